This design comes from an exercise in tuning for small area, a short achievable clock period and few clock cycles on the open sky130 flow, not from production work. At most, simulation tests tie the RTL to the original design; equivalence was not proved. Runs are listed by start time; runs that overlapped did not see each other's results, and the first one shown may already differ from the original design. Not every run is shown, and edits may drop behaviour that the tests do not exercise. No functional check of the RTL was part of runs 5 to 9, 17, 18 and 25. Power is estimated from default activity; no workload was simulated.

==> flow/design.v <==
`timescale 1ns / 1ps
module R(
    input [15:0] in_bus,
    input Read,
    input Write,
    input clk,
    input rst,
    output reg [15:0] out_bus
    );
    reg [15:0] register;
    always@(posedge clk)
            begin
                if (rst) begin
                    register <= 16'b0;
                    out_bus <= 16'b0;
                end else begin
                if (Read) begin
                    out_bus <= register;
                end else begin
                    out_bus <= 16'b0;
                end
                if (Write) begin
                    register <= in_bus;
                end
                end
            end
endmodule
`timescale 1ns / 1ps
module PC(
input [15:0] in_bus,
input fetch,
input Ins_Con,
input Write,
input clk,
input rst,
input PC1,
input [7:0] TR_PC,
input [7:0] MBR_PC,
output reg [15:0] out_bus,
output reg finish_signal
);
always@(posedge clk)
    begin
    if (rst) begin
        out_bus <= 16'b0;
        finish_signal <= 1'b0;
    end else begin
        if (Ins_Con) begin
            out_bus[15:8] <= TR_PC;
            out_bus[7:0] <= MBR_PC;
        end
        if (Write) begin
            out_bus <= in_bus;
        end
        if (PC1) begin
            out_bus <= out_bus + 1;
        end
    if (out_bus==333) begin
        finish_signal <= 1;
    end
    end
    end
endmodule
`timescale 1ns / 1ps
module IR(
input [15:0] in_bus,
input Decode,
input Write,
input clk,
input rst,
output reg [7:0] out_bus
);
always@(posedge clk)
        begin
            if (rst) begin
                out_bus <= 8'b0;
            end else if (Write) begin
                out_bus <= in_bus[7:0];
            end
        end 
endmodule
`timescale 1ns / 1ps
module MBR(
input [7:0] in_bus,
input Read,
input fetch,
input clk,
input rst,
output reg [7:0] AR_PC_MBR,
output reg [15:0] out_bus
);
reg [7:0] register;
always@(posedge clk)
        begin
            if (rst) begin
                register <= 8'b0;
                AR_PC_MBR <= 8'b0;
                out_bus <= 16'b0;
            end else begin
            if (Read) begin
                out_bus[15:8] <= 8'b0;
                out_bus[7:0] <= register;
            end else begin
                out_bus <= 16'b0;
            end
            if (fetch) begin
                register <= in_bus;
                AR_PC_MBR <= in_bus;
            end
            end
        end
endmodule
`timescale 1ns / 1ps
module TR(
input [15:0] in_bus,
input Read,
input Write,
input clk,
input rst,
output reg [7:0] AR_PC_TR,
output reg [15:0] out_bus
);
reg [7:0] register;
always@(posedge clk)
        begin
            if (rst) begin
                register <= 8'b0;
                AR_PC_TR <= 8'b0;
                out_bus <= 16'b0;
            end else begin
            if (Read) begin
                out_bus[15:8] <= 8'b0;
                out_bus[7:0] <= register;
            end else begin
                out_bus <= 16'b0;
            end
            if (Write) begin
                register <= in_bus[7:0];
                AR_PC_TR <= in_bus[7:0];
            end
            end
        end
endmodule
`timescale 1ns / 1ps
module DR(
input [15:0] in_bus,
input Read,
input Write,
input clk,
input rst,
input Mem_Read,
input Mem_Write,
input [7:0] memory_out,
output reg [7:0] memory_in,
output reg [15:0] out_bus
);
reg [7:0] register;
always@(posedge clk)
        begin
            if (rst) begin
                register <= 8'b0;
                memory_in <= 8'b0;
                out_bus <= 16'b0;
            end else begin
            if (Read) begin
                out_bus[15:8] <= 8'b0;
                out_bus[7:0] <= register;
            end else begin
                out_bus <= 16'b0;
            end
            if (Write) begin
                register <= in_bus[7:0];
                memory_in <= in_bus[7:0];
            end
            if (Mem_Read) begin
                register <= memory_out;
                memory_in <= memory_out;
            end
            end
        end
endmodule
`timescale 1ns / 1ps
module AR(
input [15:0] in_bus,
input Write,
input Mem_Read,
input Mem_Write,
input clk,
input rst,
input Ins_Con,
input [7:0] TR_AR,
input [7:0] MBR_AR,
output reg [15:0] out_bus
);
always@(posedge clk)
        begin
            if (rst) begin
                out_bus <= 16'b0;
            end else begin
            if (Ins_Con) begin
                    out_bus[15:8] <= TR_AR;
                    out_bus[7:0] <= MBR_AR;
                end
            if (Write) begin
                out_bus <= in_bus;
            end
            end
        end
endmodule
`timescale 1ns / 1ps
module ALU(
input [15:0] A_bus,
input [15:0] B_bus,
input [2:0] operation,
input [3:0] shift,
input clk,
input rst,
output reg [15:0] C_bus,
output reg z_flag
);
parameter ADD = 3'b001;
parameter SUB = 3'b010;
parameter INC = 3'b011;
parameter DEC = 3'b100;
parameter LSHIFT = 3'b101;
parameter RSHIFT = 3'b110;
parameter RESET = 3'b111;
wire [15:0] diff = A_bus - B_bus;
wire [15:0] decr = A_bus + B_bus - 1;
always@(posedge clk)
    begin
    if (rst) begin
        C_bus <= 16'b0;
        z_flag <= 1'b0;
    end else begin
    case(operation)
        ADD : C_bus <= A_bus + B_bus;
        SUB : begin
        C_bus <= diff;
        z_flag <= (diff == 16'b0) ? 1'b1 : 1'b0;
        end
        INC : C_bus <= A_bus + B_bus + 1;
        DEC : begin
        C_bus <= decr;
        z_flag <= (decr == 16'b0) ? 1'b1 : 1'b0;
        end
        RSHIFT : C_bus <= A_bus >> shift;
        LSHIFT : C_bus <= A_bus << shift;
        RESET : C_bus <= 16'b0;
        default : C_bus <= C_bus;
    endcase 
    end
    end
endmodule
`timescale 1ns / 1ps
module Control_Store(
input clk,
input rst,
input z_flag,
input Decode,
input [7:0] Dec_IN,
input [5:0] next_address_micro,
output reg [55:0] signal
);
reg [55:0] ROM_data;
reg [5:0] next_address;
reg [5:0] old_address;
reg [15:0] Read_LUT_data;
reg [17:0] Write_LUT_data;
parameter LOADACI   = 4'b0000;
parameter LOADAC    = 4'b0001;
parameter WRITEAC   = 4'b0010;
parameter TRFR2AC   = 4'b0011;
parameter LOADR     = 4'b0100;
parameter JPNZ      = 4'b0101;
parameter ADD       = 4'b0110;
parameter SUB       = 4'b0111;
parameter ADDI      = 4'b1000;
parameter SUBI      = 4'b1001;
parameter INCRMNT   = 4'b1010;
parameter DCRMNT    = 4'b1011;
parameter LSHIFT    = 4'b1100;
parameter RSHIFT    = 4'b1101;
parameter CLAC      = 4'b1110;
parameter Fetch     = 4'b1111;
wire [55:0] signal_wire;
wire [55:0] signal_wire_temp;
wire [5:0] ROM_address_decode;
wire [5:0] ROM_address_micro;
wire [5:0] ROM_address;
assign ROM_address_decode[5] = next_address[5]&z_flag;
assign ROM_address_decode[4:0] = next_address[4:0];
assign ROM_address_micro[5] = next_address_micro[5]&z_flag;
assign ROM_address_micro[4:0] = next_address_micro[4:0];
assign ROM_address = Decode? ROM_address_decode:ROM_address_micro;
assign signal_wire_temp = ROM_data;
assign signal_wire[55:45] = signal_wire_temp[55:45];
assign signal_wire[40:39] = signal_wire_temp[40:39];
assign signal_wire[22] = signal_wire_temp[22];
assign signal_wire[3:0] = signal_wire_temp[3:0];
assign signal_wire[44:41] = Dec_IN[3:0];
assign signal_wire[38:23] = signal_wire_temp[39]? Read_LUT_data: signal_wire_temp[38:23];
assign signal_wire[21:4] = signal_wire_temp[22]? Write_LUT_data: signal_wire_temp[21:4];
reg [1:0] state;
always@(posedge clk)
	begin
        if (rst) begin
            state <= 2'b00;
        end else begin
        case(state)
            2'b00 : state <= 2'b01;
            2'b01 : state <= 2'b10;
            2'b10 : state <= 2'b11;
            2'b11 : state <= 2'b00;
            default : state <= state;
        endcase
        end
	end
always@(posedge clk)
    begin
        if (rst) begin
            signal <= 56'b0;
            old_address <= 6'b0;
        end else begin
        case(state)
            2'b00 :begin
                signal[55]<=0;  
                signal[54]<=signal_wire[54];  
                signal[53:48]<=ROM_address;  
                signal[47:45]<=3'b0;         
                signal[44:41]<=signal_wire[44:41]; 
                signal[40]<=signal_wire[40];  
                signal[39]<=signal_wire[39]; 
                signal[38:23]<=signal_wire[38:23]; 
                signal[22]<=signal_wire[22]; 
                signal[21:4]<=18'b0;  
                signal[3:0]<=signal_wire[3:0];  
                old_address<=ROM_address;
            end
            2'b01 :begin
                signal[55]<=0;  
                signal[54]<=0;  
                signal[53:48]<=old_address;  
                signal[47:45]<=signal_wire[47:45];  
                signal[44:41]<=signal_wire[44:41]; 
                signal[40]<=0;  
                signal[39]<=signal_wire[39]; 
                signal[38:23]<=16'b0; 
                signal[22]<=signal_wire[22]; 
                signal[21:4]<=18'b0;  
                signal[3:0]<=signal_wire[3:0];  
            end
            2'b10 :begin
                signal[55]<=0;  
                signal[54]<=0;  
                signal[53:48]<=old_address;  
                signal[47:45]<=3'b0;         
                signal[44:41]<=signal_wire[44:41]; 
                signal[40]<=0;  
                signal[39]<=signal_wire[39]; 
                signal[38:23]<=16'b0; 
                signal[22]<=signal_wire[22]; 
                signal[21:4]<=signal_wire[21:4];  
                signal[3:0]<=signal_wire[3:0];  
            end
            2'b11 :begin
                signal[55]<=signal_wire[55];  
                signal[54]<=0;  
                signal[53:48]<=signal_wire[53:48];  
                signal[47:45]<=3'b0;         
                signal[44:41]<=signal_wire[44:41]; 
                signal[40]<=0;  
                signal[39]<=0; 
                signal[38:23]<=16'b0; 
                signal[22]<=0; 
                signal[21:4]<=18'b0;  
                signal[3:0]<=4'b0;  
            end
        endcase
        end
    end
always@(*) begin
case (Dec_IN[3:0])
4'd0:  Read_LUT_data = 16'b1000000000000000;
4'd1:  Read_LUT_data = 16'b0000000000000001;
4'd2:  Read_LUT_data = 16'b0000000000000010;
4'd3:  Read_LUT_data = 16'b0000000000000100;
4'd4:  Read_LUT_data = 16'b0000000000001000;
4'd5:  Read_LUT_data = 16'b0000000000010000;
4'd6:  Read_LUT_data = 16'b0000000000100000;
4'd7:  Read_LUT_data = 16'b0000000001000000;
4'd8:  Read_LUT_data = 16'b0000000010000000;
4'd9:  Read_LUT_data = 16'b0000000100000000;
4'd10: Read_LUT_data = 16'b0000001000000000;
4'd11: Read_LUT_data = 16'b0000010000000000;
4'd12: Read_LUT_data = 16'b0000100000000000;
default: Read_LUT_data = 16'b0;
endcase
end
always@(*) begin
case (Dec_IN[3:0])
4'd0:  Write_LUT_data = 18'b000000000000000001;
4'd1:  Write_LUT_data = 18'b000000000000000010;
4'd2:  Write_LUT_data = 18'b000000000000000100;
4'd3:  Write_LUT_data = 18'b000000000000001000;
4'd4:  Write_LUT_data = 18'b000000000000010000;
4'd5:  Write_LUT_data = 18'b000000000000100000;
4'd6:  Write_LUT_data = 18'b000000000001000000;
4'd7:  Write_LUT_data = 18'b000000000010000000;
4'd8:  Write_LUT_data = 18'b000000000100000000;
4'd9:  Write_LUT_data = 18'b000000001000000000;
4'd10: Write_LUT_data = 18'b000000010000000000;
4'd11: Write_LUT_data = 18'b000000100000000000;
4'd12: Write_LUT_data = 18'b000001000000000000;
default: Write_LUT_data = 18'b0;
endcase
end
always@(*) begin
case (Dec_IN[7:4])
LOADACI: next_address = 6'b000011;
LOADAC:  next_address = 6'b001001;
WRITEAC: next_address = 6'b001100;
TRFR2AC: next_address = 6'b001111;
LOADR:   next_address = 6'b010000;
JPNZ:    next_address = 6'b110001;
ADD:     next_address = 6'b010101;
SUB:     next_address = 6'b010110;
ADDI:    next_address = 6'b010111;
SUBI:    next_address = 6'b011001;
INCRMNT: next_address = 6'b011011;
DCRMNT:  next_address = 6'b011100;
LSHIFT:  next_address = 6'b011101;
RSHIFT:  next_address = 6'b011110;
CLAC:    next_address = 6'b011111;
default: next_address = 6'b000000;
endcase
end
always@(*) begin
case (ROM_address)
6'd0: ROM_data = 56'b0_1_0_00001_000_0000_0_0_0_000000000000000_0_000000000000000000_00_0_0;  
6'd1: ROM_data = 56'b0_0_0_00010_001_0000_1_0_0_001000000000000_0_000100000000000000_00_0_0;  
6'd2: ROM_data = 56'b1_0_0_00000_000_0000_0_0_0_000000000000000_0_000000000000000000_00_0_0;  
6'd3: ROM_data = 56'b0_1_0_00100_000_0000_1_0_0_000000000000000_0_000000000000000000_00_0_0;  
6'd4: ROM_data = 56'b0_0_0_00101_001_0000_0_0_0_001000000000000_0_001000000000000000_00_0_0;  
6'd5: ROM_data = 56'b0_1_0_00110_000_0000_1_0_0_000000000000000_0_000000000000000000_00_0_0;  
6'd6: ROM_data = 56'b0_0_0_00111_000_0000_0_0_0_000000000000000_0_000000000000000000_01_0_0;  
6'd7: ROM_data = 56'b0_0_0_01000_000_0000_0_0_0_000000000000000_0_000000000000000000_00_1_0;  
6'd8: ROM_data = 56'b0_0_0_00000_001_0000_0_0_0_100000000000000_0_000000000000000001_00_0_0;  
6'd9: ROM_data = 56'b0_0_0_01010_001_0000_0_1_0_000000000000000_0_100000000000000000_00_0_0;  
6'd10: ROM_data = 56'b0_0_0_01011_000_0000_0_0_0_000000000000000_0_000000000000000000_00_1_0;  
6'd11: ROM_data = 56'b0_0_0_00000_001_0000_0_0_0_100000000000000_0_000000000000000001_00_0_0;  
6'd12: ROM_data = 56'b0_0_0_1101_001_0000_0_0_1_000000000000000_0_010000000000000000_00_0_0;  
6'd13: ROM_data = 56'b0_0_0_1110_001_0000_0_0_0_000000000000001_0_100000000000000000_00_0_0;  
6'd14: ROM_data = 56'b0_0_0_0000_000_0000_0_0_0_000000000000000_0_000000000000000000_00_0_1;  
6'd15: ROM_data = 56'b0_0_0_00000_001_0000_0_1_0_000000000000000_0_000000000000000001_00_0_0;  
6'd16: ROM_data = 56'b0_0_0_00000_001_0000_0_0_1_000000000000000_1_000000000000000000_00_0_0;  
6'd17: ROM_data = 56'b0_1_0_10010_000_0000_1_0_0_000000000000000_0_000000000000000000_00_0_0;  
6'd18: ROM_data = 56'b0_0_0_10011_001_0000_0_0_0_001000000000000_0_001000000000000000_00_0_0;  
6'd19: ROM_data = 56'b0_1_0_10100_000_0000_1_0_0_000000000000000_0_000000000000000000_00_0_0;  
6'd20: ROM_data = 56'b0_0_0_00000_000_0000_0_0_0_000000000000000_0_000000000000000000_10_0_0;  
6'd21: ROM_data = 56'b0_0_0_00000_001_0000_0_0_1_000000000000001_0_000000000000000001_00_0_0;  
6'd22: ROM_data = 56'b0_0_0_00000_010_0000_0_0_1_000000000000001_0_000000000000000001_00_0_0;  
6'd23: ROM_data = 56'b0_1_0_11000_000_0000_1_0_0_000000000000000_0_000000000000000000_00_0_0;  
6'd24: ROM_data = 56'b0_0_0_00000_001_0000_0_0_1_001000000000000_0_000000000000000001_00_0_0;  
6'd25: ROM_data = 56'b0_1_0_11010_000_0000_1_0_0_000000000000000_0_000000000000000000_00_0_0;  
6'd26: ROM_data = 56'b0_0_0_00000_010_0000_0_0_1_001000000000000_0_000000000000000001_00_0_0;  
6'd27: ROM_data = 56'b0_0_0_00000_011_0000_0_1_0_000000000000000_1_000000000000000000_00_0_0;  
6'd28: ROM_data = 56'b0_0_0_00000_100_0000_0_1_0_000000000000000_1_000000000000000000_00_0_0;  
6'd29: ROM_data = 56'b0_0_0_00000_101_0000_0_0_1_000000000000000_0_000000000000000001_00_0_0;  
6'd30: ROM_data = 56'b0_0_0_00000_110_0000_0_0_1_000000000000000_0_000000000000000001_00_0_0;  
6'd31: ROM_data = 56'b0_0_0_00000_111_0000_0_0_1_000000000000000_0_000000000000000001_00_0_0;  
6'd49: ROM_data = 56'b0_0_1_10010_000_0000_1_0_0_000000000000000_0_000000000000000000_00_0_0;  
6'd50: ROM_data = 56'b0_0_0_00000_000_0000_1_0_0_000000000000000_0_000000000000000000_00_0_0;  
default: ROM_data = 56'b0;
endcase
end
endmodule
`timescale 1ns / 1ps
module CPU(
input [2:0] Op,
input [3:0] shift,
input clk,
input rst,
input fetch,
input Decode,
input PC1,
input Read_AC,
input [1:0] Ins_Con,
input Mem_Read,
input Mem_Write,
input [14:0] Read_RL,
input [17:0] Write_RL,
input [7:0] IM_OUT,
output wire [7:0] memory_in,
output wire [15:0] address,
input [7:0] memory_out,
output wire[7:0] Dec_IN,
output wire [15:0] IM_IN,
output wire z_flag,
output wire [15:0] C_bus,
output wire [15:0] A_bus, B_bus,
output wire finish_signal
);
wire [15:0] B_0;
wire [15:0] B_1;
wire [15:0] B_2;
wire [15:0] B_3;
wire [15:0] B_4;
wire [15:0] B_5;
wire [15:0] B_6;
wire [15:0] B_7;
wire [15:0] B_8;
wire [15:0] B_9;
wire [15:0] B_10;
wire [15:0] B_11;
wire [15:0] B_12;
wire [15:0] B_13;
wire [15:0] B_14;
wire [7:0] AR_PC_TR;
wire [7:0] AR_PC_MBR;
assign B_bus = B_0|B_1|B_2|B_3|B_4|B_5|B_6|B_7|B_8|B_9|B_10|B_11|B_12|B_13|B_14;
R AC(.in_bus(C_bus), .out_bus(A_bus), .Read(Read_AC), .Write(Write_RL[0]), .clk(clk), .rst(rst));
R R(.in_bus(C_bus), .out_bus(B_0), .Read(Read_RL[0]), .Write(Write_RL[1]), .clk(clk), .rst(rst));
R R1(.in_bus(C_bus), .out_bus(B_1), .Read(Read_RL[1]), .Write(Write_RL[2]), .clk(clk), .rst(rst));
R R2(.in_bus(C_bus), .out_bus(B_2), .Read(Read_RL[2]), .Write(Write_RL[3]), .clk(clk), .rst(rst));
R R3(.in_bus(C_bus), .out_bus(B_3), .Read(Read_RL[3]), .Write(Write_RL[4]), .clk(clk), .rst(rst));
R R4(.in_bus(C_bus), .out_bus(B_4), .Read(Read_RL[4]), .Write(Write_RL[5]), .clk(clk), .rst(rst));
R R5(.in_bus(C_bus), .out_bus(B_5), .Read(Read_RL[5]), .Write(Write_RL[6]), .clk(clk), .rst(rst));
R R6(.in_bus(C_bus), .out_bus(B_6), .Read(Read_RL[6]), .Write(Write_RL[7]), .clk(clk), .rst(rst));
R R7(.in_bus(C_bus), .out_bus(B_7), .Read(Read_RL[7]), .Write(Write_RL[8]), .clk(clk), .rst(rst));
R R8(.in_bus(C_bus), .out_bus(B_8), .Read(Read_RL[8]), .Write(Write_RL[9]), .clk(clk), .rst(rst));
R R9(.in_bus(C_bus), .out_bus(B_9), .Read(Read_RL[9]), .Write(Write_RL[10]), .clk(clk), .rst(rst));
R R10(.in_bus(C_bus), .out_bus(B_10), .Read(Read_RL[10]), .Write(Write_RL[11]), .clk(clk), .rst(rst));
R R11(.in_bus(C_bus), .out_bus(B_11), .Read(Read_RL[11]), .Write(Write_RL[12]), .clk(clk), .rst(rst));
PC PC(.in_bus(C_bus), .out_bus(IM_IN), .fetch(fetch), .Write(Write_RL[13]), .clk(clk), .rst(rst), .PC1(PC1), .Ins_Con(Ins_Con[1]),
.TR_PC(AR_PC_TR), .MBR_PC(AR_PC_MBR), .finish_signal(finish_signal));
IR IR(.in_bus(C_bus), .out_bus(Dec_IN), .Decode(Decode), .Write(Write_RL[14]), .clk(clk), .rst(rst));
MBR MBR(.in_bus(IM_OUT), .out_bus(B_12), .Read(Read_RL[12]), .fetch(fetch), .clk(clk), .rst(rst), .AR_PC_MBR(AR_PC_MBR));
TR TR(.in_bus(C_bus), .out_bus(B_13), .Read(Read_RL[13]), .Write(Write_RL[15]), .clk(clk), .rst(rst), .AR_PC_TR(AR_PC_TR));
DR DR(.in_bus(C_bus), .out_bus(B_14), .Read(Read_RL[14]), .Write(Write_RL[16]), .clk(clk), .rst(rst), .Mem_Read(Mem_Read),
.Mem_Write(Mem_Write), .memory_in(memory_in), .memory_out(memory_out));
AR AR(.in_bus(C_bus), .out_bus(address), .Write(Write_RL[17]), .Mem_Read(Mem_Read), .Mem_Write(Mem_Write), .clk(clk), .rst(rst),
.Ins_Con(Ins_Con[0]), .TR_AR(AR_PC_TR), .MBR_AR(AR_PC_MBR));
ALU alu(.A_bus(A_bus), .B_bus(B_bus), .operation(Op), .clk(clk), .rst(rst), .C_bus(C_bus), .z_flag(z_flag), .shift(shift));  
endmodule
`timescale 1ns / 1ps
module CPU_COMP(
input clk,
input rst,
output wire [15:0] imem_addr,
input [7:0] imem_data,
output wire [15:0] dmem_addr,
output wire [7:0] dmem_wdata,
output wire dmem_we,
input [7:0] dmem_rdata,
output wire done
);
wire z_flag;
wire [15:0] C_bus;
wire [15:0] A_bus, B_bus;
wire [5:0] next_address_micro;
wire [2:0] Op;
wire [3:0] shift;
wire fetch;
wire Decode;
wire PC1;
wire [7:0] Dec_IN;
wire Read_AC;
wire [1:0] Ins_Con;
wire Mem_Read;
wire Mem_Write;
wire [14:0] Read_RL;
wire [17:0] Write_RL;
wire [15:0] IM_IN;
wire [7:0] IM_OUT;
wire [7:0] memory_in;
wire [7:0] memory_out;
wire [15:0] address;
wire [55:0] signal;
wire finish_signal;
assign Mem_Write = signal[0];
assign Mem_Read = signal[1];
assign Ins_Con = signal[3:2];
assign Write_RL = signal[21:4];
assign Read_RL = signal[37:23];
assign Read_AC = signal[38];
assign PC1 = signal[40];
assign shift = signal[44:41];
assign Op = signal[47:45];
assign next_address_micro = signal[53:48];
assign fetch = signal[54];
assign Decode = signal[55];
assign imem_addr = IM_IN;
assign IM_OUT = imem_data;
assign dmem_addr = address;
assign dmem_wdata = memory_in;
assign dmem_we = Mem_Write;
assign memory_out = dmem_rdata;
assign done = finish_signal;
CPU CPU(.Op(Op), .shift(shift), .clk(clk), .rst(rst), .Read_AC(Read_AC), .z_flag(z_flag), .C_bus(C_bus), .Read_RL(Read_RL), .Write_RL(Write_RL), .A_bus(A_bus),
     .B_bus(B_bus), .fetch(fetch), .PC1(PC1), .Decode(Decode), .Mem_Read(Mem_Read), .Mem_Write(Mem_Write), .IM_OUT(IM_OUT),
     .memory_in(memory_in), .address(address), .memory_out(memory_out), .Dec_IN(Dec_IN), .IM_IN(IM_IN), .Ins_Con(Ins_Con), .finish_signal(finish_signal));
Control_Store Control_Store(.z_flag(z_flag), .Dec_IN(Dec_IN), .signal(signal), .Decode(Decode), .next_address_micro(next_address_micro), .clk(clk), .rst(rst));
endmodule
==> flow/run.sh <==
#!/bin/bash
# synth_recipe.tcl (not shown) runs the flow's synth.tcl, then flattens the netlist and writes it again
# the make line also repeats each setting of config.mk as NAME=value (left out here)
make -C /OpenROAD-flow-scripts/flow DESIGN_CONFIG=/design/flow/config.mk WORK_HOME=/design/flow/orfs CLKGATE_MAP_FILE= SYNTH_SCRIPT=/design/flow/synth_recipe.tcl finish
==> flow/config.mk <==
export PLATFORM = sky130hd
export DESIGN_NAME = CPU_COMP
export DESIGN_NICKNAME = CPU_COMP
export VERILOG_FILES = /design/flow/design.v
export SDC_FILE = /design/flow/constraint.sdc
export NUM_CORES = 4
export LEC_CHECK = 0
export CAP_MARGIN = 20
export CORE_MARGIN = 2
export CORE_UTILIZATION = 40
export SLEW_MARGIN = 20
==> flow/constraint.sdc <==
create_clock -name core_clock -period 8.0 [get_ports {clk}]
set_input_delay 1.6000 -clock core_clock [delete_from_list [all_inputs] [get_ports {clk}]]
set_output_delay 1.6000 -clock core_clock [all_outputs]
set_load 0.01 [all_outputs]
==> run_results.csv, run 1 <==
group,metric,value,unit
route,vias_per_cell,5.41,
pwr,seq_power_share,49.1,%
pwr,p_sw,1580,uW
floorplanning,die_area,0.0642,sq mm
cts,root_buffer,"clkbuf_16",
cts,clockBufferDepth,3,
grt,grt_max_degree,101,
pwr,pwr-share-clk,43.5,%
sta,report.final.slew_viol_count,0,
pwr,p_int,4700,uW
finish,top_register,"Control_Store.signal",
grt,overflow,0,
synth,syn-num-nets,2731,
synth,synthDistinctLibCells,93,
synth,yosysSeqAreaShare,48.1,%
place,hpwl,48.3,mm
finish,largest_reg_flops,52,
synth,synth-edff-count,0,
pwr,power_density,224,mW/mm^2
floorplanning,row_count,91,
cts,cts_buffers,59,
pwr,p_leak,0.0103,uW
synth,synth_flop_cell,"dfxtp_1",
sta,tightest_slew,1.18,ns
sta,hold_ws,0.416,ns
job,cap_viol_max_count,0,
synth,ys_top_cells_by_area,"dfxtp_1 48%, mux2i_1 11%, nor2_1 6.6%, and2_1 6.4%, ha_1 2.7%",
finish,antenna_cells,0,
finish,layout-drive-gt1-share,7.92,%
synth,ys_warn_count,9,
floorplanning,die_width,253,um
cts,cts.sinks,597,
setup_path,startpoint_type,"flop",
grt,antenna_found_initial,1,
pwr,power,6280,uW
setup_path,path_class,"reg2reg",
floorplanning,die_h,253,um
route,drcViolationCount,0,
sta,max_freq,216,MHz
cts,post-cts-setup-buffers,0,
cts,post_cts_resized,0,
sta,rsz0062_at_grt,"false",
finish,synthToLayoutAreaGrowth,12.7,%
grt,grt_pass1_vias,18300,
sta,period_minus_slack,4.63,ns
route,wl_per_cell,20.4,um
floorplanning,io-pin-count,60,
floorplanning,fp.coreArea,0.0616,sq mm
pwr,p_comb_share,7.4,%
pwr,switching_share,25.2,%
place,io_buffers,59,
cts,insertion_delay,0.64,ns
grt,track_usage,22.3,%
cts,path_clk_slew,0.06,ns
setup_path,worst-endpoint-arrival,5.12,ns
setup_path,end_kind,"flop",
sta,maxSlewHeadroom,21.5,%
outcome,status,"timing/DRC/antenna clean",
setup_path,cp.required,8.49,ns
place,place_area,0.0261,sq mm
floorplanning,start_util,40.4,%
sta,timing.final.crit_share,57.9,%
synth,async_reset_ff_share,0,%
setup_path,critPathMaxFanout,12,
synth,syn_inst,2658,
route,drt_iter0_markers,1561,
finish,n_fill_cell,5862,
cts,cts_tree,"built",
route,wl,72.1,mm
sta,fin_skew,0.0436,ns
grt,grt_first_pass_wirelength,110,mm
synth,synth_top_area_share,48.1,%
cts,cts_hold_buf,0,
place,place_congestion,0.942,
cts,cts_max_level,2,
route,vias,19100,
sta,setup_tns,0,ns
synth,synth_seq_cells,597,
worst_hold_path,worstHoldPathType,"reg2reg",
sta,setup_viol,0,
synth,synth.avg_cell_area,9.35,sq um
synth,yosys.area.top_type,"dfxtp_1",
finish,final_cell_area,0.0280,sq mm
pwr,irDropWorstVdd,177,uV
finish,nets,2713,
synth,syn-cell-area,0.0249,sq mm
sta,final_hold_viol_count,0,
route,dr.pass1.iters,6,
route,ant_nets,0,
## critical path: stages (launching register included)
cell,delay [ns]
dfxtp_1,0.30
nor4_1,0.78
nand4_1,0.31
ha_1,0.61
and2_0,0.33
o21a_1,0.14
o21ai_0,0.10
a31oi_1,0.36
xor2_1,0.54
nand2_1,0.20
nor4_1,0.48
mux2i_1,0.24
a21oi_1,0.08
## stage by stage
step,util [%],worst slack (ns),cells
2_1_floorplan,-,4.23,2658
3_3_place_gp,42.3,3.49,3416
3_5_place_dp,42.3,3.45,3416
4_1_cts,45.5,3.40,3527
5_1_grt,45.5,3.08,3527
6_report,45.5,3.37,3527
## layout by cell type, fill, tap and decap left out, types with 7 or more instances in the layout
master	count
a211oi_1	26
a21o_1	11
a21oi_1	99
a221oi_1	18
a22oi_1	7
a31oi_1	18
and2_1	256
and3_1	7
buf_4	43
clkbuf_1	10
clkbuf_16	59
clkbuf_8	16
clkdlybuf4s50_1	58
clkinv_2	13
dfxtp_1	594
ha_1	53
inv_1	53
mux2_2	10
mux2i_1	284
nand2_1	87
nand2b_1	19
nand3_1	36
nand4_1	19
nor2_1	440
nor2b_1	17
nor2b_2	9
nor3_1	37
nor4_1	74
o2111ai_1	8
o211ai_1	9
o21a_1	7
o21ai_0	73
o22ai_1	10
o31ai_1	9
or2_2	11
or3_1	12
or4_1	7
xnor2_1	29
xor2_1	12
## cell families (layout without fill, tap and decap cells)
logic type | Yosys count | in the layout | synth area share [%]
muxes | 300 | 300 | 12.4
buffers and inverters | 236 | 268 | 3.98
and+or+nand+nor | 1058 | 1058 | 21.3
adders and majority gates | 55 | 55 | 2.83
AOI/OAI and AO/OA | 370 | 370 | 9.92
DFF | 597 | 597 | 48.1
xor gates and xnor gates | 42 | 42 | 1.51
## per-layer routing
layer  part of all wire [%]  global-route usage (%)  up-vias
li1                       -                       -     9107
met1                     46                    30.2     9207
met2                     46                    36.3      633
met3                    5.3                    3.15      118
met4                    3.4                    7.76        0
met5                      0                       0        -
## Yosys cell counts, types with 6 or more instances
cell and n:
a22o_1 6, mux2_2 10, nor2_1 440, ha_1 53
nand4_1 19, a211oi_1 26, mux2i_1 284, or2_2 11
nand2b_1 19, a311oi_1 6, or3_1 12, a22oi_1 7
a21o_1 11, and3_1 7, nor4_1 74, a221oi_1 18
xor2_1 12, mux4_2 6, o21a_1 7, o31ai_1 9
and2_1 256, nor2b_1 26, clkbuf_1 144, nor3_1 37
nand3_1 36, a31oi_1 18, nand2_1 87, o2111ai_1 8
inv_1 53, o21ai_0 73, buf_1 21, a21oi_1 99
o22ai_1 10, dfxtp_1 597, o211ai_1 9, xnor2_1 29
or4_1 7
## path summary, 6_finish.rpt
kind                                    end  slack, ns                             from  cells after the start
max          CPU.alu.C_bus[15]$_SDFFE_PP0P_       3.37     CPU.R9.out_bus[7]$_SDFF_PP0_                     12
min            CPU.R4.out_bus[1]$_SDFF_PP0_       0.42  CPU.R4.register[1]$_SDFFE_PP0P_                      1
max reg2reg  CPU.alu.C_bus[15]$_SDFFE_PP0P_       3.37     CPU.R9.out_bus[7]$_SDFF_PP0_                     12
min reg2reg    CPU.R4.out_bus[1]$_SDFF_PP0_       0.42  CPU.R4.register[1]$_SDFFE_PP0P_                      1
## power by group through the flow
stage | sequential, uW | clock [uW] | combinational (uW)
2_1_floorplan | 3100 | 0 | 350
3_3_place_gp | 3150 | 0 | 462
3_5_place_dp | 3150 | 0 | 458
4_1_cts | 3080 | 2780 | 460
5_1_grt | 3090 | 2890 | 513
6_report | 3080 | 2730 | 466
## cell type report
class / count / area (sq um) / area share (%)
timing repair buffer: 102 / 918 / 3.28
tap: 837 / 1050 / 3.74
clock buffer: 85 / 1730 / 6.19
clock inverter: 26 / 206 / 0.737
sequential: 597 / 12000 / 42.7
inverter: 55 / 206 / 0.737
multi-input combinational: 1825 / 12000 / 42.7
Testbench counts, summed over its fixed seeds: cycles 2,833,980.
==> run 2, diff against run 1 <==
==> flow/design.v (replaced) <==
`timescale 1ns / 1ps
module CPU_COMP(
input clk,
input rst,
output wire [15:0] imem_addr,
input [7:0] imem_data,
output wire [15:0] dmem_addr,
output wire [7:0] dmem_wdata,
output wire dmem_we,
input [7:0] dmem_rdata,
output wire done
);
localparam ST_NOP  = 3'd0;    
localparam ST_OP   = 3'd1;    
localparam ST_HIL  = 3'd2;    
localparam ST_LOL  = 3'd3;    
localparam ST_HIJ  = 3'd4;    
localparam ST_IMMA = 3'd5;    
localparam ST_IMMS = 3'd6;    
reg [15:0] pc;
reg [7:0]  ir;
reg [2:0]  st;
reg [7:0]  hi;
reg [15:0] ac;
reg [15:0] g [1:12];
reg [12:1] gv;                
reg        z;
reg        done_r;
wire [3:0] op = ir[7:4];
wire [3:0] x  = ir[3:0];
wire is_op = (st == ST_OP);
wire use_g1 = (op == 4'h2) | (op == 4'h6) | (op == 4'h7);
wire [3:0] bsel = use_g1 ? 4'd1 : x;
reg [15:0] b;
integer k;
always @(*) begin
    b = (bsel == 4'd0) ? ac : 16'd0;
    for (k = 1; k <= 12; k = k + 1)
        if (bsel == k && gv[k]) b = b | g[k];
end
wire is_imm  = (st == ST_IMMA) | (st == ST_IMMS);
wire do_sub  = (is_op & (op == 4'h7)) | (st == ST_IMMS);
wire do_inc  = is_op & (op == 4'hA);
wire do_dec  = is_op & (op == 4'hB);
wire [15:0] yraw = is_imm ? {8'd0, ir} : b;
wire [15:0] xa   = do_inc ? 16'd0 : do_dec ? 16'hFFFF : ac;
wire [15:0] ya   = do_sub ? ~yraw : yraw;
wire [15:0] sum  = xa + ya + {15'd0, do_sub | do_inc};
wire [15:0] shl = ac << x;
wire [15:0] shr = ac >> x;
wire is_lol = (st == ST_LOL);
assign dmem_addr  = is_lol ? {hi, ir} : b;
assign dmem_wdata = ac[7:0];
assign dmem_we    = is_op & (op == 4'h2);
wire jpnz  = is_op & (op == 4'h5);
wire skip2 = jpnz & z;
assign imem_addr = pc;
assign done = done_r;
always @(posedge clk) begin
    ir <= imem_data;
    if (st == ST_HIL) hi <= ir;
end
always @(posedge clk) begin
    if (rst) begin
        pc <= 16'd0;
        st <= ST_NOP;
        ac <= 16'd0;
        z <= 1'b0;
        gv <= 12'd0;
        done_r <= 1'b0;
    end else begin
        if (st == ST_HIJ) begin
            pc <= {ir, imem_data};
            st <= ST_NOP;
        end else if (skip2) begin
            pc <= pc + 16'd2;
            st <= ST_NOP;
        end else begin
            pc <= pc + 16'd1;
            if (is_op) begin
                case (op)
                4'h0: st <= ST_HIL;
                4'h5: st <= ST_HIJ;
                4'h8: st <= ST_IMMA;
                4'h9: st <= ST_IMMS;
                default: st <= ST_OP;
                endcase
            end else if (st == ST_HIL) st <= ST_LOL;
            else st <= ST_OP;
        end
        if (pc[15:1] == 15'd166) done_r <= 1'b1;
        if (is_lol) ac <= {8'd0, dmem_rdata};
        else if (is_imm) ac <= sum;
        else if (is_op) begin
            case (op)
            4'h1: ac <= {8'd0, dmem_rdata};
            4'h3: ac <= b;
            4'h6, 4'h7: ac <= sum;
            4'hA, 4'hB: if (x == 4'd0) ac <= sum;
            4'hC: ac <= shl;
            4'hD: ac <= shr;
            4'hE: ac <= 16'd0;
            default: ;
            endcase
        end
        if (st == ST_IMMS) z <= (ac == {8'd0, ir});
        else if (is_op & (op == 4'h7)) z <= (ac == b);
        else if (do_dec) z <= (b == 16'd1);
        for (k = 1; k <= 12; k = k + 1)
            if (is_op & (x == k) & ((op == 4'h4) | (op == 4'hA) | (op == 4'hB)))
                gv[k] <= 1'b1;
    end
end
always @(posedge clk) begin
    for (k = 1; k <= 12; k = k + 1)
        if (is_op & (x == k)) begin
            if (op == 4'h4) g[k] <= ac;
            else if ((op == 4'hA) | (op == 4'hB)) g[k] <= sum;
        end
end
endmodule
==> run 2 against run 1 <==
Die area shrank 44%. First-iteration DRC count shrank 4.6%. Synthesized area shrank 45%. Largest power group unchanged. Still clean. Sequential power down 52%. Global-route usage increased by 4.2 points. Final area fell by 44%. Via count down 40%. Non-clock buffer count increased by 4.
==> run_results.csv, run 2 <==
group,metric,value,unit
grt,grt_first_pass_wirelength,70.9,mm
synth,async_reset_ff_share,0,%
cts,cts_max_level,1,
synth,synth_seq_cells,257,
synth,ys_warn_count,2,
sta,final_hold_viol_count,0,
synth,yosysSeqAreaShare,52.2,%
route,vias,11400,
finish,antenna_cells,0,
outcome,status,"timing/DRC/antenna clean",
floorplanning,start_util,40.8,%
floorplanning,io-pin-count,60,
cts,post-cts-setup-buffers,0,
place,io_buffers,59,
cts,insertion_delay,0.57,ns
floorplanning,fp.coreArea,0.0336,sq mm
route,wl,48.2,mm
cts,cts_hold_buf,0,
cts,cts.sinks,257,
sta,report.final.slew_viol_count,0,
route,dr.pass1.iters,8,
cts,cts_buffers,28,
synth,synth_top_area_share,43.8,%
synth,synth_fa_ha_area_share,1.94,%
setup_path,r2r_cells,20,
sta,max_freq,155,MHz
pwr,p_leak,0.00539,uW
pwr,switching_share,25.3,%
sta,period_minus_slack,6.44,ns
synth,synth_xor_area_share,3.71,%
floorplanning,die_area,0.0358,sq mm
setup_path,path_class,"reg2reg",
cts,cts_tree,"built",
sta,fin_skew,0.0316,ns
synth,synth_top_family_by_area,"compound AO/OA/AOI/OAI gates",
grt,track_usage,26.6,%
synth,synthDistinctLibCells,88,
setup_path,critPathMaxFanout,47,
pwr,p_sw,764,uW
sta,rsz0062_at_grt,"false",
cts,root_buffer,"clkbuf_16",
synth,syn-cell-area,0.0137,sq mm
cts,path_clk_slew,0.06,ns
worst_hold_path,worstHoldPathType,"reg2reg",
worst_hold_path,hold_start,"gv[7]$_SDFFE_PP0P_",
finish,layout-drive-gt1-share,11.0,%
pwr,seq_power_share,49.1,%
finish,top_register,"g",
job,cap_viol_max_count,0,
route,vias_per_cell,6.33,
grt,grt_max_degree,48,
pwr,pwr-share-clk,40.5,%
route,drcViolationCount,0,
sta,setup_viol,0,
setup_path,reg2reg_slack,1.56,ns
synth,yosys.area.top_type,"edfxtp_1",
place,place_ws,1.77,ns
setup_path,worst-endpoint-arrival,6.74,ns
finish,synthToLayoutAreaGrowth,14.1,%
place,place_area,0.0148,sq mm
synth,synth_common_cells,"200 x edfxtp_1, 158 x nor2_1, 95 x nand2_1",
route,ant_nets,0,
sta,maxSlewHeadroom,26.2,%
setup_path,startpoint_type,"flop",
finish,largest_reg_flops,192,
synth,synth.avg_cell_area,10.5,sq um
grt,antenna_found_initial,0,
synth,syn-num-nets,1338,
pwr,power,3020,uW
cts,clockBufferDepth,3,
setup_path,worstReg2RegEnd,"g[8][14]$_DFFE_PP_",
synth,synthSimpleGateAreaFrac,15.4,%
sta,timing.final.ws_setup,1.56,ns
place,place_congestion,0.949,
pwr,p_comb_share,10.4,%
route,wl_per_cell,26.8,um
place,hpwl,33.4,mm
route,drt_iter0_markers,1489,
setup_path,rr_startpoint,"ir[2]$_DFF_P_",
synth,synth_compound_area_share,19.8,%
grt,overflow,0,
finish,final_cell_area,0.0156,sq mm
finish,nets,1367,
finish,top_regs,"g (192), ac (16), pc (16)",
synth,syn_inst,1300,
setup_path,cp.required,8.30,ns
sta,setup_tns,0,ns
synth,synth_flop_cell,"edfxtp_1",
worst_hold_path,min_path_cells,2,
finish,final_cell_mix,"200 x edfxtp_1, 147 x nor2_1, 95 x nand2_1",
grt,grt_pass1_vias,10900,
synth,synth-edff-count,200,
finish,layout_commonest_cell,"edfxtp_1",
floorplanning,die_h,189,um
synth,yosysMostFrequentCell,"edfxtp_1",
cts,post_cts_resized,0,
pwr,power_density,193,mW/mm^2
setup_path,end_kind,"flop",
pwr,irDropWorstVdd,122,uV
finish,n_fill_cell,3085,
synth,muxShareOfSynthArea,3.19,%
worst_hold_path,hold_path_end,"gv[7]$_SDFFE_PP0P_",
pwr,p_int,2260,uW
floorplanning,row_count,67,
synth,ys_top_cells_by_area,"edfxtp_1 44%, dfxtp_1 8.3%, nor2_1 4.3%, o21ai_0 3.0%, nand2_1 2.6%",
floorplanning,die_width,189,um
sta,timing.final.crit_share,80.5,%
sta,tightest_slew,1.10,ns
-- run 2: cell type report --
cell class	count	area [sq um]	area share, %
clock inverter	13	134	0.856
timing repair buffer	106	938	6.00
sequential	257	7150	45.7
clock buffer	37	734	4.70
tap	448	561	3.58
inverter	8	30.0	0.192
multi-input combinational	928	6090	39.0
-- run 2: worst max-delay path by stage --
stage | startpoint | depth (start not counted) | to | slack, ns
after detailed placement | ir[2]$_DFF_P_ | 20 | g[6][14]$_DFFE_PP_ | 1.77
after global placement | ir[2]$_DFF_P_ | 20 | g[10][15]$_DFFE_PP_ | 1.89
after global routing | ir[5]$_DFF_P_ | 19 | g[12][14]$_DFFE_PP_ | 1.26
final | ir[2]$_DFF_P_ | 20 | g[8][14]$_DFFE_PP_ | 1.56
after floorplan | st[1]$_SDFF_PP0_ | 19 | g[10][15]$_DFFE_PP_ | 3.03
after CTS | ir[2]$_DFF_P_ | 20 | g[8][14]$_DFFE_PP_ | 1.71
-- run 2: worst max-delay path, cell delays in order (launching register included) --
cell	delay, ns
dfxtp_1	0.29
buf_4	0.27
nor2b_1	0.85
o2111a_1	0.85
a22oi_1	0.22
nand4_2	0.24
o21ai_0	0.13
xor2_1	0.24
fa_1	0.24
inv_1	0.07
fa_1	0.46
a21o_1	0.17
a21oi_1	0.23
nor2b_1	0.12
o2111ai_1	0.24
nand2_1	0.11
o41ai_1	0.44
o21ai_0	0.21
xor2_1	0.33
nand2_1	0.09
nand2_1	0.36
-- run 2: through the flow --
stage	std cells	hold slack, ns	util [%]
5_1_grt	1797	0.492	46.5
3_5_place_dp	1747	0.459	43.9
4_1_cts	1797	0.473	46.5
6_report	1797	0.464	46.5
2_1_floorplan	1300	0.403	-
3_3_place_gp	1747	0.450	43.9
-- run 2: per-layer routing --
layer	GRT usage, %	share of wire, %	vias to the layer above	wire [um]
li1	-	-	4995	-
met1	36.3	41	5537	19600
met2	41.9	45	698	21800
met3	3.74	9.1	150	4380
met4	12.2	4.9	0	2370
met5	0	0	-	0
-- run 2: power by group through the flow --
stage / Combinational, uW / Sequential (uW) / Clock, uW
2_1_floorplan: 186 / 1510 / 0
3_3_place_gp: 305 / 1510 / 0
3_5_place_dp: 305 / 1510 / 0
4_1_cts: 306 / 1480 / 1240
5_1_grt: 333 / 1490 / 1280
6_report: 313 / 1490 / 1220
-- run 2: cell families after synthesis --
| kind of cell | after synthesis |
|---|---|
| AND/OR/NAND/NOR | 428 |
| XOR/XNOR | 58 |
| flip-flops | 257 |
| multiplexers | 36 |
| AO/OA/AOI/OAI | 386 |
| adder cells (fa/ha/maj) | 20 |
| buffers and inverters | 115 |
Testbench counts for the RTL of run 2, summed over its fixed seeds: cycles 178,261.
==> run 3, diff against run 2 <==
--- a/flow/config.mk
+++ b/flow/config.mk
@@ -5,7 +5,9 @@
 export SDC_FILE = /design/flow/constraint.sdc
 export NUM_CORES = 4
 export LEC_CHECK = 0
+export ABC_CLOCK_PERIOD_IN_PS = 3000
 export CAP_MARGIN = 20
 export CORE_MARGIN = 2
 export CORE_UTILIZATION = 40
+export SETUP_SLACK_MARGIN = 4.5
 export SLEW_MARGIN = 20
==> run 3 against run 2 <==
First-iteration DRC count increased by 13%. Via count increased by 9.8%. Wire length grew 15%. Total power up 5.4%. Maximum frequency is 28% higher. Critical path depth rose by 1. Critical endpoint is now g[6][14]$_DFFE_PP_.
==> run_results.csv, run 3 <==
group,metric,value,unit
place,io_buffers,59,
floorplanning,start_util,40.8,%
synth,syn-cell-area,0.0137,sq mm
sta,setup_tns,0,ns
cts,path_clk_slew,0.06,ns
route,drcViolationCount,0,
grt,grt_first_pass_wirelength,78.2,mm
synth,yosys.area.top_type,"edfxtp_1",
setup_path,end_kind,"flop",
cts,root_buffer,"clkbuf_16",
finish,final_cell_mix,"200 x edfxtp_1, 141 x buf_4, 131 x nor2_1",
floorplanning,die_h,189,um
route,vias,12500,
floorplanning,die_width,189,um
sta,tightest_slew,1.25,ns
finish,layout_commonest_cell,"edfxtp_1",
synth,synth.avg_cell_area,10.5,sq um
place,place_area,0.0149,sq mm
outcome,status,"timing/DRC/antenna clean",
synth,ys_top_cells_by_area,"edfxtp_1 44%, dfxtp_1 8.3%, nor2_1 4.3%, o21ai_0 3.0%, nand2_1 2.6%",
finish,nets,1537,
sta,timing.final.crit_share,62.9,%
synth,synth_common_cells,"200 x edfxtp_1, 158 x nor2_1, 95 x nand2_1",
job,cap_viol_max_count,0,
setup_path,path_class,"reg2reg",
finish,largest_reg_flops,192,
sta,max_freq,199,MHz
synth,synth_flop_cell,"edfxtp_1",
finish,synthToLayoutAreaGrowth,35.7,%
sta,fin_skew,0.0221,ns
finish,fin_cells,1968,
sta,period_minus_slack,5.03,ns
cts,cts_tree,"built",
sta,maxSlewHeadroom,16.6,%
route,drt_iter0_markers,1683,
cts,cts.sinks,257,
setup_path,cp.required,8.39,ns
finish,antenna_cells,0,
setup_path,critPathMaxFanout,6,
synth,synthDistinctLibCells,88,
grt,grt_max_degree,44,
sta,setup_viol,0,
cts,clockBufferDepth,3,
synth,syn_inst,1300,
floorplanning,die_area,0.0358,sq mm
synth,synth_top_area_share,43.8,%
route,wl_per_cell,28.0,um
route,wl,55.2,mm
cts,cts_max_level,1,
grt,track_usage,29.5,%
synth,yosysMostFrequentCell,"edfxtp_1",
finish,layout-drive-gt1-share,33.0,%
place,place_congestion,0.955,
sta,report.final.slew_viol_count,0,
route,dr.pass1.iters,6,
cts,insertion_delay,0.58,ns
finish,top_regs,"g (192), ac (16), pc (16)",
floorplanning,fp.coreArea,0.0336,sq mm
grt,overflow,0,
synth,synth_seq_cells,257,
synth,yosysSeqAreaShare,52.2,%
sta,final_hold_viol_count,0,
place,dp_cells,1742,
place,hpwl,32.9,mm
pwr,irDropWorstVdd,129,uV
worst_hold_path,worstHoldPathType,"reg2reg",
sta,rsz0062_at_grt,"true",
synth,async_reset_ff_share,0,%
finish,final_cell_area,0.0186,sq mm
setup_path,startpoint_type,"flop",
synth,syn-num-nets,1338,
pwr,power_density,171,mW/mm^2
finish,top_register,"g",
setup_path,worst-endpoint-arrival,5.43,ns
pwr,p_leak,0.00677,uW
route,vias_per_cell,6.35,
synth,ys_warn_count,2,
floorplanning,io-pin-count,60,
grt,grt_pass1_vias,11900,
cts,cts_hold_buf,0,
synth,synth-edff-count,200,
cts,cts_buffers,28,
floorplanning,row_count,67,
pwr,power,3190,uW
grt,antenna_found_initial,0,
route,ant_nets,0,
run 3: cell counts after synthesis:
No cell type changed its count.
run 3: report_power, final:
| part | switching, uW | total [uW] | internal [uW] |
|---|---|---|---|
| clock | 538 | 1270 | 732 |
| combinational | 257 | 436 | 178 |
| sequential | 16.7 | 1480 | 1470 |
run 3: worst paths after layout:
kind | start | endpoint | slack (ns) | cells past startpoint
hold / removal | gv[11]$_SDFFE_PP0P_ | gv[11]$_SDFFE_PP0P_ | 0.47 | 2
hold reg to reg | gv[11]$_SDFFE_PP0P_ | gv[11]$_SDFFE_PP0P_ | 0.47 | 2
setup reg to reg | ir[4]$_DFF_P_ | g[6][14]$_DFFE_PP_ | 2.97 | 21
setup / recovery | ir[4]$_DFF_P_ | g[6][14]$_DFFE_PP_ | 2.97 | 21
run 3: cells by family (layout without fill, tap and decap cells):
logic type | after synthesis | after routing | share of synthesized area [%]
flops | 257 | 257 | 52.2
xor+xnor | 58 | 58 | 3.71
mux | 36 | 36 | 3.19
buf+inv | 115 | 331 | 3.83
fa+ha+maj | 20 | 20 | 1.94
compound gates | 386 | 388 | 19.8
simple gates | 428 | 430 | 15.4
run 3: critical path, cell delays in order (launching register included):
cell and delay (ns):
dfxtp_4 0.35, buf_12 0.13, and2b_4 0.19, o2111a_2 0.33
buf_12 0.15, a222oi_1 0.43, nand4_2 0.29, o21ai_2 0.21
xor2_1 0.24, fa_2 0.27, inv_2 0.04, fa_2 0.35
a21o_1 0.19, a21oi_2 0.16, nor2b_2 0.08, o2111ai_2 0.18
nand2_2 0.09, o41ai_2 0.39, o21ai_2 0.12, xor2_2 0.27
nand2_2 0.19, nand2_4 0.21
run 3: metal layers:
| metal | track usage (%) | vias to the layer above | part of all wire [%] |
|---|---|---|---|
| li1 | - | 5348 | - |
| met1 | 38.4 | 6074 | 37 |
| met2 | 45.8 | 837 | 45 |
| met3 | 5.71 | 238 | 11 |
| met4 | 17.7 | 0 | 7.1 |
| met5 | 0 | - | 0 |
run 3: per-stage QoR:
| stage | hold WS (ns) | utilization, % | worst slack [ns] |
|---|---|---|---|
| 4_1_cts | 0.474 | 52.8 | 3.24 |
| 6_report | 0.470 | 55.3 | 2.97 |
| 3_3_place_gp | 0.447 | 44.2 | 2.14 |
| 3_5_place_dp | 0.458 | 44.2 | 1.97 |
| 2_1_floorplan | 0.403 | - | 3.54 |
| 5_1_grt | 0.519 | 55.3 | 2.88 |
run 3: final cells by class:
cell class / instances / area, sq um
Clock buffer: 39 / 762
Clock inverter: 12 / 138
Timing Repair Buffer: 272 / 2730
Inverter: 8 / 37.5
Sequential cell: 257 / 7180
Tap cell: 448 / 561
Multi-Input combinational cell: 932 / 7190
Fill cell: 2772 / 15000
run 3: timing repair:
| action | CTS | global route |
|---|---|---|
| buffers inserted | 123 | 41 |
| endpoints found under the setup margin | 227 | 226 |
| cloned | 9 | 2 |
| gates resized for setup | 229 | 107 |
| pin swaps | 83 | 68 |
==> run 4, diff against run 3 <==
==> flow/config.mk (replaced) <==
export PLATFORM = sky130hd
export DESIGN_NAME = CPU_COMP
export DESIGN_NICKNAME = CPU_COMP
export VERILOG_FILES = /design/flow/design.v
export SDC_FILE = /design/flow/constraint.sdc
export NUM_CORES = 4
export LEC_CHECK = 0
export CAP_MARGIN = 20
export CORE_MARGIN = 2
export CORE_UTILIZATION = 55
export SETUP_SLACK_MARGIN = 3.5
export SLEW_MARGIN = 20
==> run 4 against run 3 <==
Clock skew up 0.0088 ns. Critical path depth unchanged. Via count up 1.7%. Sequential share of layout area up 1.7 points. Largest cell class is now flip-flops and latches.
==> run_results.csv, run 4 <==
group,metric,value,unit
outcome,status,"timing/DRC/antenna clean",
place,hpwl,32.5,mm
grt,grt_pass1_vias,12100,
synth,synth_top_area_share,43.8,%
synth,syn-cell-area,0.0137,sq mm
setup_path,cp.required,8.31,ns
route,ant_nets,0,
setup_path,rr_startpoint,"ir[7]$_DFF_P_",
grt,track_usage,39.4,%
pwr,power_density,176,mW/mm^2
sta,max_freq,203,MHz
setup_path,slowest_stage,"a311oi_2",
setup_path,critPathMaxStageDelay,0.41,ns
grt,busiest_layer,"met2",
finish,nets,1534,
route,wl_per_cell,28.8,um
sta,setup_viol,0,
floorplanning,start_util,56.2,%
cts,clockBufferDepth,3,
sta,maxSlewHeadroom,25.4,%
grt,met2_usage,62.0,%
finish,antenna_cells,0,
synth,synth_xor_area_share,3.71,%
synth,syn_inst,1300,
sta,report.final.slew_viol_count,0,
synth,synth-edff-count,200,
route,wl,53.1,mm
finish,final_cell_area,0.0178,sq mm
finish,multiInputGateArea,0.00682,sq mm
finish,top_register,"g",
floorplanning,die_width,162,um
setup_path,critical_path.startpoint,"ir[7]$_DFF_P_",
synth,async_reset_ff_share,0,%
setup_path,critPathMaxFanout,8,
grt,grt_first_pass_wirelength,76.5,mm
finish,regArea,0.00717,sq mm
synth,yosysSeqAreaShare,52.2,%
finish,final_cell_mix,"200 x edfxtp_1, 165 x buf_4, 134 x nor2_1",
place,dp_cells,1628,
finish,layout_commonest_cell,"edfxtp_1",
sta,setup_tns,0,ns
cts,root_buffer,"clkbuf_16",
grt,grt_max_degree,48,
synth,synthSimpleGateAreaFrac,15.4,%
cts,cts_buffers,27,
finish,layout-drive-gt1-share,29.3,%
place,place_ws,1.95,ns
route,drcViolationCount,0,
floorplanning,row_count,57,
worst_hold_path,worstHoldPathType,"reg2reg",
route,drt_iter0_markers,1875,
setup_path,startpoint_type,"flop",
place,place_area,0.0147,sq mm
finish,synthToLayoutAreaGrowth,30.0,%
pwr,p_leak,0.00662,uW
synth,yosysMostFrequentCell,"edfxtp_1",
synth,synth_compound_area_share,19.8,%
synth,syn-num-nets,1338,
grt,use_met1,51.1,%
finish,top_regs,"g (192), ac (16), pc (16)",
route,vias,12700,
synth,synth_seq_cells,257,
sta,fin_skew,0.0309,ns
floorplanning,fp.coreArea,0.0244,sq mm
synth,synth_common_cells,"200 x edfxtp_1, 158 x nor2_1, 95 x nand2_1",
cts,cts_tree,"built",
route,dr.pass1.iters,6,
floorplanning,die_area,0.0262,sq mm
sta,timing.final.ws_setup,3.06,ns
sta,period_minus_slack,4.94,ns
sta,timing.final.crit_share,61.7,%
floorplanning,io-pin-count,60,
sta,rsz0062_at_grt,"true",
synth,muxShareOfSynthArea,3.19,%
finish,largest_reg_flops,192,
setup_path,cp_cell_sequence,"buf_12 -> nand2b_4 -> o2111a_2 -> buf_12 -> o2bb2ai_1 -> a221oi_4 -> nand3_4 -> mux2i_2 -> xnor2_2 -> ha_1 -> nor2b_1 -> o2111ai_2 -> nand4b_1 -> a311oi_2 -> nor3_2 -> nor3_1 -> nor3_1 -> xnor2_1 -> xnor2_1 -> o21ai_4 -> buf_12",
cts,insertion_delay,0.57,ns
floorplanning,die_h,162,um
place,place_congestion,1.01,
grt,overflow,0,
synth,synth_top_family_by_area,"compound AO/OA/AOI/OAI gates",
route,vias_per_cell,6.90,
cts,cts.sinks,257,
sta,hold_ws,0.472,ns
sta,final_hold_viol_count,0,
grt,gr-usage-met3,8.78,%
setup_path,crit_top_cell,"buf_12",
cts,cts_max_level,1,
grt,antenna_found_initial,0,
cts,path_clk_slew,0.06,ns
synth,synth_fa_ha_area_share,1.94,%
finish,n_fill_cell,1730,
synth,ys_top_cells_by_area,"edfxtp_1 44%, dfxtp_1 8.3%, nor2_1 4.3%, o21ai_0 3.0%, nand2_1 2.6%",
synth,synth_flop_cell,"edfxtp_1",
finish,fin_cells,1841,
worst_hold_path,hold_start,"done_r$_SDFFE_PP0N_",
place,io_buffers,59,
setup_path,worst-endpoint-arrival,5.25,ns
setup_path,path_class,"reg2reg",
synth,ys_warn_count,2,
synth,yosys.area.top_type,"edfxtp_1",
pwr,irDropWorstVdd,195,uV
sta,tightest_slew,1.12,ns
synth,synthDistinctLibCells,88,
setup_path,end_kind,"flop",
synth,synth.avg_cell_area,10.5,sq um
job,cap_viol_max_count,0,
[run 4: layer usage]
layer | vias up | wire length (um)
li1 | 5347 | -
met1 | 6046 | 19000
met2 | 1039 | 23600
met3 | 278 | 6770
met4 | 0 | 3760
met5 | - | 0
[run 4: kinds of logic after synthesis]
logic type	Yosys count
AND/OR/NAND/NOR	428
AO/OA/AOI/OAI	386
flip-flops	257
buffers and inverters	115
XOR/XNOR	58
multiplexers	36
adder cells (fa/ha/maj)	20
[run 4: final cells by class]
type / count / share of cell area, %
Inverter: 8 / 0.218
Clock inverter: 22 / 1.19
Clock buffer: 28 / 3.81
Tap cell: 324 / 2.28
Multi-Input combinational cell: 934 / 38.3
Timing Repair Buffer: 268 / 14.0
Sequential cell: 257 / 40.3
[run 4: path summary, 6_finish.rpt]
path         cells after the start                   to  slack (ns)
min reg2reg                      2  done_r$_SDFFE_PP0N_        0.47
max                             21  g[11][15]$_DFFE_PP_        3.06
max reg2reg                     21  g[11][15]$_DFFE_PP_        3.06
min                              2  done_r$_SDFFE_PP0N_        0.47
[run 4: power breakdown]
part / switching (uW) / internal (uW) / total, uW / leakage [uW]
sequential: 18.2 / 1470 / 1480 / 0.00231
clock: 555 / 723 / 1280 / 0.000437
combinational: 233 / 145 / 377 / 0.00387
[run 4: what timing repair did]
item | 4_1_cts | 5_1_grt
hold buffers | 0 | 0
gates resized for setup | 187 | 64
pin swaps | 73 | 48
endpoints found under the setup margin | 223 | 145
gates cloned | 9 | 3
setup buffers | 120 | 31
[run 4: critical path, delay by kind of cell, from the launching register on]
kind                     cells  cell delay (ns)
adder cells (fa/ha/maj)      1             0.26
AO/OA/AOI/OAI                6             1.60
flip-flops                   1             0.33
buffers and inverters        3             0.46
multiplexers                 1             0.26
XOR/XNOR                     3             0.72
AND/OR/NAND/NOR              7             1.04
[run 4: through the flow]
| step | utilization (%) | power [uW] |
|---|---|---|
| final | 73.1 | 3140 |
| after global routing | 73.1 | 3220 |
| after CTS | 70.9 | 3100 |
| after detailed placement | 60.1 | 1810 |
| after global placement | 60.1 | 1810 |
| after floorplan | - | 1690 |
==> run 5, diff against run 4 <==
==> flow/design.v (replaced) <==
`timescale 1ns / 1ps
module CPU_COMP(
input clk,
input rst,
output wire [15:0] imem_addr,
input [7:0] imem_data,
output wire [15:0] dmem_addr,
output wire [7:0] dmem_wdata,
output wire dmem_we,
input [7:0] dmem_rdata,
output wire done
);
reg [15:0] pc;
reg [7:0]  ir;                
reg [7:0]  ir2;               
reg        t_op;              
reg        t_hil;             
reg        t_lol;             
reg        t_hij;             
reg        t_imm;             
reg [13:0] bsel;              
reg [15:0] ac;
reg [15:0] g [1:12];
reg [12:1] gv;                
reg        z;
reg        done_r;
wire [3:0] op = ir[7:4];
wire [3:0] x  = ir[3:0];
wire o_ldac = t_op & (op == 4'h1);
wire o_wr   = t_op & (op == 4'h2);
wire o_tr   = t_op & (op == 4'h3);
wire o_ldr  = t_op & (op == 4'h4);
wire o_jp   = t_op & (op == 4'h5);
wire o_add  = t_op & (op == 4'h6);
wire o_sub  = t_op & (op == 4'h7);
wire o_inc  = t_op & (op == 4'hA);
wire o_dec  = t_op & (op == 4'hB);
wire o_shl  = t_op & (op == 4'hC);
wire o_shr  = t_op & (op == 4'hD);
wire o_clac = t_op & (op == 4'hE);
wire o_two  = t_op & ((op == 4'h0) | (op == 4'h5) | (op == 4'h8) | (op == 4'h9));
wire subi   = t_imm & ir2[4];
integer k;
reg [15:0] b;
always @(*) begin
    b = bsel[0] ? ac : 16'd0;
    for (k = 1; k <= 12; k = k + 1)
        if (bsel[k] & gv[k]) b = b | g[k];
    if (bsel[13]) b = b | {t_lol ? ir2 : 8'd0, ir};
end
wire inv = o_sub | subi;
wire [15:0] xa = (o_tr | o_inc) ? 16'd0 : o_dec ? 16'hFFFF : ac;
wire [15:0] sum = xa + (b ^ {16{inv}}) + {15'd0, inv | o_inc};
wire [15:0] shl = ac << x;
wire [15:0] shr = ac >> x;
wire wg = o_ldr | o_inc | o_dec;
wire [15:0] gdata = ir[7] ? sum : ac;
assign dmem_addr  = b;
assign dmem_wdata = ac[7:0];
assign dmem_we    = o_wr;
assign imem_addr  = pc;
assign done       = done_r;
wire skip = o_jp & z;
wire n_op  = ~(t_hil | t_hij | o_two);
wire n_hil = t_op & (op == 4'h0);
wire n_hij = o_jp & ~z;
wire n_imm = t_op & ((op == 4'h8) | (op == 4'h9));
wire n_lol = t_hil;
wire [3:0] nop_ = imem_data[7:4];
wire [3:0] nx   = imem_data[3:0];
wire use_g1 = (nop_ == 4'h2) | (nop_ == 4'h6) | (nop_ == 4'h7);
wire [3:0] nsel = use_g1 ? 4'd1 : nx;
always @(posedge clk) begin
    ir  <= imem_data;
    ir2 <= ir;
end
always @(posedge clk) begin
    if (rst) begin
        pc <= 16'd0;
        t_op <= 1'b0;
        t_hil <= 1'b0;
        t_lol <= 1'b0;
        t_hij <= 1'b0;
        t_imm <= 1'b0;
        bsel <= 14'd0;
        ac <= 16'd0;
        z <= 1'b0;
        gv <= 12'd0;
        done_r <= 1'b0;
    end else begin
        if (t_hij) pc <= {ir, imem_data};
        else pc <= pc + {14'd0, skip, ~skip};
        if (pc[15:1] == 15'd166) done_r <= 1'b1;
        t_op  <= n_op;
        t_hil <= n_hil;
        t_lol <= n_lol;
        t_hij <= n_hij;
        t_imm <= n_imm;
        for (k = 0; k <= 12; k = k + 1)
            bsel[k] <= n_op & (nsel == k);
        bsel[13] <= n_imm | n_lol;
        if (t_lol | o_ldac) ac <= {8'd0, dmem_rdata};
        else if (t_imm | o_tr | o_add | o_sub | ((o_inc | o_dec) & bsel[0])) ac <= sum;
        else if (o_shl) ac <= shl;
        else if (o_shr) ac <= shr;
        else if (o_clac) ac <= 16'd0;
        if (o_sub | subi | o_dec) z <= (sum == 16'd0);
        for (k = 1; k <= 12; k = k + 1)
            if (wg & bsel[k]) gv[k] <= 1'b1;
    end
end
always @(posedge clk) begin
    for (k = 1; k <= 12; k = k + 1)
        if (wg & bsel[k]) g[k] <= gdata;
end
endmodule
--- a/flow/config.mk
+++ b/flow/config.mk
@@ -5,8 +5,9 @@
 export SDC_FILE = /design/flow/constraint.sdc
 export NUM_CORES = 4
 export LEC_CHECK = 0
+export ABC_CLOCK_PERIOD_IN_PS = 3000
 export CAP_MARGIN = 20
 export CORE_MARGIN = 2
-export CORE_UTILIZATION = 55
-export SETUP_SLACK_MARGIN = 3.5
+export CORE_UTILIZATION = 40
+export SETUP_SLACK_MARGIN = 5
 export SLEW_MARGIN = 20
==> run 5 against run 4 <==
First-iteration DRC count is 14% lower. Register-to-register slack better by 0.88 ns. Combinational power is 4% higher. Non-clock buffer count is 57 lower. Wire length is 8.0% lower.
==> run_results.csv, run 5 <==
group,metric,value,unit
route,vias_per_cell,6.31,
place,place_area,0.0140,sq mm
finish,regArea,0.00746,sq mm
setup_path,path_delay_family,"compound AO/OA/AOI/OAI gates",
synth,synth_fa_ha_area_share,2.00,%
place,place_congestion,0.947,
setup_path,startpoint_type,"flop",
route,wl_per_cell,27.9,um
place,hpwl,26.9,mm
setup_path,slowest_stage,"a222oi_1",
place,dp_cells,1550,
cts,insertion_delay,0.60,ns
place,io_buffers,59,
sta,setup_tns,0,ns
synth,synth_compound_area_share,16.5,%
cts,cts_buffers,30,
finish,antenna_cells,0,
setup_path,cp_num_buf_inv,2,
floorplanning,row_count,66,
finish,fin_cells,1749,
grt,grt_max_degree,47,
setup_path,end_kind,"flop",
pwr,power_density,201,mW/mm^2
grt,track_usage,27.9,%
sta,setup_viol,0,
sta,max_freq,247,MHz
floorplanning,die_h,184,um
synth,synth_top_area_share,44.3,%
floorplanning,fp.coreArea,0.0323,sq mm
finish,top_register,"g",
grt,grt_first_pass_wirelength,69.9,mm
synth,muxShareOfSynthArea,6.27,%
setup_path,critPathMaxStageDelay,0.53,ns
synth,syn-cell-area,0.0130,sq mm
sta,maxSlewHeadroom,32.4,%
grt,grt_pass1_vias,10400,
synth,syn_inst,1121,
synth,async_reset_ff_share,0,%
route,drcViolationCount,0,
setup_path,cp_cell_sequence,"and2_4 -> buf_6 -> a222oi_1 -> nand3_1 -> buf_4 -> xor2_1 -> ha_1 -> o21ai_2 -> o211ai_1 -> nand3_1 -> a221o_1 -> a211oi_2 -> nor2_2 -> mux2_4",
finish,top_regs,"g (192), ac (16), pc (16)",
synth,synthSimpleGateAreaFrac,12.3,%
grt,overflow,0,
job,cap_viol_max_count,0,
synth,yosys.area.top_type,"edfxtp_1",
cts,cts_tree,"built",
route,dr.pass1.iters,6,
setup_path,critPathMaxFanout,6,
floorplanning,start_util,40.3,%
synth,synth.avg_cell_area,11.6,sq um
synth,ys_warn_count,2,
finish,nets,1320,
finish,layout-drive-gt1-share,35.0,%
synth,synth-edff-count,192,
pwr,irDropWorstVdd,208,uV
synth,synth_flop_cell,"edfxtp_1",
floorplanning,io-pin-count,60,
route,ant_nets,0,
cts,root_buffer,"clkbuf_16",
synth,ys_top_cells_by_area,"edfxtp_1 44%, dfxtp_1 12%, nor2_1 3.1%, mux2i_1 2.5%, a221oi_1 2.4%",
synth,synth_common_cells,"192 x edfxtp_1, 106 x nor2_1, 81 x dfxtp_1",
outcome,status,"timing/DRC/antenna clean",
cts,clockBufferDepth,3,
floorplanning,die_area,0.0340,sq mm
sta,tightest_slew,1.01,ns
finish,n_fill_cell,2634,
finish,final_cell_area,0.0177,sq mm
cts,cts_max_level,1,
setup_path,crit_top_cell,"nand3_1",
synth,synth_xor_area_share,2.42,%
cts,cts.sinks,273,
setup_path,path_class,"reg2reg",
worst_hold_path,worstHoldPathType,"reg2reg",
sta,rsz0062_at_grt,"true",
synth,synthDistinctLibCells,76,
sta,report.final.slew_viol_count,0,
cts,path_clk_slew,0.06,ns
sta,fin_skew,0.0436,ns
finish,final_cell_mix,"192 x edfxtp_1, 103 x buf_4, 101 x nor2_1",
synth,yosysMostFrequentCell,"edfxtp_1",
synth,yosysSeqAreaShare,56.8,%
pwr,p_leak,0.00670,uW
finish,multiInputGateArea,0.00641,sq mm
setup_path,cp.required,8.30,ns
floorplanning,die_width,184,um
synth,syn-num-nets,1158,
synth,synth_top_family_by_area,"compound AO/OA/AOI/OAI gates",
route,wl,48.9,mm
finish,synthToLayoutAreaGrowth,35.9,%
setup_path,worst-endpoint-arrival,4.35,ns
sta,final_hold_viol_count,0,
finish,layout_commonest_cell,"edfxtp_1",
grt,antenna_found_initial,0,
route,vias,11000,
sta,hold_ws,0.469,ns
finish,largest_reg_flops,192,
synth,synth_seq_cells,273,
route,drt_iter0_markers,1604,
sta,timing.final.crit_share,50.7,%
sta,period_minus_slack,4.06,ns
run 5: where the power goes:
part	internal (uW)	switching [uW]	leakage (uW)
clock network	983	613	0.000544
registers	1540	26.7	0.00246
logic	165	229	0.00370
total	2690	868	0.00670
run 5: worst paths after layout:
| path | endpoint | start | cells after the start | slack (ns) |
|---|---|---|---|---|
| max | g[12][15]$_DFFE_PP_ | bsel[8]$_SDFF_PP0_ | 14 | 3.94 |
| min | gv[1]$_SDFFE_PP0P_ | gv[1]$_SDFFE_PP0P_ | 2 | 0.47 |
| max reg2reg | g[12][15]$_DFFE_PP_ | bsel[8]$_SDFF_PP0_ | 14 | 3.94 |
| min reg2reg | gv[1]$_SDFFE_PP0P_ | gv[1]$_SDFFE_PP0P_ | 2 | 0.47 |
run 5: kinds of logic (layout without fill, tap and decap cells):
family | Yosys count | in the layout
simple gates | 325 | 329
compound gates | 286 | 287
flops | 273 | 273
buf+inv | 115 | 284
mux | 67 | 79
xor+xnor | 36 | 36
fa+ha+maj | 19 | 19
run 5: worst min-delay path, stage by stage (launching register included):
cell and delay (ns):
dfxtp_2 0.32, nor2_1 0.04, nor2_1 0.07
run 5: what timing repair did:
action                                 in CTS  in global routing
setup endpoints to repair                 336                265
endpoints found under the hold margin       0                  0
hold buffers                                0                  0
gates cloned                               18                  3
resized for setup                         339                 75
pin swaps                                  71                 55
buffers inserted                           91                 31
run 5: per-layer routing:
layer	global-route usage (%)	vias up	wire length, um
met5	0	-	0
met4	11.8	0	2450
met3	5.39	180	5170
met2	42.9	753	21700
met1	38.5	5418	19600
li1	-	4678	-
run 5: metrics by stage:
stage               util (%)  power (uW)  setup slack (ns)
global placement        43.4        1860              3.52
global route            54.8        3630              3.87
detailed placement      43.4        1860              3.49
CTS                     53.0        3510              4.10
finish                  54.8        3560              3.94
floorplan                  -        1760              4.20
run 5: area by class of cell:
cell class | count | area share, %
sequential | 273 | 42.2
tap | 442 | 3.13
clock inverter | 25 | 2.26
timing repair buffer | 211 | 11.6
multi-input combinational | 750 | 36.2
inverter | 17 | 0.361
clock buffer | 31 | 4.26
==> run 6, diff against run 5 <==
--- a/flow/design.v
+++ b/flow/design.v
@@ -51,8 +51,11 @@
 wire inv = o_sub | subi;
 wire [15:0] xa = (o_tr | o_inc) ? 16'd0 : o_dec ? 16'hFFFF : ac;
 wire [15:0] sum = xa + (b ^ {16{inv}}) + {15'd0, inv | o_inc};
-wire [15:0] shl = ac << x;
-wire [15:0] shr = ac >> x;
+wire sh_two = x[3] | x[2] | x[1];
+wire sh_any = sh_two | x[0];
+wire [15:0] shl = sh_two ? {ac[13:0], 2'b0} : {ac[14:0], 1'b0};
+wire [15:0] shr = sh_two ? {2'b0, ac[15:2]} : {1'b0, ac[15:1]};
+wire stall = (o_shl | o_shr) & (x[3] | x[2] | (x[1] & x[0]));    
 wire wg = o_ldr | o_inc | o_dec;
 wire [15:0] gdata = ir[7] ? sum : ac;
 assign dmem_addr  = b;
@@ -71,7 +74,8 @@
 wire use_g1 = (nop_ == 4'h2) | (nop_ == 4'h6) | (nop_ == 4'h7);
 wire [3:0] nsel = use_g1 ? 4'd1 : nx;
 always @(posedge clk) begin
-    ir  <= imem_data;
+    if (stall) ir[3:0] <= x - 4'd2;       
+    else ir <= imem_data;
     ir2 <= ir;
 end
 always @(posedge clk) begin
@@ -89,9 +93,9 @@
         done_r <= 1'b0;
     end else begin
         if (t_hij) pc <= {ir, imem_data};
-        else pc <= pc + {14'd0, skip, ~skip};
+        else pc <= pc + {14'd0, skip, ~skip & ~stall};
         if (pc[15:1] == 15'd166) done_r <= 1'b1;
-        t_op  <= n_op;
+        t_op  <= n_op | stall;
         t_hil <= n_hil;
         t_lol <= n_lol;
         t_hij <= n_hij;
@@ -101,8 +105,8 @@
         bsel[13] <= n_imm | n_lol;
         if (t_lol | o_ldac) ac <= {8'd0, dmem_rdata};
         else if (t_imm | o_tr | o_add | o_sub | ((o_inc | o_dec) & bsel[0])) ac <= sum;
-        else if (o_shl) ac <= shl;
-        else if (o_shr) ac <= shr;
+        else if (o_shl & sh_any) ac <= shl;
+        else if (o_shr & sh_any) ac <= shr;
         else if (o_clac) ac <= 16'd0;
         if (o_sub | subi | o_dec) z <= (sum == 16'd0);
         for (k = 1; k <= 12; k = k + 1)
--- a/flow/config.mk
+++ b/flow/config.mk
@@ -5,7 +5,6 @@
 export SDC_FILE = /design/flow/constraint.sdc
 export NUM_CORES = 4
 export LEC_CHECK = 0
-export ABC_CLOCK_PERIOD_IN_PS = 3000
 export CAP_MARGIN = 20
 export CORE_MARGIN = 2
 export CORE_UTILIZATION = 40
==> run 6 against run 5 <==
Still clean on timing, DRC and antenna. Critical path depth increased by 3. Core utilization decreased by 0.71 points. Clock power decreased by 18%. Total power decreased by 8.3%. Hold slack got worse by 0.0096 ns. Count of clock-buffer cells in the layout increased by 10. Cell count decreased by 9.0%. Global-route usage decreased by 3.0 points. Critical endpoint is now g[11][15]$_DFFE_PP_.
==> run_results.csv, run 6 <==
group,metric,value,unit
outcome,status,"timing/DRC/antenna clean",
place,hpwl,22.6,mm
cts,clockBufferDepth,3,
synth,syn_inst,1013,
sta,setup_tns,0,ns
finish,nets,1217,
sta,report.final.slew_viol_count,0,
setup_path,path_class,"reg2reg",
finish,n_fill_cell,2500,
finish,synthToLayoutAreaGrowth,33.0,%
route,vias,9572,
pwr,irDropWorstVdd,147,uV
grt,grt_max_degree,47,
finish,regArea,0.00748,sq mm
grt,antenna_found_initial,1,
pwr,pwr-share-clk,40.3,%
finish,top_regs,"g (192), ac (16), pc (16)",
synth,syn-cell-area,0.0121,sq mm
synth,yosysSeqAreaShare,61.6,%
place,place_congestion,0.884,
floorplanning,fp.coreArea,0.0297,sq mm
floorplanning,start_util,40.7,%
sta,maxSlewHeadroom,34.1,%
synth,synth.avg_cell_area,11.9,sq um
cts,cts.sinks,273,
grt,grt_pass1_vias,9016,
setup_path,critPathMaxFanout,6,
floorplanning,row_count,63,
worst_hold_path,worstHoldPathType,"reg2reg",
floorplanning,die_area,0.0316,sq mm
pwr,power_density,203,mW/mm^2
sta,max_freq,243,MHz
pwr,p_comb_share,10.8,%
route,wl_per_cell,25.1,um
sta,timing.final.crit_share,51.4,%
synth,ys_warn_count,2,
finish,final_util,54.1,%
cts,insertion_delay,0.57,ns
finish,top_register,"g",
finish,fin_cells,1592,
grt,overflow,0,
cts,root_buffer,"clkbuf_16",
floorplanning,io-pin-count,60,
route,dr.pass1.iters,8,
sta,rsz0062_at_grt,"true",
finish,layout_commonest_cell,"edfxtp_1",
pwr,seq_power_share,48.9,%
sta,final_hold_viol_count,0,
synth,syn-num-nets,1051,
route,ant_nets,0,
setup_path,cp.required,8.30,ns
place,dp_cells,1409,
finish,largest_reg_flops,192,
finish,final_cell_area,0.0161,sq mm
synth,async_reset_ff_share,0,%
synth,ys_top_cells_by_area,"edfxtp_1 49%, dfxtp_1 13%, nand2_1 2.7%, nor2_1 2.5%, a21oi_1 2.4%",
cts,cts_hold_buf,0,
route,drcViolationCount,0,
finish,layout-drive-gt1-share,31.8,%
finish,multiInputGateArea,0.00520,sq mm
finish,final_cell_mix,"197 x edfxtp_1, 104 x buf_4, 84 x nand2_1",
grt,track_usage,24.8,%
sta,tightest_slew,0.983,ns
synth,synth-edff-count,197,
setup_path,startpoint_type,"flop",
synth,yosysMostFrequentCell,"edfxtp_1",
sta,fin_skew,0.0113,ns
floorplanning,die_h,178,um
place,io_buffers,59,
setup_path,end_kind,"flop",
synth,yosys.area.top_type,"edfxtp_1",
cts,cts_tree,"built",
sta,period_minus_slack,4.11,ns
pwr,p_sw,791,uW
pwr,p_leak,0.00607,uW
synth,synth_flop_cell,"edfxtp_1",
place,place_area,0.0131,sq mm
route,wl,39.9,mm
synth,synth_top_area_share,49.0,%
sta,setup_viol,0,
synth,synth_seq_cells,273,
grt,grt_first_pass_wirelength,58.3,mm
setup_path,worst-endpoint-arrival,4.41,ns
floorplanning,die_width,178,um
synth,synth_common_cells,"197 x edfxtp_1, 87 x nand2_1, 80 x nor2_1",
cts,cts_buffers,28,
cts,cts_max_level,1,
pwr,power,3260,uW
job,cap_viol_max_count,0,
route,drt_iter0_markers,1079,
pwr,switching_share,24.3,%
cts,path_clk_slew,0.06,ns
pwr,p_int,2470,uW
route,vias_per_cell,6.01,
synth,synthDistinctLibCells,70,
run 6: cell count changes in the layout (fill, tap and decap cells not counted), sizes merged, moves of 9 or more:
cell,delta
buf,-10
nand2,+21
mux2i,-31
o21ai,-15
a21oi,+19
nor2,-25
mux2,-15
a2111oi,+9
mux4,-9
nor3,+9
run 6: per-layer routing:
metal	up-vias	part of all wire, %	GRT usage (%)
li1	4241	-	-
met1	4689	40	33.4
met2	517	47	40.8
met3	125	8.8	3.60
met4	0	4.7	9.39
met5	-	0	0
run 6: kinds of logic after synthesis:
family,share of synthesized area (%)
flops,61.6
buf+inv,3.30
compound gates,15.7
simple gates,13.0
xor+xnor,2.83
mux,1.29
fa+ha+maj,2.26
run 6: worst max-delay path, stage by stage (launching register included):
cell,delay [ns]
dfxtp_2,0.31
and2_4,0.15
buf_12,0.13
a222oi_1,0.48
nand2_1,0.14
a221oi_2,0.23
nand4_1,0.18
buf_4,0.20
xor2_1,0.14
ha_1,0.37
nand3_1,0.16
o211ai_4,0.12
buf_6,0.14
a41o_1,0.23
a41oi_2,0.24
o21a_1,0.27
nor3_4,0.08
a21o_2,0.27
run 6: area by class of cell:
type                            count  share of cell area (%)
Sequential cell                   273                    46.6
Multi-Input combinational cell    661                    32.4
Timing Repair Buffer              199                    11.8
Clock buffer                       41                    4.97
Tap cell                          390                    3.04
Clock inverter                     11                   0.856
Inverter                           16                   0.374
Antenna cell                        1                  0.0156
run 6: power by group through the flow:
stage                     Clock, uW  Combinational (uW)  Sequential, uW
after floorplan                   0                 169            1610
after global placement            0                 242            1620
after detailed placement          0                 243            1620
after CTS                      1330                 315            1590
after global routing           1390                 375            1590
final                          1310                 354            1590
run 6: timing repair:
item	in CTS	in global routing
endpoints found under the setup margin	328	229
setup buffers	77	39
pin swaps	66	54
cloned	11	3
gates resized for setup	261	62
run 6: through the flow:
step | setup slack [ns] | hold WS (ns)
3_5_place_dp | 3.57 | 0.452
4_1_cts | 3.98 | 0.466
3_3_place_gp | 3.52 | 0.441
6_report | 3.89 | 0.459
2_1_floorplan | 4.34 | 0.329
5_1_grt | 3.74 | 0.479
run 6: final timing paths:
check             slack [ns]                   to               start  cells after the start
hold / removal          0.46   gv[6]$_SDFFE_PP0P_  gv[6]$_SDFFE_PP0P_                      2
setup / recovery        3.89  g[11][15]$_DFFE_PP_  bsel[5]$_SDFF_PP0_                     17
hold reg to reg         0.46   gv[6]$_SDFFE_PP0P_  gv[6]$_SDFFE_PP0P_                      2
setup reg to reg        3.89  g[11][15]$_DFFE_PP_  bsel[5]$_SDFF_PP0_                     17
==> run 7, diff against run 6 <==
--- a/flow/config.mk
+++ b/flow/config.mk
@@ -5,6 +5,7 @@
 export SDC_FILE = /design/flow/constraint.sdc
 export NUM_CORES = 4
 export LEC_CHECK = 0
+export ABC_CLOCK_PERIOD_IN_PS = 3000
 export CAP_MARGIN = 20
 export CORE_MARGIN = 2
 export CORE_UTILIZATION = 40
==> run 7 against run 6 <==
Critical path depth unchanged. Total power unchanged. Hold slack stayed put. Final area unchanged. Flip-flop and latch count unchanged. Sequential power about the same. Register-to-register slack about the same. Maximum frequency is the same.
==> run_results.csv, run 7 <==
group,metric,value,unit
sta,setup_tns,0,ns
floorplanning,die_area,0.0316,sq mm
sta,max_freq,243,MHz
pwr,switching_share,24.3,%
synth,synthDistinctLibCells,70,
grt,track_usage,24.8,%
finish,layout-drive-gt1-share,31.8,%
finish,layout_commonest_cell,"edfxtp_1",
cts,cts_tree,"built",
setup_path,critPathMaxFanout,6,
floorplanning,fp.coreArea,0.0297,sq mm
sta,maxSlewHeadroom,34.1,%
floorplanning,die_width,178,um
route,dr.pass1.iters,8,
pwr,p_leak,0.00607,uW
grt,antenna_found_initial,1,
sta,timing.final.ws_setup,3.89,ns
route,drcViolationCount,0,
synth,synth_flop_cell,"edfxtp_1",
finish,top_register,"g",
route,wl_per_cell,25.1,um
finish,synthToLayoutAreaGrowth,33.0,%
setup_path,startpoint_type,"flop",
pwr,p_sw,791,uW
synth,yosys.area.top_type,"edfxtp_1",
synth,synth-edff-count,197,
worst_hold_path,hold_start,"gv[6]$_SDFFE_PP0P_",
cts,cts_buffers,28,
synth,ys_top_cells_by_area,"edfxtp_1 49%, dfxtp_1 13%, nand2_1 2.7%, nor2_1 2.5%, a21oi_1 2.4%",
route,vias_per_cell,6.01,
route,wl,39.9,mm
setup_path,end_kind,"flop",
cts,insertion_delay,0.57,ns
synth,yosysSeqAreaShare,61.6,%
floorplanning,io-pin-count,60,
synth,synth.avg_cell_area,11.9,sq um
sta,fin_skew,0.0113,ns
setup_path,critical_path.startpoint,"bsel[5]$_SDFF_PP0_",
grt,grt_first_pass_wirelength,58.3,mm
setup_path,path_class,"reg2reg",
job,cap_viol_max_count,0,
grt,grt_max_degree,47,
route,vias,9572,
cts,path_clk_slew,0.06,ns
setup_path,worst-endpoint-arrival,4.41,ns
sta,report.final.slew_viol_count,0,
synth,synth_common_cells,"197 x edfxtp_1, 87 x nand2_1, 80 x nor2_1",
setup_path,rr_startpoint,"bsel[5]$_SDFF_PP0_",
place,place_ws,3.57,ns
floorplanning,row_count,63,
cts,clockBufferDepth,3,
sta,period_minus_slack,4.11,ns
sta,setup_viol,0,
sta,rsz0062_at_grt,"true",
synth,synth_top_area_share,49.0,%
floorplanning,start_util,40.7,%
synth,ys_warn_count,2,
cts,cts.sinks,273,
pwr,pwr-share-clk,40.3,%
sta,timing.final.crit_share,51.4,%
place,place_congestion,0.884,
finish,final_cell_mix,"197 x edfxtp_1, 104 x buf_4, 84 x nand2_1",
setup_path,cp.required,8.30,ns
finish,final_util,54.1,%
synth,yosysMostFrequentCell,"edfxtp_1",
synth,syn_inst,1013,
finish,nets,1217,
synth,syn-cell-area,0.0121,sq mm
finish,largest_reg_flops,192,
grt,grt_pass1_vias,9016,
floorplanning,die_h,178,um
place,io_buffers,59,
outcome,status,"timing/DRC/antenna clean",
synth,async_reset_ff_share,0,%
cts,root_buffer,"clkbuf_16",
synth,synth_seq_cells,273,
finish,top_regs,"g (192), ac (16), pc (16)",
sta,tightest_slew,0.983,ns
pwr,p_comb_share,10.8,%
place,hpwl,22.6,mm
pwr,irDropWorstVdd,147,uV
sta,final_hold_viol_count,0,
cts,cts_max_level,1,
pwr,seq_power_share,48.9,%
pwr,power_density,203,mW/mm^2
grt,overflow,0,
synth,syn-num-nets,1051,
route,ant_nets,0,
route,drt_iter0_markers,1079,
worst_hold_path,worstHoldPathType,"reg2reg",
pwr,p_int,2470,uW
## run 7: cell counts in the layout (fill, tap and decap cells not counted)
No cell type changed its count.
## run 7: logic make-up after synthesis
group	synth area share [%]
adder cells (fa/ha/maj)	2.26
flip-flops	61.6
AO/OA/AOI/OAI	15.7
XOR/XNOR	2.83
multiplexers	1.29
buffers and inverters	3.30
AND/OR/NAND/NOR	13.0
## run 7: power groups by stage
stage               clock (uW)  sequential, uW  combinational (uW)
floorplan                    0            1610                 169
global placement             0            1620                 242
detailed placement           0            1620                 243
CTS                       1330            1590                 315
global route              1390            1590                 375
finish                    1310            1590                 354
## run 7: critical path: stages (launching register included)
cell	delay, ns
dfxtp_2	0.31
and2_4	0.15
buf_12	0.13
a222oi_1	0.48
nand2_1	0.14
a221oi_2	0.23
nand4_1	0.18
buf_4	0.20
xor2_1	0.14
ha_1	0.37
nand3_1	0.16
o211ai_4	0.12
buf_6	0.14
a41o_1	0.23
a41oi_2	0.24
o21a_1	0.27
nor3_4	0.08
a21o_2	0.27
## run 7: final cells by class
class                           count  area, sq um
Clock buffer                       41          800
Multi-Input combinational cell    661         5200
Sequential cell                   273         7480
Tap cell                          390          488
Clock inverter                     11          138
Fill cell                        2500        13600
Timing Repair Buffer              199         1900
Inverter                           16         60.1
Antenna cell                        1         2.50
## run 7: stage by stage
step                      cells  hold slack [ns]  area [sq um]  power (uW)
after CTS                  1549            0.466         15400        3240
after detailed placement   1409            0.452         13100        1870
final                      1592            0.459         16100        3260
after global placement     1409            0.441         13100        1870
after floorplan            1013            0.329         12200        1770
after global routing       1591            0.479         16100        3360
## run 7: final timing paths
check / slack, ns / end / cells past startpoint
hold reg to reg: 0.46 / gv[6]$_SDFFE_PP0P_ / 2
setup reg to reg: 3.89 / g[11][15]$_DFFE_PP_ / 17
hold / removal: 0.46 / gv[6]$_SDFFE_PP0P_ / 2
setup / recovery: 3.89 / g[11][15]$_DFFE_PP_ / 17
## run 7: what timing repair did
item / 4_1_cts / 5_1_grt
setup buffers: 77 / 39
cloned: 11 / 3
pin swaps: 66 / 54
gates resized for setup: 261 / 62
endpoints found under the setup margin: 328 / 229
hold buffers: 0 / 0
## run 7: per-layer routing
layer	GRT usage, %	routed length (um)
met5	0	0
met1	33.4	15800
met2	40.8	18700
met4	9.39	1870
met3	3.60	3510
==> run 8, diff against run 7 <==
--- a/flow/design.v
+++ b/flow/design.v
@@ -19,6 +19,7 @@
 reg        t_hij;             
 reg        t_imm;             
 reg [13:0] bsel;              
+reg [12:1] wsel;              
 reg [15:0] ac;
 reg [15:0] g [1:12];
 reg [12:1] gv;                
@@ -45,11 +46,11 @@
 always @(*) begin
     b = bsel[0] ? ac : 16'd0;
     for (k = 1; k <= 12; k = k + 1)
-        if (bsel[k] & gv[k]) b = b | g[k];
+        if (bsel[k]) b = b | g[k];
     if (bsel[13]) b = b | {t_lol ? ir2 : 8'd0, ir};
 end
 wire inv = o_sub | subi;
-wire [15:0] xa = (o_tr | o_inc) ? 16'd0 : o_dec ? 16'hFFFF : ac;
+wire [15:0] xa = (o_tr | o_inc | o_clac) ? 16'd0 : o_dec ? 16'hFFFF : ac;
 wire [15:0] sum = xa + (b ^ {16{inv}}) + {15'd0, inv | o_inc};
 wire sh_two = x[3] | x[2] | x[1];
 wire sh_any = sh_two | x[0];
@@ -57,7 +58,7 @@
 wire [15:0] shr = sh_two ? {2'b0, ac[15:2]} : {1'b0, ac[15:1]};
 wire stall = (o_shl | o_shr) & (x[3] | x[2] | (x[1] & x[0]));    
 wire wg = o_ldr | o_inc | o_dec;
-wire [15:0] gdata = ir[7] ? sum : ac;
+wire [12:1] gw = wsel & {12{wg}};
 assign dmem_addr  = b;
 assign dmem_wdata = ac[7:0];
 assign dmem_we    = o_wr;
@@ -72,11 +73,16 @@
 wire [3:0] nop_ = imem_data[7:4];
 wire [3:0] nx   = imem_data[3:0];
 wire use_g1 = (nop_ == 4'h2) | (nop_ == 4'h6) | (nop_ == 4'h7);
+wire use_b  = (nop_ == 4'h1) | (nop_ == 4'h3) | (nop_ == 4'hA) | (nop_ == 4'hB);
 wire [3:0] nsel = use_g1 ? 4'd1 : nx;
+wire n_opb = n_op & (use_g1 | use_b);
+wire [12:1] gv_now = gv | gw;
 always @(posedge clk) begin
     if (stall) ir[3:0] <= x - 4'd2;       
     else ir <= imem_data;
     ir2 <= ir;
+    for (k = 1; k <= 12; k = k + 1)
+        wsel[k] <= (nx == k);
 end
 always @(posedge clk) begin
     if (rst) begin
@@ -100,21 +106,20 @@
         t_lol <= n_lol;
         t_hij <= n_hij;
         t_imm <= n_imm;
-        for (k = 0; k <= 12; k = k + 1)
-            bsel[k] <= n_op & (nsel == k);
+        bsel[0] <= n_opb & (nsel == 4'd0);
+        for (k = 1; k <= 12; k = k + 1)
+            bsel[k] <= n_opb & (nsel == k) & gv_now[k];
         bsel[13] <= n_imm | n_lol;
         if (t_lol | o_ldac) ac <= {8'd0, dmem_rdata};
-        else if (t_imm | o_tr | o_add | o_sub | ((o_inc | o_dec) & bsel[0])) ac <= sum;
+        else if (t_imm | o_tr | o_add | o_sub | o_clac | ((o_inc | o_dec) & (x == 4'd0))) ac <= sum;
         else if (o_shl & sh_any) ac <= shl;
         else if (o_shr & sh_any) ac <= shr;
-        else if (o_clac) ac <= 16'd0;
         if (o_sub | subi | o_dec) z <= (sum == 16'd0);
-        for (k = 1; k <= 12; k = k + 1)
-            if (wg & bsel[k]) gv[k] <= 1'b1;
+        gv <= gv_now;
     end
 end
 always @(posedge clk) begin
     for (k = 1; k <= 12; k = k + 1)
-        if (wg & bsel[k]) g[k] <= gdata;
+        if (gw[k]) g[k] <= sum;
 end
 endmodule
--- a/flow/config.mk
+++ b/flow/config.mk
@@ -5,7 +5,6 @@
 export SDC_FILE = /design/flow/constraint.sdc
 export NUM_CORES = 4
 export LEC_CHECK = 0
-export ABC_CLOCK_PERIOD_IN_PS = 3000
 export CAP_MARGIN = 20
 export CORE_MARGIN = 2
 export CORE_UTILIZATION = 40
==> run 8 against run 7 <==
Register-to-register slack worse by 0.15 ns. Clock skew grew 0.0093 ns. Largest power group unchanged. Count of clock-buffer cells in the layout fell by 2. Via count is 6.2% lower. Largest cell class unchanged. Sequential power is 4% higher. Hold slack lost 0.014 ns.
==> run_results.csv, run 8 <==
group,metric,value,unit
place,place_congestion,0.842,
place,hpwl,22.3,mm
setup_path,startpoint_type,"flop",
sta,rsz0062_at_grt,"true",
sta,max_freq,235,MHz
setup_path,cp.required,8.49,ns
cts,insertion_delay,0.56,ns
synth,synth_seq_cells,285,
cts,cts_tree,"built",
grt,track_usage,23.6,%
sta,report.final.slew_viol_count,0,
setup_path,r2r_cells,15,
synth,yosys.area.top_type,"edfxtp_1",
cts,path_clk_slew,0.06,ns
pwr,power,3280,uW
pwr,irDropWorstVdd,151,uV
floorplanning,row_count,63,
finish,top_regs,"g (192), ac (16), pc (16)",
grt,overflow,0,
sta,setup_viol,0,
pwr,seq_power_share,50.2,%
synth,syn-cell-area,0.0121,sq mm
finish,final_cell_area,0.0159,sq mm
finish,final_cell_mix,"197 x edfxtp_1, 91 x nor2_1, 78 x buf_4",
floorplanning,die_h,178,um
synth,synth_top_area_share,48.8,%
setup_path,critPathMaxFanout,6,
pwr,power_density,206,mW/mm^2
finish,antenna_cells,0,
route,drt_iter0_markers,1050,
synth,ys_top_cells_by_area,"edfxtp_1 49%, dfxtp_1 15%, nor2_1 2.9%, a22oi_1 2.9%, mux4_2 2.2%",
pwr,pwr-share-clk,40.0,%
finish,synthToLayoutAreaGrowth,31.5,%
sta,timing.final.ws_setup,3.74,ns
grt,grt_first_pass_wirelength,55.3,mm
sta,maxSlewHeadroom,43.7,%
outcome,status,"timing/DRC/antenna clean",
place,place_ws,3.05,ns
pwr,p_leak,0.00596,uW
route,vias_per_cell,5.89,
grt,grt_pass1_vias,8937,
synth,ys_warn_count,2,
setup_path,path_class,"reg2reg",
finish,layout_commonest_cell,"edfxtp_1",
finish,top_register,"g",
setup_path,end_kind,"flop",
sta,period_minus_slack,4.26,ns
finish,layout-drive-gt1-share,31.2,%
grt,grt_max_degree,50,
route,wl_per_cell,24.6,um
cts,clockBufferDepth,3,
floorplanning,start_util,40.8,%
synth,synth_common_cells,"197 x edfxtp_1, 93 x nor2_1, 88 x dfxtp_1",
route,vias,8974,
sta,timing.final.crit_share,53.3,%
floorplanning,die_area,0.0317,sq mm
floorplanning,fp.coreArea,0.0297,sq mm
pwr,switching_share,23.6,%
cts,cts_max_level,1,
synth,async_reset_ff_share,0,%
floorplanning,die_width,178,um
pwr,p_comb_share,9.8,%
route,dr.pass1.iters,5,
setup_path,worst-endpoint-arrival,4.75,ns
synth,synthDistinctLibCells,68,
route,ant_nets,0,
cts,root_buffer,"clkbuf_16",
grt,antenna_found_initial,2,
cts,cts_hold_buf,0,
pwr,p_int,2500,uW
synth,yosysMostFrequentCell,"edfxtp_1",
place,io_buffers,59,
cts,cts.sinks,285,
synth,synth.avg_cell_area,12.7,sq um
sta,tightest_slew,0.844,ns
sta,setup_tns,0,ns
cts,cts_buffers,29,
finish,nets,1148,
synth,yosysSeqAreaShare,63.4,%
sta,fin_skew,0.0206,ns
sta,final_hold_viol_count,0,
worst_hold_path,min_path_cells,0,
floorplanning,io-pin-count,60,
job,cap_viol_max_count,0,
synth,synth_flop_cell,"edfxtp_1",
synth,syn_inst,952,
synth,syn-num-nets,990,
synth,synth-edff-count,197,
place,place_area,0.0132,sq mm
worst_hold_path,worstHoldPathType,"reg2reg",
pwr,p_sw,773,uW
finish,largest_reg_flops,192,
route,drcViolationCount,0,
route,wl,37.5,mm
-- run 8: cell types whose count changed in the layout (fill, tap and decap cells not counted), moves of 12 or more --
cell | previous run | this run
mux2_4 | 22 | 0
buf_6 | 19 | 45
and3_1 | 4 | 20
nand2_1 | 84 | 44
nor2_1 | 74 | 91
mux4_2 | 0 | 12
o21a_1 | 16 | 2
buf_4 | 104 | 78
a21oi_1 | 51 | 32
-- run 8: path summary, 6_finish.rpt --
check | startpoint | to | slack (ns)
worst max-delay path | bsel[2]$_SDFF_PP0_ | z$_SDFFE_PP0P_ | 3.74
worst min-delay path | ir[2]$_DFF_P_ | ir2[2]$_DFF_P_ | 0.45
worst max register to register | bsel[2]$_SDFF_PP0_ | z$_SDFFE_PP0P_ | 3.74
worst min register to register | ir[2]$_DFF_P_ | ir2[2]$_DFF_P_ | 0.45
-- run 8: layout make-up --
cell class	count	area (sq um)
Clock buffer	39	803
Clock inverter	15	115
Fill cell	2437	13800
Inverter	12	45.0
Multi-Input combinational cell	589	4860
Sequential cell	285	7750
Tap cell	390	488
Timing Repair Buffer	193	1870
-- run 8: power by group through the flow --
stage / registers, uW / logic (uW) / clock network, uW
2_1_floorplan: 1670 / 145 / 0
3_3_place_gp: 1680 / 207 / 0
3_5_place_dp: 1680 / 209 / 0
4_1_cts: 1640 / 285 / 1330
5_1_grt: 1650 / 341 / 1390
6_report: 1650 / 320 / 1310
-- run 8: logic make-up (layout without fill, tap and decap cells) --
logic type,after synthesis,in the layout,share of synthesized area [%]
DFF,285,285,63.4
xor gates and xnor gates,39,39,2.93
muxes,17,17,2.64
adders and majority gates,20,20,2.25
buffers and inverters,78,259,2.87
AOI/OAI and AO/OA,228,228,14.1
and+or+nand+nor,285,285,11.9
-- run 8: per-stage QoR --
stage                     std cells  hold slack [ns]  util (%)
after CTS                      1498            0.440      52.2
after global placement         1354            0.419      44.4
after global routing           1523            0.467      53.6
after floorplan                 952            0.343         -
after detailed placement       1355            0.423      44.4
final                          1523            0.446      53.6
-- run 8: routing by layer --
layer	GRT usage [%]	share of wire (%)	vias to the layer above
met1	31.0	40	4484
met4	7.58	3.0	0
li1	-	-	3996
met5	0	0	-
met2	39.7	49	415
met3	4.48	8.5	79
-- run 8: worst max-delay path: stages, from the launching register on --
cell and delay, ns:
dfxtp_2 0.33, buf_12 0.14, a22oi_2 0.15, nand2_1 0.09
a221oi_2 0.27, nand3_2 0.18, xor2_2 0.19, fa_2 0.42
fa_2 0.42, a21o_1 0.22, a21oi_4 0.22, xnor2_4 0.11
or4_4 0.54, or3_1 0.33, or4_1 0.48, o21ai_1 0.12
-- run 8: what timing repair did --
action / 4_1_cts / 5_1_grt
endpoints found under the hold margin: 0 / 0
pin swaps: 57 / 53
endpoints found under the setup margin: 258 / 207
setup buffers: 89 / 23
gates cloned: 0 / 2
resized for setup: 268 / 63
==> run 9, diff against run 8 <==
==> flow/design.v (replaced) <==
`timescale 1ns / 1ps
module CPU_COMP(
input clk,
input rst,
output wire [15:0] imem_addr,
input [7:0] imem_data,
output wire [15:0] dmem_addr,
output wire [7:0] dmem_wdata,
output wire dmem_we,
input [7:0] dmem_rdata,
output wire done
);
reg [15:0] pc;
reg [7:0]  ir;                
reg        t_op;              
reg        t_hil;             
reg        t_lol;             
reg        t_hij;             
reg        t_imm;             
reg [15:0] breg;              
reg [12:1] wsel;              
reg        c_inv;             
reg        c_cin;
reg        c_x0;              
reg        c_xf;              
reg        c_we;              
reg [15:0] ac;
reg [15:0] g [1:12];
reg [12:1] gv;                
reg        z;
reg        done_r;
integer    k;
wire [3:0] op = ir[7:4];
wire [3:0] x  = ir[3:0];
wire o_ldac = t_op & (op == 4'h1);
wire o_tr   = t_op & (op == 4'h3);
wire o_ldr  = t_op & (op == 4'h4);
wire o_jp   = t_op & (op == 4'h5);
wire o_add  = t_op & (op == 4'h6);
wire o_sub  = t_op & (op == 4'h7);
wire o_inc  = t_op & (op == 4'hA);
wire o_dec  = t_op & (op == 4'hB);
wire o_shl  = t_op & (op == 4'hC);
wire o_shr  = t_op & (op == 4'hD);
wire o_clac = t_op & (op == 4'hE);
wire o_two  = t_op & ((op == 4'h0) | (op == 4'h5) | (op == 4'h8) | (op == 4'h9));
wire [15:0] xa = c_x0 ? 16'd0 : c_xf ? 16'hFFFF : ac;
wire [15:0] yb = breg ^ {16{c_inv}};
wire [15:0] sum = xa + yb + {15'd0, c_cin};
wire [15:0] xy_x = xa ^ yb;
wire sum_zero = c_xf ? (breg == 16'd1) : &xy_x;
wire sh_two = x[3] | x[2] | x[1];
wire sh_any = sh_two | x[0];
wire [15:0] shl = sh_two ? {ac[13:0], 2'b0} : {ac[14:0], 1'b0};
wire [15:0] shr = sh_two ? {2'b0, ac[15:2]} : {1'b0, ac[15:1]};
wire stall = (o_shl | o_shr) & (x[3] | x[2] | (x[1] & x[0]));    
wire wg = o_ldr | o_inc | o_dec;
wire [12:1] gw = wsel & {12{wg}};
wire [12:1] gv_now = gv | gw;
reg [15:0] ac_d;
always @(*) begin
    if (t_lol | o_ldac) ac_d = {8'd0, dmem_rdata};
    else if (t_imm | o_tr | o_add | o_sub | o_clac | ((o_inc | o_dec) & (x == 4'd0))) ac_d = sum;
    else if (o_shl & sh_any) ac_d = shl;
    else if (o_shr & sh_any) ac_d = shr;
    else ac_d = ac;
end
assign dmem_addr  = breg;
assign dmem_wdata = ac[7:0];
assign dmem_we    = c_we;
assign imem_addr  = pc;
assign done       = done_r;
wire skip = o_jp & z;
wire n_op  = ~(t_hil | t_hij | o_two);
wire n_hil = t_op & (op == 4'h0);
wire n_hij = o_jp & ~z;
wire n_imm = t_op & ((op == 4'h8) | (op == 4'h9));
wire n_lol = t_hil;
wire n_subi = t_op & (op == 4'h9);
wire [3:0] nop_ = imem_data[7:4];
wire [3:0] nx   = imem_data[3:0];
wire use_g1 = (nop_ == 4'h2) | (nop_ == 4'h6) | (nop_ == 4'h7);
wire use_b  = (nop_ == 4'h1) | (nop_ == 4'h3) | (nop_ == 4'hA) | (nop_ == 4'hB);
wire [3:0] nsel = use_g1 ? 4'd1 : nx;
wire n_opb = n_op & (use_g1 | use_b);
wire [12:1] gsel;
genvar gi;
generate for (gi = 1; gi <= 12; gi = gi + 1) begin : gs
    assign gsel[gi] = n_opb & (nsel == gi);
end endgenerate
wire fwd_g = |(gsel & gw);             
wire [12:1] grd = gsel & gv & ~gw;
reg [15:0] b_d;
always @(*) begin
    b_d = (n_opb & (nsel == 4'd0)) ? ac_d : 16'd0;
    if (fwd_g) b_d = b_d | sum;
    for (k = 1; k <= 12; k = k + 1)
        if (grd[k]) b_d = b_d | g[k];
    if (n_imm | n_lol) b_d = {n_lol ? ir : 8'd0, imem_data};
end
always @(posedge clk) begin
    if (stall) ir[3:0] <= x - 4'd2;       
    else ir <= imem_data;
    for (k = 1; k <= 12; k = k + 1)
        wsel[k] <= (nx == k);
    breg <= b_d;
end
always @(posedge clk) begin
    if (rst) begin
        pc <= 16'd0;
        t_op <= 1'b0;
        t_hil <= 1'b0;
        t_lol <= 1'b0;
        t_hij <= 1'b0;
        t_imm <= 1'b0;
        c_inv <= 1'b0;
        c_cin <= 1'b0;
        c_x0 <= 1'b0;
        c_xf <= 1'b0;
        c_we <= 1'b0;
        ac <= 16'd0;
        z <= 1'b0;
        gv <= 12'd0;
        done_r <= 1'b0;
    end else begin
        if (t_hij) pc <= {ir, imem_data};
        else pc <= pc + {14'd0, skip, ~skip & ~stall};
        if (pc[15:1] == 15'd166) done_r <= 1'b1;
        t_op  <= n_op | stall;
        t_hil <= n_hil;
        t_lol <= n_lol;
        t_hij <= n_hij;
        t_imm <= n_imm;
        c_inv <= (n_op & (nop_ == 4'h7)) | n_subi;
        c_cin <= (n_op & ((nop_ == 4'h7) | (nop_ == 4'hA))) | n_subi;
        c_x0  <= n_op & ((nop_ == 4'h3) | (nop_ == 4'hA) | (nop_ == 4'hE));
        c_xf  <= n_op & (nop_ == 4'hB);
        c_we  <= n_op & ~stall & (nop_ == 4'h2);
        ac <= ac_d;
        if (o_sub | (t_imm & c_inv) | o_dec) z <= sum_zero;
        gv <= gv_now;
    end
end
always @(posedge clk) begin
    for (k = 1; k <= 12; k = k + 1)
        if (gw[k]) g[k] <= sum;
end
endmodule
==> run 9 against run 8 <==
Clock power grew 8%. Hold slack gained 0.027 ns. Register-to-register slack gained 0.98 ns. Critical path depth shrank 5. Core utilization shrank 2.2 points. Flip-flop and latch count shrank 1. Cell count grew 15%. Count of clock-buffer cells in the layout shrank 9. Sequential share of layout area shrank 2.3 points. Die area grew 8.0%. Highest routed layer unchanged.
==> run_results.csv, run 9 <==
group,metric,value,unit
outcome,status,"timing/DRC/antenna clean",
cts,root_buffer,"clkbuf_16",
job,cap_viol_max_count,0,
sta,timing.final.ws_setup,4.67,ns
route,ant_nets,0,
finish,final_cell_mix,"197 x edfxtp_1, 125 x nor2_1, 86 x buf_4",
synth,ys_warn_count,2,
setup_path,critPathMaxStageDelay,0.48,ns
synth,synthSimpleGateAreaFrac,16.4,%
finish,layout_commonest_cell,"edfxtp_1",
setup_path,worstReg2RegEnd,"breg[6]$_DFF_P_",
route,wl,42.0,mm
cts,cts_max_level,1,
worst_hold_path,worstHoldPathType,"reg2reg",
worst_hold_path,min_path_cells,2,
pwr,p_int,2610,uW
finish,top_register,"g",
route,wl_per_cell,23.9,um
setup_path,crit_top_cell,"buf_6",
synth,synth_seq_cells,284,
pwr,irDropWorstVdd,159,uV
synth,ys_top_cells_by_area,"edfxtp_1 45%, dfxtp_1 13%, nor2_1 3.7%, nand2_1 2.2%, a21oi_1 2.0%",
synth,yosysMostFrequentCell,"edfxtp_1",
finish,regArea,0.00771,sq mm
cts,cts.sinks,284,
synth,synth_top_area_share,45.1,%
grt,overflow,0,
finish,synthToLayoutAreaGrowth,26.9,%
pwr,power,3490,uW
floorplanning,die_width,185,um
floorplanning,start_util,40.5,%
setup_path,critPathMaxFanout,6,
synth,synthDistinctLibCells,78,
route,drcViolationCount,0,
sta,fin_skew,0.0129,ns
pwr,pwr-share-clk,40.8,%
grt,grt_pass1_vias,10100,
grt,track_usage,24.5,%
setup_path,critical_path.startpoint,"imem_data[5]",
sta,period_minus_slack,3.33,ns
synth,async_reset_ff_share,0,%
synth,synth_compound_area_share,15.6,%
setup_path,rr_startpoint,"ir[7]$_DFFE_PN_",
setup_path,r2r_cells,9,
synth,synth_fa_ha_area_share,2.18,%
pwr,power_density,210,mW/mm^2
worst_hold_path,hold_path_end,"gv[6]$_SDFF_PP0_",
setup_path,slowest_stage,"or4_4",
floorplanning,die_h,185,um
synth,yosysSeqAreaShare,58.4,%
finish,layout-drive-gt1-share,23.9,%
place,dp_cells,1618,
route,vias,10400,
floorplanning,io-pin-count,60,
cts,cts_tree,"built",
sta,hold_ws,0.473,ns
setup_path,worst-endpoint-arrival,3.76,ns
cts,cts_buffers,29,
finish,antenna_cells,0,
setup_path,reg2reg_slack,4.72,ns
worst_hold_path,hold_start,"gv[6]$_SDFF_PP0_",
place,place_congestion,0.906,
cts,clockBufferDepth,3,
grt,grt_max_degree,49,
finish,n_fill_cell,2858,
floorplanning,die_area,0.0342,sq mm
synth,syn-cell-area,0.0131,sq mm
synth,synth.avg_cell_area,11.3,sq um
setup_path,path_delay_family,"compound AO/OA/AOI/OAI gates",
synth,syn_inst,1165,
synth,yosys.area.top_type,"edfxtp_1",
place,place_ws,2.94,ns
sta,max_freq,300,MHz
grt,antenna_found_initial,0,
synth,muxShareOfSynthArea,1.18,%
route,dr.pass1.iters,5,
finish,nets,1332,
cts,insertion_delay,0.56,ns
pwr,seq_power_share,47.8,%
setup_path,path_class,"in2reg",
finish,multiInputGateArea,0.00565,sq mm
sta,tightest_slew,1.09,ns
sta,setup_tns,0,ns
route,vias_per_cell,5.94,
synth,synth_top_family_by_area,"simple AND/OR/NAND/NOR gates",
finish,fin_cells,1757,
floorplanning,fp.coreArea,0.0324,sq mm
synth,synth_common_cells,"197 x edfxtp_1, 128 x nor2_1, 87 x dfxtp_1",
sta,final_hold_viol_count,0,
sta,timing.final.crit_share,41.6,%
sta,setup_viol,0,
setup_path,cp_cell_sequence,"buf_12 -> a21boi_4 -> o221ai_4 -> buf_6 -> nor4_2 -> buf_6 -> a21o_1 -> a221o_1 -> or4_4 -> o32a_1",
setup_path,end_kind,"flop",
place,hpwl,27.5,mm
pwr,p_leak,0.00609,uW
synth,synth_flop_cell,"edfxtp_1",
floorplanning,row_count,66,
setup_path,cp_num_buf_inv,3,
pwr,switching_share,25.1,%
route,drt_iter0_markers,1177,
cts,path_clk_slew,0.06,ns
setup_path,cp.required,8.43,ns
grt,grt_first_pass_wirelength,63.0,mm
synth,synth-edff-count,197,
setup_path,startpoint_type,"primary input",
synth,syn-num-nets,1204,
synth,synth_xor_area_share,2.81,%
sta,report.final.slew_viol_count,0,
finish,largest_reg_flops,192,
place,io_buffers,59,
sta,maxSlewHeadroom,27.6,%
sta,rsz0062_at_grt,"true",
pwr,p_sw,877,uW
pwr,p_comb_share,11.4,%
[run 9: tightest hold or removal path, cell delays in order, from the launching register on]
cell and delay [ns]:
dfxtp_1 0.33, nor2_1 0.05, nor2_1 0.07
[run 9: cell type report]
cell class | instances | share of cell area (%)
sequential | 284 | 46.4
inverter | 34 | 0.812
multi-input combinational | 774 | 34.0
timing repair buffer | 169 | 9.49
tap | 442 | 3.32
clock buffer | 30 | 4.39
timing repair inverter | 1 | 0.0451
clock inverter | 23 | 1.57
[run 9: stage by stage]
step | instance area [sq um] | util, %
after floorplan | 13300 | -
after global placement | 14300 | 44.1
after detailed placement | 14300 | 44.2
after CTS | 16100 | 49.8
after global routing | 16600 | 51.4
final | 16600 | 51.4
[run 9: how the worst max path moves through the flow]
stage,slack (ns),cells past startpoint,endpoint
6_report,4.67,10,breg[6]$_DFF_P_
4_1_cts,4.72,9,breg[6]$_DFF_P_
2_1_floorplan,4.34,9,breg[6]$_DFF_P_
3_5_place_dp,2.94,9,breg[6]$_DFF_P_
5_1_grt,4.66,12,breg[8]$_DFF_P_
3_3_place_gp,2.98,9,breg[6]$_DFF_P_
[run 9: repair_timing]
action,4_1_cts,5_1_grt
pin swaps,39,31
setup buffers,60,24
cloned,1,0
hold buffers,0,0
setup endpoints to repair,356,84
resized for setup,221,47
[run 9: cell families after synthesis]
| logic type | count (synthesis) |
|---|---|
| buf+inv | 107 |
| xor+xnor | 42 |
| compound gates | 271 |
| fa+ha+maj | 21 |
| flops | 284 |
| simple gates | 425 |
| mux | 15 |
[run 9: power by group through the flow]
| stage | clock (uW) | sequential (uW) | combinational (uW) |
|---|---|---|---|
| CTS | 1430 | 1670 | 358 |
| finish | 1420 | 1670 | 399 |
| global placement | 0 | 1710 | 312 |
| floorplan | 0 | 1690 | 205 |
| global route | 1490 | 1670 | 428 |
| detailed placement | 0 | 1710 | 319 |
[run 9: routing by layer]
layer / global-route usage (%) / up-vias / share of wire, %
li1: - / 4699 / -
met1: 34.1 / 5172 / 43
met2: 39.7 / 483 / 46
met3: 3.50 / 83 / 7.8
met4: 7.84 / 0 / 3.2
met5: 0 / - / 0
==> run 10, diff against run 9 <==
==> flow/design.v (replaced) <==
`timescale 1ns / 1ps
module CPU_COMP(
input clk,
input rst,
output wire [15:0] imem_addr,
input [7:0] imem_data,
output wire [15:0] dmem_addr,
output wire [7:0] dmem_wdata,
output wire dmem_we,
input [7:0] dmem_rdata,
output wire done
);
reg [15:0] pc;
reg [7:0]  ir_r;
reg        r_op;              
reg        r_hil;             
reg        r_lol;             
reg        r_hij;             
reg        r_imm;             
reg        m_r;               
reg [7:0]  ir_e;
reg        e_op;
reg        e_lol;
reg        e_imm;
reg        m_e;
reg [15:0] breg;              
reg [12:1] wsel;              
reg        c_inv;             
reg        c_cin;
reg        c_x0;              
reg        c_xf;              
reg        c_we;              
reg [15:0] ac;
reg [15:0] g [1:12];
reg [12:1] gv;                
reg        z;
reg        done_r;
integer    k;
wire [3:0] op = ir_e[7:4];
wire [3:0] x  = ir_e[3:0];
wire o_ldac = e_op & (op == 4'h1);
wire o_tr   = e_op & (op == 4'h3);
wire o_ldr  = e_op & (op == 4'h4);
wire o_jp   = e_op & (op == 4'h5);
wire o_add  = e_op & (op == 4'h6);
wire o_sub  = e_op & (op == 4'h7);
wire o_inc  = e_op & (op == 4'hA);
wire o_dec  = e_op & (op == 4'hB);
wire o_shl  = e_op & (op == 4'hC);
wire o_shr  = e_op & (op == 4'hD);
wire o_clac = e_op & (op == 4'hE);
wire [15:0] xa = c_x0 ? 16'd0 : c_xf ? 16'hFFFF : ac;
wire [15:0] yb = breg ^ {16{c_inv}};
wire [15:0] sum = xa + yb + {15'd0, c_cin};
wire [15:0] xy_x = xa ^ yb;
wire sum_zero = c_xf ? (breg == 16'd1) : &xy_x;
wire sh_two = x[3] | x[2] | x[1];
wire sh_any = sh_two | x[0];
wire [15:0] shl = sh_two ? {ac[13:0], 2'b0} : {ac[14:0], 1'b0};
wire [15:0] shr = sh_two ? {2'b0, ac[15:2]} : {1'b0, ac[15:1]};
wire stall = (o_shl | o_shr) & (x[3] | x[2] | (x[1] & x[0]));    
wire wg = o_ldr | o_inc | o_dec;
wire [12:1] gw = wsel & {12{wg}};
reg [15:0] ac_d;
always @(*) begin
    if (e_lol | o_ldac) ac_d = {8'd0, dmem_rdata};
    else if (e_imm | o_tr | o_add | o_sub | o_clac | ((o_inc | o_dec) & (x == 4'd0))) ac_d = sum;
    else if (o_shl & sh_any) ac_d = shl;
    else if (o_shr & sh_any) ac_d = shr;
    else ac_d = ac;
end
wire jump = o_jp & ~z;
assign dmem_addr  = breg;
assign dmem_wdata = ac[7:0];
assign dmem_we    = c_we;
assign imem_addr  = pc;
assign done       = done_r | m_e;
wire [3:0] rop = ir_r[7:4];
wire [3:0] rx  = ir_r[3:0];
wire n_hil = r_op & (rop == 4'h0);
wire n_hij = r_op & (rop == 4'h5);
wire n_imm = r_op & ((rop == 4'h8) | (rop == 4'h9));
wire n_lol = r_hil;
wire n_op  = ~(n_hil | n_hij | n_imm | r_hil | r_hij);
wire use_g1 = (rop == 4'h2) | (rop == 4'h6) | (rop == 4'h7);
wire use_b  = (rop == 4'h1) | (rop == 4'h3) | (rop == 4'hA) | (rop == 4'hB);
wire [3:0] rsel = use_g1 ? 4'd1 : rx;
wire r_opb = r_op & (use_g1 | use_b);
wire [12:1] gsel;
genvar gi;
generate for (gi = 1; gi <= 12; gi = gi + 1) begin : gs
    assign gsel[gi] = r_opb & (rsel == gi);
end endgenerate
wire fwd_g = |(gsel & gw);             
wire [12:1] grd = gsel & gv & ~gw;
reg [15:0] b_d;
always @(*) begin
    b_d = (r_opb & (rsel == 4'd0)) ? ac_d : 16'd0;
    if (fwd_g) b_d = b_d | sum;
    for (k = 1; k <= 12; k = k + 1)
        if (grd[k]) b_d = b_d | g[k];
    if (r_imm | r_lol) b_d = {r_lol ? ir_e : 8'd0, ir_r};
end
wire r_subi = r_imm & ir_e[4];
always @(posedge clk) begin
    if (stall) ir_e[3:0] <= x - 4'd2;     
    else begin
        ir_e <= ir_r;
        ir_r <= imem_data;
    end
    for (k = 1; k <= 12; k = k + 1)
        wsel[k] <= (rx == k);
    breg <= b_d;
end
always @(posedge clk) begin
    if (rst) begin
        pc <= 16'd0;
        r_op <= 1'b0;
        r_hil <= 1'b0;
        r_lol <= 1'b0;
        r_hij <= 1'b0;
        r_imm <= 1'b0;
        m_r <= 1'b0;
        e_op <= 1'b0;
        e_lol <= 1'b0;
        e_imm <= 1'b0;
        m_e <= 1'b0;
        c_inv <= 1'b0;
        c_cin <= 1'b0;
        c_x0 <= 1'b0;
        c_xf <= 1'b0;
        c_we <= 1'b0;
        ac <= 16'd0;
        z <= 1'b0;
        gv <= 12'd0;
        done_r <= 1'b0;
    end else begin
        if (jump) pc <= {ir_r, imem_data};
        else if (!stall) pc <= pc + 16'd1;
        if (!stall) begin
            r_op  <= n_op;
            r_hil <= n_hil;
            r_lol <= n_lol;
            r_hij <= n_hij;
            r_imm <= n_imm;
            m_r   <= (pc[15:1] == 15'd166);
            e_op  <= r_op;
            e_lol <= r_lol;
            e_imm <= r_imm;
            m_e   <= m_r;
        end
        c_inv <= (r_op & (rop == 4'h7)) | r_subi;
        c_cin <= (r_op & ((rop == 4'h7) | (rop == 4'hA))) | r_subi;
        c_x0  <= r_op & ((rop == 4'h3) | (rop == 4'hA) | (rop == 4'hE));
        c_xf  <= r_op & (rop == 4'hB);
        c_we  <= r_op & ~stall & (rop == 4'h2);
        if (m_e) done_r <= 1'b1;
        ac <= ac_d;
        if (o_sub | (e_imm & c_inv) | o_dec) z <= sum_zero;
        gv <= gv | gw;
    end
end
always @(posedge clk) begin
    for (k = 1; k <= 12; k = k + 1)
        if (gw[k]) g[k] <= sum;
end
endmodule
==> run 10 against run 9 <==
Synthesized area is 0.77% higher. Clock skew rose by 0.014 ns. Core utilization down 1.4 points. Maximum frequency is 12% higher. Die area increased by 0.75%. Synthesized cell count down 0.26%. Count of clock-buffer cells in the layout up 15. Still clean on timing, DRC and antenna. First-iteration DRC count is 5.2% higher. Clock power about the same. Combinational power decreased by 49%. Total power decreased by 3.9%. Non-clock buffer count shrank 45.
==> run_results.csv, run 10 <==
group,metric,value,unit
pwr,irDropWorstVdd,154,uV
cts,cts_buffers,34,
synth,synth_flop_cell,"edfxtp_1",
cts,cts_tree,"built",
sta,final_hold_viol_count,0,
setup_path,critPathMaxFanout,4,
grt,track_usage,23.3,%
setup_path,startpoint_type,"flop",
floorplanning,die_area,0.0345,sq mm
grt,grt_pass1_vias,9759,
route,wl_per_cell,23.6,um
sta,timing.final.crit_share,37.2,%
place,place_congestion,0.884,
route,vias_per_cell,5.99,
setup_path,cp_cell_sequence,"buf_12 -> xor2_4 -> inv_2 -> fa_2 -> fa_2 -> nor2b_4 -> o31ai_4 -> a211o_1 -> nand3b_1 -> xor2_4 -> mux2_4 -> nand2_1 -> a21oi_1",
cts,root_buffer,"clkbuf_16",
synth,syn-cell-area,0.0132,sq mm
grt,grt_first_pass_wirelength,60.4,mm
cts,path_clk_slew,0.06,ns
synth,synth_top_area_share,46.6,%
finish,nets,1282,
floorplanning,start_util,40.6,%
finish,layout-drive-gt1-share,19.1,%
synth,yosys.area.top_type,"edfxtp_1",
synth,synth_common_cells,"205 x edfxtp_1, 123 x nor2_1, 97 x nand2_1",
route,drt_iter0_markers,1238,
synth,ys_top_cells_by_area,"edfxtp_1 47%, dfxtp_1 14%, nor2_1 3.5%, a21oi_1 2.8%, nand2_1 2.8%",
synth,synth.avg_cell_area,11.4,sq um
finish,top_register,"g",
place,io_buffers,59,
grt,use_met1,34.0,%
sta,maxSlewHeadroom,23.5,%
grt,busiest_layer,"met2",
finish,antenna_cells,0,
synth,synth-edff-count,205,
finish,final_cell_mix,"205 x edfxtp_1, 121 x nor2_1, 97 x nand2_1",
synth,yosysSeqAreaShare,60.5,%
sta,max_freq,336,MHz
synth,synthDistinctLibCells,72,
setup_path,worst-endpoint-arrival,3.42,ns
cts,clockBufferDepth,3,
sta,hold_ws,0.452,ns
grt,met2_usage,36.0,%
setup_path,path_class,"reg2reg",
sta,setup_viol,0,
finish,largest_reg_flops,192,
route,drcViolationCount,0,
setup_path,critPathMaxStageDelay,0.41,ns
synth,ys_warn_count,2,
job,cap_viol_max_count,0,
pwr,p_leak,0.00574,uW
grt,gr-usage-met3,3.33,%
grt,grt_max_degree,59,
route,ant_nets,0,
floorplanning,row_count,66,
floorplanning,die_h,186,um
cts,cts_max_level,2,
setup_path,path_delay_family,"adder cells",
synth,syn-num-nets,1199,
place,hpwl,25.1,mm
grt,antenna_found_initial,2,
setup_path,slowest_stage,"fa_2",
sta,report.final.slew_viol_count,0,
floorplanning,fp.coreArea,0.0325,sq mm
setup_path,end_kind,"flop",
setup_path,cp_num_buf_inv,2,
synth,async_reset_ff_share,0,%
route,vias,10300,
route,dr.pass1.iters,7,
synth,synth_seq_cells,297,
sta,setup_tns,0,ns
worst_hold_path,worstHoldPathType,"reg2reg",
finish,synthToLayoutAreaGrowth,23.1,%
sta,rsz0062_at_grt,"true",
sta,tightest_slew,1.15,ns
setup_path,cp.required,8.44,ns
synth,syn_inst,1162,
synth,yosysMostFrequentCell,"edfxtp_1",
finish,layout_commonest_cell,"edfxtp_1",
route,wl,40.5,mm
floorplanning,die_width,186,um
floorplanning,io-pin-count,60,
grt,overflow,0,
sta,period_minus_slack,2.98,ns
cts,cts.sinks,297,
pwr,power_density,206,mW/mm^2
outcome,status,"timing/DRC/antenna clean",
sta,fin_skew,0.0267,ns
cts,insertion_delay,0.53,ns
[run 10: cell count changes after synthesis, moves of 13 or more]
cell	change
a21oi_1	+21
nand2_1	+21
a22oi_1	+20
nand3_1	-16
a221oi_1	+15
inv_1	-13
[run 10: worst paths after layout]
path / from / to / slack (ns) / cells after the start
worst min-delay path: m_r$_SDFFE_PP0N_ / m_r$_SDFFE_PP0N_ / 0.45 / 2
worst max-delay path: c_inv$_SDFF_PP0_ / breg[10]$_DFF_P_ / 5.02 / 13
worst min register to register: m_r$_SDFFE_PP0N_ / m_r$_SDFFE_PP0N_ / 0.45 / 2
worst max register to register: c_inv$_SDFF_PP0_ / breg[10]$_DFF_P_ / 5.02 / 13
[run 10: cell families (layout without fill, tap and decap cells)]
family / count (synthesis) / after routing / share of synthesized area, %
DFF: 297 / 297 / 60.5
adders and majority gates: 19 / 19 / 1.91
muxes: 5 / 5 / 0.417
buffers and inverters: 97 / 204 / 3.12
and+or+nand+nor: 399 / 399 / 14.7
xor gates and xnor gates: 37 / 37 / 2.45
AOI/OAI and AO/OA: 308 / 309 / 16.9
[run 10: timing repair]
item                       4_1_cts  5_1_grt
gates resized for setup        132       47
hold buffers                     0        0
setup endpoints to repair      310       47
buffers inserted                28        9
pin swaps                       20       22
cloned                           1        0
[run 10: per-layer routing]
metal	wire (um)	part of all wire, %
met2	18500	46
met1	17700	44
met4	1080	2.7
met5	11	0.027
met3	3170	7.8
[run 10: where the power goes]
| group | total (uW) | leakage, uW | internal (uW) | switching (uW) |
|---|---|---|---|---|
| combinational | 203 | 0.00257 | 78.2 | 125 |
| sequential | 1700 | 0.00267 | 1670 | 33.5 |
| clock | 1450 | 0.000496 | 831 | 616 |
| total | 3350 | 0.00574 | 2580 | 774 |
[run 10: layout make-up]
type	instances	area (sq um)
Clock inverter	16	123
Timing Repair Buffer	124	1120
Fill cell	2929	16300
Clock buffer	45	902
Inverter	19	73.8
Sequential cell	297	8050
Multi-Input combinational cell	769	5450
Tap cell	442	553
[run 10: stage by stage]
step                power [uW]  area (sq um)  std cells  worst slack, ns  utilization, %
detailed placement        1900         14400       1613             3.93            44.2
global route              3440         16300       1712             4.86            50.0
finish                    3350         16300       1712             5.02            50.0
floorplan                 1830         13300       1162             5.02               -
global placement          1900         14400       1613             4.01            44.2
CTS                       3350         15900       1703             4.98            48.9
[run 10: tightest hold or removal path: stages (launching register included)]
cell and delay [ns]:
dfxtp_1 0.30, nand2_1 0.05, a21oi_1 0.05
Testbench counts for the RTL of run 10, summed over its fixed seeds: cycles 179,256.
==> run 11, diff against run 10 <==
--- a/flow/config.mk
+++ b/flow/config.mk
@@ -7,6 +7,7 @@
 export LEC_CHECK = 0
 export CAP_MARGIN = 20
 export CORE_MARGIN = 2
-export CORE_UTILIZATION = 40
+export CORE_UTILIZATION = 50
+export CTS_BUF_LIST = sky130_fd_sc_hd__clkbuf_4 sky130_fd_sc_hd__clkbuf_8
 export SETUP_SLACK_MARGIN = 5
 export SLEW_MARGIN = 20
==> run 11 against run 10 <==
First-iteration DRC count decreased by 9.9%. Sequential power about the same. Wire length increased by 0.85%. Global-route usage increased by 5.1 points. Highest routed layer is now met4. Die area decreased by 20%. Synthesized area unchanged. Core utilization increased by 12 points. Non-clock buffer count increased by 19. Clock power decreased by 6%. Via count increased by 1.6%. Register-to-register slack about the same. Combinational power about the same.
==> run_results.csv, run 11 <==
group,metric,value,unit
outcome,status,"timing/DRC/antenna clean",
setup_path,critPathMaxFanout,16,
worst_hold_path,worstHoldPathType,"reg2reg",
cts,root_buffer,"clkbuf_8",
grt,grt_pass1_vias,9836,
synth,synthDistinctLibCells,72,
floorplanning,start_util,50.8,%
route,vias_per_cell,6.30,
sta,tightest_slew,1.11,ns
route,dr.pass1.iters,6,
finish,top_register,"g",
place,place_area,0.0143,sq mm
setup_path,startpoint_type,"flop",
synth,synth_common_cells,"205 x edfxtp_1, 123 x nor2_1, 97 x nand2_1",
setup_path,path_class,"reg2reg",
sta,timing.final.crit_share,37.2,%
cts,cts_max_level,2,
synth,synth-edff-count,205,
sta,period_minus_slack,2.97,ns
place,hpwl,25.2,mm
job,cap_viol_max_count,0,
synth,syn-num-nets,1199,
cts,insertion_delay,0.58,ns
pwr,irDropWorstVdd,219,uV
synth,muxShareOfSynthArea,0.417,%
synth,yosysSeqAreaShare,60.5,%
route,drt_iter0_markers,1116,
floorplanning,fp.coreArea,0.0260,sq mm
grt,overflow,0,
finish,synthToLayoutAreaGrowth,22.3,%
sta,setup_tns,0,ns
synth,synth_seq_cells,297,
synth,async_reset_ff_share,0,%
synth,synthSimpleGateAreaFrac,14.7,%
synth,synth.avg_cell_area,11.4,sq um
grt,track_usage,28.4,%
setup_path,cp.required,8.45,ns
cts,cts_buffers,49,
synth,syn_inst,1162,
finish,final_cell_area,0.0162,sq mm
setup_path,worst-endpoint-arrival,3.42,ns
floorplanning,io-pin-count,60,
finish,layout-drive-gt1-share,21.9,%
finish,multiInputGateArea,0.00536,sq mm
finish,n_fill_cell,2146,
floorplanning,row_count,59,
pwr,p_leak,0.00585,uW
pwr,power_density,203,mW/mm^2
finish,nets,1316,
route,wl,40.8,mm
finish,regArea,0.00805,sq mm
route,vias,10400,
route,drcViolationCount,0,
grt,antenna_found_initial,1,
cts,clockBufferDepth,3,
finish,largest_reg_flops,192,
place,io_buffers,59,
sta,setup_viol,0,
synth,synth_xor_area_share,2.45,%
synth,synth_flop_cell,"edfxtp_1",
grt,grt_max_degree,59,
setup_path,end_kind,"flop",
route,wl_per_cell,24.7,um
synth,yosys.area.top_type,"edfxtp_1",
synth,synth_top_area_share,46.6,%
synth,synth_compound_area_share,16.9,%
sta,final_hold_viol_count,0,
finish,antenna_cells,0,
synth,syn-cell-area,0.0132,sq mm
synth,yosysMostFrequentCell,"edfxtp_1",
finish,final_cell_mix,"205 x edfxtp_1, 119 x nor2_1, 97 x nand2_1",
synth,synth_fa_ha_area_share,1.91,%
finish,final_util,62.2,%
synth,ys_warn_count,2,
sta,maxSlewHeadroom,25.9,%
cts,cts.sinks,297,
finish,layout_commonest_cell,"edfxtp_1",
synth,ys_top_cells_by_area,"edfxtp_1 47%, dfxtp_1 14%, nor2_1 3.5%, a21oi_1 2.8%, nand2_1 2.8%",
cts,cts_tree,"built",
cts,path_clk_slew,0.06,ns
sta,max_freq,336,MHz
sta,fin_skew,0.0317,ns
floorplanning,die_width,167,um
floorplanning,die_area,0.0277,sq mm
sta,report.final.slew_viol_count,0,
sta,rsz0062_at_grt,"true",
floorplanning,die_h,167,um
route,ant_nets,0,
grt,grt_first_pass_wirelength,60.4,mm
place,place_congestion,0.932,
synth,synth_top_family_by_area,"compound AO/OA/AOI/OAI gates",
==> run 11: repair_timing <==
action	CTS	global route
buffers inserted	22	30
endpoints found under the setup margin	330	50
pin swaps	17	22
gates cloned	1	0
resized for setup	129	39
hold buffers	0	0
==> run 11: area by class of cell <==
class	instances	share of cell area, %
clock inverters	28	1.35
inverters	19	0.441
repair buffers	143	7.70
multi-input cells	769	33.1
clock buffers	64	4.95
well taps	335	2.59
flip-flops and latches	297	49.8
==> run 11: through the flow <==
stage / power, uW / hold slack, ns / instances / setup WS (ns)
CTS: 3280 / 0.456 / 1624 / 4.99
floorplan: 1830 / 0.424 / 1162 / 5.02
detailed placement: 1900 / 0.447 / 1509 / 3.85
global placement: 1900 / 0.441 / 1507 / 3.98
global route: 3380 / 0.478 / 1655 / 4.93
finish: 3280 / 0.453 / 1655 / 5.03
==> run 11: routing by layer <==
metal  share of wire, %  global-route usage (%)  vias up
li1                   -                       -     4684
met1                 42                    40.3     5080
met2                 46                    44.6      562
met3                9.0                    4.78       94
met4                3.1                    9.97        0
met5                  0                       0        -
==> run 11: worst max-delay path, cell delays in order (launching register included) <==
cell	delay [ns]
edfxtp_1	0.39
or4b_4	0.60
a21boi_4	0.20
buf_12	0.20
a2111oi_2	0.09
buf_4	0.25
a22o_1	0.25
a221oi_1	0.23
nand3_1	0.17
a2111oi_1	0.35
a21oi_1	0.13
==> run 11: cells by family after synthesis <==
group | Yosys count
DFF | 297
muxes | 5
xor gates and xnor gates | 37
adders and majority gates | 19
buffers and inverters | 97
and+or+nand+nor | 399
AOI/OAI and AO/OA | 308
==> run 11: path summary, 6_finish.rpt <==
path | depth (start not counted) | from | slack [ns] | to
hold / removal | 2 | m_e$_SDFFE_PP0N_ | 0.45 | m_e$_SDFFE_PP0N_
setup / recovery | 10 | ir_e[7]$_DFFE_PN_ | 5.03 | breg[9]$_DFF_P_
setup reg to reg | 10 | ir_e[7]$_DFFE_PN_ | 5.03 | breg[9]$_DFF_P_
hold reg to reg | 2 | m_e$_SDFFE_PP0N_ | 0.45 | m_e$_SDFFE_PP0N_
==> run 11: where the power goes <==
part,switching [uW],total [uW],leakage (uW),internal (uW)
sequential,31.3,1700,0.00267,1670
combinational,126,205,0.00265,78.9
clock,617,1370,0.000529,757
==> run 12, diff against run 11 <==
--- a/flow/config.mk
+++ b/flow/config.mk
@@ -9,5 +9,5 @@
 export CORE_MARGIN = 2
 export CORE_UTILIZATION = 50
 export CTS_BUF_LIST = sky130_fd_sc_hd__clkbuf_4 sky130_fd_sc_hd__clkbuf_8
-export SETUP_SLACK_MARGIN = 5
+export SETUP_SLACK_MARGIN = 4.6
 export SLEW_MARGIN = 20
==> run 12 against run 11 <==
Non-clock buffer count down 30. Hold slack better by 0.00080 ns. Wire length down 2.5%. Die area unchanged. Count of clock-buffer cells in the layout up 5. Cell count down 1.8%. Global-route usage down 0.24 points. Largest cell class unchanged.
==> run_results.csv, run 12 <==
group,metric,value,unit
cts,cts_hold_buf,0,
synth,yosysSeqAreaShare,60.5,%
pwr,p_leak,0.00544,uW
synth,yosys.area.top_type,"edfxtp_1",
worst_hold_path,worstHoldPathType,"reg2reg",
floorplanning,die_h,167,um
synth,synth_fa_ha_area_share,1.91,%
cts,cts_buffers,49,
setup_path,startpoint_type,"flop",
floorplanning,row_count,59,
setup_path,cp_num_buf_inv,1,
cts,cts_tree,"built",
route,dr.pass1.iters,7,
place,hpwl,25.2,mm
route,ant_nets,0,
grt,grt_pass1_vias,9813,
sta,fin_skew,0.0260,ns
pwr,irDropWorstVdd,119,uV
outcome,status,"timing/DRC/antenna clean",
floorplanning,io-pin-count,60,
place,place_congestion,0.903,
synth,synth_top_family_by_area,"compound AO/OA/AOI/OAI gates",
setup_path,cp.required,6.40,ns
synth,syn_inst,1162,
synth,synth_top_area_share,46.6,%
sta,max_freq,306,MHz
synth,async_reset_ff_share,0,%
grt,track_usage,28.2,%
grt,grt_max_degree,59,
route,vias_per_cell,6.27,
finish,multiInputGateArea,0.00505,sq mm
finish,top_register,"g",
synth,syn-cell-area,0.0132,sq mm
place,place_area,0.0142,sq mm
grt,antenna_found_initial,0,
synth,synth.avg_cell_area,11.4,sq um
pwr,power_density,206,mW/mm^2
sta,period_minus_slack,3.27,ns
finish,n_fill_cell,2170,
finish,layout-drive-gt1-share,14.7,%
finish,regArea,0.00801,sq mm
synth,ys_top_cells_by_area,"edfxtp_1 47%, dfxtp_1 14%, nor2_1 3.5%, a21oi_1 2.8%, nand2_1 2.8%",
cts,cts.sinks,297,
sta,timing.final.crit_share,40.8,%
sta,setup_viol,0,
finish,final_cell_area,0.0156,sq mm
route,vias,10200,
synth,muxShareOfSynthArea,0.417,%
sta,final_hold_viol_count,0,
cts,cts_max_level,2,
sta,hold_ws,0.454,ns
sta,report.final.slew_viol_count,0,
sta,timing.final.ws_setup,4.73,ns
setup_path,slowest_stage,"clkdlybuf4s50_1",
finish,synthToLayoutAreaGrowth,17.9,%
cts,clockBufferDepth,3,
setup_path,worst-endpoint-arrival,1.67,ns
synth,synth_seq_cells,297,
finish,final_cell_mix,"205 x edfxtp_1, 122 x nor2_1, 97 x nand2_1",
route,wl_per_cell,24.5,um
route,wl,39.8,mm
grt,grt_first_pass_wirelength,60.0,mm
setup_path,end_kind,"primary output",
setup_path,critPathMaxFanout,9,
route,drcViolationCount,0,
synth,synth_common_cells,"205 x edfxtp_1, 123 x nor2_1, 97 x nand2_1",
floorplanning,die_width,167,um
finish,antenna_cells,0,
place,io_buffers,59,
synth,synth-edff-count,205,
floorplanning,die_area,0.0277,sq mm
route,drt_iter0_markers,1119,
setup_path,cp_cell_sequence,"clkdlybuf4s50_1",
synth,synth_xor_area_share,2.45,%
setup_path,critPathMaxStageDelay,0.60,ns
synth,synth_compound_area_share,16.9,%
floorplanning,fp.coreArea,0.0260,sq mm
finish,layout_commonest_cell,"edfxtp_1",
synth,synth_flop_cell,"edfxtp_1",
sta,tightest_slew,1.14,ns
job,cap_viol_max_count,0,
cts,root_buffer,"clkbuf_8",
sta,rsz0062_at_grt,"false",
synth,synthSimpleGateAreaFrac,14.7,%
synth,synthDistinctLibCells,72,
sta,maxSlewHeadroom,23.9,%
floorplanning,start_util,50.8,%
finish,nets,1286,
place,place_ws,3.60,ns
cts,insertion_delay,0.59,ns
setup_path,path_delay_family,"buffers and inverters",
synth,ys_warn_count,2,
cts,path_clk_slew,0.06,ns
sta,setup_tns,0,ns
finish,final_util,60.0,%
finish,largest_reg_flops,192,
grt,overflow,0,
synth,syn-num-nets,1199,
synth,yosysMostFrequentCell,"edfxtp_1",
setup_path,path_class,"reg2out",
[run 12: cell counts after synthesis]
No cell type changed its count.
[run 12: cell families (layout without fill, tap and decap cells)]
logic type | Yosys count | count (layout)
XOR/XNOR | 37 | 37
multiplexers | 5 | 5
AND/OR/NAND/NOR | 399 | 399
adder cells (fa/ha/maj) | 19 | 19
buffers and inverters | 97 | 224
AO/OA/AOI/OAI | 308 | 309
flip-flops | 297 | 297
[run 12: area by class of cell]
class	count	area share, %
inverter	19	0.458
timing repair buffer	113	6.67
multi-input combinational	769	32.4
tap	335	2.69
clock inverter	23	0.763
clock buffer	69	5.57
sequential	297	51.4
[run 12: repair_timing]
action,CTS,global route
gates cloned,1,0
pin swaps,3,3
endpoints found under the setup margin,136,40
resized for setup,18,13
setup buffers,8,13
[run 12: path summary, 6_finish.rpt]
| kind | startpoint | endpoint | slack (ns) | depth (start not counted) |
|---|---|---|---|---|
| max | pc[10]$_SDFFE_PP0P_ | imem_addr[10] | 4.73 | 1 |
| min | m_e$_SDFFE_PP0N_ | m_e$_SDFFE_PP0N_ | 0.45 | 2 |
| min reg2reg | m_e$_SDFFE_PP0N_ | m_e$_SDFFE_PP0N_ | 0.45 | 2 |
| max reg2reg | ir_r[7]$_DFFE_PN_ | breg[11]$_DFF_P_ | 4.76 | 7 |
[run 12: power breakdown]
group | switching [uW] | internal [uW]
sequential | 35.0 | 1670
clock | 614 | 708
combinational | 116 | 69.8
total | 765 | 2450
[run 12: per-stage QoR]
stage | power, uW | cells
floorplan | 1820 | 1162
global placement | 1900 | 1510
detailed placement | 1900 | 1510
CTS | 3220 | 1611
finish | 3210 | 1625
global route | 3320 | 1625
[run 12: metal layers]
layer | share of wire (%) | wire [um] | vias to the layer above | GRT usage, %
met5 | 0 | 0 | - | 0
met4 | 2.9 | 1150 | 0 | 8.92
met3 | 8.2 | 3270 | 78 | 5.23
met2 | 47 | 18500 | 492 | 44.9
met1 | 42 | 16900 | 5001 | 39.5
li1 | - | - | 4622 | -
==> run 13, diff against run 12 <==
--- a/flow/config.mk
+++ b/flow/config.mk
@@ -8,6 +8,8 @@
 export CAP_MARGIN = 20
 export CORE_MARGIN = 2
 export CORE_UTILIZATION = 50
-export CTS_BUF_LIST = sky130_fd_sc_hd__clkbuf_4 sky130_fd_sc_hd__clkbuf_8
-export SETUP_SLACK_MARGIN = 4.6
+export CTS_BUF_LIST = sky130_fd_sc_hd__clkbuf_8 sky130_fd_sc_hd__clkbuf_16
+export CTS_CLUSTER_DIAMETER = 100
+export CTS_CLUSTER_SIZE = 30
+export SETUP_SLACK_MARGIN = 5
 export SLEW_MARGIN = 20
==> run 13 against run 12 <==
Still clean on timing, DRC and antenna. Synthesized cell count is the same. Global-route usage shrank 0.18 points. Non-clock buffer count grew 22. Clock skew shrank 0.0024 ns. Sequential share of layout area grew 0.22 points. First-iteration DRC count grew 4.5%. Cell count shrank 2.8%. Total power shrank 13%. Die area is the same. Critical endpoint is now breg[12]$_DFF_P_. Largest cell class unchanged.
==> run_results.csv, run 13 <==
group,metric,value,unit
worst_hold_path,worstHoldPathType,"reg2reg",
cts,cts_buffers,14,
setup_path,r2r_cells,12,
route,wl_per_cell,25.5,um
finish,nets,1273,
route,ant_nets,0,
synth,synth_seq_cells,297,
setup_path,worstReg2RegEnd,"breg[12]$_DFF_P_",
place,hpwl,25.2,mm
finish,final_util,60.3,%
finish,final_cell_mix,"205 x edfxtp_1, 119 x nor2_1, 97 x nand2_1",
finish,layout_commonest_cell,"edfxtp_1",
floorplanning,start_util,50.8,%
sta,report.final.slew_viol_count,0,
pwr,power_density,179,mW/mm^2
grt,grt_max_degree,59,
cts,path_clk_slew,0.12,ns
pwr,p_int,2140,uW
route,dr.pass1.iters,5,
route,wl,40.3,mm
sta,tightest_slew,1.10,ns
grt,grt_pass1_vias,9533,
finish,final_cell_area,0.0157,sq mm
synth,syn-num-nets,1199,
grt,overflow,0,
finish,antenna_cells,0,
pwr,switching_share,23.5,%
synth,synth_top_area_share,46.6,%
setup_path,worst-endpoint-arrival,3.50,ns
synth,yosys.area.top_type,"edfxtp_1",
worst_hold_path,min_path_cells,2,
place,io_buffers,59,
finish,regArea,0.00809,sq mm
sta,rsz0062_at_grt,"true",
finish,layout-drive-gt1-share,19.1,%
setup_path,end_kind,"flop",
pwr,pwr-share-clk,32.3,%
synth,yosysSeqAreaShare,60.5,%
pwr,p_leak,0.00558,uW
synth,syn-cell-area,0.0132,sq mm
setup_path,cp.required,8.44,ns
floorplanning,fp.coreArea,0.0260,sq mm
sta,max_freq,328,MHz
sta,final_hold_viol_count,0,
synth,synth_flop_cell,"edfxtp_1",
finish,top_register,"g",
worst_hold_path,hold_path_end,"m_e$_SDFFE_PP0N_",
floorplanning,die_width,167,um
cts,clockBufferDepth,3,
outcome,status,"timing/DRC/antenna clean",
synth,synth-edff-count,205,
setup_path,rr_startpoint,"c_inv$_SDFF_PP0_",
floorplanning,die_area,0.0277,sq mm
pwr,power,2800,uW
synth,async_reset_ff_share,0,%
floorplanning,io-pin-count,60,
pwr,p_comb_share,7.2,%
place,place_congestion,0.932,
sta,maxSlewHeadroom,26.8,%
place,place_area,0.0143,sq mm
finish,largest_reg_flops,192,
finish,n_fill_cell,2169,
worst_hold_path,hold_start,"m_e$_SDFFE_PP0N_",
sta,setup_tns,0,ns
synth,syn_inst,1162,
pwr,p_sw,658,uW
grt,antenna_found_initial,1,
pwr,seq_power_share,60.6,%
grt,grt_first_pass_wirelength,59.5,mm
synth,ys_warn_count,2,
sta,hold_ws,0.461,ns
setup_path,critPathMaxFanout,4,
sta,setup_viol,0,
cts,cts.sinks,297,
job,cap_viol_max_count,0,
floorplanning,die_h,167,um
setup_path,startpoint_type,"flop",
cts,cts_tree,"built",
cts,root_buffer,"clkbuf_16",
synth,yosysMostFrequentCell,"edfxtp_1",
synth,synth.avg_cell_area,11.4,sq um
route,vias,10100,
setup_path,path_class,"reg2reg",
sta,timing.final.crit_share,38.2,%
sta,period_minus_slack,3.05,ns
grt,track_usage,28.0,%
cts,insertion_delay,0.52,ns
floorplanning,row_count,59,
finish,multiInputGateArea,0.00540,sq mm
synth,synthDistinctLibCells,72,
route,drt_iter0_markers,1169,
setup_path,reg2reg_slack,4.95,ns
synth,synth_common_cells,"205 x edfxtp_1, 123 x nor2_1, 97 x nand2_1",
synth,ys_top_cells_by_area,"edfxtp_1 47%, dfxtp_1 14%, nor2_1 3.5%, a21oi_1 2.8%, nand2_1 2.8%",
route,drcViolationCount,0,
sta,fin_skew,0.0236,ns
route,vias_per_cell,6.38,
finish,synthToLayoutAreaGrowth,18.5,%
pwr,irDropWorstVdd,175,uV
cts,cts_max_level,1,
run 13: cells by family after synthesis:
logic type	count (synthesis)	synth area share, %
XOR/XNOR	37	2.45
multiplexers	5	0.417
AND/OR/NAND/NOR	399	14.7
buffers and inverters	97	3.12
adder cells (fa/ha/maj)	19	1.91
AO/OA/AOI/OAI	308	16.9
flip-flops	297	60.5
run 13: final cells by class:
class / instances / share of cell area (%)
clock inverters: 10 / 0.791
clock buffers: 14 / 2.24
flip-flops and latches: 297 / 51.6
well taps: 335 / 2.68
inverters: 19 / 0.455
repair buffers: 135 / 7.73
multi-input cells: 769 / 34.5
run 13: repair_timing:
item                                    in CTS  in global routing
pin swaps                                   18                 19
endpoints found under the setup margin     338                 61
endpoints found under the hold margin        0                  0
setup buffers                               24                 19
hold buffers                                 0                  0
cloned                                       2                  0
gates resized for setup                    149                 49
run 13: how the worst max path moves through the flow:
| stage | startpoint | endpoint | slack [ns] |
|---|---|---|---|
| final | c_inv$_SDFF_PP0_ | breg[12]$_DFF_P_ | 4.95 |
| after global routing | c_inv$_SDFF_PP0_ | breg[14]$_DFF_P_ | 4.87 |
| after CTS | c_xf$_SDFF_PP0_ | breg[15]$_DFF_P_ | 4.96 |
| after detailed placement | ir_e[7]$_DFFE_PN_ | breg[8]$_DFF_P_ | 3.85 |
| after global placement | ir_e[7]$_DFFE_PN_ | breg[9]$_DFF_P_ | 3.98 |
| after floorplan | c_xf$_SDFF_PP0_ | breg[14]$_DFF_P_ | 5.02 |
run 13: power groups by stage:
stage | registers, uW | logic (uW) | clock network [uW]
6_report | 1700 | 200 | 904
3_3_place_gp | 1740 | 164 | 0
5_1_grt | 1700 | 215 | 971
3_5_place_dp | 1740 | 166 | 0
4_1_cts | 1700 | 182 | 918
2_1_floorplan | 1720 | 111 | 0
run 13: layer usage:
metal	GRT usage (%)	part of all wire [%]	vias up
met5	0	0	-
li1	-	-	4555
met3	3.07	7.3	67
met4	7.57	2.6	0
met2	45.0	47	445
met1	40.8	43	5009
run 13: stage by stage:
stage	cells	worst slack, ns
after floorplan	1162	5.02
after global placement	1507	3.98
after detailed placement	1509	3.85
after CTS	1559	4.96
after global routing	1579	4.87
final	1579	4.95
run 13: worst max-delay path: stages, from the launching register on:
cell and delay [ns]:
dfxtp_4 0.43, xor2_4 0.19, inv_2 0.06, fa_2 0.39, fa_2 0.41, nor2b_4 0.15, o31ai_2 0.10, a211o_1 0.33
a31oi_4 0.23, xnor2_2 0.12, o21a_2 0.25, a2bb2oi_2 0.17, o21ai_1 0.14
==> run 14, diff against run 13 <==
==> flow/config.mk (replaced) <==
export PLATFORM = sky130hd
export DESIGN_NAME = CPU_COMP
export DESIGN_NICKNAME = CPU_COMP
export VERILOG_FILES = /design/flow/design.v
export SDC_FILE = /design/flow/constraint.sdc
export NUM_CORES = 4
export LEC_CHECK = 0
export CAP_MARGIN = 20
export CORE_MARGIN = 2
export CORE_UTILIZATION = 65
export CTS_BUF_LIST = sky130_fd_sc_hd__clkbuf_4 sky130_fd_sc_hd__clkbuf_8
export SETUP_SLACK_MARGIN = 5
export SLEW_MARGIN = 20
==> run 14 against run 13 <==
Total power is 15% higher. Synthesized area stayed put. Clock skew is 0.0021 ns lower. First-iteration DRC count is 27% higher. Cell count is 0.89% lower. Non-clock buffer count is 11 lower. Worst setup slack worse by 0.0012 ns. Largest cell class unchanged. Highest routed layer unchanged.
==> run_results.csv, run 14 <==
group,metric,value,unit
outcome,status,"timing/DRC/antenna clean",
setup_path,reg2reg_slack,4.95,ns
synth,syn_inst,1162,
pwr,seq_power_share,52.8,%
sta,max_freq,327,MHz
grt,grt_pass1_vias,9974,
synth,yosysSeqAreaShare,60.5,%
place,io_buffers,59,
setup_path,cp_num_buf_inv,2,
floorplanning,die_h,147,um
floorplanning,io-pin-count,60,
synth,yosys.area.top_type,"edfxtp_1",
setup_path,critPathMaxFanout,11,
setup_path,critical_path.startpoint,"ir_e[5]$_DFFE_PN_",
route,drt_iter0_markers,1482,
synth,yosysMostFrequentCell,"edfxtp_1",
sta,timing.final.ws_setup,4.95,ns
pwr,power,3220,uW
floorplanning,die_width,147,um
route,wl_per_cell,25.0,um
cts,insertion_delay,0.58,ns
sta,setup_viol,0,
setup_path,end_kind,"flop",
finish,largest_reg_flops,192,
job,cap_viol_max_count,0,
synth,syn-cell-area,0.0132,sq mm
synth,ys_top_cells_by_area,"edfxtp_1 47%, dfxtp_1 14%, nor2_1 3.5%, a21oi_1 2.8%, nand2_1 2.8%",
floorplanning,fp.coreArea,0.0201,sq mm
pwr,power_density,202,mW/mm^2
grt,grt_max_degree,59,
place,place_congestion,0.959,
pwr,p_comb_share,6.1,%
worst_hold_path,min_path_cells,2,
finish,antenna_cells,0,
synth,synthDistinctLibCells,72,
setup_path,worstReg2RegEnd,"breg[10]$_DFF_P_",
finish,layout-drive-gt1-share,21.9,%
setup_path,cp.required,8.46,ns
finish,fin_cells,1565,
grt,overflow,0,
setup_path,r2r_cells,10,
grt,track_usage,35.6,%
synth,synth_seq_cells,297,
synth,ys_warn_count,2,
cts,cts_tree,"built",
pwr,p_sw,748,uW
pwr,pwr-share-clk,41.1,%
place,place_area,0.0142,sq mm
sta,timing.final.crit_share,38.2,%
pwr,p_int,2470,uW
floorplanning,row_count,52,
finish,synthToLayoutAreaGrowth,20.9,%
sta,tightest_slew,1.21,ns
cts,root_buffer,"clkbuf_8",
finish,nets,1294,
pwr,switching_share,23.2,%
sta,maxSlewHeadroom,19.5,%
grt,grt_first_pass_wirelength,57.7,mm
finish,final_cell_area,0.0160,sq mm
synth,synth-edff-count,205,
setup_path,path_class,"reg2reg",
route,ant_nets,0,
synth,synth_flop_cell,"edfxtp_1",
route,dr.pass1.iters,6,
synth,synth_top_area_share,46.6,%
finish,layout_commonest_cell,"edfxtp_1",
cts,path_clk_slew,0.07,ns
finish,top_register,"g",
sta,report.final.slew_viol_count,0,
setup_path,path_delay_family,"compound AO/OA/AOI/OAI gates",
cts,clockBufferDepth,3,
cts,cts.sinks,297,
finish,final_cell_mix,"205 x edfxtp_1, 119 x nor2_1, 96 x nand2_1",
sta,rsz0062_at_grt,"true",
setup_path,worst-endpoint-arrival,3.51,ns
worst_hold_path,hold_start,"m_e$_SDFFE_PP0N_",
place,place_ws,3.85,ns
pwr,p_leak,0.00575,uW
pwr,irDropWorstVdd,187,uV
setup_path,slowest_stage,"or4b_4",
synth,synth.avg_cell_area,11.4,sq um
sta,fin_skew,0.0215,ns
synth,syn-num-nets,1199,
setup_path,cp_cell_sequence,"or4b_4 -> a21boi_4 -> clkbuf_16 -> a211oi_4 -> buf_6 -> a22o_1 -> a221oi_1 -> nand3_1 -> a2111oi_4 -> a21oi_2",
route,wl,39.1,mm
sta,period_minus_slack,3.05,ns
route,drcViolationCount,0,
place,dp_cells,1440,
floorplanning,die_area,0.0215,sq mm
sta,setup_tns,0,ns
route,vias,10500,
setup_path,critPathMaxStageDelay,0.58,ns
worst_hold_path,worstHoldPathType,"reg2reg",
worst_hold_path,hold_path_end,"m_e$_SDFFE_PP0N_",
floorplanning,start_util,65.7,%
synth,async_reset_ff_share,0,%
setup_path,startpoint_type,"flop",
sta,final_hold_viol_count,0,
grt,antenna_found_initial,0,
route,vias_per_cell,6.70,
place,hpwl,23.6,mm
cts,cts_max_level,2,
cts,cts_buffers,46,
synth,synth_common_cells,"205 x edfxtp_1, 123 x nor2_1, 97 x nand2_1",
setup_path,rr_startpoint,"ir_e[5]$_DFFE_PN_",
-- run 14: cell type report --
class                           count  area (sq um)
Inverter                           19          71.3
Clock inverter                     16           140
Sequential cell                   297          8050
Timing Repair Buffer              124          1130
Fill cell                        1247          4130
Tap cell                          270           338
Clock buffer                       70           826
Multi-Input combinational cell    769          5420
-- run 14: logic make-up after synthesis --
group	count (synthesis)	synth area share, %
buffers and inverters	97	3.12
AO/OA/AOI/OAI	308	16.9
adder cells (fa/ha/maj)	19	1.91
AND/OR/NAND/NOR	399	14.7
multiplexers	5	0.417
XOR/XNOR	37	2.45
flip-flops	297	60.5
-- run 14: power groups by stage --
stage               sequential, uW  clock [uW]  combinational (uW)
floorplan                     1720           0                 111
global placement              1740           0                 160
detailed placement            1740           0                 163
CTS                           1700        1330                 179
global route                  1700        1390                 210
finish                        1700        1320                 197
-- run 14: metal layers --
layer  wire length (um)  GRT usage [%]  vias up
met5                  0              0        -
met4               1430           12.7        0
met3               4770           8.31      107
met2              18300           56.7      748
met1              14500           48.6     5005
li1                   -              -     4628
-- run 14: through the flow --
step	utilization, %	hold slack (ns)
after floorplan	-	0.424
after global placement	70.4	0.440
after detailed placement	70.4	0.444
after CTS	77.3	0.451
after global routing	79.5	0.498
final	79.5	0.450
-- run 14: worst max path at each step --
stage / cells after the start / slack (ns) / endpoint
final: 10 / 4.95 / breg[10]$_DFF_P_
after CTS: 13 / 4.93 / breg[9]$_DFF_P_
after global routing: 12 / 4.89 / breg[14]$_DFF_P_
after global placement: 12 / 4.00 / breg[6]$_DFF_P_
after detailed placement: 7 / 3.85 / breg[9]$_DFF_P_
after floorplan: 13 / 5.02 / breg[14]$_DFF_P_
-- run 14: worst register-to-register path, stage by stage, from the launching register on --
cell and delay, ns:
edfxtp_1 0.40, or4b_4 0.58, a21boi_4 0.27, clkbuf_16 0.22, a211oi_4 0.12, buf_6 0.20, a22o_1 0.25, a221oi_1 0.26
nand3_1 0.25, a2111oi_4 0.33, a21oi_2 0.09
-- run 14: what timing repair did --
| action | in CTS | in global routing |
|---|---|---|
| gates resized for setup | 124 | 58 |
| endpoints found under the hold margin | 0 | 0 |
| hold buffers | 0 | 0 |
| endpoints found under the setup margin | 380 | 44 |
| pin swaps | 13 | 27 |
| gates cloned | 1 | 1 |
| buffers inserted | 23 | 12 |
==> run 15, diff against run 14 <==
==> flow/flow/run.sh (new file) <==
#!/bin/bash
set -euo pipefail
sed 's/SETUP_SLACK_MARGIN=[0-9.]*/SETUP_SLACK_MARGIN=5.4/' standard.sh > standard_margin.sh
bash standard_margin.sh > standard.log 2>&1
==> flow/standard.sh (new file) <==
#!/bin/bash
# synth_recipe.tcl (not shown) runs the flow's synth.tcl, then flattens the netlist and writes it again
# the make line also repeats each setting of config.mk as NAME=value (left out here)
make -C /OpenROAD-flow-scripts/flow DESIGN_CONFIG=/design/flow/config.mk WORK_HOME=/design/flow/orfs CLKGATE_MAP_FILE= SYNTH_SCRIPT=/design/flow/synth_recipe.tcl "${@:-finish}"
--- a/flow/config.mk
+++ b/flow/config.mk
@@ -7,7 +7,9 @@
 export LEC_CHECK = 0
 export CAP_MARGIN = 20
 export CORE_MARGIN = 2
-export CORE_UTILIZATION = 65
-export CTS_BUF_LIST = sky130_fd_sc_hd__clkbuf_4 sky130_fd_sc_hd__clkbuf_8
+export CORE_UTILIZATION = 50
+export CTS_BUF_LIST = sky130_fd_sc_hd__clkbuf_8 sky130_fd_sc_hd__clkbuf_16
+export CTS_CLUSTER_DIAMETER = 100
+export CTS_CLUSTER_SIZE = 30
 export SETUP_SLACK_MARGIN = 5
 export SLEW_MARGIN = 20
removed: flow/run.sh
==> run 15 against run 14 <==
Still clean on timing, DRC and antenna. Count of clock-buffer cells in the layout decreased by 55. Hold slack improved by 0.0075 ns. Total power shrank 12%. Critical endpoint is now breg[12]$_DFF_P_.
==> run_results.csv, run 15 <==
group,metric,value,unit
sta,timing.final.crit_share,38.3,%
sta,final_hold_viol_count,0,
sta,tightest_slew,0.887,ns
setup_path,critPathMaxStageDelay,0.42,ns
pwr,power,2840,uW
finish,largest_reg_flops,192,
sta,period_minus_slack,3.06,ns
outcome,status,"timing/DRC/antenna clean",
grt,grt_first_pass_wirelength,64.3,mm
place,hpwl,24.8,mm
synth,synth-edff-count,205,
synth,yosysMostFrequentCell,"edfxtp_1",
grt,antenna_found_initial,2,
cts,cts.sinks,297,
setup_path,end_kind,"flop",
floorplanning,row_count,59,
route,vias_per_cell,6.32,
synth,ys_top_cells_by_area,"edfxtp_1 47%, dfxtp_1 14%, nor2_1 3.5%, a21oi_1 2.8%, nand2_1 2.8%",
synth,syn-cell-area,0.0132,sq mm
sta,hold_ws,0.457,ns
sta,max_freq,327,MHz
floorplanning,die_area,0.0277,sq mm
finish,top_register,"g",
setup_path,cp_num_buf_inv,0,
synth,synth_common_cells,"205 x edfxtp_1, 123 x nor2_1, 97 x nand2_1",
grt,use_met1,42.4,%
cts,cts_tree,"built",
setup_path,critPathMaxFanout,3,
synth,syn_inst,1162,
synth,synth_seq_cells,297,
cts,cts_buffers,14,
route,vias,10700,
setup_path,path_delay_family,"compound AO/OA/AOI/OAI gates",
cts,clockBufferDepth,3,
sta,report.final.slew_viol_count,0,
synth,ys_warn_count,2,
sta,setup_viol,0,
synth,syn-num-nets,1199,
pwr,power_density,162,mW/mm^2
place,place_congestion,0.888,
synth,synth_top_area_share,46.6,%
setup_path,path_class,"reg2reg",
floorplanning,start_util,50.8,%
sta,fin_skew,0.0319,ns
sta,rsz0062_at_grt,"true",
route,wl,43.8,mm
synth,yosysSeqAreaShare,60.5,%
finish,final_cell_mix,"205 x edfxtp_1, 130 x buf_4, 112 x nor2_1",
finish,regArea,0.00813,sq mm
grt,track_usage,30.6,%
finish,multiInputGateArea,0.00598,sq mm
setup_path,crit_top_cell,"fa_2",
finish,layout-drive-gt1-share,34.9,%
worst_hold_path,worstHoldPathType,"reg2reg",
synth,synthDistinctLibCells,72,
cts,cts_max_level,1,
setup_path,reg2reg_slack,4.94,ns
grt,met2_usage,48.3,%
sta,setup_tns,0,ns
route,drcViolationCount,0,
synth,synth.avg_cell_area,11.4,sq um
floorplanning,die_h,167,um
setup_path,cp.required,8.42,ns
synth,async_reset_ff_share,0,%
synth,yosys.area.top_type,"edfxtp_1",
grt,overflow,0,
grt,gr-usage-met3,6.70,%
finish,antenna_cells,0,
setup_path,startpoint_type,"flop",
setup_path,cp_cell_sequence,"nor2_2 -> or2_4 -> fa_2 -> fa_2 -> nor2b_4 -> o31ai_4 -> a211o_1 -> a31oi_2 -> xnor2_2 -> o21a_2 -> a2bb2oi_2 -> o21ai_1",
route,ant_nets,0,
floorplanning,io-pin-count,60,
setup_path,slowest_stage,"fa_2",
cts,root_buffer,"clkbuf_16",
route,drt_iter0_markers,1341,
cts,insertion_delay,0.52,ns
finish,layout_commonest_cell,"edfxtp_1",
sta,maxSlewHeadroom,40.8,%
pwr,irDropWorstVdd,142,uV
grt,busiest_layer,"met2",
pwr,p_leak,0.00626,uW
grt,grt_max_degree,59,
setup_path,worst-endpoint-arrival,3.48,ns
job,cap_viol_max_count,0,
finish,synthToLayoutAreaGrowth,32.5,%
route,wl_per_cell,25.9,um
cts,path_clk_slew,0.12,ns
place,io_buffers,59,
finish,n_fill_cell,1951,
synth,synth_flop_cell,"edfxtp_1",
finish,nets,1388,
grt,grt_pass1_vias,10300,
route,dr.pass1.iters,5,
floorplanning,die_width,167,um
floorplanning,fp.coreArea,0.0260,sq mm
## run 15: worst register-to-register path, cell delays in order (launching register included)
cell and delay, ns:
dfxtp_4 0.39, nor2_2 0.04, or2_4 0.24, fa_2 0.39, fa_2 0.42, nor2b_4 0.18
o31ai_4 0.08, a211o_1 0.37, a31oi_2 0.20, xnor2_2 0.18, o21a_2 0.23, a2bb2oi_2 0.18
o21ai_1 0.07
## run 15: worst paths after layout
check | startpoint | end | cells past startpoint
setup / recovery | c_xf$_SDFF_PP0_ | breg[12]$_DFF_P_ | 12
hold reg to reg | m_e$_SDFFE_PP0N_ | m_e$_SDFFE_PP0N_ | 2
setup reg to reg | c_xf$_SDFF_PP0_ | breg[12]$_DFF_P_ | 12
hold / removal | m_e$_SDFFE_PP0N_ | m_e$_SDFFE_PP0N_ | 2
## run 15: cells by family after synthesis
logic type	Yosys count	synth area share (%)
adders and majority gates	19	1.91
buffers and inverters	97	3.12
DFF	297	60.5
AOI/OAI and AO/OA	308	16.9
muxes	5	0.417
and+or+nand+nor	399	14.7
xor gates and xnor gates	37	2.45
## run 15: per-stage QoR
step	cells	util, %	cell area [sq um]	setup slack, ns
after floorplan	1162	-	13500	5.23
after global placement	1503	55.4	14400	4.13
after detailed placement	1503	55.5	14400	4.08
after CTS	1650	64.4	16700	4.99
after global routing	1694	67.4	17500	4.87
final	1694	67.4	17500	4.94
## run 15: power by group
| group | switching (uW) | leakage [uW] | internal [uW] | total, uW |
|---|---|---|---|---|
| sequential | 28.8 | 0.00268 | 1660 | 1690 |
| combinational | 150 | 0.00333 | 117 | 266 |
| clock | 493 | 0.000243 | 387 | 880 |
## run 15: layout make-up
class | instances | area share, %
sequential | 297 | 46.5
multi-input combinational | 769 | 34.2
timing repair buffer | 249 | 13.8
tap | 335 | 2.39
clock buffer | 15 | 2.14
inverter | 19 | 0.493
clock inverter | 9 | 0.479
timing repair inverter | 1 | 0.0429
## run 15: metal layers
layer | share of wire, % | vias to the layer above
met5 | 0.059 | -
met4 | 3.5 | 4
met3 | 8.4 | 94
met2 | 46 | 542
met1 | 42 | 5263
li1 | - | 4796
## run 15: timing repair
action	CTS	global route
hold buffers	0	0
cloned	11	2
buffers inserted	112	42
pin swaps	69	54
setup endpoints to repair	464	321
resized for setup	403	105
==> run 16, diff against run 15 <==
==> flow/run.sh (new file) <==
#!/bin/bash
# synth_recipe.tcl (not shown) runs the flow's synth.tcl, then flattens the netlist and writes it again
# the make line also repeats each setting of config.mk as NAME=value (left out here)
make -C /OpenROAD-flow-scripts/flow DESIGN_CONFIG=/design/flow/config.mk WORK_HOME=/design/flow/orfs CLKGATE_MAP_FILE= SYNTH_SCRIPT=/design/flow/synth_recipe.tcl finish
--- a/flow/config.mk
+++ b/flow/config.mk
@@ -9,7 +9,7 @@
 export CORE_MARGIN = 2
 export CORE_UTILIZATION = 50
 export CTS_BUF_LIST = sky130_fd_sc_hd__clkbuf_8 sky130_fd_sc_hd__clkbuf_16
-export CTS_CLUSTER_DIAMETER = 100
-export CTS_CLUSTER_SIZE = 30
+export CTS_CLUSTER_DIAMETER = 80
+export CTS_CLUSTER_SIZE = 22
 export SETUP_SLACK_MARGIN = 5
 export SLEW_MARGIN = 20
removed: flow/flow/run.sh
removed: flow/standard.sh
==> run 16 against run 15 <==
First-iteration DRC count down 13%. Maximum frequency is 2.0% higher. Largest power group unchanged. Synthesized area stayed put. Critical path depth fell by 2. Core utilization fell by 6.8 points. Flip-flop and latch count unchanged. Synthesized cell count stayed put. Wire length is 7.2% lower. Worst setup slack better by 0.059 ns. Non-clock buffer count decreased by 112. Count of clock-buffer cells in the layout rose by 4. Hold slack barely moved.
==> run_results.csv, run 16 <==
group,metric,value,unit
floorplanning,die_h,167,um
synth,synth.avg_cell_area,11.4,sq um
setup_path,path_class,"reg2reg",
synth,synth_top_family_by_area,"compound AO/OA/AOI/OAI gates",
setup_path,worst-endpoint-arrival,3.41,ns
cts,path_clk_slew,0.10,ns
cts,cts_buffers,18,
synth,ys_top_cells_by_area,"edfxtp_1 47%, dfxtp_1 14%, nor2_1 3.5%, a21oi_1 2.8%, nand2_1 2.8%",
synth,yosys.area.top_type,"edfxtp_1",
pwr,p_int,2180,uW
grt,busiest_layer,"met2",
finish,layout-drive-gt1-share,19.1,%
cts,cts_max_level,1,
synth,synth-edff-count,205,
floorplanning,io-pin-count,60,
synth,synth_flop_cell,"edfxtp_1",
floorplanning,row_count,59,
pwr,switching_share,23.8,%
sta,maxSlewHeadroom,24.7,%
place,io_buffers,59,
floorplanning,fp.coreArea,0.0260,sq mm
setup_path,path_delay_family,"compound AO/OA/AOI/OAI gates",
setup_path,slowest_stage,"or4b_4",
cts,insertion_delay,0.53,ns
sta,report.final.slew_viol_count,0,
finish,antenna_cells,0,
pwr,p_sw,680,uW
cts,clockBufferDepth,3,
grt,use_met1,40.1,%
synth,syn-num-nets,1199,
setup_path,cp_cell_sequence,"or4b_4 -> a21boi_4 -> buf_12 -> a2111oi_4 -> clkbuf_8 -> a22o_1 -> a221oi_1 -> nand4_1 -> a21oi_1 -> a21oi_1",
route,dr.pass1.iters,5,
setup_path,critPathMaxStageDelay,0.57,ns
cts,cts.sinks,297,
route,wl_per_cell,25.6,um
pwr,p_comb_share,7.0,%
job,cap_viol_max_count,0,
pwr,power_density,182,mW/mm^2
synth,synth_xor_area_share,2.45,%
sta,timing.final.crit_share,37.5,%
grt,grt_first_pass_wirelength,59.6,mm
synth,async_reset_ff_share,0,%
route,wl,40.6,mm
pwr,pwr-share-clk,33.6,%
synth,yosysMostFrequentCell,"edfxtp_1",
setup_path,crit_top_cell,"a21oi_1",
setup_path,cp_num_buf_inv,2,
synth,synth_seq_cells,297,
route,vias,10100,
route,drt_iter0_markers,1166,
synth,ys_warn_count,2,
grt,overflow,0,
sta,rsz0062_at_grt,"true",
outcome,status,"timing/DRC/antenna clean",
floorplanning,die_area,0.0277,sq mm
place,place_congestion,0.932,
route,vias_per_cell,6.39,
worst_hold_path,worstHoldPathType,"reg2reg",
grt,gr-usage-met3,3.94,%
grt,grt_max_degree,59,
setup_path,critPathMaxFanout,8,
setup_path,startpoint_type,"flop",
setup_path,end_kind,"flop",
grt,track_usage,28.0,%
synth,synth_common_cells,"205 x edfxtp_1, 123 x nor2_1, 97 x nand2_1",
finish,final_cell_area,0.0157,sq mm
synth,synth_compound_area_share,16.9,%
setup_path,cp.required,8.40,ns
grt,antenna_found_initial,1,
cts,cts_hold_buf,0,
finish,top_register,"g",
synth,synth_fa_ha_area_share,1.91,%
synth,syn_inst,1162,
finish,synthToLayoutAreaGrowth,19.1,%
route,drcViolationCount,0,
finish,final_cell_mix,"205 x edfxtp_1, 119 x nor2_1, 97 x nand2_1",
floorplanning,start_util,50.8,%
sta,setup_tns,0,ns
sta,tightest_slew,1.13,ns
pwr,p_leak,0.00563,uW
pwr,seq_power_share,59.4,%
pwr,irDropWorstVdd,185,uV
sta,setup_viol,0,
finish,largest_reg_flops,192,
synth,synthDistinctLibCells,72,
synth,synth_top_area_share,46.6,%
place,place_area,0.0143,sq mm
synth,muxShareOfSynthArea,0.417,%
grt,grt_pass1_vias,9595,
sta,final_hold_viol_count,0,
finish,nets,1279,
finish,layout_commonest_cell,"edfxtp_1",
sta,hold_ws,0.458,ns
synth,yosysSeqAreaShare,60.5,%
route,ant_nets,0,
sta,period_minus_slack,3.00,ns
sta,max_freq,333,MHz
synth,syn-cell-area,0.0132,sq mm
sta,fin_skew,0.0218,ns
grt,met2_usage,44.8,%
cts,cts_tree,"built",
synth,synthSimpleGateAreaFrac,14.7,%
place,hpwl,25.2,mm
cts,root_buffer,"clkbuf_16",
floorplanning,die_width,167,um
## run 16: cell counts after synthesis
Identical to the previous run, type by type.
## run 16: cells by family after synthesis
group	Yosys count
fa+ha+maj	19
buf+inv	97
compound gates	308
xor+xnor	37
flops	297
simple gates	399
mux	5
## run 16: power by group through the flow
stage	Combinational (uW)	Clock, uW	Sequential [uW]
2_1_floorplan	111	0	1720
3_3_place_gp	164	0	1740
3_5_place_dp	166	0	1740
4_1_cts	182	981	1700
5_1_grt	215	1030	1700
6_report	201	960	1700
## run 16: final timing paths
path / startpoint / end / slack (ns) / cells past startpoint
worst max-delay path: ir_e[5]$_DFFE_PN_ / breg[0]$_DFF_P_ / 5.00 / 10
worst min-delay path: m_e$_SDFFE_PP0N_ / m_e$_SDFFE_PP0N_ / 0.46 / 2
worst max register to register: ir_e[5]$_DFFE_PN_ / breg[0]$_DFF_P_ / 5.00 / 10
worst min register to register: m_e$_SDFFE_PP0N_ / m_e$_SDFFE_PP0N_ / 0.46 / 2
## run 16: through the flow
stage / power (uW) / std cells / utilization (%) / setup WS [ns]
after floorplan: 1830 / 1162 / - / 5.02
after global placement: 1900 / 1507 / 54.9 / 3.98
after detailed placement: 1900 / 1509 / 55.0 / 3.85
after CTS: 2860 / 1564 / 58.8 / 4.96
after global routing: 2950 / 1589 / 60.5 / 4.93
final: 2860 / 1589 / 60.5 / 5.00
## run 16: metal layers
layer | up-vias | part of all wire [%]
li1 | 4578 | -
met1 | 5037 | 43
met2 | 463 | 46
met3 | 69 | 8.2
met4 | 0 | 2.7
met5 | - | 0
## run 16: timing repair
item / CTS / global route
setup endpoints to repair: 338 / 60
resized for setup: 140 / 43
pin swaps: 18 / 28
cloned: 1 / 2
setup buffers: 22 / 23
## run 16: cell type report
class,count,area (sq um)
well taps,335,419
fillers,2171,10300
clock inverters,13,87.6
clock buffers,19,464
multi-input cells,769,5410
repair buffers,137,1210
inverters,19,71.3
flip-flops and latches,297,8070
## run 16: worst reg2reg max path: stages (launching register included)
cell and delay (ns):
edfxtp_1 0.41, or4b_4 0.57, a21boi_4 0.25, buf_12 0.18, a2111oi_4 0.12, clkbuf_8 0.21
a22o_1 0.26, a221oi_1 0.35, nand4_1 0.21, a21oi_1 0.21, a21oi_1 0.11
==> run 17, diff against run 16 <==
--- a/flow/design.v
+++ b/flow/design.v
@@ -32,7 +32,6 @@
 reg        c_we;              
 reg [15:0] ac;
 reg [15:0] g [1:12];
-reg [12:1] gv;                
 reg        z;
 reg        done_r;
 integer    k;
@@ -92,7 +91,7 @@
     assign gsel[gi] = r_opb & (rsel == gi);
 end endgenerate
 wire fwd_g = |(gsel & gw);             
-wire [12:1] grd = gsel & gv & ~gw;
+wire [12:1] grd = gsel & ~gw;
 reg [15:0] b_d;
 always @(*) begin
     b_d = (r_opb & (rsel == 4'd0)) ? ac_d : 16'd0;
@@ -132,7 +131,6 @@
         c_we <= 1'b0;
         ac <= 16'd0;
         z <= 1'b0;
-        gv <= 12'd0;
         done_r <= 1'b0;
     end else begin
         if (jump) pc <= {ir_r, imem_data};
@@ -157,11 +155,11 @@
         if (m_e) done_r <= 1'b1;
         ac <= ac_d;
         if (o_sub | (e_imm & c_inv) | o_dec) z <= sum_zero;
-        gv <= gv | gw;
     end
 end
+wire [15:0] gdata = sum & {16{~rst}};
 always @(posedge clk) begin
     for (k = 1; k <= 12; k = k + 1)
-        if (gw[k]) g[k] <= sum;
+        if (gw[k] | rst) g[k] <= gdata;
 end
 endmodule
==> run 17 against run 16 <==
Flip-flop and latch count shrank 12. Largest power group unchanged. Highest routed layer unchanged. Core utilization is 0.27 points lower. Critical path depth rose by 5. Hold slack better by 0.0062 ns. First-iteration DRC count increased by 4.3%. Combinational power is 58% higher.
==> run_results.csv, run 17 <==
group,metric,value,unit
cts,cts_tree,"built",
worst_hold_path,worstHoldPathType,"reg2reg",
synth,synth-edff-count,205,
setup_path,reg2reg_slack,4.93,ns
floorplanning,fp.coreArea,0.0253,sq mm
grt,met2_usage,44.8,%
cts,cts_max_level,1,
cts,root_buffer,"clkbuf_16",
finish,regArea,0.00784,sq mm
worst_hold_path,hold_start,"m_r$_SDFFE_PP0N_",
grt,use_met1,40.9,%
synth,synth.avg_cell_area,11.4,sq um
synth,async_reset_ff_share,0,%
finish,nets,1236,
grt,grt_first_pass_wirelength,57.4,mm
cts,cts_buffers,18,
grt,antenna_found_initial,0,
place,io_buffers,59,
synth,yosysMostFrequentCell,"edfxtp_1",
finish,largest_reg_flops,192,
floorplanning,die_width,164,um
job,cap_viol_max_count,0,
setup_path,critical_path.startpoint,"c_inv$_SDFF_PP0_",
grt,gr-usage-met3,3.16,%
grt,track_usage,28.5,%
finish,top_register,"g",
cts,insertion_delay,0.53,ns
setup_path,startpoint_type,"flop",
pwr,irDropWorstVdd,200,uV
setup_path,worst-endpoint-arrival,3.46,ns
finish,fin_cells,1541,
synth,yosys.area.top_type,"edfxtp_1",
synth,syn-num-nets,1163,
sta,report.final.slew_viol_count,0,
cts,cts.sinks,285,
sta,max_freq,326,MHz
finish,antenna_cells,0,
place,dp_cells,1464,
outcome,status,"timing/DRC/antenna clean",
cts,path_clk_slew,0.10,ns
synth,synth_top_area_share,47.8,%
sta,final_hold_viol_count,0,
finish,multiInputGateArea,0.00520,sq mm
finish,layout_commonest_cell,"edfxtp_1",
sta,fin_skew,0.0281,ns
sta,tightest_slew,1.10,ns
setup_path,path_class,"reg2reg",
setup_path,end_kind,"flop",
synth,synth_flop_cell,"edfxtp_1",
route,wl,38.5,mm
route,vias_per_cell,6.35,
pwr,power_density,199,mW/mm^2
worst_hold_path,min_path_cells,2,
route,wl_per_cell,25.0,um
floorplanning,start_util,51.0,%
grt,overflow,0,
floorplanning,row_count,58,
finish,final_cell_mix,"205 x edfxtp_1, 119 x nor2_1, 104 x nand2_1",
synth,syn-cell-area,0.0129,sq mm
sta,period_minus_slack,3.07,ns
grt,grt_pass1_vias,9173,
route,drcViolationCount,0,
setup_path,worstReg2RegEnd,"breg[14]$_DFF_P_",
synth,syn_inst,1126,
route,dr.pass1.iters,7,
sta,rsz0062_at_grt,"true",
sta,timing.final.crit_share,38.4,%
finish,layout-drive-gt1-share,19.3,%
sta,hold_ws,0.464,ns
sta,setup_tns,0,ns
floorplanning,die_area,0.0270,sq mm
synth,ys_warn_count,2,
finish,synthToLayoutAreaGrowth,18.3,%
synth,synth_common_cells,"205 x edfxtp_1, 131 x nor2_1, 116 x nand2_1",
floorplanning,die_h,164,um
setup_path,rr_startpoint,"c_inv$_SDFF_PP0_",
synth,synth_seq_cells,285,
sta,setup_viol,0,
synth,ys_top_cells_by_area,"edfxtp_1 48%, dfxtp_1 12%, nor2_1 3.8%, nand2_1 3.4%, a22oi_1 2.3%",
cts,clockBufferDepth,3,
setup_path,critPathMaxFanout,9,
synth,synthDistinctLibCells,72,
route,drt_iter0_markers,1216,
setup_path,r2r_cells,15,
pwr,p_leak,0.00563,uW
grt,grt_max_degree,55,
synth,yosysSeqAreaShare,60.3,%
finish,n_fill_cell,2108,
sta,maxSlewHeadroom,26.6,%
place,hpwl,25.5,mm
grt,busiest_layer,"met2",
worst_hold_path,hold_path_end,"m_r$_SDFFE_PP0N_",
place,place_congestion,0.917,
route,ant_nets,0,
setup_path,cp.required,8.39,ns
route,vias,9785,
floorplanning,io-pin-count,60,
run 17: changes by cell type after synthesis, sizes merged, moves of 6 or more:
cell and delta:
a222oi +10, nand2 +19, nor3 -6, and2 -9
dfxtp -12, a21oi -19, and3 +9, a22o -13
mux2i +10, nor2 +8, o32a +6
run 17: report_power, final:
part	switching [uW]	leakage, uW	internal, uW
Combinational	205	0.00255	112
Sequential	64.0	0.00279	1700
Clock	514	0.000294	428
Total	783	0.00563	2240
run 17: how the worst max path moves through the flow:
stage / slack (ns) / cells past startpoint / end
detailed placement: 4.01 / 4 / g[12][10]$_DFFE_PP_
CTS: 4.92 / 11 / breg[15]$_DFF_P_
floorplan: 5.00 / 13 / breg[14]$_DFF_P_
global placement: 4.03 / 4 / g[12][10]$_DFFE_PP_
finish: 4.93 / 15 / breg[14]$_DFF_P_
global route: 4.80 / 15 / breg[14]$_DFF_P_
run 17: cell families after synthesis:
kind of cell / share of synthesized area [%]
xor gates and xnor gates: 2.52
AOI/OAI and AO/OA: 16.5
muxes: 1.29
and+or+nand+nor: 14.3
adders and majority gates: 1.96
DFF: 60.3
buffers and inverters: 3.12
run 17: area by class of cell:
cell class                      count  share of cell area [%]
Clock buffer                       18                    2.96
Clock inverter                     14                   0.658
Inverter                           21                   0.543
Multi-Input combinational cell    748                    34.1
Sequential cell                   285                    51.5
Tap cell                          330                    2.71
Timing Repair Buffer              124                    7.45
Timing Repair inverter              1                  0.0493
run 17: metrics by stage:
stage,worst slack [ns],util [%],power (uW),cell area (sq um)
after floorplan,5.00,-,1940,12900
after global placement,4.03,54.8,2070,13800
after detailed placement,4.01,54.8,2070,13800
after CTS,4.92,59.2,3020,14900
after global routing,4.80,60.3,3120,15200
final,4.93,60.3,3030,15200
run 17: per-layer routing:
layer	wire (um)	up-vias	part of all wire (%)
li1	-	4418	-
met1	16600	4873	43
met2	17800	416	46
met3	2620	78	6.8
met4	1430	0	3.7
met5	0	-	0
run 17: repair_timing:
action,4_1_cts,5_1_grt
pin swaps,16,19
setup endpoints to repair,438,152
buffers inserted,27,15
resized for setup,148,37
hold buffers,0,0
gates cloned,2,1
run 17: critical path, cell delays in order (launching register included):
cell       delay (ns)
dfxtp_2          0.34
buf_12           0.14
xor2_2           0.16
inv_1            0.07
fa_2             0.37
fa_2             0.38
nor2b_4          0.13
o2111ai_2        0.16
a21oi_2          0.19
buf_4            0.15
o31ai_4          0.07
a311oi_2         0.28
buf_4            0.18
nor2_1           0.06
a21oi_2          0.14
o211ai_1         0.10
==> run 18, diff against run 17 <==
--- a/flow/config.mk
+++ b/flow/config.mk
@@ -9,7 +9,7 @@
 export CORE_MARGIN = 2
 export CORE_UTILIZATION = 50
 export CTS_BUF_LIST = sky130_fd_sc_hd__clkbuf_8 sky130_fd_sc_hd__clkbuf_16
-export CTS_CLUSTER_DIAMETER = 80
-export CTS_CLUSTER_SIZE = 22
+export CTS_CLUSTER_DIAMETER = 100
+export CTS_CLUSTER_SIZE = 30
 export SETUP_SLACK_MARGIN = 5
 export SLEW_MARGIN = 20
==> run 18 against run 17 <==
Critical endpoint unchanged. Still clean on timing, DRC and antenna. Highest routed layer unchanged. Total power decreased by 5.4%. Largest power group unchanged. Critical path depth did not move. Non-clock buffer count increased by 7. Clock power down 18%. Critical path type unchanged. First-iteration DRC count increased by 2.3%. Cell count shrank 0.13%. Global-route usage down 0.11 points.
==> run_results.csv, run 18 <==
group,metric,value,unit
outcome,status,"timing/DRC/antenna clean",
finish,top_register,"g",
cts,root_buffer,"clkbuf_16",
floorplanning,row_count,58,
synth,ys_top_cells_by_area,"edfxtp_1 48%, dfxtp_1 12%, nor2_1 3.8%, nand2_1 3.4%, a22oi_1 2.3%",
route,drt_iter0_markers,1244,
pwr,p_leak,0.00559,uW
sta,tightest_slew,1.13,ns
setup_path,critPathMaxStageDelay,0.39,ns
pwr,irDropWorstVdd,178,uV
synth,synth.avg_cell_area,11.4,sq um
setup_path,cp_cell_sequence,"buf_12 -> xor2_2 -> inv_1 -> fa_2 -> fa_2 -> nor2b_4 -> o2111ai_2 -> a21oi_2 -> buf_4 -> o31ai_4 -> a311oi_2 -> buf_4 -> o2111ai_1 -> nand2_1 -> o211ai_1",
setup_path,r2r_cells,15,
setup_path,cp_num_buf_inv,4,
route,dr.pass1.iters,5,
sta,timing.final.ws_setup,4.87,ns
worst_hold_path,hold_start,"m_r$_SDFFE_PP0N_",
sta,fin_skew,0.0163,ns
cts,cts_tree,"built",
setup_path,reg2reg_slack,4.87,ns
worst_hold_path,worstHoldPathType,"reg2reg",
cts,insertion_delay,0.51,ns
grt,track_usage,28.3,%
sta,maxSlewHeadroom,24.1,%
cts,cts_hold_buf,0,
sta,max_freq,320,MHz
grt,grt_pass1_vias,9167,
synth,synth_seq_cells,285,
synth,synth_compound_area_share,16.5,%
setup_path,worstReg2RegEnd,"breg[14]$_DFF_P_",
synth,synth_top_area_share,47.8,%
floorplanning,fp.coreArea,0.0253,sq mm
synth,syn_inst,1126,
sta,period_minus_slack,3.13,ns
place,hpwl,25.5,mm
synth,synth_xor_area_share,2.52,%
worst_hold_path,hold_path_end,"m_r$_SDFFE_PP0N_",
finish,layout-drive-gt1-share,20.6,%
cts,clockBufferDepth,3,
synth,syn-num-nets,1163,
route,vias,9827,
floorplanning,start_util,51.0,%
finish,nets,1239,
route,drcViolationCount,0,
floorplanning,die_width,164,um
floorplanning,die_h,164,um
finish,layout_commonest_cell,"edfxtp_1",
synth,synth_flop_cell,"edfxtp_1",
setup_path,end_kind,"flop",
grt,overflow,0,
pwr,power_density,188,mW/mm^2
finish,largest_reg_flops,192,
place,place_area,0.0138,sq mm
sta,rsz0062_at_grt,"true",
grt,antenna_found_initial,0,
sta,report.final.slew_viol_count,0,
synth,synth_top_family_by_area,"compound AO/OA/AOI/OAI gates",
floorplanning,die_area,0.0270,sq mm
cts,path_clk_slew,0.12,ns
sta,timing.final.crit_share,39.1,%
synth,synth_common_cells,"205 x edfxtp_1, 131 x nor2_1, 116 x nand2_1",
route,wl_per_cell,25.2,um
place,place_ws,4.01,ns
setup_path,cp.required,8.38,ns
synth,muxShareOfSynthArea,1.29,%
setup_path,path_class,"reg2reg",
setup_path,slowest_stage,"fa_2",
finish,final_cell_area,0.0152,sq mm
setup_path,path_delay_family,"compound AO/OA/AOI/OAI gates",
finish,antenna_cells,0,
synth,synth-edff-count,205,
route,vias_per_cell,6.39,
sta,setup_tns,0,ns
finish,synthToLayoutAreaGrowth,18.4,%
setup_path,rr_startpoint,"c_inv$_SDFF_PP0_",
job,cap_viol_max_count,0,
finish,final_cell_mix,"205 x edfxtp_1, 117 x nor2_1, 103 x nand2_1",
synth,ys_warn_count,2,
cts,cts_buffers,13,
place,place_congestion,0.917,
finish,n_fill_cell,2119,
setup_path,startpoint_type,"flop",
route,ant_nets,0,
synth,yosysMostFrequentCell,"edfxtp_1",
floorplanning,io-pin-count,60,
route,wl,38.8,mm
sta,final_hold_viol_count,0,
synth,syn-cell-area,0.0129,sq mm
cts,cts_max_level,1,
cts,cts.sinks,285,
finish,final_util,60.4,%
place,io_buffers,59,
synth,synthSimpleGateAreaFrac,14.3,%
synth,yosysSeqAreaShare,60.3,%
synth,synth_fa_ha_area_share,1.96,%
synth,synthDistinctLibCells,72,
synth,yosys.area.top_type,"edfxtp_1",
synth,async_reset_ff_share,0,%
worst_hold_path,min_path_cells,2,
grt,grt_first_pass_wirelength,57.2,mm
setup_path,critPathMaxFanout,9,
grt,grt_max_degree,55,
sta,setup_viol,0,
setup_path,worst-endpoint-arrival,3.51,ns
-- run 18: cell count changes in the layout (fill, tap and decap cells not counted), moves of 3 or more --
cell,before,now
a221oi_1,19,15
a221oi_2,8,11
buf_4,55,59
buf_6,2,6
clkbuf_16,19,13
dfxtp_1,41,37
dfxtp_2,27,18
dfxtp_4,12,25
o21bai_1,3,0
o21bai_2,0,3
-- run 18: cells by family (layout without fill, tap and decap cells) --
logic type,Yosys count,count (layout)
simple gates,398,399
flops,285,285
compound gates,279,280
buf+inv,94,175
xor+xnor,37,37
fa+ha+maj,19,19
mux,14,14
-- run 18: power breakdown --
group          total (uW)  leakage (uW)  switching [uW]  internal, uW
registers            1770       0.00279            64.9          1700
logic                 328       0.00259             210           118
clock network         768      0.000207             460           308
total                2860       0.00559             735          2130
-- run 18: what timing repair did --
action,CTS,global route
cloned,2,1
pin swaps,17,22
setup endpoints to repair,438,144
setup buffers,25,25
gates resized for setup,167,58
-- run 18: routing by layer --
metal | up-vias | GRT usage, % | part of all wire, %
met3 | 73 | 3.24 | 6.3
li1 | 4416 | - | -
met4 | 0 | 9.25 | 3.1
met5 | - | 0 | 0
met2 | 442 | 45.5 | 47
met1 | 4896 | 40.5 | 44
-- run 18: worst max path at each step --
stage	from	to	slack [ns]	cells past startpoint
final	c_inv$_SDFF_PP0_	breg[14]$_DFF_P_	4.87	15
after global routing	c_inv$_SDFF_PP0_	breg[14]$_DFF_P_	4.79	15
after CTS	c_inv$_SDFF_PP0_	breg[15]$_DFF_P_	4.91	11
after detailed placement	rst	g[12][10]$_DFFE_PP_	4.01	4
after global placement	rst	g[12][10]$_DFFE_PP_	4.03	4
after floorplan	c_xf$_SDFF_PP0_	breg[14]$_DFF_P_	5.00	13
-- run 18: stage by stage --
step           hold slack, ns  power (uW)  cells
3_3_place_gp            0.438        2070   1464
2_1_floorplan           0.421        1940   1126
3_5_place_dp            0.444        2070   1464
5_1_grt                 0.503        2950   1539
4_1_cts                 0.463        2840   1513
6_report                0.466        2860   1539
-- run 18: area by class of cell --
class,instances,area [sq um],share of cell area (%)
clock buffers,13,325,2.13
clock inverters,9,48.8,0.320
inverters,21,82.6,0.542
multi-input cells,749,5310,34.8
flip-flops and latches,285,7870,51.7
well taps,330,413,2.71
repair buffers,131,1180,7.77
repair inverters,1,7.51,0.0493
-- run 18: worst reg2reg max path: stages, from the launching register on --
cell and delay (ns):
dfxtp_2 0.36, buf_12 0.13, xor2_2 0.16, inv_1 0.07
fa_2 0.37, fa_2 0.39, nor2b_4 0.14, o2111ai_2 0.17
a21oi_2 0.19, buf_4 0.15, o31ai_4 0.07, a311oi_2 0.26
buf_4 0.18, o2111ai_1 0.16, nand2_1 0.11, o211ai_1 0.10
==> run 19, diff against run 18 <==
--- a/flow/design.v
+++ b/flow/design.v
@@ -50,7 +50,8 @@
 wire o_clac = e_op & (op == 4'hE);
 wire [15:0] xa = c_x0 ? 16'd0 : c_xf ? 16'hFFFF : ac;
 wire [15:0] yb = breg ^ {16{c_inv}};
-wire [15:0] sum = xa + yb + {15'd0, c_cin};
+wire [16:0] sum17 = {xa, c_cin} + {yb, c_cin};    
+wire [15:0] sum = sum17[16:1];
 wire [15:0] xy_x = xa ^ yb;
 wire sum_zero = c_xf ? (breg == 16'd1) : &xy_x;
 wire sh_two = x[3] | x[2] | x[1];
@@ -110,6 +111,10 @@
     for (k = 1; k <= 12; k = k + 1)
         wsel[k] <= (rx == k);
     breg <= b_d;
+    c_inv <= (r_op & (rop == 4'h7)) | r_subi;
+    c_cin <= (r_op & ((rop == 4'h7) | (rop == 4'hA))) | r_subi;
+    c_x0  <= r_op & ((rop == 4'h3) | (rop == 4'hA) | (rop == 4'hE));
+    c_xf  <= r_op & (rop == 4'hB);
 end
 always @(posedge clk) begin
     if (rst) begin
@@ -124,10 +129,6 @@
         e_lol <= 1'b0;
         e_imm <= 1'b0;
         m_e <= 1'b0;
-        c_inv <= 1'b0;
-        c_cin <= 1'b0;
-        c_x0 <= 1'b0;
-        c_xf <= 1'b0;
         c_we <= 1'b0;
         ac <= 16'd0;
         z <= 1'b0;
@@ -147,10 +148,6 @@
             e_imm <= r_imm;
             m_e   <= m_r;
         end
-        c_inv <= (r_op & (rop == 4'h7)) | r_subi;
-        c_cin <= (r_op & ((rop == 4'h7) | (rop == 4'hA))) | r_subi;
-        c_x0  <= r_op & ((rop == 4'h3) | (rop == 4'hA) | (rop == 4'hE));
-        c_xf  <= r_op & (rop == 4'hB);
         c_we  <= r_op & ~stall & (rop == 4'h2);
         if (m_e) done_r <= 1'b1;
         ac <= ac_d;
==> flow/config.mk (replaced) <==
export PLATFORM = sky130hd
export DESIGN_NAME = CPU_COMP
export DESIGN_NICKNAME = CPU_COMP
export VERILOG_FILES = /design/flow/design.v
export SDC_FILE = /design/flow/constraint.sdc
export NUM_CORES = 4
export LEC_CHECK = 0
export CAP_MARGIN = 5
export CORE_MARGIN = 2
export CORE_UTILIZATION = 50
export CTS_BUF_LIST = sky130_fd_sc_hd__clkbuf_8 sky130_fd_sc_hd__clkbuf_16
export CTS_CLUSTER_DIAMETER = 80
export CTS_CLUSTER_SIZE = 22
export SETUP_SLACK_MARGIN = 5
export SLEW_MARGIN = 5
==> run 19 against run 18 <==
Largest cell class unchanged. Synthesized cell count up 2.5%. Final area down 0.54%. Synthesized area up 0.59%. Hold slack about the same. Core utilization down 0.50 points. Maximum frequency up 3.9%.
==> run_results.csv, run 19 <==
group,metric,value,unit
floorplanning,die_h,165,um
finish,layout_commonest_cell,"edfxtp_1",
grt,track_usage,28.7,%
sta,period_minus_slack,3.01,ns
grt,grt_pass1_vias,9181,
synth,synth-edff-count,205,
setup_path,slowest_stage,"or4b_4",
cts,cts_hold_buf,0,
synth,synthDistinctLibCells,72,
cts,insertion_delay,0.54,ns
sta,rsz0062_at_grt,"true",
route,wl,39.3,mm
sta,fin_skew,0.0302,ns
setup_path,path_class,"reg2reg",
synth,synth_common_cells,"205 x edfxtp_1, 142 x nor2_1, 112 x nand2_1",
finish,n_fill_cell,2135,
pwr,irDropWorstVdd,162,uV
place,dp_cells,1491,
pwr,power_density,203,mW/mm^2
finish,antenna_cells,0,
grt,grt_max_degree,56,
finish,layout-drive-gt1-share,18.4,%
worst_hold_path,worstHoldPathType,"reg2reg",
setup_path,critPathMaxStageDelay,0.61,ns
synth,async_reset_ff_share,0,%
synth,yosysSeqAreaShare,59.9,%
setup_path,cp_cell_sequence,"or4b_4 -> a21boi_4 -> buf_12 -> a211oi_2 -> buf_4 -> a222oi_1 -> o2111ai_2 -> a221o_1",
floorplanning,die_width,165,um
floorplanning,start_util,51.1,%
setup_path,critPathMaxFanout,16,
floorplanning,die_area,0.0272,sq mm
grt,grt_first_pass_wirelength,57.9,mm
route,drcViolationCount,0,
route,ant_nets,0,
finish,nets,1263,
synth,syn-num-nets,1190,
synth,synth.avg_cell_area,11.2,sq um
grt,antenna_found_initial,0,
sta,setup_viol,0,
route,vias_per_cell,6.38,
setup_path,startpoint_type,"flop",
sta,timing.final.crit_share,37.6,%
route,dr.pass1.iters,6,
synth,synth_flop_cell,"edfxtp_1",
finish,synthToLayoutAreaGrowth,17.1,%
finish,final_util,59.9,%
place,place_congestion,0.930,
cts,cts_max_level,1,
finish,final_cell_mix,"205 x edfxtp_1, 130 x nor2_1, 100 x nand2_1",
sta,report.final.slew_viol_count,0,
finish,top_register,"g",
synth,syn_inst,1154,
grt,overflow,0,
pwr,p_leak,0.00562,uW
synth,yosysMostFrequentCell,"edfxtp_1",
setup_path,path_delay_family,"compound AO/OA/AOI/OAI gates",
setup_path,cp.required,8.43,ns
sta,tightest_slew,0.931,ns
finish,largest_reg_flops,192,
sta,final_hold_viol_count,0,
pwr,power,3070,uW
route,drt_iter0_markers,1174,
synth,synth_seq_cells,285,
cts,clockBufferDepth,3,
floorplanning,row_count,58,
cts,cts.sinks,285,
outcome,status,"timing/DRC/antenna clean",
sta,max_freq,332,MHz
job,cap_viol_max_count,0,
setup_path,cp_num_buf_inv,2,
place,hpwl,26.3,mm
floorplanning,io-pin-count,60,
floorplanning,fp.coreArea,0.0253,sq mm
synth,ys_warn_count,2,
sta,maxSlewHeadroom,37.4,%
setup_path,end_kind,"flop",
finish,fin_cells,1569,
synth,ys_top_cells_by_area,"edfxtp_1 48%, dfxtp_1 12%, nor2_1 4.1%, nand2_1 3.2%, a21oi_1 2.4%",
cts,cts_tree,"built",
route,wl_per_cell,25.1,um
synth,synth_top_area_share,47.6,%
cts,path_clk_slew,0.09,ns
sta,timing.final.ws_setup,4.99,ns
setup_path,worst-endpoint-arrival,3.44,ns
place,io_buffers,59,
synth,syn-cell-area,0.0129,sq mm
cts,root_buffer,"clkbuf_16",
route,vias,10000,
synth,yosys.area.top_type,"edfxtp_1",
cts,cts_buffers,18,
place,place_ws,4.00,ns
sta,setup_tns,0,ns
run 19: layer usage:
layer	GRT usage, %	vias to the layer above	wire [um]
li1	-	4530	-
met1	42.5	4943	17300
met2	45.2	478	17900
met3	2.81	62	2980
met4	8.54	0	1170
met5	0	-	0
run 19: what timing repair did:
action                     4_1_cts  5_1_grt
buffers inserted                25       19
resized for setup              135       45
setup endpoints to repair      441      315
pin swaps                        6       13
cloned                           1        1
run 19: final cells by class:
cell class	instances	area, sq um	area share (%)
repair buffers	126	1060	7.02
multi-input cells	776	5190	34.2
clock inverters	14	125	0.825
flip-flops and latches	285	7840	51.7
inverters	20	78.8	0.520
well taps	330	413	2.72
clock buffers	18	450	2.97
run 19: worst register-to-register path, cell delays in order, from the launching register on:
cell       delay [ns]
edfxtp_1         0.41
or4b_4           0.61
a21boi_4         0.20
buf_12           0.16
a211oi_2         0.08
buf_4            0.23
a222oi_1         0.62
o2111ai_2        0.26
a221o_1          0.36
run 19: path summary, 6_finish.rpt:
check	from	end	slack (ns)	depth (start not counted)
worst max-delay path	ir_e[7]$_DFFE_PN_	breg[13]$_DFF_P_	4.99	8
worst min-delay path	m_r$_SDFFE_PP0N_	m_r$_SDFFE_PP0N_	0.47	2
worst max register to register	ir_e[7]$_DFFE_PN_	breg[13]$_DFF_P_	4.99	8
worst min register to register	m_r$_SDFFE_PP0N_	m_r$_SDFFE_PP0N_	0.47	2
run 19: logic make-up (layout without fill, tap and decap cells):
family | after synthesis | in the layout | synth area share (%)
AO/OA/AOI/OAI | 307 | 308 | 17.3
XOR/XNOR | 35 | 35 | 2.37
adder cells (fa/ha/maj) | 18 | 18 | 1.80
buffers and inverters | 95 | 178 | 3.14
flip-flops | 285 | 285 | 59.9
multiplexers | 9 | 9 | 0.735
AND/OR/NAND/NOR | 405 | 406 | 14.7
run 19: metrics by stage:
stage / instance area (sq um) / hold WS (ns)
6_report: 15200 / 0.466
5_1_grt: 15200 / 0.492
4_1_cts: 14800 / 0.464
3_5_place_dp: 13900 / 0.445
3_3_place_gp: 13900 / 0.444
2_1_floorplan: 13000 / 0.421
run 19: where the power goes:
| part | internal (uW) | total [uW] | leakage (uW) | switching [uW] |
|---|---|---|---|---|
| registers | 1710 | 1770 | 0.00279 | 64.1 |
| logic | 123 | 345 | 0.00252 | 221 |
| clock network | 433 | 955 | 0.000309 | 522 |
| total | 2270 | 3070 | 0.00562 | 807 |
Testbench counts for the RTL of run 19, summed over its fixed seeds: cycles 179,256.
==> run 20, diff against run 19 <==
--- a/flow/config.mk
+++ b/flow/config.mk
@@ -5,11 +5,11 @@
 export SDC_FILE = /design/flow/constraint.sdc
 export NUM_CORES = 4
 export LEC_CHECK = 0
-export CAP_MARGIN = 5
+export CAP_MARGIN = 20
 export CORE_MARGIN = 2
 export CORE_UTILIZATION = 50
 export CTS_BUF_LIST = sky130_fd_sc_hd__clkbuf_8 sky130_fd_sc_hd__clkbuf_16
 export CTS_CLUSTER_DIAMETER = 80
 export CTS_CLUSTER_SIZE = 22
 export SETUP_SLACK_MARGIN = 5
-export SLEW_MARGIN = 5
+export SLEW_MARGIN = 20
==> run 20 against run 19 <==
Largest power group unchanged. Count of clock-buffer cells in the layout stayed put. Non-clock buffer count stayed put. Still clean. Synthesized area stayed put. Sequential share of layout area stayed put. Clock power hardly changed. Worst setup slack stayed put. Hold slack stayed put.
==> run_results.csv, run 20 <==
group,metric,value,unit
synth,synth-edff-count,205,
setup_path,end_kind,"flop",
sta,final_hold_viol_count,0,
sta,maxSlewHeadroom,37.4,%
pwr,irDropWorstVdd,162,uV
finish,final_cell_mix,"205 x edfxtp_1, 130 x nor2_1, 100 x nand2_1",
setup_path,critPathCapture,"breg[13]$_DFF_P_",
route,drcViolationCount,0,
grt,met2_usage,45.2,%
cts,cts_tree,"built",
finish,multiInputGateArea,0.00519,sq mm
floorplanning,row_count,58,
synth,yosysMostFrequentCell,"edfxtp_1",
finish,regArea,0.00784,sq mm
cts,clockBufferDepth,3,
route,ant_nets,0,
finish,top_register,"g",
job,cap_viol_max_count,0,
cts,cts.sinks,285,
cts,root_buffer,"clkbuf_16",
finish,antenna_cells,0,
synth,synth_flop_cell,"edfxtp_1",
grt,grt_first_pass_wirelength,57.9,mm
pwr,power,3070,uW
finish,largest_reg_flops,192,
setup_path,critPathMaxFanout,16,
synth,ys_top_cells_by_area,"edfxtp_1 48%, dfxtp_1 12%, nor2_1 4.1%, nand2_1 3.2%, a21oi_1 2.4%",
synth,synth_seq_cells,285,
sta,setup_viol,0,
grt,grt_pass1_vias,9181,
route,wl_per_cell,25.1,um
floorplanning,fp.coreArea,0.0253,sq mm
setup_path,r2r_cells,8,
setup_path,startpoint_type,"flop",
grt,track_usage,28.7,%
finish,fin_cells,1569,
grt,gr-usage-met3,2.81,%
place,hpwl,26.3,mm
outcome,status,"timing/DRC/antenna clean",
sta,setup_tns,0,ns
synth,synthDistinctLibCells,72,
synth,yosys.area.top_type,"edfxtp_1",
route,wl,39.3,mm
sta,fin_skew,0.0302,ns
finish,layout-drive-gt1-share,18.4,%
synth,syn-num-nets,1190,
setup_path,worst-endpoint-arrival,3.44,ns
pwr,power_density,203,mW/mm^2
synth,async_reset_ff_share,0,%
grt,grt_max_degree,56,
cts,path_clk_slew,0.09,ns
setup_path,reg2reg_slack,4.99,ns
setup_path,rr_startpoint,"ir_e[7]$_DFFE_PN_",
synth,synth_top_area_share,47.6,%
floorplanning,start_util,51.1,%
grt,use_met1,42.5,%
place,dp_cells,1491,
worst_hold_path,worstHoldPathType,"reg2reg",
finish,synthToLayoutAreaGrowth,17.1,%
synth,yosysSeqAreaShare,59.9,%
synth,synth.avg_cell_area,11.2,sq um
cts,cts_max_level,1,
sta,period_minus_slack,3.01,ns
route,dr.pass1.iters,6,
route,vias_per_cell,6.38,
setup_path,cp.required,8.43,ns
cts,cts_buffers,18,
synth,ys_warn_count,2,
floorplanning,die_area,0.0272,sq mm
finish,layout_commonest_cell,"edfxtp_1",
sta,rsz0062_at_grt,"true",
sta,tightest_slew,0.931,ns
grt,antenna_found_initial,0,
setup_path,path_class,"reg2reg",
floorplanning,io-pin-count,60,
sta,timing.final.crit_share,37.6,%
floorplanning,die_width,165,um
cts,cts_hold_buf,0,
grt,busiest_layer,"met2",
place,place_congestion,0.930,
setup_path,worstReg2RegEnd,"breg[13]$_DFF_P_",
sta,max_freq,332,MHz
sta,report.final.slew_viol_count,0,
finish,n_fill_cell,2135,
cts,insertion_delay,0.54,ns
pwr,p_leak,0.00562,uW
finish,nets,1263,
setup_path,critical_path.startpoint,"ir_e[7]$_DFFE_PN_",
grt,overflow,0,
synth,syn-cell-area,0.0129,sq mm
floorplanning,die_h,165,um
route,vias,10000,
synth,synth_common_cells,"205 x edfxtp_1, 142 x nor2_1, 112 x nand2_1",
place,io_buffers,59,
route,drt_iter0_markers,1174,
synth,syn_inst,1154,
-- run 20: timing repair --
action	in CTS	in global routing
endpoints found under the hold margin	0	0
gates cloned	1	1
resized for setup	135	45
setup buffers	25	19
setup endpoints to repair	441	315
pin swaps	6	13
-- run 20: report_power, final --
group          internal, uW  leakage, uW  switching (uW)
Clock                   433     0.000309             522
Sequential             1710      0.00279            64.1
Combinational           123      0.00252             221
Total                  2270      0.00562             807
-- run 20: final cells by class --
class                      count  area share [%]
inverter                      20           0.520
tap                          330            2.72
clock inverter                14           0.825
sequential                   285            51.7
timing repair buffer         126            7.02
clock buffer                  18            2.97
multi-input combinational    776            34.2
-- run 20: worst min-delay path by stage --
stage / start / endpoint / slack [ns] / cells past startpoint
after global routing: m_r$_SDFFE_PP0N_ / m_r$_SDFFE_PP0N_ / 0.49 / 2
final: m_r$_SDFFE_PP0N_ / m_r$_SDFFE_PP0N_ / 0.47 / 2
after detailed placement: m_r$_SDFFE_PP0N_ / m_r$_SDFFE_PP0N_ / 0.44 / 2
after floorplan: ir_r[7]$_DFFE_PN_ / ir_e[7]$_DFFE_PN_ / 0.42 / 0
after global placement: m_e$_SDFFE_PP0N_ / m_e$_SDFFE_PP0N_ / 0.44 / 2
after CTS: m_r$_SDFFE_PP0N_ / m_r$_SDFFE_PP0N_ / 0.46 / 2
-- run 20: stage by stage --
stage / setup slack [ns] / util [%] / area, sq um / hold WS (ns)
after floorplan: 5.03 / - / 13000 / 0.421
after global placement: 4.07 / 54.7 / 13900 / 0.444
after detailed placement: 4.00 / 54.7 / 13900 / 0.445
after CTS: 4.94 / 58.6 / 14800 / 0.464
after global routing: 4.91 / 59.9 / 15200 / 0.492
final: 4.99 / 59.9 / 15200 / 0.466
-- run 20: logic make-up after synthesis --
| logic type | count (synthesis) | share of synthesized area, % |
|---|---|---|
| buffers and inverters | 95 | 3.14 |
| adders and majority gates | 18 | 1.80 |
| AOI/OAI and AO/OA | 307 | 17.3 |
| and+or+nand+nor | 405 | 14.7 |
| DFF | 285 | 59.9 |
| muxes | 9 | 0.735 |
| xor gates and xnor gates | 35 | 2.37 |
-- run 20: critical path: stages, from the launching register on --
cell and delay, ns:
edfxtp_1 0.41, or4b_4 0.61, a21boi_4 0.20, buf_12 0.16, a211oi_2 0.07, buf_4 0.23
a222oi_1 0.61, o2111ai_2 0.26, a221o_1 0.36
-- run 20: layer usage --
layer,part of all wire [%],vias to the layer above
met5,0,-
met4,3.0,0
met3,7.6,62
met2,45,478
met1,44,4943
li1,-,4530
==> run 21, diff against run 20 <==
--- a/flow/design.v
+++ b/flow/design.v
@@ -22,7 +22,6 @@
 reg        e_op;
 reg        e_lol;
 reg        e_imm;
-reg        m_e;
 reg [15:0] breg;              
 reg [12:1] wsel;              
 reg        c_inv;             
@@ -74,7 +73,7 @@
 assign dmem_wdata = ac[7:0];
 assign dmem_we    = c_we;
 assign imem_addr  = pc;
-assign done       = done_r | m_e;
+assign done       = done_r;
 wire [3:0] rop = ir_r[7:4];
 wire [3:0] rx  = ir_r[3:0];
 wire n_hil = r_op & (rop == 4'h0);
@@ -128,7 +127,6 @@
         e_op <= 1'b0;
         e_lol <= 1'b0;
         e_imm <= 1'b0;
-        m_e <= 1'b0;
         c_we <= 1'b0;
         ac <= 16'd0;
         z <= 1'b0;
@@ -146,10 +144,9 @@
             e_op  <= r_op;
             e_lol <= r_lol;
             e_imm <= r_imm;
-            m_e   <= m_r;
         end
         c_we  <= r_op & ~stall & (rop == 4'h2);
-        if (m_e) done_r <= 1'b1;
+        if (m_r & ~stall) done_r <= 1'b1;
         ac <= ac_d;
         if (o_sub | (e_imm & c_inv) | o_dec) z <= sum_zero;
     end
==> run 21 against run 20 <==
Still clean on timing, DRC and antenna. Core utilization is 2.2 points lower. Clock skew is 0.0019 ns lower. Critical path depth is 2 higher.
==> run_results.csv, run 21 <==
group,metric,value,unit
outcome,status,"timing/DRC/antenna clean",
worst_hold_path,worstHoldPathType,"reg2reg",
cts,cts_hold_buf,0,
finish,final_util,57.7,%
floorplanning,fp.coreArea,0.0261,sq mm
synth,ys_top_cells_by_area,"edfxtp_1 46%, dfxtp_1 12%, nor2_1 3.3%, nand2_1 2.6%, a22oi_1 2.3%",
finish,largest_reg_flops,192,
sta,tightest_slew,1.03,ns
synth,yosysMostFrequentCell,"edfxtp_1",
floorplanning,die_h,168,um
finish,layout_commonest_cell,"edfxtp_1",
sta,setup_tns,0,ns
setup_path,end_kind,"flop",
cts,cts_buffers,18,
finish,nets,1241,
grt,antenna_found_initial,0,
route,vias,9917,
place,io_buffers,59,
sta,maxSlewHeadroom,30.8,%
sta,period_minus_slack,3.01,ns
setup_path,startpoint_type,"flop",
synth,yosysSeqAreaShare,57.8,%
sta,setup_viol,0,
setup_path,path_delay_family,"compound AO/OA/AOI/OAI gates",
setup_path,slowest_stage,"or4_1",
synth,syn-cell-area,0.0134,sq mm
cts,root_buffer,"clkbuf_16",
floorplanning,die_width,168,um
synth,synth_flop_cell,"edfxtp_1",
synth,synthDistinctLibCells,85,
floorplanning,die_area,0.0281,sq mm
setup_path,path_class,"reg2reg",
synth,synth.avg_cell_area,11.4,sq um
route,wl_per_cell,25.3,um
synth,synth_seq_cells,284,
cts,cts.sinks,284,
cts,clockBufferDepth,3,
sta,final_hold_viol_count,0,
route,drt_iter0_markers,1174,
floorplanning,start_util,51.2,%
pwr,power_density,202,mW/mm^2
pwr,irDropWorstVdd,226,uV
setup_path,critPathMaxStageDelay,0.51,ns
setup_path,cp_cell_sequence,"buf_12 -> xor2_1 -> ha_1 -> a21oi_1 -> o22ai_2 -> o31ai_4 -> a21boi_2 -> or4_1 -> nand4_1 -> o211ai_1",
synth,synth-edff-count,205,
synth,syn-num-nets,1208,
grt,overflow,0,
job,cap_viol_max_count,0,
finish,final_cell_mix,"205 x edfxtp_1, 112 x nor2_1, 94 x nand2_1",
synth,syn_inst,1172,
cts,insertion_delay,0.54,ns
setup_path,critPathMaxFanout,9,
floorplanning,row_count,59,
cts,cts_tree,"built",
grt,track_usage,27.6,%
grt,grt_max_degree,66,
finish,top_register,"g",
finish,fin_cells,1552,
sta,rsz0062_at_grt,"true",
setup_path,worst-endpoint-arrival,3.42,ns
route,dr.pass1.iters,6,
synth,synth_top_area_share,46.0,%
pwr,power,3050,uW
cts,path_clk_slew,0.10,ns
grt,grt_first_pass_wirelength,58.6,mm
floorplanning,io-pin-count,60,
sta,timing.final.crit_share,37.6,%
sta,max_freq,333,MHz
route,wl,39.2,mm
synth,ys_warn_count,2,
setup_path,cp.required,8.41,ns
finish,n_fill_cell,2233,
place,place_congestion,0.860,
synth,yosys.area.top_type,"edfxtp_1",
route,drcViolationCount,0,
sta,fin_skew,0.0283,ns
finish,antenna_cells,0,
finish,synthToLayoutAreaGrowth,12.7,%
grt,grt_pass1_vias,9433,
setup_path,cp_num_buf_inv,1,
place,hpwl,25.2,mm
cts,cts_max_level,1,
place,dp_cells,1494,
sta,report.final.slew_viol_count,0,
synth,synth_common_cells,"205 x edfxtp_1, 118 x nor2_1, 94 x nand2_1",
route,ant_nets,0,
pwr,p_leak,0.00555,uW
route,vias_per_cell,6.39,
synth,async_reset_ff_share,0,%
finish,layout-drive-gt1-share,16.4,%
==> run 21: cell count changes after synthesis, sizes merged, moves of 9 or more <==
cell    previous run  this run
a21oi             61        51
o211ai             7        24
nand2            112        94
nand3             24        38
nand2b            15        24
buf               21        42
a222oi            25         8
a22oi             28        41
and3               9        26
o21ai             45        23
clkbuf            54        45
nor2             142       118
==> run 21: logic make-up after synthesis <==
| group | count (synthesis) | synth area share, % |
|---|---|---|
| mux | 15 | 1.22 |
| simple gates | 412 | 15.3 |
| fa+ha+maj | 18 | 1.74 |
| buf+inv | 108 | 4.27 |
| compound gates | 303 | 17.5 |
| flops | 284 | 57.8 |
| xor+xnor | 32 | 2.10 |
==> run 21: what timing repair did <==
action	in CTS	in global routing
setup buffers	13	13
resized for setup	127	29
pin swaps	3	2
endpoints found under the setup margin	317	195
cloned	0	0
==> run 21: stage by stage <==
step / hold WS, ns / area (sq um) / setup slack, ns
after global placement: 0.439 / 14000 / 3.96
after CTS: 0.455 / 14900 / 4.96
after floorplan: 0.421 / 13400 / 4.95
after detailed placement: 0.445 / 14000 / 3.80
after global routing: 0.490 / 15100 / 4.91
final: 0.457 / 15100 / 4.99
==> run 21: where the power goes <==
part           switching, uW  internal, uW  total, uW
logic                    210           109        319
registers               63.8          1710       1780
clock network            524           428        952
total                    798          2250       3050
==> run 21: worst min-delay path, cell delays in order, from the launching register on <==
cell and delay (ns):
dfxtp_1 0.32, nand2_1 0.05, a21oi_1 0.05
==> run 21: routing by layer <==
| layer | global-route usage [%] | up-vias | wire length [um] |
|---|---|---|---|
| met5 | 0 | - | 0 |
| met4 | 9.22 | 0 | 1410 |
| met3 | 3.85 | 77 | 2840 |
| met2 | 44.7 | 404 | 18100 |
| met1 | 38.6 | 4909 | 16900 |
| li1 | - | 4527 | - |
==> run 21: area by class of cell <==
cell class	count	area [sq um]	area share (%)
clock buffer	18	450	2.99
timing repair buffer	100	880	5.83
clock inverter	14	105	0.697
tap	335	419	2.78
sequential	284	7800	51.8
multi-input combinational	780	5340	35.4
inverter	21	78.8	0.523
==> run 21: final timing paths <==
kind	cells after the start	start	slack, ns	endpoint
worst max register to register	10	c_inv$_DFF_P_	4.99	breg[14]$_DFF_P_
worst min-delay path	2	e_lol$_SDFFE_PP0N_	0.46	e_lol$_SDFFE_PP0N_
worst max-delay path	10	c_inv$_DFF_P_	4.99	breg[14]$_DFF_P_
worst min register to register	2	e_lol$_SDFFE_PP0N_	0.46	e_lol$_SDFFE_PP0N_
Testbench counts for the RTL of run 21, summed over its fixed seeds: cycles 179,256.
==> run 22, diff against run 21 <==
--- a/flow/config.mk
+++ b/flow/config.mk
@@ -13,3 +13,4 @@
 export CTS_CLUSTER_SIZE = 22
 export SETUP_SLACK_MARGIN = 5
 export SLEW_MARGIN = 20
+export TNS_END_PERCENT = 30
==> run 22 against run 21 <==
Still clean on timing, DRC and antenna. Sequential power about the same. Largest cell class unchanged. Via count increased by 0.16%. Combinational power increased by 4%. Global-route usage decreased by 0.074 points.
==> run_results.csv, run 22 <==
group,metric,value,unit
outcome,status,"timing/DRC/antenna clean",
setup_path,end_kind,"flop",
finish,layout_commonest_cell,"edfxtp_1",
floorplanning,fp.coreArea,0.0261,sq mm
route,dr.pass1.iters,5,
job,cap_viol_max_count,0,
place,place_ws,3.80,ns
synth,ys_top_cells_by_area,"edfxtp_1 46%, dfxtp_1 12%, nor2_1 3.3%, nand2_1 2.6%, a22oi_1 2.3%",
sta,timing.final.ws_setup,4.85,ns
synth,synth_seq_cells,284,
synth,synthDistinctLibCells,85,
pwr,power_density,202,mW/mm^2
finish,layout-drive-gt1-share,15.8,%
sta,max_freq,317,MHz
grt,overflow,0,
synth,yosysMostFrequentCell,"edfxtp_1",
pwr,p_sw,796,uW
worst_hold_path,worstHoldPathType,"reg2reg",
setup_path,r2r_cells,10,
pwr,switching_share,26.1,%
route,drcViolationCount,0,
synth,synth.avg_cell_area,11.4,sq um
setup_path,slowest_stage,"nand2b_1",
route,vias_per_cell,6.36,
floorplanning,io-pin-count,60,
setup_path,critical_path.startpoint,"rst",
synth,yosys.area.top_type,"edfxtp_1",
finish,largest_reg_flops,192,
place,place_area,0.0140,sq mm
cts,path_clk_slew,0.08,ns
synth,async_reset_ff_share,0,%
sta,final_hold_viol_count,0,
sta,tightest_slew,1.13,ns
finish,final_util,58.0,%
sta,timing.final.crit_share,39.4,%
synth,yosysSeqAreaShare,57.8,%
cts,root_buffer,"clkbuf_16",
setup_path,worstReg2RegEnd,"breg[10]$_DFF_P_",
grt,antenna_found_initial,0,
route,drt_iter0_markers,1128,
floorplanning,die_width,168,um
sta,maxSlewHeadroom,24.8,%
finish,nets,1250,
route,ant_nets,0,
floorplanning,row_count,59,
setup_path,startpoint_type,"primary input",
synth,synth_top_area_share,46.0,%
cts,cts_max_level,1,
finish,fin_cells,1561,
setup_path,cp_cell_sequence,"buf_2 -> buf_4 -> nand2b_1",
sta,fin_skew,0.0244,ns
place,place_congestion,0.860,
route,wl,39.1,mm
cts,cts_buffers,18,
cts,clockBufferDepth,3,
setup_path,rr_startpoint,"c_inv$_DFF_P_",
grt,track_usage,27.5,%
cts,cts_tree,"built",
sta,period_minus_slack,3.15,ns
finish,regArea,0.00778,sq mm
setup_path,critPathCapture,"g[2][6]$_DFFE_PP_",
finish,final_cell_mix,"205 x edfxtp_1, 112 x nor2_1, 93 x nand2_1",
grt,grt_pass1_vias,9423,
synth,ys_warn_count,2,
finish,antenna_cells,0,
sta,setup_tns,0,ns
finish,n_fill_cell,2212,
pwr,seq_power_share,58.1,%
setup_path,worst-endpoint-arrival,3.30,ns
floorplanning,start_util,51.2,%
floorplanning,die_h,168,um
route,wl_per_cell,25.1,um
finish,top_register,"g",
sta,setup_viol,0,
pwr,irDropWorstVdd,226,uV
setup_path,path_class,"in2reg",
synth,syn-cell-area,0.0134,sq mm
grt,grt_first_pass_wirelength,58.5,mm
setup_path,critPathMaxFanout,65,
sta,report.final.slew_viol_count,0,
finish,multiInputGateArea,0.00533,sq mm
cts,cts.sinks,284,
synth,syn-num-nets,1208,
finish,final_cell_area,0.0152,sq mm
cts,insertion_delay,0.53,ns
finish,synthToLayoutAreaGrowth,13.3,%
grt,grt_max_degree,66,
setup_path,cp.required,8.15,ns
pwr,pwr-share-clk,31.1,%
route,vias,9933,
setup_path,critPathMaxStageDelay,0.96,ns
floorplanning,die_area,0.0281,sq mm
synth,synth_flop_cell,"edfxtp_1",
place,dp_cells,1494,
pwr,p_comb_share,10.8,%
place,hpwl,25.2,mm
synth,syn_inst,1172,
synth,synth_common_cells,"205 x edfxtp_1, 118 x nor2_1, 94 x nand2_1",
pwr,p_int,2260,uW
pwr,p_leak,0.00543,uW
synth,synth-edff-count,205,
sta,rsz0062_at_grt,"true",
setup_path,reg2reg_slack,4.98,ns
place,io_buffers,59,
-- run 22: cell counts after synthesis --
Identical to the previous run, type by type.
-- run 22: worst min-delay path by stage --
stage	from	endpoint	slack, ns	cells after the start
after floorplan	ir_r[7]$_DFFE_PN_	ir_e[7]$_DFFE_PN_	0.42	0
after global placement	e_lol$_SDFFE_PP0N_	e_lol$_SDFFE_PP0N_	0.44	2
after detailed placement	m_r$_SDFFE_PP0N_	m_r$_SDFFE_PP0N_	0.45	2
after CTS	m_r$_SDFFE_PP0N_	m_r$_SDFFE_PP0N_	0.46	2
after global routing	m_r$_SDFFE_PP0N_	m_r$_SDFFE_PP0N_	0.49	2
final	e_lol$_SDFFE_PP0N_	e_lol$_SDFFE_PP0N_	0.46	2
-- run 22: logic make-up (layout without fill, tap and decap cells) --
kind of cell / Yosys count / in the layout / share of synthesized area, %
simple gates: 412 / 412 / 15.3
buf+inv: 108 / 162 / 4.27
fa+ha+maj: 18 / 18 / 1.74
flops: 284 / 284 / 57.8
compound gates: 303 / 303 / 17.5
mux: 15 / 15 / 1.22
xor+xnor: 32 / 32 / 2.10
-- run 22: power groups by stage --
stage	combinational [uW]	clock [uW]	sequential, uW
2_1_floorplan	195	0	1780
3_3_place_gp	289	0	1810
3_5_place_dp	291	0	1820
4_1_cts	307	962	1780
5_1_grt	357	1010	1790
6_report	331	950	1780
-- run 22: routing by layer --
metal / share of wire (%) / wire length, um / global-route usage [%] / vias to the layer above
li1: - / - / - / 4552
met1: 43 / 16900 / 38.6 / 4927
met2: 46 / 18200 / 44.7 / 387
met3: 6.8 / 2640 / 3.52 / 67
met4: 3.6 / 1390 / 9.15 / 0
met5: 0 / 0 / 0 / -
-- run 22: critical path: cells and delay by family --
kind	cells	cell delay [ns]
buf+inv	2	0.67
simple gates	1	0.96
-- run 22: final cells by class --
type	count	area share, %
multi-input combinational	780	35.2
sequential	284	51.3
timing repair buffer	109	6.60
clock inverter	14	0.693
clock buffer	18	2.97
tap	335	2.76
inverter	21	0.520
-- run 22: metrics by stage --
stage	hold slack, ns	total power, uW
final	0.460	3060
after global routing	0.490	3160
after CTS	0.455	3050
after detailed placement	0.445	2110
after global placement	0.439	2100
after floorplan	0.421	1980
-- run 22: repair_timing --
item,4_1_cts,5_1_grt
setup endpoints to repair,317,300
buffers inserted,12,23
pin swaps,3,1
hold buffers,0,0
resized for setup,60,35
==> run 23, diff against run 22 <==
--- a/flow/config.mk
+++ b/flow/config.mk
@@ -11,6 +11,6 @@
 export CTS_BUF_LIST = sky130_fd_sc_hd__clkbuf_8 sky130_fd_sc_hd__clkbuf_16
 export CTS_CLUSTER_DIAMETER = 80
 export CTS_CLUSTER_SIZE = 22
+export PLACE_DENSITY = 0.75
 export SETUP_SLACK_MARGIN = 5
 export SLEW_MARGIN = 20
-export TNS_END_PERCENT = 30
==> run 23 against run 22 <==
Clock skew shrank 0.0028 ns. First-iteration DRC count grew 31%. Critical endpoint is now g[6][7]$_DFFE_PP_. Synthesized cell count is the same. Maximum frequency grew 6.4%. Die area is the same. Largest power group unchanged. Global-route usage shrank 1.3 points. Sequential power is essentially flat. Register-to-register slack gained 0.06 ns. Wire length shrank 3.8%. Hold slack gained 0.0046 ns.
==> run_results.csv, run 23 <==
group,metric,value,unit
outcome,status,"timing/DRC/antenna clean",
sta,setup_tns,0,ns
route,wl_met1,14.9,mm
finish,largest_reg_flops,192,
cts,cts_max_level,1,
worst_hold_path,hold_start,"e_lol$_SDFFE_PP0N_",
route,dr.pass1.iters,6,
finish,antenna_cells,0,
job,cap_viol_max_count,0,
setup_path,reg2reg_slack,5.04,ns
setup_path,path_delay_family,"simple AND/OR/NAND/NOR gates",
synth,async_reset_ff_share,0,%
setup_path,rr_startpoint,"c_inv$_DFF_P_",
synth,yosysMostFrequentCell,"edfxtp_1",
grt,track_usage,26.2,%
grt,grt_max_degree,66,
finish,nets,1248,
sta,setup_viol,0,
route,vias,10200,
synth,synthDistinctLibCells,85,
synth,synth_flop_cell,"edfxtp_1",
finish,layout_commonest_cell,"edfxtp_1",
setup_path,path_class,"reg2reg",
place,place_area,0.0140,sq mm
place,io_buffers,59,
worst_hold_path,worstHoldPathType,"reg2reg",
cts,cts.sinks,284,
route,top_layer,"met4",
sta,timing.final.ws_setup,5.04,ns
sta,tightest_slew,0.951,ns
setup_path,r2r_cells,7,
floorplanning,die_area,0.0281,sq mm
grt,grt_pass1_vias,9626,
pwr,power_density,202,mW/mm^2
finish,final_cell_area,0.0151,sq mm
route,drcViolationCount,0,
sta,maxSlewHeadroom,36.3,%
sta,final_hold_viol_count,0,
setup_path,slowest_stage,"nor2_1",
floorplanning,row_count,59,
finish,synthToLayoutAreaGrowth,12.7,%
setup_path,critPathMaxFanout,12,
setup_path,worst-endpoint-arrival,3.15,ns
worst_hold_path,min_path_cells,2,
synth,ys_warn_count,2,
setup_path,critPathMaxStageDelay,0.68,ns
route,wl,37.7,mm
sta,max_freq,338,MHz
route,wl_per_cell,24.2,um
synth,synth-edff-count,205,
setup_path,startpoint_type,"flop",
sta,period_minus_slack,2.96,ns
cts,cts_buffers,18,
setup_path,cp_cell_sequence,"xor2_1 -> ha_1 -> nor2b_1 -> o31ai_2 -> a21oi_1 -> o21bai_1 -> nor2_1",
place,place_ws,4.00,ns
synth,yosysSeqAreaShare,57.8,%
setup_path,cp.required,8.19,ns
cts,cts_tree,"built",
sta,timing.final.crit_share,37.0,%
grt,grt_first_pass_wirelength,56.8,mm
setup_path,cp_num_buf_inv,0,
place,hpwl,24.2,mm
cts,path_clk_slew,0.09,ns
cts,cts_hold_buf,0,
floorplanning,fp.coreArea,0.0261,sq mm
synth,ys_top_cells_by_area,"edfxtp_1 46%, dfxtp_1 12%, nor2_1 3.3%, nand2_1 2.6%, a22oi_1 2.3%",
synth,synth_top_area_share,46.0,%
pwr,p_leak,0.00557,uW
floorplanning,die_width,168,um
synth,yosys.area.top_type,"edfxtp_1",
finish,layout-drive-gt1-share,16.7,%
synth,synth_common_cells,"205 x edfxtp_1, 118 x nor2_1, 94 x nand2_1",
sta,rsz0062_at_grt,"true",
synth,syn_inst,1172,
finish,final_util,57.7,%
setup_path,worstReg2RegEnd,"g[6][7]$_DFFE_PP_",
route,vias_per_cell,6.55,
worst_hold_path,hold_path_end,"e_lol$_SDFFE_PP0N_",
route,drt_iter0_markers,1480,
finish,n_fill_cell,2098,
floorplanning,io-pin-count,60,
cts,insertion_delay,0.52,ns
floorplanning,die_h,168,um
pwr,power,3040,uW
setup_path,end_kind,"flop",
place,place_congestion,0.950,
floorplanning,start_util,51.2,%
synth,synth_seq_cells,284,
pwr,irDropWorstVdd,133,uV
route,ant_nets,0,
grt,antenna_found_initial,0,
sta,report.final.slew_viol_count,0,
synth,syn-num-nets,1208,
grt,overflow,0,
finish,final_cell_mix,"205 x edfxtp_1, 110 x nor2_1, 94 x nand2_1",
cts,clockBufferDepth,3,
synth,synth.avg_cell_area,11.4,sq um
finish,top_register,"g",
synth,syn-cell-area,0.0134,sq mm
route,wl_met2,17.2,mm
cts,root_buffer,"clkbuf_16",
route,wl_met3,3.96,mm
sta,fin_skew,0.0215,ns
-- run 23: logic make-up (layout without fill, tap and decap cells) --
family	after synthesis	after routing	share of synthesized area (%)
flops	284	284	57.8
fa+ha+maj	18	18	1.74
buf+inv	108	155	4.27
simple gates	412	412	15.3
mux	15	15	1.22
xor+xnor	32	32	2.10
compound gates	303	303	17.5
-- run 23: final cells by class --
| cell class | instances | area [sq um] | share of cell area, % |
|---|---|---|---|
| inverters | 21 | 78.8 | 0.523 |
| clock inverters | 7 | 62.6 | 0.415 |
| multi-input cells | 780 | 5300 | 35.2 |
| clock buffers | 20 | 489 | 3.24 |
| well taps | 335 | 419 | 2.78 |
| flip-flops and latches | 284 | 7800 | 51.7 |
| repair buffers | 107 | 931 | 6.17 |
-- run 23: stage by stage --
stage / std cells / hold slack (ns)
after floorplan: 1172 / 0.421
after global placement: 1495 / 0.441
after detailed placement: 1495 / 0.457
after CTS: 1527 / 0.470
after global routing: 1554 / 0.496
final: 1554 / 0.465
-- run 23: worst max path at each step --
| stage | start | to | slack (ns) | cells after the start |
|---|---|---|---|---|
| 6_report | c_inv$_DFF_P_ | g[6][7]$_DFFE_PP_ | 5.04 | 7 |
| 5_1_grt | c_xf$_DFF_P_ | g[5][4]$_DFFE_PP_ | 4.86 | 8 |
| 4_1_cts | rst | g[12][12]$_DFFE_PP_ | 4.96 | 3 |
| 3_5_place_dp | c_inv$_DFF_P_ | g[8][14]$_DFFE_PP_ | 4.00 | 8 |
| 3_3_place_gp | c_inv$_DFF_P_ | g[12][14]$_DFFE_PP_ | 4.15 | 8 |
| 2_1_floorplan | rst | g[1][0]$_DFFE_PP_ | 4.95 | 3 |
-- run 23: repair_timing --
action                     in CTS  in global routing
setup endpoints to repair     324                183
buffers inserted                5                 27
hold endpoints to repair        0                  0
pin swaps                       2                  2
gates resized for setup       118                 30
-- run 23: worst register-to-register path: stages (launching register included) --
cell	delay [ns]
dfxtp_4	0.41
xor2_1	0.18
ha_1	0.38
nor2b_1	0.19
o31ai_2	0.35
a21oi_1	0.20
o21bai_1	0.25
nor2_1	0.68
-- run 23: layer usage --
metal  up-vias  global-route usage (%)
met5         -                       0
met4         0                    10.8
met3       105                    5.20
met2       601                    41.8
met1      4918                    35.3
li1       4561                       -
-- run 23: power by group --
part / switching, uW / leakage [uW] / internal, uW
Combinational: 206 / 0.00251 / 111
Sequential: 65.1 / 0.00277 / 1710
Clock: 495 / 0.000281 / 452
Total: 766 / 0.00557 / 2280
==> run 24, diff against run 23 <==
--- a/flow/config.mk
+++ b/flow/config.mk
@@ -7,10 +7,10 @@
 export LEC_CHECK = 0
 export CAP_MARGIN = 20
 export CORE_MARGIN = 2
-export CORE_UTILIZATION = 50
+export CORE_UTILIZATION = 55
 export CTS_BUF_LIST = sky130_fd_sc_hd__clkbuf_8 sky130_fd_sc_hd__clkbuf_16
 export CTS_CLUSTER_DIAMETER = 80
 export CTS_CLUSTER_SIZE = 22
-export PLACE_DENSITY = 0.75
+export PLACE_DENSITY = 0.85
 export SETUP_SLACK_MARGIN = 5
 export SLEW_MARGIN = 20
==> run 24 against run 23 <==
Still clean on timing, DRC and antenna. Die area shrank 8.9%. Combinational power barely moved. Clock skew up 0.0018 ns. Register-to-register slack got worse by 0.02 ns. Synthesized area is the same. Maximum frequency shrank 0.62%. Critical path depth is 3 higher. Critical path type unchanged.
==> run_results.csv, run 24 <==
group,metric,value,unit
outcome,status,"timing/DRC/antenna clean",
floorplanning,start_util,55.5,%
finish,layout_commonest_cell,"edfxtp_1",
setup_path,cp_num_buf_inv,3,
setup_path,critPathMaxFanout,16,
setup_path,end_kind,"flop",
finish,largest_reg_flops,192,
floorplanning,die_area,0.0256,sq mm
sta,report.final.slew_viol_count,0,
sta,tightest_slew,0.974,ns
pwr,p_sw,753,uW
setup_path,path_class,"reg2reg",
place,dp_cells,1478,
grt,track_usage,28.8,%
pwr,power_density,198,mW/mm^2
finish,antenna_cells,0,
floorplanning,die_width,160,um
floorplanning,row_count,57,
floorplanning,io-pin-count,60,
sta,fin_skew,0.0233,ns
sta,setup_tns,0,ns
synth,syn-num-nets,1208,
pwr,p_int,2230,uW
synth,synth_top_area_share,46.0,%
sta,rsz0062_at_grt,"true",
cts,cts_tree,"built",
finish,final_cell_mix,"205 x edfxtp_1, 112 x nor2_1, 93 x nand2_1",
synth,synth_common_cells,"205 x edfxtp_1, 118 x nor2_1, 94 x nand2_1",
pwr,switching_share,25.3,%
finish,layout-drive-gt1-share,16.6,%
setup_path,worst-endpoint-arrival,3.38,ns
setup_path,cp.required,8.40,ns
route,dr.pass1.iters,8,
sta,maxSlewHeadroom,34.9,%
cts,insertion_delay,0.52,ns
synth,synth-edff-count,205,
cts,clockBufferDepth,3,
floorplanning,die_h,160,um
setup_path,crit_top_cell,"buf_6",
finish,synthToLayoutAreaGrowth,12.5,%
pwr,seq_power_share,59.7,%
cts,cts_max_level,1,
place,place_congestion,0.960,
grt,overflow,0,
setup_path,cp_cell_sequence,"nor4b_4 -> buf_6 -> buf_4 -> o211ai_1 -> and3_1 -> buf_6 -> a22o_1 -> a221oi_2 -> nand4_1 -> o32a_1",
synth,synth_flop_cell,"edfxtp_1",
synth,ys_top_cells_by_area,"edfxtp_1 46%, dfxtp_1 12%, nor2_1 3.3%, nand2_1 2.6%, a22oi_1 2.3%",
place,hpwl,24.0,mm
grt,grt_first_pass_wirelength,56.9,mm
sta,final_hold_viol_count,0,
sta,hold_ws,0.457,ns
setup_path,critPathMaxStageDelay,0.52,ns
cts,path_clk_slew,0.09,ns
cts,cts.sinks,284,
synth,syn-cell-area,0.0134,sq mm
cts,cts_buffers,17,
pwr,p_comb_share,10.7,%
route,wl_per_cell,24.9,um
floorplanning,fp.coreArea,0.0241,sq mm
sta,max_freq,336,MHz
setup_path,startpoint_type,"flop",
synth,yosys.area.top_type,"edfxtp_1",
finish,fin_cells,1545,
job,cap_viol_max_count,0,
setup_path,slowest_stage,"edfxtp_1",
cts,root_buffer,"clkbuf_16",
worst_hold_path,worstHoldPathType,"reg2reg",
finish,nets,1251,
grt,antenna_found_initial,0,
route,vias_per_cell,6.75,
synth,yosysMostFrequentCell,"edfxtp_1",
sta,period_minus_slack,2.98,ns
finish,final_cell_area,0.0150,sq mm
synth,ys_warn_count,2,
route,vias,10400,
sta,setup_viol,0,
sta,timing.final.crit_share,37.2,%
route,wl,38.5,mm
setup_path,path_delay_family,"compound AO/OA/AOI/OAI gates",
synth,async_reset_ff_share,0,%
place,place_area,0.0140,sq mm
route,drt_iter0_markers,1434,
synth,yosysSeqAreaShare,57.8,%
grt,grt_pass1_vias,9933,
pwr,pwr-share-clk,29.6,%
pwr,p_leak,0.00556,uW
route,ant_nets,0,
route,drcViolationCount,0,
synth,syn_inst,1172,
synth,synth.avg_cell_area,11.4,sq um
pwr,irDropWorstVdd,150,uV
finish,top_register,"g",
synth,synth_seq_cells,284,
grt,grt_max_degree,66,
synth,synthDistinctLibCells,85,
place,io_buffers,59,
run 24: changes by cell type in the layout (fill, tap and decap cells not counted), sizes merged:
cell and delta:
dlygate4sd2 -1, clkinvlp +1, clkinv -3, inv +2
buf +4, clkbuf -2, clkdlybuf4s50 +1
run 24: final cells by class:
class | instances | area, sq um
Tap cell | 324 | 405
Timing Repair Buffer | 111 | 955
Fill cell | 1821 | 9060
Clock buffer | 18 | 439
Inverter | 21 | 82.6
Sequential cell | 284 | 7790
Clock inverter | 7 | 46.3
Multi-Input combinational cell | 780 | 5320
run 24: layer usage:
metal | GRT usage [%] | wire length [um]
met3 | 5.69 | 4520
met4 | 13.1 | 1780
met1 | 37.7 | 14000
met2 | 46.7 | 18200
met5 | 0 | 0
run 24: through the flow:
step	utilization (%)	worst slack [ns]	total power [uW]
global route	62.4	4.94	3060
floorplan	-	4.95	1980
detailed placement	58.0	4.05	2090
finish	62.4	5.02	2980
global placement	58.0	4.15	2080
CTS	60.8	4.96	2950
run 24: repair_timing:
| item | CTS | global route |
|---|---|---|
| cloned | 0 | 1 |
| endpoints found under the hold margin | 0 | 0 |
| resized for setup | 117 | 34 |
| endpoints found under the setup margin | 390 | 207 |
| setup buffers | 10 | 31 |
| hold buffers | 0 | 0 |
| pin swaps | 3 | 5 |
run 24: power by group through the flow:
stage          registers [uW]  clock network [uW]  logic [uW]
2_1_floorplan            1780                   0         195
3_3_place_gp             1810                   0         271
3_5_place_dp             1820                   0         279
4_1_cts                  1780                 882         286
5_1_grt                  1790                 931         340
6_report                 1780                 882         320
run 24: final timing paths:
| kind | to | startpoint | slack, ns | cells past startpoint |
|---|---|---|---|---|
| min | m_r$_SDFFE_PP0N_ | m_r$_SDFFE_PP0N_ | 0.46 | 2 |
| min reg2reg | m_r$_SDFFE_PP0N_ | m_r$_SDFFE_PP0N_ | 0.46 | 2 |
| max reg2reg | breg[5]$_DFF_P_ | ir_e[5]$_DFFE_PN_ | 5.02 | 10 |
| max | breg[5]$_DFF_P_ | ir_e[5]$_DFFE_PN_ | 5.02 | 10 |
run 24: worst min-delay path, cell delays in order, from the launching register on:
cell	delay, ns
dfxtp_1	0.32
nand2_1	0.05
a21oi_1	0.05
run 24: cell families after synthesis:
| logic type | synth area share, % |
|---|---|
| adders and majority gates | 1.74 |
| buffers and inverters | 4.27 |
| xor gates and xnor gates | 2.10 |
| muxes | 1.22 |
| AOI/OAI and AO/OA | 17.5 |
| DFF | 57.8 |
| and+or+nand+nor | 15.3 |
==> run 25, diff against run 24 <==
--- a/flow/design.v
+++ b/flow/design.v
@@ -23,7 +23,6 @@
 reg        e_lol;
 reg        e_imm;
 reg [15:0] breg;              
-reg [12:1] wsel;              
 reg        c_inv;             
 reg        c_cin;
 reg        c_x0;              
@@ -59,7 +58,10 @@
 wire [15:0] shr = sh_two ? {2'b0, ac[15:2]} : {1'b0, ac[15:1]};
 wire stall = (o_shl | o_shr) & (x[3] | x[2] | (x[1] & x[0]));    
 wire wg = o_ldr | o_inc | o_dec;
-wire [12:1] gw = wsel & {12{wg}};
+reg [12:1] gw;
+always @(*)
+    for (k = 1; k <= 12; k = k + 1)
+        gw[k] = wg & (x == k);
 reg [15:0] ac_d;
 always @(*) begin
     if (e_lol | o_ldac) ac_d = {8'd0, dmem_rdata};
@@ -107,8 +109,6 @@
         ir_e <= ir_r;
         ir_r <= imem_data;
     end
-    for (k = 1; k <= 12; k = k + 1)
-        wsel[k] <= (rx == k);
     breg <= b_d;
     c_inv <= (r_op & (rop == 4'h7)) | r_subi;
     c_cin <= (r_op & ((rop == 4'h7) | (rop == 4'hA))) | r_subi;
--- a/flow/config.mk
+++ b/flow/config.mk
@@ -7,10 +7,10 @@
 export LEC_CHECK = 0
 export CAP_MARGIN = 20
 export CORE_MARGIN = 2
-export CORE_UTILIZATION = 55
+export CORE_UTILIZATION = 50
 export CTS_BUF_LIST = sky130_fd_sc_hd__clkbuf_8 sky130_fd_sc_hd__clkbuf_16
 export CTS_CLUSTER_DIAMETER = 80
 export CTS_CLUSTER_SIZE = 22
-export PLACE_DENSITY = 0.85
+export PLACE_DENSITY = 0.75
 export SETUP_SLACK_MARGIN = 5
 export SLEW_MARGIN = 20
==> run 25 against run 24 <==
Clock skew decreased by 0.0010 ns. Synthesized cell count shrank 7.9%. Hold slack improved by 0.012 ns. Count of clock-buffer cells in the layout is 1 lower. Clock power down 2%. Flip-flop and latch count is 12 lower. Via count down 6.1%. Largest cell class unchanged.
==> run_results.csv, run 25 <==
group,metric,value,unit
grt,antenna_found_initial,0,
finish,antenna_cells,0,
cts,cts_tree,"built",
sta,tightest_slew,1.01,ns
route,drcViolationCount,0,
synth,ys_top_cells_by_area,"edfxtp_1 48%, dfxtp_1 10%, nor2_1 3.4%, nand2_1 2.2%, mux4_2 2.1%",
route,wl,36.0,mm
synth,synth_top_area_share,47.8,%
place,hpwl,23.4,mm
finish,layout-drive-gt1-share,20.5,%
grt,met2_usage,40.8,%
setup_path,worst-endpoint-arrival,3.44,ns
place,io_buffers,59,
finish,largest_reg_flops,192,
synth,synth_flop_cell,"edfxtp_1",
grt,grt_first_pass_wirelength,54.3,mm
sta,max_freq,321,MHz
synth,synth.avg_cell_area,11.9,sq um
worst_hold_path,worstHoldPathType,"reg2reg",
sta,report.final.slew_viol_count,0,
setup_path,end_kind,"flop",
finish,nets,1184,
grt,busiest_layer,"met2",
sta,fin_skew,0.0223,ns
synth,synth_common_cells,"205 x edfxtp_1, 116 x nor2_1, 75 x nand2_1",
synth,yosysSeqAreaShare,58.2,%
grt,track_usage,26.4,%
place,place_congestion,0.910,
synth,synth_xor_area_share,2.65,%
finish,multiInputGateArea,0.00542,sq mm
sta,setup_viol,0,
grt,grt_max_degree,50,
floorplanning,die_width,165,um
floorplanning,start_util,51.0,%
grt,use_met1,38.2,%
cts,clockBufferDepth,3,
route,drt_iter0_markers,1260,
sta,setup_tns,0,ns
finish,layout_commonest_cell,"edfxtp_1",
finish,n_fill_cell,1950,
pwr,p_leak,0.00552,uW
floorplanning,die_h,165,um
route,ant_nets,0,
grt,gr-usage-met3,5.50,%
finish,final_cell_mix,"205 x edfxtp_1, 106 x nor2_1, 65 x nand2_1",
route,dr.pass1.iters,7,
route,wl_per_cell,24.2,um
synth,syn-num-nets,1115,
place,place_area,0.0136,sq mm
sta,timing.final.ws_setup,4.88,ns
synth,syn-cell-area,0.0129,sq mm
synth,synthSimpleGateAreaFrac,13.5,%
synth,syn_inst,1079,
cts,cts_buffers,17,
sta,rsz0062_at_grt,"true",
synth,synth_compound_area_share,15.9,%
outcome,status,"timing/DRC/antenna clean",
finish,final_cell_area,0.0151,sq mm
synth,async_reset_ff_share,0,%
floorplanning,die_area,0.0271,sq mm
cts,insertion_delay,0.51,ns
synth,ys_warn_count,2,
finish,synthToLayoutAreaGrowth,17.2,%
floorplanning,fp.coreArea,0.0253,sq mm
cts,path_clk_slew,0.09,ns
sta,final_hold_viol_count,0,
pwr,power_density,195,mW/mm^2
synth,synthDistinctLibCells,81,
sta,period_minus_slack,3.12,ns
synth,muxShareOfSynthArea,4.23,%
grt,overflow,0,
grt,grt_pass1_vias,9186,
finish,top_register,"g",
sta,timing.final.crit_share,39.0,%
synth,synth_seq_cells,272,
sta,maxSlewHeadroom,32.1,%
synth,yosys.area.top_type,"edfxtp_1",
synth,yosysMostFrequentCell,"edfxtp_1",
place,place_ws,3.80,ns
setup_path,startpoint_type,"flop",
cts,cts_max_level,1,
synth,synth_top_family_by_area,"compound AO/OA/AOI/OAI gates",
route,vias_per_cell,6.60,
pwr,irDropWorstVdd,162,uV
synth,synth_fa_ha_area_share,1.81,%
setup_path,critPathMaxFanout,8,
cts,root_buffer,"clkbuf_16",
floorplanning,io-pin-count,60,
cts,cts.sinks,272,
setup_path,cp.required,8.32,ns
job,cap_viol_max_count,0,
floorplanning,row_count,58,
finish,regArea,0.00756,sq mm
synth,synth-edff-count,205,
route,vias,9797,
setup_path,path_class,"reg2reg",
==> run 25: cell count changes after synthesis, sizes merged, moves of 8 or more <==
| cell | before | now |
|---|---|---|
| nand3 | 38 | 14 |
| nand2 | 94 | 75 |
| o211ai | 24 | 6 |
| nand2b | 24 | 7 |
| a21oi | 51 | 38 |
| a211oi | 23 | 11 |
| dfxtp | 79 | 67 |
| mux4 | 0 | 12 |
| nor3 | 23 | 14 |
| o2111ai | 2 | 11 |
| and3 | 26 | 18 |
| clkbuf | 45 | 37 |
==> run 25: worst max-delay path, cell delays in order, from the launching register on <==
cell and delay [ns]:
dfxtp_4 0.41, xor2_1 0.17, ha_1 0.34, and3_4 0.19, a221o_1 0.42, o2bb2ai_2 0.17, o41a_1 0.44, buf_4 0.17
nor4_4 0.18, nor3_4 0.08, buf_12 0.17, nor2_4 0.17
==> run 25: final timing paths <==
check / startpoint / to / slack [ns] / cells past startpoint
worst max-delay path: c_inv$_DFF_P_ / g[2][14]$_DFFE_PP_ / 4.88 / 11
worst min-delay path: e_lol$_SDFFE_PP0N_ / e_lol$_SDFFE_PP0N_ / 0.47 / 2
worst max register to register: c_inv$_DFF_P_ / g[2][14]$_DFFE_PP_ / 4.88 / 11
worst min register to register: e_lol$_SDFFE_PP0N_ / e_lol$_SDFFE_PP0N_ / 0.47 / 2
==> run 25: metal layers <==
metal / share of wire (%) / vias to the layer above / wire, um
li1: - / 4337 / -
met1: 41 / 4838 / 14700
met2: 46 / 561 / 16500
met3: 11 / 61 / 3990
met4: 2.3 / 0 / 816
met5: 0 / - / 0
==> run 25: cell type report <==
| cell class | count | share of cell area, % |
|---|---|---|
| clock buffer | 17 | 2.82 |
| clock inverter | 8 | 0.414 |
| inverter | 24 | 0.655 |
| multi-input combinational | 709 | 35.9 |
| sequential | 272 | 50.1 |
| tap | 330 | 2.74 |
| timing repair buffer | 124 | 7.39 |
==> run 25: stage by stage <==
step           hold slack (ns)  power [uW]  std cells  utilization, %
2_1_floorplan            0.421        1900       1079               -
3_3_place_gp             0.444        2010       1406            53.9
3_5_place_dp             0.457        2020       1406            53.9
4_1_cts                  0.470        2890       1466            58.0
5_1_grt                  0.497        3020       1484            59.8
6_report                 0.469        2940       1484            59.8
==> run 25: logic make-up after synthesis <==
group                      count (synthesis)
and+or+nand+nor                          342
buffers and inverters                    100
DFF                                      272
xor gates and xnor gates                  39
adders and majority gates                 18
muxes                                     38
AOI/OAI and AO/OA                        270
==> run 25: what timing repair did <==
| action | 4_1_cts | 5_1_grt |
|---|---|---|
| endpoints found under the setup margin | 415 | 178 |
| setup buffers | 34 | 17 |
| pin swaps | 13 | 24 |
| cloned | 1 | 1 |
| gates resized for setup | 139 | 58 |
| hold buffers | 0 | 0 |
==> run 25: power breakdown <==
group	internal, uW	total [uW]	switching (uW)	leakage (uW)
clock	397	863	466	0.000246
combinational	140	364	223	0.00260
sequential	1650	1710	63.2	0.00267
total	2190	2940	752	0.00552

port drivers added, routing unchanged:
No port has a modelled driver above. Below, the same layouts with a new extraction and two added sets of constraints.
Step 1: set_driving_cell puts a clkbuf_16 on clk and a buf_2 on each other input, an assumption about the parent block.
Step 2 moves the port delays by t, midway between the first and last clock arrival at a register: inputs arrive t later, outputs are due t later. That takes back most of the time a late clock gives input paths.
a / b / c = no drivers / after step 1 / after step 2; a / b = the first two.
run | t, ns | setup WS [ns] | worst setup path after step 2 | worst register clock-pin slew, ns | cell pins on the clock port's net
run 1 | 0.676 | 3.366 / 3.366 / 3.366 | register to register | 0.07 / 0.07 | 1
run 2 | 0.611 | 1.557 / 1.557 / 1.557 | register to register | 0.07 / 0.07 | 1
run 3 | 0.616 | 2.968 / 2.968 / 2.968 | register to register | 0.07 / 0.07 | 1
run 4 | 0.601 | 3.063 / 3.063 / 3.063 | register to register | 0.07 / 0.07 | 1
run 5 | 0.629 | 3.945 / 3.945 / 3.945 | register to register | 0.07 / 0.07 | 1
run 6 | 0.608 | 3.890 / 3.872 / 3.890 | register to register | 0.07 / 0.07 | 1
run 7 | 0.608 | 3.890 / 3.872 / 3.890 | register to register | 0.07 / 0.07 | 1
run 8 | 0.600 | 3.739 / 3.739 / 3.739 | register to register | 0.07 / 0.07 | 1
run 9 | 0.604 | 4.670 / 4.680 / 4.076 | input to register | 0.07 / 0.07 | 1
run 10 | 0.564 | 5.021 / 5.006 / 4.957 | input to register | 0.07 / 0.07 | 1
run 11 | 0.615 | 5.027 / 4.989 / 5.013 | input to register | 0.07 / 0.07 | 1
run 12 | 0.622 | 4.735 / 4.688 / 4.758 | register to register | 0.06 / 0.06 | 1
run 13 | 0.559 | 4.947 / 4.947 / 4.947 | register to register | 0.12 / 0.12 | 1
run 14 | 0.612 | 4.946 / 4.946 / 4.946 | register to register | 0.07 / 0.07 | 1
run 15 | 0.556 | 4.939 / 4.939 / 4.939 | register to register | 0.12 / 0.12 | 1
run 16 | 0.566 | 4.999 / 4.999 / 4.999 | register to register | 0.10 / 0.10 | 1
run 17 | 0.563 | 4.930 / 4.930 / 4.571 | input to register | 0.10 / 0.10 | 1
run 18 | 0.552 | 4.873 / 4.873 / 4.538 | input to register | 0.12 / 0.12 | 1
run 19 | 0.575 | 4.991 / 4.991 / 4.591 | input to register | 0.09 / 0.09 | 1
run 20 | 0.575 | 4.991 / 4.991 / 4.591 | input to register | 0.09 / 0.09 | 1
run 21 | 0.574 | 4.993 / 4.990 / 4.592 | input to register | 0.10 / 0.10 | 1
run 22 | 0.574 | 4.849 / 4.809 / 4.304 | input to register | 0.10 / 0.10 | 1
run 23 | 0.560 | 5.039 / 5.039 / 4.599 | input to register | 0.09 / 0.09 | 1
run 24 | 0.559 | 5.021 / 5.020 / 4.544 | input to register | 0.10 / 0.10 | 1
run 25 | 0.551 | 4.880 / 4.880 / 4.620 | input to register | 0.09 / 0.09 | 1
After both steps setup and hold are still met in every run listed. For run 9, which loses most, drivers alone change the setup slack by +0.010 ns; drivers and shift together by -0.594 ns.
